This is an optimization exercise on Yosys and OpenROAD, whose aim is small area, not a production implementation. At most, simulation tests tie the RTL to the original design; equivalence was not proved. Order is by start time. A run may have started before the one above it ended, and the first run may already hold edits. Some runs may be left out. An edit can pass the tests and still lose a function that they never use. The RTL of run 4 was laid out without a check of its function. The flow treats the clock pin as an ideal source, which a real chip does not have.

[constraint.sdc]
create_clock -name core_clock -period 10.0 [get_ports {clk}]
set_input_delay 2.0000 -clock core_clock [delete_from_list [all_inputs] [get_ports {clk}]]
set_output_delay 2.0000 -clock core_clock [all_outputs]
set_load 0.01 [all_outputs]
[lc3_microcode.mem]
01001001000000000000000000000000000
01001000000000011001000000000010000
01100100000100000100010001000000000
01011100000100000100010001000000000
01010001100000010000100000001000000
01001000000000011001000000000010100
01100100000100000100010010100010000
01011100000100000100010010100010000
00000000000000000000000000000000000
01001000000000011001000000000011000
01100000000100000100010001000000000
01110100000100000100010001000000000
01001000000000100000001010000010000
00000000000000000000000000000000000
01001000000000011100010001000000000
01110000000100000100000000000000000
01000000100000000000000000000000011
00000000000000000000000000000000000
10000110100100100000100000000000000
00000000000000000000000000000000000
01001000000000100000001010000010000
01001000000000100000001001100000000
01001000000000100000001001000000000
01000000000010000001000000000001100
01100000100010000000000000000000010
01100100100010000000000000000000010
01100100000100000010000000000000000
01001000000000011010000000000000000
01110000100010010000100000001000010
01110100100010000000000000000000010
01001000000000100010000100000000000
01011100000100000010000000000000000
00000000011000000000000000000000000
10000100100010000000000000000000010
00000000000000000000000000000000000
10000000000001000010000000000000000
00000000000000000000000000000000000
00000000000000000000000000000000000
00000000000000000000000000000000000
00000000000000000000000000000000000
00000000000000000000000000000000000
00000000000000000000000000000000000
00000000000000000000000000000000000
00000000000000000000000000000000000
00000000000000000000000000000000000
00000000000000000000000000000000000
00000000000000000000000000000000000
00000000000000000000000000000000000
00000000000000000000000000000000000
00000000000000000000000000000000000
00000000000000000000000000000000000
00000000000000000000000000000000000
00000000000000000000000000000000000
00000000000000000000000000000000000
00000000000000000000000000000000000
00000000000000000000000000000000000
00000000000000000000000000000000000
00000000000000000000000000000000000
00000000000000000000000000000000000
00000000000000000000000000000000000
00000000000000000000000000000000000
00000000000000000000000000000000000
00000000000000000000000000000000000
00000000000000000000000000000000000
[design.v]
module lc3_addr_sel
  (addr1mux,
   addr2mux,
   ir,
   pc,
   sr1out,
   addr_out
   );
  input         addr1mux;
  input  [1:0]  addr2mux;
  input  [15:0] ir;
  input  [15:0] pc;
  input  [15:0] sr1out;
  output [15:0] addr_out;
  reg    [15:0] addr1mux_out;
  reg    [15:0] addr2mux_out;
  always @(*)
    begin
      case (addr1mux)
        1'b0:    addr1mux_out = pc;
        1'b1:    addr1mux_out = sr1out;
        default: addr1mux_out = pc;
      endcase
    end
  always @(*)
    begin
      case (addr2mux)
        2'b00:   addr2mux_out = {16{1'b0}};
        2'b01:   addr2mux_out = {{10{ir[5]}}, ir[5:0]};
        2'b10:   addr2mux_out = {{7{ir[8]}}, ir[8:0]};
        2'b11:   addr2mux_out = {{5{ir[10]}}, ir[10:0]};
        default: addr2mux_out = 4'h0;
      endcase
    end
  assign addr_out = addr1mux_out + addr2mux_out;
endmodule
module lc3_alu
  (aluk,
   sr1out,
   ir,
   sr2out,
   alu_out
   );
  input  [1:0]   aluk;
  input  [15:0]  sr1out;
  input  [15:0]  ir;
  input  [15:0]  sr2out;
  output [15:0]  alu_out;
  reg    [15:0]  alu_comp;
  wire [15:0]    op_b;
  assign op_b = (ir[5] == 1'b1) ? {{11{ir[4]}}, ir[4:0]} : sr2out;
  always @(*)
    begin
      case (aluk)
        2'b00:   alu_comp = sr1out + op_b;
        2'b01:   alu_comp = sr1out & op_b;
        2'b10:   alu_comp = ~sr1out;
        2'b11:   alu_comp = sr1out;
        default: alu_comp = sr1out;
      endcase
    end
  assign alu_out = alu_comp;
endmodule
module lc3_control
  (clk,
   rst,
   ready,
   ir,
   ben,
   control_bits
   );
  input         clk;
  input         rst;
  input         ready;
  input [15:0]  ir;
  input         ben;
  output [25:0] control_bits;
  reg [34:0]    control_store [0:63];
  reg [5:0]     state;
  initial
    begin
      $readmemb("lc3_microcode.mem", control_store);
    end
  always @(posedge clk or negedge rst)
    begin
      if (rst == 1'b0)
        begin
          state <= 6'b010010;  
        end
      else
        begin
          if (control_store[state][25] == 1'b1)
            begin
              state <= {2'b00, ir[15:12]};
            end
          else
            begin
              case (control_store[state][28:26])
                3'b000: state <= control_store[state][34:29];
                3'b001: state <= control_store[state][34:29] | {4'h0, ready, 1'b0};
                3'b010: state <= control_store[state][34:29] | {3'b000, ben, 2'b00};
                3'b011: state <= control_store[state][34:29] | {5'h0, ir[11]};
                default: state <= control_store[state][34:29];
              endcase
            end  
        end
    end  
  assign control_bits = control_store[state][24:0];
endmodule
module lc3_ir
  (clk,
   rst,
   data_bus,
   ld_ir,
   ir
   );
  input              clk;
  input              rst;
  input [15:0]       data_bus;
  input              ld_ir;
  output [15:0]      ir;
  reg [15:0]         ir;
  always @(posedge clk or negedge rst)
    begin
      if (rst == 1'b0)
        begin
          ir <= {16{1'b0}};
        end
      else if (ld_ir)
        begin
          ir <= data_bus;
        end
    end
endmodule
module lc3_marmux
  (marmux,
   ir,
   addr_out,
   marmux_out
   );
  input         marmux;
  input [15:0]  ir;
  input [15:0]  addr_out;
  output [15:0] marmux_out;
  wire [15:0]   marmux_mux_out;
  assign marmux_mux_out = (marmux == 1'b1)
                           ? addr_out
                          : {{8{1'b0}}, ir[7:0]};
  assign marmux_out = marmux_mux_out;
endmodule
module lc3_mem
  (clk,
   rst,
   ld_mar,
   ld_mdr,
   mio_en,
   data_bus,
   mem_rdata,
   mar,
   mdr
   );
  input         clk;
  input         rst;
  input         ld_mar;
  input         ld_mdr;
  input         mio_en;
  input [15:0]  data_bus;
  input [15:0]  mem_rdata;
  output [15:0] mar;
  output [15:0] mdr;
  reg [15:0]    mar;
  reg [15:0]    mdr;
  always @(posedge clk or negedge rst)
    begin
      if (rst == 1'b0)
        begin
          mar <= {16{1'b0}};
          mdr <= {16{1'b0}};
        end
      else
        begin
          if (ld_mar)
            begin
              mar <= data_bus;
            end
          if (ld_mdr)
            begin
              mdr <= (mio_en == 1'b1) ? mem_rdata : data_bus;
            end
        end
    end
endmodule
module lc3_nzp
  (clk,
   rst,
   ld_cc,
   ld_ben,
   data_bus,
   ir,
   ben
   );
  input        clk;
  input        rst;
  input [15:0] ir;
  input [15:0] data_bus;
  input        ld_cc;
  input        ld_ben;
  output       ben;
  reg          n;
  reg          z;
  reg          p;
  reg          ben;
  always @(posedge clk or negedge rst)
    begin
      if (rst == 1'b0)
        begin
          n <= 1'b0;
          z <= 1'b0;
          p <= 1'b0;
          ben <= 1'b0;
        end
      else
        begin
          if (ld_cc)
            begin
              n <= data_bus[15];
              z <= data_bus == {16{1'b0}};
              p <= ~data_bus[15] && data_bus != 0;  
            end
          if (ld_ben)
            begin
              ben <= (ir[11] && n) || (ir[10] && z) || (ir[9] && p);
            end
        end
    end
endmodule
module lc3_pc
  (clk,
   rst,
   pcmux,
   ld_pc,
   addr_out,
   data_bus,
   pc
   );
  input         clk;
  input         rst;
  input  [1:0]  pcmux;
  input         ld_pc;
  input  [15:0] addr_out;
  input  [15:0] data_bus;
  output [15:0] pc;
  reg    [15:0] pc;
  always @(posedge clk or negedge rst)
    begin
      if (rst == 1'b0)
        begin
          pc <= 16'h0200;  
        end
      else if (ld_pc)
        begin
          case (pcmux)
            2'b00:   pc <= pc + 1'b1;
            2'b01:   pc <= data_bus;
            2'b10:   pc <= addr_out;
            default: pc <= pc + 1'b1;
          endcase
        end
    end  
endmodule
module lc3_regfile
  (clk,
   rst,
   ld_reg,
   drmux,
   sr1mux,
   ir,
   data_bus,
   sr1out,
   sr2out
   );
  input         clk;
  input         rst;
  input         ld_reg;
  input  [1:0]  drmux;
  input  [1:0]  sr1mux;
  input  [15:0] ir;
  input  [15:0] data_bus;
  output [15:0] sr1out;
  output [15:0] sr2out;
  reg    [15:0] registers [0:7];
  reg    [15:0] sr1out;
  integer       i;
  always @(posedge clk or negedge rst)
    begin
      if (rst == 1'b0)
        begin
          for (i = 0; i < 8; i = i + 1)
            begin
              registers[i] <= {16{1'b0}};
            end
        end
      else if (ld_reg)
        begin
          case (drmux)
            2'b00:   registers[ir[11:9]] <= data_bus;
            2'b01:   registers[3'b111] <= data_bus;
            2'b10:   registers[3'b110] <= data_bus;
            default: registers[ir[11:9]] <= data_bus;
          endcase  
        end
    end  
  always @(*)
    begin
      case (sr1mux)
        2'b00:   sr1out = registers[ir[11:9]];
        2'b01:   sr1out = registers[ir[8:6]];
        2'b10:   sr1out = registers[3'b110];
        default: sr1out = registers[ir[11:9]];
      endcase  
    end
  assign sr2out = registers[ir[2:0]];
endmodule
module lc3_datapath
  (clk,
   rst,
   mem_en,
   mem_we,
   mem_addr,
   mem_wdata,
   mem_ready,
   mem_rdata
   );
  input         clk;
  input         rst;
  output        mem_en;
  output        mem_we;
  output [15:0] mem_addr;
  output [15:0] mem_wdata;
  input         mem_ready;
  input  [15:0] mem_rdata;
  wire [15:0]   ir;
  wire          ben;
  wire          ready;
  wire          addr1mux;
  wire [1:0]    addr2mux;
  wire [1:0]    aluk;
  wire          clk;
  wire [1:0]    drmux;
  wire          gate_alu;
  wire          gate_marmux;
  wire          gate_mdr;
  wire          gate_pc;
  wire          ld_ben;
  wire          ld_cc;
  wire          ld_ir;
  wire          ld_mar;
  wire          ld_mdr;
  wire          ld_pc;
  wire          ld_reg;
  wire          marmux;
  wire          mio_en;
  wire [15:0]   pc;
  wire [1:0]    pcmux;
  wire          r_w;
  wire          rst;
  wire [1:0]    sr1mux;
  wire [15:0]   addr_out;
  wire [15:0]   data_bus;
  wire [15:0]   sr1out;
  wire [15:0]   sr2out;
  wire [25:0]   control_bits;
  wire [15:0]   alu_out;
  wire [15:0]   marmux_out;
  wire [15:0]   mar;
  wire [15:0]   mdr;
  assign data_bus = ({16{gate_alu}}    & alu_out)    |
                    ({16{gate_marmux}} & marmux_out) |
                    ({16{gate_mdr}}    & mdr)        |
                    ({16{gate_pc}}     & pc);
  assign ready     = mem_ready;
  assign mem_en    = mio_en;
  assign mem_we    = r_w;
  assign mem_addr  = mar;
  assign mem_wdata = mdr;
  assign {ld_ben, ld_mar, ld_mdr, ld_ir, ld_pc,
          ld_reg, ld_cc, gate_marmux, gate_mdr, gate_alu,
          gate_pc, marmux, pcmux, addr1mux, addr2mux, drmux,
          sr1mux, aluk, mio_en, r_w} = control_bits;
  lc3_addr_sel lc3_addr_sel_u1
    (.addr1mux(addr1mux),
     .addr2mux(addr2mux),
     .addr_out(addr_out),
     .ir(ir),
     .pc(pc),
     .sr1out(sr1out)
     );
  lc3_alu lc3_alu_u2
    (.aluk(aluk),
     .alu_out(alu_out),
     .ir(ir),
     .sr1out(sr1out),
     .sr2out(sr2out)
     );
  lc3_control lc3_control_u3
    (.ben(ben),
     .clk(clk),
     .control_bits(control_bits),
     .ir(ir),
     .ready(ready),
     .rst(rst)
     );
  lc3_ir lc3_ir_u4
    (.clk(clk),
     .data_bus(data_bus),
     .ir(ir),
     .ld_ir(ld_ir),
     .rst(rst)
     );
  lc3_marmux lc3_marmux_u5
    (.addr_out(addr_out),
     .marmux_out(marmux_out),
     .ir(ir),
     .marmux(marmux)
     );
  lc3_mem lc3_mem_u6
    (.clk(clk),
     .data_bus(data_bus),
     .ld_mar(ld_mar),
     .ld_mdr(ld_mdr),
     .mio_en(mio_en),
     .mem_rdata(mem_rdata),
     .mar(mar),
     .mdr(mdr),
     .rst(rst)
     );
  lc3_nzp lc3_nzp_u7
    (.ben(ben),
     .clk(clk),
     .data_bus(data_bus),
     .ir(ir),
     .ld_ben(ld_ben),
     .ld_cc(ld_cc),
     .rst(rst)
     );
  lc3_pc lc3_pc_u8
    (.addr_out(addr_out),
     .clk(clk),
     .data_bus(data_bus),
     .ld_pc(ld_pc),
     .pcmux(pcmux),
     .pc(pc),
     .rst(rst)
     );
  lc3_regfile lc3_regfile_u9
    (.clk(clk),
     .data_bus(data_bus),
     .drmux(drmux),
     .ir(ir),
     .ld_reg(ld_reg),
     .rst(rst),
     .sr1mux(sr1mux),
     .sr1out(sr1out),
     .sr2out(sr2out)
     );
endmodule
[config.mk]
export PLATFORM = sky130hd
export DESIGN_NAME = lc3_datapath
export DESIGN_NICKNAME = lc3_datapath
export VERILOG_FILES = /design/flow/design.v
export SDC_FILE = /design/flow/constraint.sdc
export NUM_CORES = 4
export LEC_CHECK = 0
export CAP_MARGIN = 20
export CORE_MARGIN = 2
export CORE_UTILIZATION = 40
export PLACE_DENSITY = 0.6
export SLEW_MARGIN = 20
[run.sh]
#!/bin/bash
# synth_recipe.tcl (not shown) runs the flow's synth.tcl, then flattens the netlist and writes it again
# the make line also repeats each setting of config.mk as NAME=value (left out here)
make -C /OpenROAD-flow-scripts/flow DESIGN_CONFIG=/design/flow/config.mk WORK_HOME=/design/flow/orfs CLKGATE_MAP_FILE= SYNTH_SCRIPT=/design/flow/synth_recipe.tcl finish
==> results of run 1 <==
==> worst paths after layout <==
path	start	endpoint	cells past startpoint	slack [ps]
min in group asynchronous	rst	lc3_mem_u6.mdr[0]$_DFFE_PN0P_	1	1410
max	lc3_control_u3.state[1]$_DFF_PN1_	lc3_nzp_u7.z$_DFFE_PN0P_	18	3470
max reg2reg	lc3_control_u3.state[1]$_DFF_PN1_	lc3_nzp_u7.z$_DFFE_PN0P_	18	3470
min	lc3_ir_u4.ir[12]$_DFFE_PN0P_	lc3_ir_u4.ir[12]$_DFFE_PN0P_	2	480
min reg2reg	lc3_ir_u4.ir[12]$_DFFE_PN0P_	lc3_ir_u4.ir[12]$_DFFE_PN0P_	2	480
max in group asynchronous	rst	lc3_ir_u4.ir[1]$_DFFE_PN0P_	2	7040
==> sequential cells by signal, summed over array words and instances (netlist names) <==
signal / count
lc3_regfile_u9.registers: 128
lc3_mem_u6.mdr: 16
lc3_control_u3.state: 6
lc3_nzp_u7.p: 1
lc3_nzp_u7.ben: 1
lc3_ir_u4.ir: 16
lc3_nzp_u7.n: 1
lc3_nzp_u7.z: 1
lc3_mem_u6.mar: 16
lc3_pc_u8.pc: 16
==> Yosys cell counts, drive strengths merged, types with 21 or more instances <==
library cell	number
a211oi	35
a21o	28
a21oi	148
a221oi	27
buf	37
clkbuf	101
dfrtp	199
ha	40
inv	52
mux2	66
mux2i	89
mux4	23
nand2	210
nand3	30
nor2	127
nor2b	28
o21ai	176
o22ai	21
o31ai	25
==> worst reg2reg max path: cells and delay by family, from the launching register on <==
| kind | cells | cell delay, ps |
|---|---|---|
| flip-flops | 1 | 440 |
| AND/OR/NAND/NOR | 6 | 2050 |
| adder cells (fa/ha/maj) | 2 | 820 |
| XOR/XNOR | 1 | 90 |
| AO/OA/AOI/OAI | 8 | 2810 |
| buffers and inverters | 1 | 240 |
==> stage by stage <==
step / instance area, µm² / hold slack, ps / setup slack, ps / util (%) / instances
floorplan: 15000 / 450 / 4800 / - / 1749
global placement: 15900 / 465 / 3550 / 43.2 / 2173
detailed placement: 15900 / 472 / 3620 / 43.3 / 2173
CTS: 16700 / 485 / 3540 / 45.5 / 2216
global route: 16700 / 519 / 3120 / 45.5 / 2217
finish: 16700 / 479 / 3470 / 45.5 / 2217
==> cell type report <==
| cell class | count | area, µm² |
|---|---|---|
| clock inverters | 9 | 150 |
| flip-flops and latches | 202 | 5060 |
| repair buffers | 95 | 855 |
| fillers | 3632 | 20000 |
| well taps | 468 | 586 |
| clock buffers | 34 | 658 |
| multi-input cells | 1354 | 9230 |
| inverters | 55 | 206 |
==> layer usage <==
layer	share of wire, %	vias to the layer above	track usage (%)
met2	44	701	45.5
met4	4.0	2	10.2
met5	0.057	-	0
met1	43	6929	40.4
li1	-	6427	-
met3	8.1	117	4.39
==> kinds of logic after synthesis <==
| logic type | share of synthesized area (%) |
|---|---|
| and+or+nand+nor | 16.1 |
| buffers and inverters | 5.30 |
| xor gates and xnor gates | 1.43 |
| AOI/OAI and AO/OA | 25.5 |
| DFF | 33.7 |
| adders and majority gates | 3.60 |
| muxes | 14.3 |
==> impl_metrics.json, run 1 <==
{
  "io-pin-count": 53,
  "tightest_slew_ps": 1080,
  "synth_nets": 1810,
  "wl_per_cell_um": 25.3,
  "grt_max_degree": 77,
  "report.final.slew_viol_count": 0,
  "cts_tree": "yes",
  "drc": 0,
  "path_cells": "inv_1 -> ha_1 -> nand2_1 -> nor3b_2 -> o211ai_1 -> a21o_1 -> nand2_1 -> o21ai_0 -> ha_1 -> a211oi_1 -> o21a_1 -> o31a_1 -> xnor2_1 -> a222oi_1 -> nand3_1 -> or4_4 -> nor4_4 -> a32o_1",
  "vias": 14200,
  "hold_violations": 0,
  "clockBufferDepth": 3,
  "crit_slowest_cell": "o211ai_1",
  "cts_made_buffers": 24,
  "layout_commonest_cell": "nand2_1",
  "cts.hold.buffers_added": 0,
  "min_path_type": "reg -> reg",
  "fmax_ghz": 0.153,
  "post_cts_buffers": 0,
  "dp_hpwl_um": 39400,
  "start_kind": "register",
  "setup_viol": 0,
  "cp_max_fo": 14,
  "syn-cell-area_um2": 15000,
  "synth-seq-cells": 202,
  "period_minus_slack_ps": 6530,
  "dieArea_um2": 39100,
  "synth.avg_cell_area_um2": 8.58,
  "cts_resized": 0,
  "synth_area_leader_cell": "dfrtp_1",
  "critical_path_buf_inv_count": 1,
  "grt_pass1_vias": 13500,
  "endpoint_kind": "register",
  "totalWireLength_um": 56100,
  "cp.arrival_ps": 7040,
  "grt_overflow": 0,
  "drtIter0Drc": 1722,
  "port_buffers": 52,
  "cts_sinks": 202,
  "final_nets": 1793,
  "insertedDiodeCount": 0,
  "yosysTopAreaCellShare_pct": 33.2,
  "rows": 70,
  "synth_edf_count": 0,
  "layout_common_cells": "nand2_1 (210), dfrtp_1 (195), o21ai_0 (172)",
  "netlist_instances": 1749,
  "synth_cell_types": 86,
  "slew_headroom_pct": 27.8,
  "clkTransAtPathRegs_ps": 60,
  "area_growth_pct": 11.6,
  "clk_latency_ps": 570,
  "start_util_pct": 40.8,
  "yosys_warnings": 9,
  "die_h_um": 198,
  "antenna_found_initial": 1,
  "root_buffer": "clkbuf_16",
  "core_area_um2": 36800,
  "htree_levels": 1,
  "final.setup.tns_ps": 0,
  "critical_path.max_stage_delay_ps": 870,
  "gp_congestion": 1.00,
  "period_share_pct": 65.3,
  "ant_nets": 0,
  "required_ps": 10510,
  "path_class": "reg -> reg",
  "grt_use_total_pct": 28.9,
  "synth_area_leaders": "dfrtp_1 (33%), mux2i_1 (5.9%), o21ai_0 (5.8%), nand2_1 (5.3%), mux2_2 (5.0%)",
  "cap_violations": 0,
  "grt_pass1_wl_um": 86200,
  "drive_above_1_share_pct": 11.9,
  "status": "complete, no violations",
  "drtPass1Iterations": 6,
  "clock_skew_ps": 15.3,
  "die_w_um": 198,
  "ys_seq_area_share_pct": 33.7,
  "cp_top_family": "compound AO/OA/AOI/OAI gates",
  "drt-vias-per-instance": 6.39,
  "async_reset_ff_share_pct": 100,
  "synth_ff_type": "dfrtp_1",
  "rsz0062_at_grt": "no"
}
Power of run 1 is not shown: the default activity estimate is doubtful for this run.
==> run 2, diff against run 1 <==
--- a/design.v
+++ b/design.v
@@ -341,126 +341,198 @@
   input  [15:0] mem_rdata;
-  wire [15:0]   ir;
-  wire          ben;
-  wire          ready;
-  wire          addr1mux;
-  wire [1:0]    addr2mux;
-  wire [1:0]    aluk;
-  wire          clk;
-  wire [1:0]    drmux;
-  wire          gate_alu;
-  wire          gate_marmux;
-  wire          gate_mdr;
-  wire          gate_pc;
-  wire          ld_ben;
-  wire          ld_cc;
-  wire          ld_ir;
-  wire          ld_mar;
-  wire          ld_mdr;
-  wire          ld_pc;
-  wire          ld_reg;
-  wire          marmux;
-  wire          mio_en;
-  wire [15:0]   pc;
-  wire [1:0]    pcmux;
-  wire          r_w;
-  wire          rst;
-  wire [1:0]    sr1mux;
-  wire [15:0]   addr_out;
-  wire [15:0]   data_bus;
-  wire [15:0]   sr1out;
-  wire [15:0]   sr2out;
-  wire [25:0]   control_bits;
-  wire [15:0]   alu_out;
-  wire [15:0]   marmux_out;
-  wire [15:0]   mar;
-  wire [15:0]   mdr;
-  assign data_bus = ({16{gate_alu}}    & alu_out)    |
-                    ({16{gate_marmux}} & marmux_out) |
-                    ({16{gate_mdr}}    & mdr)        |
-                    ({16{gate_pc}}     & pc);
-  assign ready     = mem_ready;
-  assign mem_en    = mio_en;
-  assign mem_we    = r_w;
+  localparam [4:0] S_INIT  = 5'd0,
+                   S_FETCH = 5'd1,
+                   S_INC   = 5'd2,
+                   S_CPY   = 5'd3,
+                   S_ALU   = 5'd4,
+                   S_BR    = 5'd5,
+                   S_JMP   = 5'd6,
+                   S_JSR   = 5'd7,
+                   S_JSRR  = 5'd8,
+                   S_LEA   = 5'd9,
+                   S_TRAP  = 5'd10,
+                   S_EA    = 5'd11,
+                   S_RDP   = 5'd12,
+                   S_RD    = 5'd13,
+                   S_WB    = 5'd14,
+                   S_SWAP  = 5'd15,
+                   S_WR    = 5'd16,
+                   S_RST   = 5'd17;
+  reg  [4:0]  state;
+  reg  [4:0]  state_nx;
+  reg  [3:0]  phase;
+  reg         run;
+  reg         carry;
+  reg  [1:0]  cc;           
+  reg  [15:0] ir;
+  reg  [15:0] mar;
+  reg  [15:0] t;
+  reg  [15:0] r [0:7];
+  wire is_req  = (state == S_FETCH) | (state == S_RDP) |
+                 (state == S_RD) | (state == S_WR);
+  wire is_pass = ~is_req;
+  wire act     = is_pass & run;
+  wire last    = (phase == 4'd15);
+  assign mem_en    = is_req;
+  assign mem_we    = (state == S_WR);
   assign mem_addr  = mar;
-  assign mem_wdata = mdr;
-  assign {ld_ben, ld_mar, ld_mdr, ld_ir, ld_pc,
-          ld_reg, ld_cc, gate_marmux, gate_mdr, gate_alu,
-          gate_pc, marmux, pcmux, addr1mux, addr2mux, drmux,
-          sr1mux, aluk, mio_en, r_w} = control_bits;
-  lc3_addr_sel lc3_addr_sel_u1
-    (.addr1mux(addr1mux),
-     .addr2mux(addr2mux),
-     .addr_out(addr_out),
-     .ir(ir),
-     .pc(pc),
-     .sr1out(sr1out)
-     );
-  lc3_alu lc3_alu_u2
-    (.aluk(aluk),
-     .alu_out(alu_out),
-     .ir(ir),
-     .sr1out(sr1out),
-     .sr2out(sr2out)
-     );
-  lc3_control lc3_control_u3
-    (.ben(ben),
-     .clk(clk),
-     .control_bits(control_bits),
-     .ir(ir),
-     .ready(ready),
-     .rst(rst)
-     );
-  lc3_ir lc3_ir_u4
-    (.clk(clk),
-     .data_bus(data_bus),
-     .ir(ir),
-     .ld_ir(ld_ir),
-     .rst(rst)
-     );
-  lc3_marmux lc3_marmux_u5
-    (.addr_out(addr_out),
-     .marmux_out(marmux_out),
-     .ir(ir),
-     .marmux(marmux)
-     );
-  lc3_mem lc3_mem_u6
-    (.clk(clk),
-     .data_bus(data_bus),
-     .ld_mar(ld_mar),
-     .ld_mdr(ld_mdr),
-     .mio_en(mio_en),
-     .mem_rdata(mem_rdata),
-     .mar(mar),
-     .mdr(mdr),
-     .rst(rst)
-     );
-  lc3_nzp lc3_nzp_u7
-    (.ben(ben),
-     .clk(clk),
-     .data_bus(data_bus),
-     .ir(ir),
-     .ld_ben(ld_ben),
-     .ld_cc(ld_cc),
-     .rst(rst)
-     );
-  lc3_pc lc3_pc_u8
-    (.addr_out(addr_out),
-     .clk(clk),
-     .data_bus(data_bus),
-     .ld_pc(ld_pc),
-     .pcmux(pcmux),
-     .pc(pc),
-     .rst(rst)
-     );
-  lc3_regfile lc3_regfile_u9
-    (.clk(clk),
-     .data_bus(data_bus),
-     .drmux(drmux),
-     .ir(ir),
-     .ld_reg(ld_reg),
-     .rst(rst),
-     .sr1mux(sr1mux),
-     .sr1out(sr1out),
-     .sr2out(sr2out)
-     );
+  assign mem_wdata = t;
+  reg  [2:0] rsel;
+  always @(*)
+    case (state)
+      S_CPY:         rsel = ir[2:0];
+      S_SWAP, S_RST: rsel = ir[11:9];
+      default:       rsel = ir[8:6];
+    endcase
+  wire rd = r[rsel][0];
+  wire mo = mar[0];
+  wire to = t[0];
+  reg  [3:0] olen;
+  reg        oext;
+  always @(*)
+    begin
+      olen = 4'd9;
+      oext = ir[8];
+      case (state)
+        S_ALU:  begin olen = 4'd5;  oext = ir[4];  end
+        S_EA:   if (ir[14]) begin olen = 4'd6; oext = ir[5]; end
+        S_JSR:  begin olen = 4'd11; oext = ir[10]; end
+        S_TRAP: begin olen = 4'd8;  oext = 1'b0;   end
+        default: ;
+      endcase
+    end
+  wire ob = (state == S_INIT) ? (phase == 4'd9) :
+            (phase < olen) ? ir[phase] : oext;
+  reg  a;
+  reg  b;
+  always @(*)
+    begin
+      case (state)
+        S_ALU, S_JMP: a = rd;
+        S_EA:         a = ir[14] ? rd : mo;
+        S_TRAP, S_INIT: a = 1'b0;
+        default:      a = mo;
+      endcase
+      case (state)
+        S_ALU:        b = ir[5] ? ob : to;
+        S_INC, S_JMP: b = 1'b0;
+        default:      b = ob;
+      endcase
+    end
+  wire ci   = (phase == 4'd0) ? (state == S_INC) : carry;
+  wire sum  = a ^ b ^ ci;
+  wire cout = (a & b) | (ci & (a ^ b));
+  reg alu;
+  always @(*)
+    if (state == S_ALU)
+      case (ir[15:14])
+        2'b01:   alu = a & b;
+        2'b10:   alu = ~a;
+        default: alu = sum;
+      endcase
+    else
+      alu = sum;
+  wire r7dst = (state == S_JSR) | (state == S_JSRR) | (state == S_TRAP);
+  wire wr    = act & ((state == S_ALU) | (state == S_LEA) | (state == S_WB) |
+                      (state == S_SWAP) | (state == S_RST) | r7dst |
+                      (state == S_INIT));
+  wire [2:0] dst = r7dst ? 3'd7 : ir[11:9];
+  reg wbit;
+  always @(*)
+    case (state)
+      S_INIT:                          wbit = 1'b0;
+      S_ALU, S_LEA:                    wbit = alu;
+      S_WB, S_JSR, S_JSRR, S_TRAP:     wbit = mo;
+      default:                         wbit = to;
+    endcase
+  integer i;
+  always @(posedge clk)
+    for (i = 0; i < 8; i = i + 1)
+      r[i] <= {(wr & ((state == S_INIT) | (dst == i))) ? wbit : r[i][0],
+               r[i][15:1]};
+  wire mar_sh = act & ((state == S_INIT) | (state == S_INC) | (state == S_BR) |
+                       (state == S_JMP) | (state == S_JSR) | (state == S_TRAP) |
+                       (state == S_EA) | (state == S_WB) | (state == S_RST) |
+                       (state == S_JSRR) | (state == S_LEA));
+  wire mar_in = (state == S_WB) ? to : (state == S_RST) ? rd :
+                ((state == S_JSRR) | (state == S_LEA)) ? mo : alu;
+  wire mar_ld = mem_ready & ((state == S_RDP) | (state == S_RD));
+  always @(posedge clk)
+    if (mar_ld)
+      mar <= mem_rdata;
+    else if (mar_sh)
+      mar <= {mar_in, mar[15:1]};
+  wire t_sh = act & ((state == S_EA) | (state == S_SWAP) | (state == S_CPY) |
+                     (state == S_ALU) | (state == S_WB) | (state == S_RST));
+  wire t_in = (state == S_EA) ? mo : rd;
+  always @(posedge clk)
+    if (t_sh)
+      t <= {t_in, t[15:1]};
+  always @(posedge clk)
+    if (mem_ready & (state == S_FETCH))
+      ir <= mem_rdata;
+  wire ben = (ir[11] & (cc == 2'b11)) | (ir[10] & (cc == 2'b10)) |
+             (ir[9] & (cc == 2'b01));
+  always @(*)
+    begin
+      state_nx = state;
+      case (state)
+        S_FETCH: if (mem_ready) state_nx = S_INC;
+        S_RDP:   if (mem_ready) state_nx = ir[14] ? S_FETCH :
+                                           ir[12] ? S_SWAP : S_RD;
+        S_RD:    if (mem_ready) state_nx = S_WB;
+        S_WR:    if (mem_ready) state_nx = S_RST;
+        default:
+          if (act & last)
+            case (state)
+              S_INC:
+                case (ir[15:12])
+                  4'b0000: state_nx = ben ? S_BR : S_FETCH;
+                  4'b0001,
+                  4'b0101: state_nx = ir[5] ? S_ALU : S_CPY;
+                  4'b1001: state_nx = S_ALU;
+                  4'b0010, 4'b0011, 4'b0110, 4'b0111,
+                  4'b1010, 4'b1011: state_nx = S_EA;
+                  4'b0100: state_nx = ir[11] ? S_JSR : S_JSRR;
+                  4'b1100: state_nx = S_JMP;
+                  4'b1110: state_nx = S_LEA;
+                  4'b1111: state_nx = S_TRAP;
+                  default: state_nx = S_FETCH;
+                endcase
+              S_CPY:  state_nx = S_ALU;
+              S_JSRR: state_nx = S_JMP;
+              S_TRAP: state_nx = S_RDP;
+              S_EA:   state_nx = ir[15] ? S_RDP : ir[12] ? S_SWAP : S_RD;
+              S_SWAP: state_nx = S_WR;
+              default: state_nx = S_FETCH;
+            endcase
+      endcase
+    end
+  wire nx_pass = ~((state_nx == S_FETCH) | (state_nx == S_RDP) |
+                   (state_nx == S_RD) | (state_nx == S_WR));
+  wire setcc = act & ((state == S_ALU) | (state == S_LEA) | (state == S_WB));
+  always @(posedge clk or negedge rst)
+    if (rst == 1'b0)
+      begin
+        state <= S_INIT;
+        phase <= 4'd0;
+        run   <= 1'b1;
+        carry <= 1'b0;
+        cc    <= 2'b00;
+      end
+    else
+      begin
+        state <= state_nx;
+        phase <= phase + 4'd1;
+        run   <= nx_pass & (last | (run & is_pass));
+        carry <= cout;
+        if (setcc)
+          begin
+            if (phase == 4'd0)
+              cc <= wbit ? 2'b01 : 2'b10;
+            else if (last)
+              cc <= wbit ? 2'b11 : cc;
+            else if (wbit)
+              cc <= 2'b01;
+          end
+      end
 endmodule
==> impl_metrics.json, run 2 <==
{
  "drc": 0,
  "synth_area_leaders": "dfxtp_1 (39%), edfxtp_1 (22%), dfrtp_1 (4.6%), mux2_2 (3.2%), ha_1 (2.1%)",
  "htree_levels": 4,
  "netlist_instances": 527,
  "cts_sinks": 189,
  "num-fill-cells": 1446,
  "vias": 4253,
  "cp.arrival_ps": 2850,
  "cts.hold.buffers_added": 0,
  "fin_area_um2": 7860,
  "async_reset_ff_share_pct": 6.88,
  "path_class": "reg -> out",
  "critical_path.max_stage_delay_ps": 960,
  "drtPass1Iterations": 5,
  "period_minus_slack_ps": 4850,
  "cts_made_buffers": 17,
  "report.final.slew_viol_count": 0,
  "top_usage_layer": "met2",
  "synth.most_common_cell": "dfxtp_1",
  "grt_max_degree": 32,
  "drive_above_1_share_pct": 12.3,
  "dieArea_um2": 17500,
  "ant_nets": 0,
  "multiInputGateArea_um2": 2050,
  "period_share_pct": 48.5,
  "largest_reg_flops": 128,
  "place_area_um2": 7280,
  "hold_violations": 0,
  "final_nets": 604,
  "status": "complete, no violations",
  "critPathLaunch": "state[4]$_DFF_PN0_",
  "netlist_top_cells_count": "dfxtp_1 (128), edfxtp_1 (48), nand2_1 (32), a21oi_1 (24)",
  "wl_per_cell_um": 18.0,
  "post_cts_buffers": 0,
  "r2r_slack_ps": 5150,
  "synth_edf_count": 48,
  "dp_hpwl_um": 10000,
  "gp_congestion": 0.916,
  "synth.avg_cell_area_um2": 12.5,
  "grt_use_met1_pct": 24.5,
  "root_buffer": "clkbuf_16",
  "rows": 46,
  "path_cells": "or3b_2 -> nor2_1 -> o21ai_1 -> inv_1 -> clkdlybuf4s50_1",
  "die_h_um": 132,
  "placed_cells": 770,
  "insertedDiodeCount": 0,
  "grt_use_total_pct": 17.3,
  "r2r-start": "state[4]$_DFF_PN0_",
  "rsz0062_at_grt": "no",
  "cts_resized": 0,
  "core_area_um2": 16000,
  "top_register": "r",
  "grt_overflow": 0,
  "cts_tree": "yes",
  "synth_cell_types": 76,
  "crit_slowest_cell": "dfrtp_1",
  "reg2reg_to": "r[4][15]$_DFF_P_",
  "regArea_um2": 4330,
  "die_w_um": 132,
  "clkTransAtPathRegs_ps": 70,
  "grt_use_met2_pct": 25.3,
  "io-pin-count": 53,
  "grt_pass1_vias": 4304,
  "min_path_type": "reg -> reg",
  "antenna_found_initial": 0,
  "clockBufferDepth": 2,
  "ff2ff_path_depth": 13,
  "clock_skew_ps": 12.0,
  "cp_top_family": "flip-flops",
  "endpoint_kind": "primary output",
  "instances_no_fill": 801,
  "syn-cell-area_um2": 6590,
  "start_util_pct": 41.2,
  "final.setup.tns_ps": 0,
  "layout_commonest_cell": "dfxtp_1",
  "layout_common_cells": "dfxtp_1 (128), clkdlybuf4s50_1 (52), edfxtp_1 (48)",
  "cp-endpoint": "mem_en",
  "slew_headroom_pct": 37.1,
  "synth-seq-cells": 189,
  "totalWireLength_um": 14400,
  "clk_latency_ps": 430,
  "drtIter0Drc": 450,
  "synth_area_leader_cell": "dfxtp_1",
  "worstSetupPathDepth": 5,
  "utilization_pct": 49.1,
  "yosys_warnings": 2,
  "fmax_ghz": 0.206,
  "start_kind": "register",
  "port_buffers": 52,
  "grt_pass1_wl_um": 23300,
  "tightest_slew_ps": 943,
  "cp_max_fo": 29,
  "yosysTopAreaCellShare_pct": 38.9,
  "synth_nets": 558,
  "setup_viol": 0,
  "area_growth_pct": 19.3,
  "critical_path_buf_inv_count": 2,
  "required_ps": 8000,
  "synth_ff_type": "dfxtp_1",
  "ys_seq_area_share_pct": 65.7,
  "drt-vias-per-instance": 5.31,
  "grtUsageMet3_pct": 4.23,
  "cap_violations": 0
}
==> run 2: changes by cell type after synthesis, sizes merged, moves of 47 or more <==
cell	before	now
dfrtp	199	12
nand2	210	32
o21ai	176	24
dfxtp	0	128
a21oi	148	25
nor2	127	23
mux2i	89	5
clkbuf	101	18
edfxtp	0	48
mux2	66	19
==> run 2: logic make-up after synthesis <==
| family | after synthesis | share of synthesized area, % |
|---|---|---|
| AOI/OAI and AO/OA | 119 | 12.8 |
| xor gates and xnor gates | 4 | 0.532 |
| adders and majority gates | 12 | 2.39 |
| buffers and inverters | 51 | 3.17 |
| DFF | 189 | 65.7 |
| muxes | 28 | 5.37 |
| and+or+nand+nor | 124 | 10.0 |
==> run 2: how the worst min path moves through the flow <==
stage                startpoint                to  depth (start not counted)
3_3_place_gp   r[6][14]$_DFF_P_  r[6][13]$_DFF_P_                          0
2_1_floorplan   r[0][1]$_DFF_P_   r[0][0]$_DFF_P_                          0
4_1_cts         r[3][1]$_DFF_P_   r[3][0]$_DFF_P_                          0
3_5_place_dp    r[5][1]$_DFF_P_   r[5][0]$_DFF_P_                          0
6_report        r[3][1]$_DFF_P_   r[3][0]$_DFF_P_                          0
5_1_grt        r[0][12]$_DFF_P_  r[0][11]$_DFF_P_                          0
==> run 2: layout make-up <==
type | instances | share of cell area, %
inverter | 24 | 1.15
clock buffer | 17 | 5.41
multi-input combinational | 287 | 26.1
timing repair buffer | 54 | 6.81
sequential | 189 | 55.1
clock inverter | 14 | 1.94
tap | 216 | 3.44
==> run 2: per-stage QoR <==
stage | worst slack [ps] | hold slack (ps)
after floorplan | 5970 | 310
after global placement | 5300 | 310
after detailed placement | 5220 | 312
after CTS | 5170 | 326
after global routing | 4800 | 331
final | 5150 | 323
==> run 2: routing by layer <==
layer  routed length, µm  vias up
li1                    -     2008
met4                 171        0
met1                6990     2095
met2                6430      137
met5                   0        -
met3                 843       13
Power of run 2 is not shown: the default activity estimate is doubtful for this run.
==> run 3, diff against run 2 <==
--- a/config.mk
+++ b/config.mk
@@ -7,2 +7,3 @@
 export LEC_CHECK = 0
+export ABC_AREA = 1
 export CAP_MARGIN = 20
@@ -10,2 +11,4 @@
 export CORE_UTILIZATION = 40
+export CTS_BUF_LIST = sky130_fd_sc_hd__clkbuf_8
+export CTS_CLUSTER_SIZE = 30
 export PLACE_DENSITY = 0.6
==> impl_metrics.json, run 3 <==
{
  "cp_max_fo": 6,
  "grt_use_total_pct": 16.1,
  "r2r-start": "state[1]$_DFF_PN0_",
  "period_share_pct": 42.7,
  "synth_area_leader_cell": "dfxtp_1",
  "syn-cell-area_um2": 6370,
  "die_w_um": 130,
  "top_layer": "met4",
  "wl_per_cell_um": 14.3,
  "synth-seq-cells": 189,
  "clkTransAtPathRegs_ps": 110,
  "period_minus_slack_ps": 4270,
  "path_cells": "inv_2 -> nand2_1 -> nor2_1 -> nand2_2 -> nand2_2 -> nor2_4 -> inv_1 -> clkdlybuf4s50_1",
  "cts_made_buffers": 17,
  "vias": 4191,
  "core_area_um2": 15700,
  "wl_met2_um": 5430,
  "grt_pass1_wl_um": 20800,
  "critical_path_buf_inv_count": 3,
  "root_buffer": "clkbuf_8",
  "drt-met1-wl_um": 6460,
  "antenna_found_initial": 0,
  "drtPass1Iterations": 5,
  "cts_sinks": 189,
  "synth.most_common_cell": "dfxtp_1",
  "largest_reg_flops": 128,
  "async_reset_ff_share_pct": 6.88,
  "synth_area_leaders": "dfxtp_1 (40%), edfxtp_1 (23%), nand2_1 (7.5%), dfrtp_1 (4.7%), inv_1 (3.6%)",
  "critical_path.max_stage_delay_ps": 540,
  "slew_headroom_pct": 38.3,
  "synth.avg_cell_area_um2": 10.7,
  "grt_overflow": 0,
  "layout_common_cells": "dfxtp_1 (128), nand2_1 (127), inv_1 (62)",
  "layout_commonest_cell": "dfxtp_1",
  "dp_hpwl_um": 9220,
  "grt_pass1_vias": 4149,
  "cts_tree": "yes",
  "htree_levels": 4,
  "yosysTopAreaCellShare_pct": 40.2,
  "netlist_top_cells_count": "dfxtp_1 (128), nand2_1 (127), inv_1 (61), edfxtp_1 (48), nor2_1 (46)",
  "drtIter0Drc": 282,
  "drc": 0,
  "ys_seq_area_share_pct": 68.0,
  "yosys_warnings": 2,
  "rows": 46,
  "drt-vias-per-instance": 4.72,
  "num-fill-cells": 1404,
  "r2r_slack_ps": 6280,
  "fmax_ghz": 0.234,
  "timing.final.ws_setup_ps": 5730,
  "top_register": "r",
  "dieArea_um2": 17000,
  "die_h_um": 130,
  "reg2reg_to": "mar[15]$_DFFE_PP_",
  "post_cts_buffers": 0,
  "clockBufferDepth": 2,
  "whs_endpoint": "r[4][6]$_DFF_P_",
  "synth_edf_count": 48,
  "insertedDiodeCount": 0,
  "final.setup.tns_ps": 0,
  "utilization_pct": 48.1,
  "area_growth_pct": 18.6,
  "clk_latency_ps": 450,
  "tightest_slew_ps": 925,
  "port_buffers": 52,
  "holdPathStages": 0,
  "cts_resized": 0,
  "report.final.slew_viol_count": 0,
  "setup_viol": 0,
  "clock_skew_ps": 25.2,
  "start_util_pct": 40.6,
  "final_nets": 691,
  "cp_top_family": "buffers and inverters",
  "synth_ff_type": "dfxtp_1",
  "start_kind": "register",
  "cp.arrival_ps": 2270,
  "totalWireLength_um": 12700,
  "wl_met3_um": 645,
  "drive_above_1_share_pct": 10.6,
  "cts.hold.buffers_added": 0,
  "crit_slowest_cell": "clkdlybuf4s50_1",
  "status": "complete, no violations",
  "ant_nets": 0,
  "rsz0062_at_grt": "no",
  "endpoint_kind": "primary output",
  "path_class": "reg -> out",
  "synth_nets": 628,
  "post-place-ws_ps": 5570,
  "crit_top_cell": "nand2_2",
  "cap_violations": 0,
  "grt_max_degree": 18,
  "ff2ff_path_depth": 23,
  "io-pin-count": 53,
  "synth_cell_types": 47,
  "critPathLaunch": "state[0]$_DFF_PN0_",
  "gp_congestion": 0.927,
  "netlist_instances": 597,
  "min_from": "r[4][7]$_DFF_P_",
  "min_path_type": "reg -> reg",
  "required_ps": 8000,
  "hold_violations": 0
}
-- run 3: cell count changes after synthesis, moves of 9 or more --
cell and change:
clkbuf_1 -12, nand2_1 +95, nand2_2 +9, mux2_2 -19, nor3_1 -13, nor2_1 +24
inv_1 +38, o21ai_1 +9
-- run 3: per-layer routing --
layer	GRT usage, %	up-vias
met1	22.7	1969
li1	-	2082
met2	24.0	127
met5	0	-
met3	4.55	13
met4	5.57	0
-- run 3: worst reg2reg max path: stages, from the launching register on --
cell      delay (ps)
dfrtp_1          480
inv_1            120
nor2_2           130
nand2_1          100
nor2_1           260
inv_1            130
nor2_1           210
nor2_1            80
ha_1             270
a21oi_1          140
nand3b_1         150
o211ai_1          90
nand2_1           70
nand3_1           70
nand2_1           60
nand2_1          100
fa_1             520
nand2_1           80
nand2_1           70
nand2_1           40
nand2_1           50
nand2_1          100
nand2_1           90
nand2_1           50
-- run 3: logic make-up after synthesis --
| family | synth area share, % |
|---|---|
| fa+ha+maj | 2.47 |
| compound gates | 7.38 |
| buf+inv | 4.81 |
| simple gates | 17.0 |
| flops | 68.0 |
| xor+xnor | 0.412 |
-- run 3: worst max-delay path by stage --
stage	endpoint	slack, ps	depth (start not counted)
after floorplan	mar[0]$_DFFE_PP_	6280	4
after global placement	mar[15]$_DFFE_PP_	5640	5
after detailed placement	mar[10]$_DFFE_PP_	5570	5
after CTS	mem_en	5710	8
after global routing	mem_en	5620	8
final	mem_en	5730	8
-- run 3: area by class of cell --
type | instances | area (µm²) | area share, %
Timing Repair Buffer | 53 | 528 | 6.98
Clock inverter | 12 | 159 | 2.10
Inverter | 69 | 262 | 3.46
Clock buffer | 19 | 262 | 3.46
Multi-Input combinational cell | 330 | 1750 | 23.1
Sequential cell | 189 | 4330 | 57.3
Tap cell | 216 | 270 | 3.57
-- run 3: metrics by stage --
stage,area [µm²],std cells,hold WS [ps]
final,7560,888,329
after global routing,7560,888,325
after CTS,7550,888,329
after detailed placement,7130,857,312
after global placement,7130,857,313
after floorplan,6370,597,310
Power of run 3 is not shown: the default activity estimate is doubtful for this run.
==> run 4, diff against run 3 <==
--- a/design.v
+++ b/design.v
@@ -342,19 +342,17 @@
   localparam [4:0] S_INIT  = 5'd0,
-                   S_FETCH = 5'd1,
-                   S_INC   = 5'd2,
-                   S_CPY   = 5'd3,
-                   S_ALU   = 5'd4,
-                   S_BR    = 5'd5,
-                   S_JMP   = 5'd6,
-                   S_JSR   = 5'd7,
-                   S_JSRR  = 5'd8,
-                   S_LEA   = 5'd9,
-                   S_TRAP  = 5'd10,
-                   S_EA    = 5'd11,
-                   S_RDP   = 5'd12,
-                   S_RD    = 5'd13,
-                   S_WB    = 5'd14,
-                   S_SWAP  = 5'd15,
-                   S_WR    = 5'd16,
-                   S_RST   = 5'd17;
+                   S_INC   = 5'd1,
+                   S_CPY   = 5'd2,
+                   S_ALU   = 5'd3,
+                   S_BR    = 5'd4,
+                   S_JMP   = 5'd5,
+                   S_JSR   = 5'd6,
+                   S_TRAP  = 5'd7,
+                   S_EA    = 5'd8,
+                   S_WB    = 5'd9,
+                   S_SWAP  = 5'd10,
+                   S_RST   = 5'd11,
+                   S_FETCH = 5'd16,
+                   S_RDP   = 5'd17,
+                   S_RD    = 5'd18,
+                   S_WR    = 5'd19;
   reg  [4:0]  state;
@@ -369,6 +367,4 @@
   reg  [15:0] r [0:7];
-  wire is_req  = (state == S_FETCH) | (state == S_RDP) |
-                 (state == S_RD) | (state == S_WR);
-  wire is_pass = ~is_req;
-  wire act     = is_pass & run;
+  wire is_req  = state[4];
+  wire act     = ~state[4] & run;
   wire last    = (phase == 4'd15);
@@ -378,9 +374,16 @@
   assign mem_wdata = t;
-  reg  [2:0] rsel;
-  always @(*)
-    case (state)
-      S_CPY:         rsel = ir[2:0];
-      S_SWAP, S_RST: rsel = ir[11:9];
-      default:       rsel = ir[8:6];
-    endcase
+  wire st_init = (state == S_INIT);
+  wire st_inc  = (state == S_INC);
+  wire st_cpy  = (state == S_CPY);
+  wire st_alu  = (state == S_ALU);
+  wire st_br   = (state == S_BR);
+  wire st_jmp  = (state == S_JMP);
+  wire st_jsr  = (state == S_JSR);
+  wire st_trap = (state == S_TRAP);
+  wire st_ea   = (state == S_EA);
+  wire st_wb   = (state == S_WB);
+  wire st_swap = (state == S_SWAP);
+  wire st_rst  = (state == S_RST);
+  wire [2:0] rsel = st_cpy ? ir[2:0] :
+                    (st_swap | st_rst) ? ir[11:9] : ir[8:6];
   wire rd = r[rsel][0];
@@ -391,32 +394,18 @@
   always @(*)
-    begin
-      olen = 4'd9;
-      oext = ir[8];
-      case (state)
-        S_ALU:  begin olen = 4'd5;  oext = ir[4];  end
-        S_EA:   if (ir[14]) begin olen = 4'd6; oext = ir[5]; end
-        S_JSR:  begin olen = 4'd11; oext = ir[10]; end
-        S_TRAP: begin olen = 4'd8;  oext = 1'b0;   end
-        default: ;
-      endcase
-    end
-  wire ob = (state == S_INIT) ? (phase == 4'd9) :
-            (phase < olen) ? ir[phase] : oext;
-  reg  a;
-  reg  b;
-  always @(*)
-    begin
-      case (state)
-        S_ALU, S_JMP: a = rd;
-        S_EA:         a = ir[14] ? rd : mo;
-        S_TRAP, S_INIT: a = 1'b0;
-        default:      a = mo;
-      endcase
-      case (state)
-        S_ALU:        b = ir[5] ? ob : to;
-        S_INC, S_JMP: b = 1'b0;
-        default:      b = ob;
-      endcase
-    end
-  wire ci   = (phase == 4'd0) ? (state == S_INC) : carry;
+    case (ir[15:12])
+      4'b0001, 4'b0101: begin olen = 4'd5;  oext = ir[4];  end  
+      4'b0110, 4'b0111: begin olen = 4'd6;  oext = ir[5];  end  
+      4'b0100:          begin olen = 4'd11; oext = ir[10]; end  
+      4'b1111:          begin olen = 4'd8;  oext = 1'b0;   end  
+      default:          begin olen = 4'd9;  oext = ir[8];  end
+    endcase
+  wire ob_en = (st_alu & ir[5]) | st_br | (st_jsr & ir[11]) | st_trap | st_ea;
+  wire ob    = (ob_en & ((phase < olen) ? ir[phase] : oext)) |
+               (st_init & (phase == 4'd9));
+  wire a_rd  = st_alu | st_jmp | st_rst | (st_ea & ~ir[15] & ir[14]);
+  wire a_0   = st_trap | st_wb | st_init;
+  wire a     = a_rd ? rd : a_0 ? 1'b0 : mo;
+  wire b_to  = st_wb | (st_alu & ~ir[5]);
+  wire b     = b_to ? to : ob;
+  wire ci   = (phase == 4'd0) ? st_inc : carry;
   wire sum  = a ^ b ^ ci;
@@ -425,3 +414,3 @@
   always @(*)
-    if (state == S_ALU)
+    if (st_alu)
       case (ir[15:14])
@@ -433,15 +422,8 @@
       alu = sum;
-  wire r7dst = (state == S_JSR) | (state == S_JSRR) | (state == S_TRAP);
-  wire wr    = act & ((state == S_ALU) | (state == S_LEA) | (state == S_WB) |
-                      (state == S_SWAP) | (state == S_RST) | r7dst |
-                      (state == S_INIT));
+  wire r7dst = st_jsr | st_trap;
+  wire wr    = act & (st_alu | st_wb | st_swap | st_rst | r7dst | st_init);
   wire [2:0] dst = r7dst ? 3'd7 : ir[11:9];
-  reg wbit;
-  always @(*)
-    case (state)
-      S_INIT:                          wbit = 1'b0;
-      S_ALU, S_LEA:                    wbit = alu;
-      S_WB, S_JSR, S_JSRR, S_TRAP:     wbit = mo;
-      default:                         wbit = to;
-    endcase
+  wire wbit  = st_init ? 1'b0 :
+               st_alu ? alu :
+               (st_swap | st_rst) ? to : mo;
   integer i;
@@ -449,11 +431,5 @@
     for (i = 0; i < 8; i = i + 1)
-      r[i] <= {(wr & ((state == S_INIT) | (dst == i))) ? wbit : r[i][0],
-               r[i][15:1]};
-  wire mar_sh = act & ((state == S_INIT) | (state == S_INC) | (state == S_BR) |
-                       (state == S_JMP) | (state == S_JSR) | (state == S_TRAP) |
-                       (state == S_EA) | (state == S_WB) | (state == S_RST) |
-                       (state == S_JSRR) | (state == S_LEA));
-  wire mar_in = (state == S_WB) ? to : (state == S_RST) ? rd :
-                ((state == S_JSRR) | (state == S_LEA)) ? mo : alu;
-  wire mar_ld = mem_ready & ((state == S_RDP) | (state == S_RD));
+      r[i] <= {(wr & (st_init | (dst == i))) ? wbit : r[i][0], r[i][15:1]};
+  wire mar_sh = act & ~st_alu;
+  wire mar_ld = mem_ready & (state == S_RDP | state == S_RD);
   always @(posedge clk)
@@ -462,9 +438,6 @@
     else if (mar_sh)
-      mar <= {mar_in, mar[15:1]};
-  wire t_sh = act & ((state == S_EA) | (state == S_SWAP) | (state == S_CPY) |
-                     (state == S_ALU) | (state == S_WB) | (state == S_RST));
-  wire t_in = (state == S_EA) ? mo : rd;
+      mar <= {alu, mar[15:1]};
   always @(posedge clk)
-    if (t_sh)
-      t <= {t_in, t[15:1]};
+    if (act)
+      t <= {st_ea ? mo : rd, t[15:1]};
   always @(posedge clk)
@@ -493,6 +466,5 @@
                   4'b0010, 4'b0011, 4'b0110, 4'b0111,
-                  4'b1010, 4'b1011: state_nx = S_EA;
-                  4'b0100: state_nx = ir[11] ? S_JSR : S_JSRR;
+                  4'b1010, 4'b1011, 4'b1110: state_nx = S_EA;
+                  4'b0100: state_nx = S_JSR;
                   4'b1100: state_nx = S_JMP;
-                  4'b1110: state_nx = S_LEA;
                   4'b1111: state_nx = S_TRAP;
@@ -501,5 +473,6 @@
               S_CPY:  state_nx = S_ALU;
-              S_JSRR: state_nx = S_JMP;
+              S_JSR:  state_nx = ir[11] ? S_FETCH : S_JMP;
               S_TRAP: state_nx = S_RDP;
-              S_EA:   state_nx = ir[15] ? S_RDP : ir[12] ? S_SWAP : S_RD;
+              S_EA:   state_nx = (ir[15] & ir[14]) ? S_WB :
+                                 ir[15] ? S_RDP : ir[12] ? S_SWAP : S_RD;
               S_SWAP: state_nx = S_WR;
@@ -509,5 +482,3 @@
     end
-  wire nx_pass = ~((state_nx == S_FETCH) | (state_nx == S_RDP) |
-                   (state_nx == S_RD) | (state_nx == S_WR));
-  wire setcc = act & ((state == S_ALU) | (state == S_LEA) | (state == S_WB));
+  wire setcc = act & (st_alu | st_wb);
   always @(posedge clk or negedge rst)
@@ -518,3 +489,2 @@
         run   <= 1'b1;
-        carry <= 1'b0;
         cc    <= 2'b00;
@@ -525,4 +495,3 @@
         phase <= phase + 4'd1;
-        run   <= nx_pass & (last | (run & is_pass));
-        carry <= cout;
+        run   <= ~state_nx[4] & (last | run);
         if (setcc)
@@ -537,2 +506,4 @@
       end
+  always @(posedge clk)
+    carry <= cout;
 endmodule
==> flow/run.sh (new file) <==
#!/bin/bash
# Standard ORFS layout (standard.sh), with two changes:
#  - the port buffers are the smallest buffer, sky130_fd_sc_hd__buf_1
#  - the clock tree uses larger sink clusters and no dummy loads
set -euo pipefail
export BUFFER_PORTS_ARGS="-buffer_cell sky130_fd_sc_hd__buf_1"
export CTS_ARGS="-sink_clustering_enable -repair_clock_nets -buf_list sky130_fd_sc_hd__clkbuf_16 -sink_clustering_size 40 -dont_use_dummy_load"
bash standard.sh finish > standard_make.log 2>&1
==> standard.sh (new file) <==
#!/bin/bash
# synth_recipe.tcl (not shown) runs the flow's synth.tcl, then flattens the netlist and writes it again
# the make line also repeats each setting of config.mk as NAME=value (left out here)
make -C /OpenROAD-flow-scripts/flow DESIGN_CONFIG=/design/flow/config.mk WORK_HOME=/design/flow/orfs CLKGATE_MAP_FILE= SYNTH_SCRIPT=/design/flow/synth_recipe.tcl "${@:-finish}"
--- a/config.mk
+++ b/config.mk
@@ -11,4 +11,2 @@
 export CORE_UTILIZATION = 40
-export CTS_BUF_LIST = sky130_fd_sc_hd__clkbuf_8
-export CTS_CLUSTER_SIZE = 30
 export PLACE_DENSITY = 0.6
removed: run.sh
==> impl_metrics.json, run 4 <==
{
  "status": "complete, no violations",
  "min_from": "r[1][10]$_DFF_P_",
  "path_class": "in -> reg",
  "synth_cell_types": 48,
  "gp_congestion": 0.919,
  "largest_reg_flops": 128,
  "synth_edf_count": 48,
  "layout_common_cells": "dfxtp_1 (129), nand2_1 (122), buf_1 (52)",
  "synth-seq-cells": 189,
  "start_kind": "primary input",
  "die_h_um": 129,
  "yosysTopAreaCellShare_pct": 41.6,
  "netlist_top_cells_count": "dfxtp_1 (129), nand2_1 (122), edfxtp_1 (48), inv_1 (47), nor2_1 (34)",
  "die_w_um": 129,
  "clkTransAtPathRegs_ps": 60,
  "cts_resized": 0,
  "setup_viol": 0,
  "timing.final.ws_setup_ps": 5790,
  "final_nets": 659,
  "dieArea_um2": 16500,
  "wl_per_cell_um": 14.4,
  "cap_violations": 0,
  "insertedDiodeCount": 0,
  "dp_hpwl_um": 8450,
  "root_buffer": "clkbuf_16",
  "drtPass1Iterations": 5,
  "antenna_found_initial": 0,
  "post_cts_buffers": 0,
  "synth_ff_type": "dfxtp_1",
  "async_reset_ff_share_pct": 6.35,
  "htree_levels": 4,
  "layout_commonest_cell": "dfxtp_1",
  "endpoint_kind": "register",
  "drtIter0Drc": 319,
  "start_util_pct": 40.9,
  "grt_pass1_vias": 3873,
  "r2r-start": "ir[15]$_DFFE_PP_",
  "totalWireLength_um": 11700,
  "fmax_ghz": 0.238,
  "grt_max_degree": 18,
  "netlist_instances": 561,
  "cp_max_fo": 17,
  "ant_nets": 0,
  "final.setup.tns_ps": 0,
  "post-place-ws_ps": 5370,
  "cts_tree": "yes",
  "area_growth_pct": 13.5,
  "clockBufferDepth": 2,
  "holdWs_ps": 308,
  "cts.hold.buffers_added": 0,
  "synth_nets": 593,
  "hold_violations": 0,
  "core_area_um2": 15200,
  "min_path_type": "reg -> reg",
  "drt-vias-per-instance": 4.93,
  "synth.most_common_cell": "dfxtp_1",
  "clk_latency_ps": 420,
  "report.final.slew_viol_count": 0,
  "slew_headroom_pct": 44.3,
  "tightest_slew_ps": 835,
  "top_register": "r",
  "vias": 4012,
  "grt_pass1_wl_um": 19200,
  "period_share_pct": 42.1,
  "synth_area_leader_cell": "dfxtp_1",
  "syn-cell-area_um2": 6210,
  "clock_skew_ps": 15.9,
  "drc": 0,
  "required_ps": 10030,
  "cts_made_buffers": 17,
  "cp.arrival_ps": 4240,
  "rsz0062_at_grt": "no",
  "cts_sinks": 189,
  "yosys_warnings": 2,
  "port_buffers": 52,
  "rows": 45,
  "grt_overflow": 0,
  "drive_above_1_share_pct": 8.16,
  "critPathLaunch": "mem_ready",
  "ys_seq_area_share_pct": 69.6,
  "period_minus_slack_ps": 4210,
  "io-pin-count": 53,
  "grt_use_total_pct": 15.2,
  "synth.avg_cell_area_um2": 11.1,
  "synth_area_leaders": "dfxtp_1 (42%), edfxtp_1 (23%), nand2_1 (7.4%), dfrtp_1 (4.4%), inv_1 (2.8%)"
}
==> run 4: cell types whose count changed after synthesis, moves of 3 or more <==
cell / before / now
clkbuf_1: 6 / 3
nand2_1: 127 / 122
o21ai_0: 30 / 24
nor2_1: 46 / 34
inv_1: 61 / 47
nand3_1: 17 / 26
nor3_1: 4 / 7
a21oi_1: 21 / 18
==> run 4: routing by layer <==
layer  global-route usage [%]  routed length, µm  up-vias
met5                        0                  0        -
met4                     7.16                260        0
met2                     22.4               5030      143
met1                     20.9               5810     1867
li1                         -                  -     1978
met3                     4.32                630       24
==> run 4: worst max-delay path, stage by stage <==
cell and delay (ps):
buf_1 110, inv_1 70, nor2_1 180, inv_1 140, a21oi_2 560, clkinv_1 630, o21ai_2 540
==> run 4: path summary, 6_finish.rpt <==
path | to | slack (ps) | cells past startpoint
min | r[1][9]$_DFF_P_ | 310 | 0
min in group asynchronous | state[1]$_DFFE_PN0P_ | 1640 | 1
max reg2reg | mar[15]$_DFFE_PP_ | 6090 | 19
max | mar[7]$_DFFE_PP_ | 5790 | 7
max in group asynchronous | cc[0]$_DFFE_PN0P_ | 7870 | 1
min reg2reg | r[1][9]$_DFF_P_ | 310 | 0
==> run 4: kinds of logic (layout without fill, tap and decap cells) <==
logic type	Yosys count	count (layout)	share of synthesized area [%]
simple gates	221	221	16.3
flops	189	189	69.6
compound gates	75	75	7.23
buf+inv	61	125	3.87
fa+ha+maj	13	13	2.74
xor+xnor	2	2	0.282
==> run 4: per-stage QoR <==
stage / utilization, % / cell area, µm² / instances
after CTS: 46.4 / 7050 / 813
after floorplan: - / 6210 / 561
after detailed placement: 43.6 / 6630 / 796
after global placement: 43.6 / 6620 / 796
after global routing: 46.4 / 7050 / 813
final: 46.4 / 7050 / 813
==> run 4: final cells by class <==
class,instances,area [µm²]
Clock buffer,17,425
Fill cell,1421,8150
Inverter,54,204
Multi-Input combinational cell,311,1650
Sequential cell,189,4330
Tap cell,188,235
Timing Repair Buffer,54,210
Power of run 4 is not shown: the default activity estimate is doubtful for this run.
==> run 5, diff against run 4 <==
--- a/design.v
+++ b/design.v
@@ -391,15 +391,9 @@
   wire to = t[0];
-  reg  [3:0] olen;
-  reg        oext;
-  always @(*)
-    case (ir[15:12])
-      4'b0001, 4'b0101: begin olen = 4'd5;  oext = ir[4];  end  
-      4'b0110, 4'b0111: begin olen = 4'd6;  oext = ir[5];  end  
-      4'b0100:          begin olen = 4'd11; oext = ir[10]; end  
-      4'b1111:          begin olen = 4'd8;  oext = 1'b0;   end  
-      default:          begin olen = 4'd9;  oext = ir[8];  end
-    endcase
+  wire op_rs  = ~ir[15] & ir[14] & ir[13];          
   wire ob_en = (st_alu & ir[5]) | st_br | (st_jsr & ir[11]) | st_trap | st_ea;
-  wire ob    = (ob_en & ((phase < olen) ? ir[phase] : oext)) |
-               (st_init & (phase == 4'd9));
+  wire osh   = act & ob_en;
+  wire sh4   = osh & ~(st_alu);                     
+  wire sh5   = sh4 & ~(st_ea & op_rs);              
+  wire sh8   = osh & st_jsr;                        
+  wire ob    = (ob_en & ir[0]) | (st_init & (phase == 4'd9));
   wire a_rd  = st_alu | st_jmp | st_rst | (st_ea & ~ir[15] & ir[14]);
@@ -442,5 +436,16 @@
       t <= {st_ea ? mo : rd, t[15:1]};
+  wire ld_ir = mem_ready & (state == S_FETCH);
+  always @(posedge clk)
+    if (ld_ir)
+      ir[15:10] <= mem_rdata[15:10];
   always @(posedge clk)
-    if (mem_ready & (state == S_FETCH))
-      ir <= mem_rdata;
+    if (ld_ir)
+      ir[9:0] <= mem_rdata[9:0];
+    else
+      begin
+        if (osh) ir[3:0] <= ir[4:1];
+        if (sh4) ir[4]   <= ir[5];
+        if (sh5) ir[7:5] <= {ir[8] & ~st_trap, ir[7:6]};
+        if (sh8) ir[9:8] <= ir[10:9];
+      end
   wire ben = (ir[11] & (cc == 2'b11)) | (ir[10] & (cc == 2'b10)) |
==> flow/run.sh (replaced) <==
#!/bin/bash
# The standard layout (standard.sh), with the port buffers made from the
# smallest buffer (sky130_fd_sc_hd__buf_1) and no dummy loads in the clock tree.
# make's full output goes to standard_make.log in this folder; each ORFS step
# also keeps its own log under orfs/logs/.
set -euo pipefail
export BUFFER_PORTS_ARGS="-buffer_cell sky130_fd_sc_hd__buf_1"
export CTS_ARGS="-sink_clustering_enable -repair_clock_nets -buf_list sky130_fd_sc_hd__clkbuf_8 -dont_use_dummy_load"
bash standard.sh finish > standard_make.log 2>&1
--- a/config.mk
+++ b/config.mk
@@ -11,2 +11,3 @@
 export CORE_UTILIZATION = 40
+export CTS_BUF_LIST = sky130_fd_sc_hd__clkbuf_8
 export PLACE_DENSITY = 0.6
==> impl_metrics.json, run 5 <==
{
  "status": "complete, no violations",
  "wl_per_cell_um": 14.3,
  "drtIter0Drc": 228,
  "critical_path.max_stage_delay_ps": 510,
  "synth_area_leaders": "dfxtp_1 (43%), edfxtp_1 (24%), nand2_1 (8.2%), dfrtp_1 (4.5%), inv_1 (3.2%)",
  "ant_nets": 0,
  "die_w_um": 127,
  "area_growth_pct": 10.5,
  "hold_violations": 0,
  "synth_area_leader_cell": "dfxtp_1",
  "clkTransAtPathRegs_ps": 80,
  "layout_commonest_cell": "nand2_1",
  "final_nets": 629,
  "period_minus_slack_ps": 3540,
  "setup_viol": 0,
  "min_path_type": "reg -> reg",
  "path_class": "reg -> out",
  "critical_path_buf_inv_count": 1,
  "synth-seq-cells": 189,
  "syn-cell-area_um2": 6060,
  "largest_reg_flops": 128,
  "path_cells": "nor2_2 -> nand2_1 -> nor2_1 -> buf_1",
  "rows": 44,
  "synth_cell_types": 46,
  "start_kind": "register",
  "antenna_found_initial": 0,
  "vias": 3842,
  "root_buffer": "clkbuf_8",
  "ys_seq_area_share_pct": 71.4,
  "cp.arrival_ps": 1540,
  "insertedDiodeCount": 0,
  "synth.avg_cell_area_um2": 11.3,
  "async_reset_ff_share_pct": 6.35,
  "drc": 0,
  "clockBufferDepth": 2,
  "tightest_slew_ps": 685,
  "endpoint_kind": "primary output",
  "yosys_warnings": 2,
  "port_buffers": 52,
  "cp_top_family": "flip-flops",
  "cts_sinks": 189,
  "synth_nets": 563,
  "synth_edf_count": 48,
  "clock_skew_ps": 25.4,
  "period_share_pct": 35.4,
  "grt_use_total_pct": 14.9,
  "fmax_ghz": 0.283,
  "r2r-start": "state[3]$_DFFE_PN0P_",
  "cts_resized": 0,
  "grt_overflow": 0,
  "critPathLaunch": "state[3]$_DFFE_PN0P_",
  "io-pin-count": 53,
  "layout_common_cells": "nand2_1 (133), dfxtp_1 (129), buf_1 (52)",
  "yosysTopAreaCellShare_pct": 42.6,
  "drtPass1Iterations": 5,
  "grt_pass1_vias": 3626,
  "cts_made_buffers": 17,
  "holdWs_ps": 314,
  "slew_headroom_pct": 54.2,
  "die_h_um": 127,
  "num-fill-cells": 1393,
  "crit_slowest_cell": "dfrtp_1",
  "top_register": "r",
  "dp_hpwl_um": 8240,
  "totalWireLength_um": 11200,
  "start_util_pct": 41.4,
  "cap_violations": 0,
  "htree_levels": 4,
  "netlist_instances": 535,
  "final.setup.tns_ps": 0,
  "drive_above_1_share_pct": 7.51,
  "required_ps": 8000,
  "drt-vias-per-instance": 4.91,
  "cp_max_fo": 9,
  "rsz0062_at_grt": "no",
  "clk_latency_ps": 440,
  "netlist_top_cells_count": "nand2_1 (133), dfxtp_1 (129), inv_1 (51), edfxtp_1 (48), nor2_1 (29)",
  "post_cts_buffers": 0,
  "synth_ff_type": "dfxtp_1",
  "gp_congestion": 0.900,
  "synth.most_common_cell": "nand2_1",
  "grt_max_degree": 25,
  "cts.hold.buffers_added": 0,
  "dieArea_um2": 16100,
  "grt_pass1_wl_um": 18400,
  "core_area_um2": 14600,
  "report.final.slew_viol_count": 0,
  "cts_tree": "yes",
  "min_from": "r[6][4]$_DFF_P_"
}
run 5: path summary, 6_finish.rpt:
check	cells after the start	endpoint	slack, ps
worst max-delay path	4	mem_we	6460
worst min-delay path	0	r[6][3]$_DFF_P_	310
worst max register to register	17	mar[15]$_DFFE_PP_	6520
worst min register to register	0	r[6][3]$_DFF_P_	310
max in group asynchronous	1	phase[1]$_DFF_PN0_	7980
min in group asynchronous	1	cc[0]$_DFFE_PN0P_	1580
run 5: through the flow:
stage,cell area [µm²],setup WS [ps],utilization [%],instances
after floorplan,6060,6350,-,535
after global placement,6460,6350,44.1,766
after detailed placement,6460,6210,44.1,766
after CTS,6690,6410,45.7,783
after global routing,6690,6270,45.7,783
final,6690,6460,45.7,783
run 5: logic make-up after synthesis:
group	Yosys count	synth area share [%]
and+or+nand+nor	215	15.6
DFF	189	71.4
buffers and inverters	60	4.05
adders and majority gates	9	1.98
xor gates and xnor gates	2	0.289
AOI/OAI and AO/OA	60	6.63
run 5: cell type report:
type | count | area [µm²] | share of cell area (%)
clock buffer | 17 | 234 | 3.50
timing repair buffer | 55 | 218 | 3.25
sequential | 189 | 4330 | 64.6
tap | 184 | 230 | 3.44
multi-input combinational | 286 | 1490 | 22.2
inverter | 52 | 198 | 2.95
run 5: worst register-to-register path: cells and delay by family, from the launching register on:
kind | cells | cell delay [ps]
buffers and inverters | 5 | 520
adders and majority gates | 1 | 520
AOI/OAI and AO/OA | 3 | 440
and+or+nand+nor | 8 | 1290
DFF | 1 | 510
run 5: layer usage:
| metal | part of all wire [%] | vias up | global-route usage, % |
|---|---|---|---|
| li1 | - | 1875 | - |
| met1 | 50 | 1812 | 21.4 |
| met2 | 41 | 129 | 20.8 |
| met3 | 6.1 | 26 | 4.15 |
| met4 | 2.2 | 0 | 7.11 |
| met5 | 0 | - | 0 |
Power of run 5 is not shown: the default activity estimate is doubtful for this run.
==> run 6, diff against run 5 <==
--- a/design.v
+++ b/design.v
@@ -341,20 +341,17 @@
   input  [15:0] mem_rdata;
-  localparam [4:0] S_INIT  = 5'd0,
-                   S_INC   = 5'd1,
-                   S_CPY   = 5'd2,
-                   S_ALU   = 5'd3,
-                   S_BR    = 5'd4,
-                   S_JMP   = 5'd5,
-                   S_JSR   = 5'd6,
-                   S_TRAP  = 5'd7,
-                   S_EA    = 5'd8,
-                   S_WB    = 5'd9,
-                   S_SWAP  = 5'd10,
-                   S_RST   = 5'd11,
-                   S_FETCH = 5'd16,
-                   S_RDP   = 5'd17,
-                   S_RD    = 5'd18,
-                   S_WR    = 5'd19;
-  reg  [4:0]  state;
-  reg  [4:0]  state_nx;
+  localparam [3:0] S_INIT  = 4'd4,    
+                   S_INC   = 4'd7,    
+                   S_ALU   = 4'd8,    
+                   S_BR    = 4'd0,    
+                   S_JMP   = 4'd5,    
+                   S_LINK  = 4'd10,    
+                   S_EA    = 4'd1,    
+                   S_WB    = 4'd3,    
+                   S_RST   = 4'd2,    
+                   S_FETCH = 4'd13,   
+                   S_RDP   = 4'd12,   
+                   S_RD    = 4'd15,   
+                   S_WR    = 4'd14;   
+  reg  [3:0]  state;
+  reg  [3:0]  state_nx;
   reg  [3:0]  phase;
@@ -367,12 +364,8 @@
   reg  [15:0] r [0:7];
-  wire is_req  = state[4];
-  wire act     = ~state[4] & run;
+  wire is_req  = state[3] & state[2];
+  wire act     = ~is_req & run;
+  wire ph0     = (phase == 4'd0);
   wire last    = (phase == 4'd15);
-  assign mem_en    = is_req;
-  assign mem_we    = (state == S_WR);
-  assign mem_addr  = mar;
-  assign mem_wdata = t;
   wire st_init = (state == S_INIT);
   wire st_inc  = (state == S_INC);
-  wire st_cpy  = (state == S_CPY);
   wire st_alu  = (state == S_ALU);
@@ -380,26 +373,27 @@
   wire st_jmp  = (state == S_JMP);
-  wire st_jsr  = (state == S_JSR);
-  wire st_trap = (state == S_TRAP);
+  wire st_link = (state == S_LINK);
   wire st_ea   = (state == S_EA);
   wire st_wb   = (state == S_WB);
-  wire st_swap = (state == S_SWAP);
   wire st_rst  = (state == S_RST);
-  wire [2:0] rsel = st_cpy ? ir[2:0] :
-                    (st_swap | st_rst) ? ir[11:9] : ir[8:6];
-  wire rd = r[rsel][0];
-  wire mo = mar[0];
-  wire to = t[0];
-  wire op_rs  = ~ir[15] & ir[14] & ir[13];          
-  wire ob_en = (st_alu & ir[5]) | st_br | (st_jsr & ir[11]) | st_trap | st_ea;
+  assign mem_en    = is_req;
+  assign mem_we    = (state == S_WR);
+  assign mem_addr  = mar;
+  assign mem_wdata = t;
+  wire rd  = r[ir[8:6]][0];
+  wire rd2 = r[st_alu ? ir[2:0] : ir[11:9]][0];
+  wire mo  = mar[0];
+  wire to  = t[0];
+  wire trap  = st_link & ir[15];                    
+  wire op_rs = ~ir[15] & ir[14];                    
+  wire ob_en = (st_alu & ir[5]) | st_br | (st_link & (ir[11] | ir[15])) | st_ea;
   wire osh   = act & ob_en;
-  wire sh4   = osh & ~(st_alu);                     
+  wire sh4   = osh & ~st_alu;                       
   wire sh5   = sh4 & ~(st_ea & op_rs);              
-  wire sh8   = osh & st_jsr;                        
+  wire sh8   = osh & st_link & ~ir[15];             
   wire ob    = (ob_en & ir[0]) | (st_init & (phase == 4'd9));
-  wire a_rd  = st_alu | st_jmp | st_rst | (st_ea & ~ir[15] & ir[14]);
-  wire a_0   = st_trap | st_wb | st_init;
+  wire a_rd  = st_alu | st_jmp | (st_ea & op_rs);
+  wire a_0   = trap | st_wb | st_rst | st_init;
   wire a     = a_rd ? rd : a_0 ? 1'b0 : mo;
-  wire b_to  = st_wb | (st_alu & ~ir[5]);
-  wire b     = b_to ? to : ob;
-  wire ci   = (phase == 4'd0) ? st_inc : carry;
+  wire b     = ((st_alu & ~ir[5]) | st_wb | st_rst) ? rd2 : ob;
+  wire ci   = ph0 ? st_inc : carry;
   wire sum  = a ^ b ^ ci;
@@ -416,8 +410,7 @@
       alu = sum;
-  wire r7dst = st_jsr | st_trap;
-  wire wr    = act & (st_alu | st_wb | st_swap | st_rst | r7dst | st_init);
-  wire [2:0] dst = r7dst ? 3'd7 : ir[11:9];
+  wire wr    = act & (st_alu | st_wb | st_ea | st_rst | st_link | st_init);
+  wire [2:0] dst = st_link ? 3'd7 : ir[11:9];
   wire wbit  = st_init ? 1'b0 :
                st_alu ? alu :
-               (st_swap | st_rst) ? to : mo;
+               st_rst ? to : mo;
   integer i;
@@ -427,3 +420,3 @@
   wire mar_sh = act & ~st_alu;
-  wire mar_ld = mem_ready & (state == S_RDP | state == S_RD);
+  wire mar_ld = mem_ready & ((state == S_RDP) | (state == S_RD));
   always @(posedge clk)
@@ -435,3 +428,3 @@
     if (act)
-      t <= {st_ea ? mo : rd, t[15:1]};
+      t <= {rd2, t[15:1]};
   wire ld_ir = mem_ready & (state == S_FETCH);
@@ -447,3 +440,3 @@
         if (sh4) ir[4]   <= ir[5];
-        if (sh5) ir[7:5] <= {ir[8] & ~st_trap, ir[7:6]};
+        if (sh5) ir[7:5] <= {ir[8] & ~trap, ir[7:6]};
         if (sh8) ir[9:8] <= ir[10:9];
@@ -458,3 +451,3 @@
         S_RDP:   if (mem_ready) state_nx = ir[14] ? S_FETCH :
-                                           ir[12] ? S_SWAP : S_RD;
+                                           ir[12] ? S_WR : S_RD;
         S_RD:    if (mem_ready) state_nx = S_WB;
@@ -465,20 +458,13 @@
               S_INC:
-                case (ir[15:12])
+                casez (ir[15:12])
                   4'b0000: state_nx = ben ? S_BR : S_FETCH;
-                  4'b0001,
-                  4'b0101: state_nx = ir[5] ? S_ALU : S_CPY;
-                  4'b1001: state_nx = S_ALU;
-                  4'b0010, 4'b0011, 4'b0110, 4'b0111,
-                  4'b1010, 4'b1011, 4'b1110: state_nx = S_EA;
-                  4'b0100: state_nx = S_JSR;
-                  4'b1100: state_nx = S_JMP;
-                  4'b1111: state_nx = S_TRAP;
-                  default: state_nx = S_FETCH;
+                  4'b??01: state_nx = S_ALU;             
+                  4'b0100,
+                  4'b1111: state_nx = S_LINK;            
+                  4'b1?00: state_nx = S_JMP;             
+                  default: state_nx = S_EA;              
                 endcase
-              S_CPY:  state_nx = S_ALU;
-              S_JSR:  state_nx = ir[11] ? S_FETCH : S_JMP;
-              S_TRAP: state_nx = S_RDP;
+              S_LINK: state_nx = ir[15] ? S_RDP : ir[11] ? S_FETCH : S_JMP;
               S_EA:   state_nx = (ir[15] & ir[14]) ? S_WB :
-                                 ir[15] ? S_RDP : ir[12] ? S_SWAP : S_RD;
-              S_SWAP: state_nx = S_WR;
+                                 ir[15] ? S_RDP : ir[12] ? S_WR : S_RD;
               default: state_nx = S_FETCH;
@@ -500,6 +486,6 @@
         phase <= phase + 4'd1;
-        run   <= ~state_nx[4] & (last | run);
+        run   <= ~(state_nx[3] & state_nx[2]) & (last | run);
         if (setcc)
           begin
-            if (phase == 4'd0)
+            if (ph0)
               cc <= wbit ? 2'b01 : 2'b10;
==> impl_metrics.json, run 6 <==
{
  "synth_edf_count": 48,
  "drtIter0Drc": 344,
  "utilization_pct": 44.9,
  "synth.avg_cell_area_um2": 11.5,
  "period_minus_slack_ps": 3550,
  "vias": 3565,
  "cts.hold.buffers_added": 0,
  "cts_resized": 0,
  "clockBufferDepth": 2,
  "netlist_top_cells_count": "dfxtp_1 (129), nand2_1 (124), edfxtp_1 (48), inv_1 (45), o21ai_0 (35)",
  "rows": 44,
  "period_share_pct": 35.5,
  "synth_nets": 535,
  "drc": 0,
  "synth_cell_types": 35,
  "path_class": "in -> reg",
  "layout_common_cells": "dfxtp_1 (129), nand2_1 (124), buf_1 (52)",
  "cp.arrival_ps": 3590,
  "drtPass1Iterations": 5,
  "setup_viol": 0,
  "post_cts_buffers": 0,
  "num-fill-cells": 1336,
  "yosys_warnings": 2,
  "cts_made_buffers": 17,
  "start_util_pct": 40.5,
  "area_growth_pct": 10.8,
  "insertedDiodeCount": 0,
  "grt_max_degree": 22,
  "rsz0062_at_grt": "no",
  "root_buffer": "clkbuf_8",
  "die_w_um": 125,
  "drive_above_1_share_pct": 7.03,
  "antenna_found_initial": 0,
  "fmax_ghz": 0.282,
  "start_kind": "primary input",
  "min_path_type": "reg -> reg",
  "die_h_um": 125,
  "status": "complete, no violations",
  "grt_overflow": 0,
  "cap_violations": 0,
  "htree_levels": 4,
  "top_register": "r",
  "cts_sinks": 188,
  "slew_headroom_pct": 35.7,
  "grt_use_total_pct": 14.0,
  "ant_nets": 0,
  "synth-seq-cells": 188,
  "clk_latency_ps": 440,
  "largest_reg_flops": 128,
  "io-pin-count": 53,
  "cts_tree": "yes",
  "grt_pass1_vias": 3465,
  "tightest_slew_ps": 964,
  "gp_congestion": 0.853,
  "cp_max_fo": 21,
  "report.final.slew_viol_count": 0,
  "async_reset_ff_share_pct": 5.85,
  "place_area_um2": 6210,
  "netlist_instances": 507,
  "final_nets": 599,
  "ys_seq_area_share_pct": 73.9,
  "synth.most_common_cell": "dfxtp_1",
  "core_area_um2": 14400,
  "endpoint_kind": "register",
  "totalWireLength_um": 10400,
  "dieArea_um2": 15500,
  "synth_area_leaders": "dfxtp_1 (44%), edfxtp_1 (25%), nand2_1 (8.0%), dfrtp_1 (3.9%), o21ai_0 (3.0%)",
  "dp_hpwl_um": 7430,
  "grt_pass1_wl_um": 17200,
  "wl_per_cell_um": 13.8,
  "synth_area_leader_cell": "dfxtp_1",
  "holdWs_ps": 307,
  "yosysTopAreaCellShare_pct": 44.4,
  "clock_skew_ps": 32.6,
  "port_buffers": 52,
  "drt-vias-per-instance": 4.73,
  "clkTransAtPathRegs_ps": 100,
  "final.setup.tns_ps": 0,
  "required_ps": 10040,
  "synth_ff_type": "dfxtp_1",
  "fin_area_um2": 6450,
  "layout_commonest_cell": "dfxtp_1",
  "hold_violations": 0,
  "syn-cell-area_um2": 5820
}
==> run 6: final timing paths <==
| check | start | to | slack (ps) | cells past startpoint |
|---|---|---|---|---|
| max in group asynchronous | rst | phase[1]$_DFF_PN0_ | 8070 | 1 |
| hold reg to reg | r[6][6]$_DFF_P_ | r[6][5]$_DFF_P_ | 310 | 0 |
| hold / removal | r[6][6]$_DFF_P_ | r[6][5]$_DFF_P_ | 310 | 0 |
| setup reg to reg | state[1]$_DFFE_PN0P_ | r[5][15]$_DFF_P_ | 6690 | 17 |
| setup / recovery | mem_ready | mar[12]$_DFFE_PP_ | 6450 | 5 |
| min in group asynchronous | rst | phase[3]$_DFF_PN0_ | 1540 | 1 |
==> run 6: critical path, cell delays in order <==
cell and delay [ps]:
buf_1 70, nand2_1 100, a21oi_2 490, inv_1 460, o21ai_2 460
==> run 6: final cells by class <==
| class | count | area [µm²] | area share, % |
|---|---|---|---|
| Sequential cell | 188 | 4300 | 66.7 |
| Clock buffer | 17 | 234 | 3.63 |
| Tap cell | 184 | 230 | 3.57 |
| Multi-Input combinational cell | 262 | 1300 | 20.1 |
| Inverter | 49 | 184 | 2.85 |
| Timing Repair Buffer | 53 | 203 | 3.14 |
==> run 6: stage by stage <==
step / instances / worst slack (ps)
3_3_place_gp: 736 / 5340
6_report: 753 / 6450
3_5_place_dp: 736 / 5520
2_1_floorplan: 507 / 6440
4_1_cts: 753 / 5960
5_1_grt: 753 / 6250
==> run 6: cell families (layout without fill, tap and decap cells) <==
logic type | after synthesis | count (layout) | share of synthesized area (%)
DFF | 188 | 188 | 73.9
and+or+nand+nor | 183 | 183 | 13.1
AOI/OAI and AO/OA | 68 | 68 | 6.73
buffers and inverters | 57 | 119 | 3.93
adders and majority gates | 9 | 9 | 2.06
xor gates and xnor gates | 2 | 2 | 0.301
==> run 6: per-layer routing <==
metal | global-route usage (%) | routed length [µm] | vias up
li1 | - | - | 1770
met1 | 20.4 | 5110 | 1656
met2 | 19.3 | 4470 | 126
met3 | 4.51 | 659 | 13
met4 | 5.49 | 174 | 0
met5 | 0 | 0 | -
Power of run 6 is not shown: the default activity estimate is doubtful for this run.
==> run 7, diff against run 6 <==
==> flow/run.sh (replaced) <==
#!/bin/bash
# The standard layout (standard.sh) with three changes:
#  1. after the standard synthesis, the combinational logic of its netlist is
#     mapped again by ABC for area (flow/reabc.abc); the flip-flops, their
#     cell types and names are kept as the standard synthesis made them;
#  2. the port buffers are the smallest buffer, sky130_fd_sc_hd__buf_1;
#  3. the clock tree uses sky130_fd_sc_hd__clkbuf_8 and no dummy loads.
# Each tool's output goes to a log of its own in this folder
# (standard_synth.log, reabc.log, standard_make.log); the ORFS steps also
# keep their logs under orfs/logs/.
set -euo pipefail
HERE=$(pwd)
R=$HERE/orfs/results/${FLOW_PLATFORM}/lc3_datapath/base
LIB=$FLOW_HOME/platforms/${FLOW_PLATFORM}/lib/sky130_fd_sc_hd__tt_025C_1v80.lib
YOSYS=$FLOW_HOME/../tools/install/yosys/bin/yosys
[ -x "$YOSYS" ] || YOSYS=yosys

bash standard.sh synth > standard_synth.log 2>&1

cp "$R/1_2_yosys.v" "$HERE/standard_synth_netlist.v"
cat > "$HERE/reabc.ys" <<EOS
read_liberty -ignore_miss_func $LIB
blackbox sky130_fd_sc_hd__df* sky130_fd_sc_hd__edf* sky130_fd_sc_hd__sdf* sky130_fd_sc_hd__dl* sky130_fd_sc_hd__conb_1
read_verilog $HERE/standard_synth_netlist.v
hierarchy -top ${FLOW_TOP}
flatten
hierarchy -top ${FLOW_TOP}
opt_clean
stat -liberty $LIB
abc -liberty $LIB -script $HERE/flow/reabc.abc -dont_use sky130_fd_sc_hd__probe_p_8 -dont_use sky130_fd_sc_hd__probec_p_8 -dont_use sky130_fd_sc_hd__lpflow_*
opt_clean -purge
hilomap -singleton -hicell sky130_fd_sc_hd__conb_1 HI -locell sky130_fd_sc_hd__conb_1 LO
splitnets
rename -hide w:*.*
opt_clean -purge
stat -liberty $LIB
read_liberty -lib -overwrite $LIB
check -assert
select ${FLOW_TOP}
write_verilog -noattr -selected $HERE/reabc_netlist.v
EOS
"$YOSYS" -s "$HERE/reabc.ys" > reabc.log 2>&1

cp "$HERE/reabc_netlist.v" "$R/1_2_yosys.v"
rm -f "$R/1_synth.odb" "$R/1_synth.sdc"
touch "$R/1_2_yosys.v" "$R/1_2_yosys.sdc"

export BUFFER_PORTS_ARGS="-buffer_cell sky130_fd_sc_hd__buf_1"
export CTS_ARGS="-sink_clustering_enable -repair_clock_nets -buf_list sky130_fd_sc_hd__clkbuf_8 -dont_use_dummy_load"
bash standard.sh finish > standard_make.log 2>&1
==> flow/reabc.abc (new file) <==
strash
dch -f
amap -F 20 -A 30 -C 5000
topo
==> impl_metrics.json, run 7 <==
{
  "report.final.slew_viol_count": 0,
  "netlist_instances": 405,
  "grt_use_total_pct": 14.5,
  "synth.avg_cell_area_um2": 13.5,
  "die_w_um": 121,
  "critical_path.max_stage_delay_ps": 480,
  "area_growth_pct": 12.6,
  "cts_resized": 0,
  "ff2ff_path_depth": 19,
  "start_kind": "register",
  "grt_pass1_wl_um": 16100,
  "cap_violations": 0,
  "port_buffers": 52,
  "required_ps": 10340,
  "grt_max_degree": 19,
  "utilization_pct": 46.3,
  "totalWireLength_um": 9750,
  "crit_slowest_cell": "dfrtp_1",
  "io-pin-count": 53,
  "rsz0062_at_grt": "no",
  "path_cells": "nor2_1 -> clkinv_1 -> nor3_1 -> buf_4 -> clkinv_1 -> o22ai_1 -> nor2_1 -> a222oi_1 -> a32oi_1 -> a222oi_1 -> nor2b_1 -> or2_0 -> xor2_1 -> nor3_1 -> o21ai_0 -> o21ai_0 -> nor2_1 -> nor3_1 -> a21oi_1",
  "status": "complete, no violations",
  "layout_commonest_cell": "dfxtp_1",
  "period_share_pct": 44.0,
  "synth_nets": 424,
  "cp.arrival_ps": 4740,
  "dieArea_um2": 14600,
  "min_path_type": "reg -> reg",
  "yosys_warnings": 2,
  "r2r_slack_ps": 5600,
  "path_class": "reg -> reg",
  "final_nets": 500,
  "endpoint_kind": "register",
  "grt_pass1_vias": 3228,
  "top_register": "r",
  "layout_common_cells": "dfxtp_1 (129), buf_1 (52), edfxtp_1 (48)",
  "critPathLaunch": "state[1]$_DFFE_PN0P_",
  "worstSetupPathDepth": 19,
  "wl_per_cell_um": 14.9,
  "antenna_found_initial": 0,
  "drt-vias-per-instance": 4.92,
  "fmax_ghz": 0.227,
  "cp-endpoint": "cc[1]$_DFFE_PN0P_",
  "cts_sinks": 188,
  "drtIter0Drc": 381,
  "cp_top_family": "compound AO/OA/AOI/OAI gates",
  "cts.hold.buffers_added": 0,
  "syn-cell-area_um2": 5470,
  "slew_headroom_pct": 31.8,
  "cts_tree": "yes",
  "core_area_um2": 13300,
  "htree_levels": 4,
  "final.setup.tns_ps": 0,
  "clock_skew_ps": 33.0,
  "reg2reg_to": "cc[1]$_DFFE_PN0P_",
  "drive_above_1_share_pct": 5.22,
  "root_buffer": "clkbuf_8",
  "start_util_pct": 41.1,
  "insertedDiodeCount": 0,
  "cts_made_buffers": 17,
  "critical_path_buf_inv_count": 3,
  "r2r-start": "state[1]$_DFFE_PN0P_",
  "hold_violations": 0,
  "period_minus_slack_ps": 4400,
  "drc": 0,
  "clkTransAtPathRegs_ps": 100,
  "vias": 3224,
  "drtPass1Iterations": 5,
  "dp_hpwl_um": 6990,
  "die_h_um": 121,
  "setup_viol": 0,
  "ant_nets": 0,
  "tightest_slew_ps": 1010,
  "post_cts_buffers": 0,
  "cp_max_fo": 11,
  "gp_congestion": 0.820,
  "num-fill-cells": 1220,
  "rows": 42,
  "largest_reg_flops": 128,
  "grt_overflow": 0,
  "clk_latency_ps": 440,
  "clockBufferDepth": 2
}
## run 7: cell count changes in the layout (fill, tap and decap cells not counted), moves of 9 or more
cell	delta
inv_1	-45
nand3_1	-24
nand2_1	-100
nor2_1	+17
o22ai_1	+9
nor3_1	+11
o22a_1	+21
clkinv_1	+31
## run 7: final cells by class
class	count	area [µm²]	share of cell area, %
Inverter	31	116	1.89
Multi-Input combinational cell	186	1060	17.2
Sequential cell	188	4300	69.8
Timing Repair Buffer	57	233	3.78
Clock buffer	17	234	3.80
Tap cell	176	220	3.57
## run 7: metal layers
metal	GRT usage, %	vias up	part of all wire, %
li1	-	1591	-
met3	5.08	10	6.3
met2	21.1	96	45
met4	5.67	0	0.90
met1	19.8	1527	48
met5	0	-	0
## run 7: worst register-to-register path, delay by kind of cell, from the launching register on
| kind | cells | cell delay (ps) |
|---|---|---|
| XOR/XNOR | 1 | 190 |
| flip-flops | 1 | 480 |
| buffers and inverters | 3 | 460 |
| AO/OA/AOI/OAI | 7 | 2020 |
| AND/OR/NAND/NOR | 8 | 1170 |
## run 7: worst min-delay path by stage
stage / startpoint / endpoint / slack (ps) / cells after the start
after floorplan: r[0][1]$_DFF_P_ / r[0][0]$_DFF_P_ / 310 / 0
after global placement: r[4][15]$_DFF_P_ / r[4][14]$_DFF_P_ / 310 / 0
after detailed placement: r[1][15]$_DFF_P_ / r[1][14]$_DFF_P_ / 310 / 0
after CTS: r[3][1]$_DFF_P_ / r[3][0]$_DFF_P_ / 300 / 0
after global routing: r[5][15]$_DFF_P_ / r[5][14]$_DFF_P_ / 300 / 0
final: r[0][14]$_DFF_P_ / r[0][13]$_DFF_P_ / 300 / 0
## run 7: per-stage QoR
step / cells / instance area (µm²) / hold slack, ps / setup slack (ps)
after global placement: 638 / 5920 / 310 / 5980
final: 655 / 6160 / 297 / 5600
after detailed placement: 638 / 5920 / 313 / 5700
after floorplan: 405 / 5470 / 310 / 5640
after CTS: 655 / 6160 / 301 / 5660
after global routing: 655 / 6160 / 300 / 5070
Power of run 7 is not shown: the default activity estimate is doubtful for this run.
==> run 8, diff against run 7 <==
--- a/flow/run.sh
+++ b/flow/run.sh
@@ -6,3 +6,5 @@
 #  2. the port buffers are the smallest buffer, sky130_fd_sc_hd__buf_1;
-#  3. the clock tree uses sky130_fd_sc_hd__clkbuf_8 and no dummy loads.
+#  3. the clock tree uses sky130_fd_sc_hd__clkbuf_8 and no dummy loads, and
+#     after it is built each leaf buffer is swapped for a smaller one where
+#     the slew at its flip-flops stays low (flow/clk_downsize.tcl).
 # Each tool's output goes to a log of its own in this folder
@@ -49,2 +51,5 @@
 export CTS_ARGS="-sink_clustering_enable -repair_clock_nets -buf_list sky130_fd_sc_hd__clkbuf_8 -dont_use_dummy_load"
+export POST_CTS_TCL=$HERE/flow/clk_downsize.tcl
+export CLK_SLEW_LIMIT=0.105
+export CLK_SMALL_BUFS="sky130_fd_sc_hd__clkbuf_2 sky130_fd_sc_hd__clkbuf_4"
 bash standard.sh finish > standard_make.log 2>&1
==> flow/clk_downsize.tcl (new file) <==
# Run after clock tree synthesis (POST_CTS_TCL): each clock buffer that
# drives only flip-flop clock pins is swapped for the smallest buffer of
# CLK_SMALL_BUFS that keeps the slew at all of its flip-flops at or below
# CLK_SLEW_LIMIT (ns, placement-based estimate); otherwise it is left as is.
proc clk_sink_slew {net} {
  set worst 0
  foreach it [$net getITerms] {
    if {[[$it getMTerm] getName] != "CLK"} { continue }
    set pin [get_pins -quiet [$it getName]]
    if {$pin == ""} { continue }
    foreach rf {rise fall} {
      set s [get_property $pin slew_max_$rf]
      if {$s > $worst} { set worst $s }
    }
  }
  return $worst
}
set clk_limit $::env(CLK_SLEW_LIMIT)
set clk_small $::env(CLK_SMALL_BUFS)
set clk_changed 0
foreach inst [[ord::get_db_block] getInsts] {
  set m [[$inst getMaster] getName]
  if {![string match "sky130_fd_sc_hd__clkbuf_*" $m]} { continue }
  set out [[$inst findITerm X] getNet]
  if {$out == "NULL"} { continue }
  set leaf 1
  foreach it [$out getITerms] {
    set t [[$it getMTerm] getName]
    if {$t != "X" && $t != "CLK"} { set leaf 0 }
  }
  if {!$leaf} { continue }
  set sta_inst [get_cells [$inst getName]]
  foreach cand $clk_small {
    replace_cell $sta_inst $cand
    estimate_parasitics -placement
    set w [clk_sink_slew $out]
    if {$w <= $clk_limit} {
      puts "clk_downsize: [$inst getName] $m -> $cand (slew $w)"
      incr clk_changed
      set m $cand
      break
    }
    replace_cell $sta_inst $m
  }
}
estimate_parasitics -placement
puts "clk_downsize: $clk_changed clock buffers downsized"
--- a/config.mk
+++ b/config.mk
@@ -8,3 +8,3 @@
 export ABC_AREA = 1
-export CAP_MARGIN = 20
+export CAP_MARGIN = 0
 export CORE_MARGIN = 2
@@ -13,2 +13,2 @@
 export PLACE_DENSITY = 0.6
-export SLEW_MARGIN = 20
+export SLEW_MARGIN = 0
==> impl_metrics.json, run 8 <==
{
  "status": "complete, no violations",
  "cp_max_fo": 11,
  "clock_skew_ps": 26.7,
  "area_growth_pct": 11.8,
  "grtUsageMet3_pct": 5.08,
  "drive_above_1_share_pct": 5.01,
  "hold_violations": 0,
  "wl_per_cell_um": 14.9,
  "start_util_pct": 41.1,
  "drtPass1Iterations": 5,
  "ant_nets": 0,
  "synth.avg_cell_area_um2": 13.5,
  "fmax_ghz": 0.228,
  "yosys_warnings": 2,
  "crit_slowest_cell": "dfrtp_1",
  "regArea_um2": 4300,
  "dp_hpwl_um": 6990,
  "netlist_instances": 405,
  "die_w_um": 121,
  "insertedDiodeCount": 0,
  "grt_pass1_wl_um": 16100,
  "path_cells": "nor2_1 -> clkinv_1 -> nor3_1 -> buf_4 -> clkinv_1 -> o22ai_1 -> nor2_1 -> a222oi_1 -> a32oi_1 -> a222oi_1 -> nor2b_1 -> or2_0 -> xor2_1 -> nor3_1 -> o21ai_0 -> o21ai_0 -> nor2_1 -> nor3_1 -> a21oi_1",
  "min_path_type": "reg -> reg",
  "slew_headroom_pct": 35.3,
  "grt_overflow": 0,
  "cp.arrival_ps": 4730,
  "grt_use_met2_pct": 21.1,
  "core_area_um2": 13300,
  "multiInputGateArea_um2": 1050,
  "synth_nets": 424,
  "endpoint_kind": "register",
  "start_kind": "register",
  "antenna_found_initial": 0,
  "io-pin-count": 53,
  "place_area_um2": 5920,
  "report.final.slew_viol_count": 0,
  "grt_use_met1_pct": 19.8,
  "ff2ff_path_depth": 19,
  "grt_max_degree": 19,
  "period_minus_slack_ps": 4380,
  "num-fill-cells": 1228,
  "layout_common_cells": "dfxtp_1 (129), buf_1 (52), edfxtp_1 (48)",
  "required_ps": 10350,
  "cap_violations": 0,
  "cts_tree": "yes",
  "drtIter0Drc": 340,
  "final_nets": 500,
  "layout_commonest_cell": "dfxtp_1",
  "grt_pass1_vias": 3224,
  "vias": 3279,
  "setup_viol": 0,
  "port_buffers": 52,
  "die_h_um": 121,
  "clkTransAtPathRegs_ps": 100,
  "gp_congestion": 0.820,
  "period_share_pct": 43.8,
  "grt_use_total_pct": 14.5,
  "fin_area_um2": 6110,
  "totalWireLength_um": 9740,
  "dieArea_um2": 14600,
  "rows": 42,
  "top_usage_layer": "met2",
  "rsz0062_at_grt": "no",
  "cts_sinks": 188,
  "holdPathStages": 0,
  "largest_reg_flops": 128,
  "tightest_slew_ps": 961,
  "critical_path.max_stage_delay_ps": 480,
  "syn-cell-area_um2": 5470,
  "final.setup.tns_ps": 0,
  "holdWs_ps": 303,
  "clk_latency_ps": 420,
  "drt-vias-per-instance": 5.01,
  "drc": 0,
  "path_class": "reg -> reg",
  "top_register": "r"
}
run 8: path summary, 6_finish.rpt:
kind | start | endpoint | slack, ps
setup / recovery | state[1]$_DFFE_PN0P_ | cc[1]$_DFFE_PN0P_ | 5620
hold / removal | r[7][7]$_DFF_P_ | r[7][6]$_DFF_P_ | 300
setup reg to reg | state[1]$_DFFE_PN0P_ | cc[1]$_DFFE_PN0P_ | 5620
hold reg to reg | r[7][7]$_DFF_P_ | r[7][6]$_DFF_P_ | 300
max in group asynchronous | rst | cc[0]$_DFFE_PN0P_ | 8070
min in group asynchronous | rst | phase[1]$_DFF_PN0_ | 1550
run 8: final cells by class:
class | count | share of cell area [%]
clock buffer | 17 | 3.11
sequential | 188 | 70.4
inverter | 31 | 1.90
multi-input combinational | 186 | 17.2
timing repair buffer | 57 | 3.81
tap | 176 | 3.60
run 8: worst max-delay path: cells and delay by family (launching register included):
| kind | cells | cell delay [ps] |
|---|---|---|
| xor+xnor | 1 | 190 |
| simple gates | 8 | 1160 |
| buf+inv | 3 | 450 |
| flops | 1 | 480 |
| compound gates | 7 | 2010 |
run 8: metrics by stage:
step | cells | util (%) | setup WS (ps)
2_1_floorplan | 405 | - | 5640
5_1_grt | 655 | 46.0 | 5080
6_report | 655 | 46.0 | 5620
3_3_place_gp | 638 | 44.6 | 5980
3_5_place_dp | 638 | 44.6 | 5700
run 8: metal layers:
layer	wire, µm	share of wire [%]
met5	0	0
met4	120	1.2
met3	670	6.9
met2	4290	44
met1	4660	48
Power of run 8 is not shown: the default activity estimate is doubtful for this run.
==> run 9, diff against run 8 <==
--- a/design.v
+++ b/design.v
@@ -421,7 +421,6 @@
   wire mar_ld = mem_ready & ((state == S_RDP) | (state == S_RD));
+  wire mar_hd = ~(mar_ld | mar_sh);
   always @(posedge clk)
-    if (mar_ld)
-      mar <= mem_rdata;
-    else if (mar_sh)
-      mar <= {alu, mar[15:1]};
+    mar <= ({16{mar_ld}} & mem_rdata) | ({16{mar_sh}} & {alu, mar[15:1]}) |
+           ({16{mar_hd}} & mar);
   always @(posedge clk)
@@ -433,12 +432,8 @@
       ir[15:10] <= mem_rdata[15:10];
+  wire [9:0] ir_sh = {sh8, sh8, sh5, sh5, sh5, sh4, osh, osh, osh, osh};
+  wire [9:0] ir_hd = ~(ir_sh | {10{ld_ir}});
   always @(posedge clk)
-    if (ld_ir)
-      ir[9:0] <= mem_rdata[9:0];
-    else
-      begin
-        if (osh) ir[3:0] <= ir[4:1];
-        if (sh4) ir[4]   <= ir[5];
-        if (sh5) ir[7:5] <= {ir[8] & ~trap, ir[7:6]};
-        if (sh8) ir[9:8] <= ir[10:9];
-      end
+    ir[9:0] <= ({10{ld_ir}} & mem_rdata[9:0]) |
+               (ir_sh & {ir[10:9], ir[8] & ~trap, ir[7:1]}) |
+               (ir_hd & ir[9:0]);
   wire ben = (ir[11] & (cc == 2'b11)) | (ir[10] & (cc == 2'b10)) |
==> impl_metrics.json, run 9 <==
{
  "synth_nets": 451,
  "min_from": "r[2][14]$_DFF_P_",
  "clk_latency_ps": 430,
  "setup_viol": 0,
  "io-pin-count": 53,
  "multiInputGateArea_um2": 1090,
  "required_ps": 10290,
  "dp_hpwl_um": 6830,
  "num-fill-cells": 1231,
  "grt_use_total_pct": 14.3,
  "min_path_type": "reg -> reg",
  "critical_path.max_stage_delay_ps": 670,
  "layout_common_cells": "dfxtp_1 (155), clkinv_1 (58), buf_1 (52)",
  "clock_skew_ps": 34.9,
  "fmax_ghz": 0.192,
  "drive_above_1_share_pct": 4.55,
  "totalWireLength_um": 9620,
  "area_growth_pct": 12.1,
  "path_cells": "clkinv_1 -> nand2_1 -> nor3_1 -> clkinv_1 -> o22ai_1 -> clkinv_1 -> o22ai_1 -> nor2_1 -> o31a_1 -> a222oi_1 -> clkinv_1 -> nand2_1 -> o21ai_0 -> xor2_1 -> o22ai_1 -> a31oi_1 -> o22ai_1 -> nor2_1 -> nor3_1 -> a21oi_1",
  "grt_overflow": 0,
  "cap_violations": 0,
  "regArea_um2": 4040,
  "port_buffers": 52,
  "wl_per_cell_um": 14.1,
  "layout_commonest_cell": "dfxtp_1",
  "rows": 42,
  "r2r_slack_ps": 4780,
  "start_util_pct": 40.7,
  "final.setup.tns_ps": 0,
  "whs_endpoint": "r[2][13]$_DFF_P_",
  "place_area_um2": 5790,
  "period_share_pct": 52.2,
  "report.final.slew_viol_count": 0,
  "die_w_um": 120,
  "top_register": "r",
  "hold_violations": 0,
  "insertedDiodeCount": 0,
  "final_nets": 526,
  "tightest_slew_ps": 1020,
  "ant_nets": 0,
  "largest_reg_flops": 128,
  "reg2reg_to": "cc[1]$_DFFE_PN0P_",
  "start_kind": "register",
  "fin_area_um2": 5990,
  "cts_tree": "yes",
  "crit_slowest_cell": "nor3_1",
  "yosys_warnings": 2,
  "dieArea_um2": 14300,
  "drc": 0,
  "cp.arrival_ps": 5510,
  "cts_sinks": 188,
  "clkTransAtPathRegs_ps": 100,
  "drtIter0Drc": 354,
  "drtPass1Iterations": 6,
  "grt_pass1_wl_um": 15800,
  "grt_pass1_vias": 3201,
  "syn-cell-area_um2": 5350,
  "vias": 3449,
  "path_class": "reg -> reg",
  "synth.avg_cell_area_um2": 12.4,
  "core_area_um2": 13100,
  "status": "complete, no violations",
  "rsz0062_at_grt": "no",
  "grt_max_degree": 19,
  "antenna_found_initial": 0,
  "ff2ff_path_depth": 20,
  "period_minus_slack_ps": 5220,
  "die_h_um": 120,
  "cp_max_fo": 10,
  "netlist_instances": 432,
  "r2r-start": "state[1]$_DFFE_PN0P_",
  "slew_headroom_pct": 31.6,
  "endpoint_kind": "register",
  "gp_congestion": 0.957,
  "drt-vias-per-instance": 5.06,
  "holdPathStages": 0
}
-- run 9: cell type report --
class / instances / share of cell area [%]
inverters: 58 / 3.63
multi-input cells: 186 / 18.1
clock buffers: 17 / 3.38
flip-flops and latches: 188 / 67.4
well taps: 176 / 3.67
repair buffers: 56 / 3.76
-- run 9: how the worst max path moves through the flow --
stage	startpoint	end	slack, ps	cells past startpoint
2_1_floorplan	state[1]$_DFFE_PN0P_	cc[1]$_DFFE_PN0P_	5860	19
3_3_place_gp	state[1]$_DFFE_PN0P_	cc[1]$_DFFE_PN0P_	5270	19
3_5_place_dp	state[1]$_DFFE_PN0P_	cc[1]$_DFFE_PN0P_	4970	20
5_1_grt	state[1]$_DFFE_PN0P_	cc[1]$_DFFE_PN0P_	4370	20
6_report	state[1]$_DFFE_PN0P_	cc[1]$_DFFE_PN0P_	4780	20
-- run 9: through the flow --
stage	hold slack (ps)	util, %	setup WS [ps]	std cells
finish	296	45.6	4780	681
global route	302	45.6	4370	681
detailed placement	312	44.1	4970	664
global placement	311	44.1	5270	664
floorplan	310	-	5860	432
-- run 9: worst max-delay path: cells and delay by family (launching register included) --
| family | cells | cell delay [ps] |
|---|---|---|
| flip-flops | 1 | 420 |
| XOR/XNOR | 1 | 180 |
| AO/OA/AOI/OAI | 9 | 2180 |
| buffers and inverters | 4 | 970 |
| AND/OR/NAND/NOR | 6 | 1300 |
-- run 9: metal layers --
metal | wire (µm) | global-route usage, % | vias to the layer above | part of all wire [%]
met5 | 0 | 0 | - | 0
met1 | 4720 | 19.8 | 1616 | 49
met4 | 78 | 5.22 | 0 | 0.81
li1 | - | - | 1679 | -
met3 | 601 | 4.52 | 11 | 6.2
met2 | 4220 | 21.0 | 143 | 44
Power of run 9 is not shown: the default activity estimate is doubtful for this run.
==> run 10, diff against run 9 <==
--- a/config.mk
+++ b/config.mk
@@ -12,2 +12,3 @@
 export CTS_BUF_LIST = sky130_fd_sc_hd__clkbuf_8
+export GPL_TIMING_DRIVEN = 0
 export PLACE_DENSITY = 0.6
==> impl_metrics.json, run 10 <==
{
  "drtPass1Iterations": 6,
  "port_buffers": 52,
  "dieArea_um2": 14300,
  "final.setup.tns_ps": 0,
  "drtIter0Drc": 399,
  "area_growth_pct": 11.8,
  "netlist_instances": 432,
  "path_class": "reg -> reg",
  "gp_congestion": 0.867,
  "antenna_found_initial": 0,
  "yosys_warnings": 2,
  "ant_nets": 0,
  "holdPathStages": 0,
  "drc": 0,
  "synth.avg_cell_area_um2": 12.4,
  "ff2ff_path_depth": 18,
  "largest_reg_flops": 128,
  "period_share_pct": 54.1,
  "die_w_um": 120,
  "min_from": "r[1][3]$_DFF_P_",
  "grt_use_total_pct": 14.4,
  "required_ps": 10250,
  "regArea_um2": 4040,
  "num-fill-cells": 1283,
  "synth_nets": 451,
  "vias": 3420,
  "io-pin-count": 53,
  "grt_overflow": 0,
  "rows": 42,
  "layout_commonest_cell": "dfxtp_1",
  "drt-vias-per-instance": 5.05,
  "die_h_um": 120,
  "syn-cell-area_um2": 5350,
  "min_path_type": "reg -> reg",
  "tightest_slew_ps": 1180,
  "drive_above_1_share_pct": 3.99,
  "start_util_pct": 40.7,
  "start_kind": "register",
  "place_area_um2": 5760,
  "period_minus_slack_ps": 5410,
  "hold_violations": 0,
  "fin_area_um2": 5980,
  "r2r_slack_ps": 4590,
  "clkTransAtPathRegs_ps": 90,
  "core_area_um2": 13100,
  "cp_max_fo": 10,
  "final_nets": 522,
  "status": "complete, no violations",
  "slew_headroom_pct": 21.4,
  "dp_hpwl_um": 6840,
  "cap_violations": 0,
  "endpoint_kind": "register",
  "fmax_ghz": 0.185,
  "report.final.slew_viol_count": 0,
  "multiInputGateArea_um2": 1090,
  "cp.arrival_ps": 5660,
  "totalWireLength_um": 9600,
  "setup_viol": 0,
  "top_register": "r",
  "clock_skew_ps": 36.8,
  "grt_max_degree": 19,
  "grt_pass1_wl_um": 15800,
  "utilization_pct": 45.5,
  "wl_per_cell_um": 14.2,
  "grt_pass1_vias": 3145,
  "reg2reg_to": "r[1][15]$_DFF_P_",
  "cts_sinks": 188,
  "rsz0062_at_grt": "no",
  "insertedDiodeCount": 0,
  "clk_latency_ps": 450,
  "layout_common_cells": "dfxtp_1 (155), clkinv_1 (58), buf_1 (52)",
  "cts_tree": "yes",
  "whs_endpoint": "r[1][2]$_DFF_P_",
  "r2r-start": "state[1]$_DFFE_PN0P_"
}
-- run 10: changes by cell type in the layout (fill, tap and decap cells not counted) --
| cell | previous run | this run |
|---|---|---|
| buf_4 | 4 | 0 |
| clkbuf_4 | 5 | 4 |
| clkbuf_8 | 12 | 13 |
| nor4_1 | 6 | 5 |
| nor4_2 | 0 | 1 |
-- run 10: layout make-up --
type / count / share of cell area, %
Tap cell: 176 / 3.69
Sequential cell: 188 / 67.6
Inverter: 58 / 3.64
Clock buffer: 17 / 3.50
Timing Repair Buffer: 52 / 3.27
Multi-Input combinational cell: 186 / 18.3
-- run 10: worst max path at each step --
stage                              endpoint            startpoint  cells past startpoint  slack (ps)
after floorplan           cc[1]$_DFFE_PN0P_  state[1]$_DFFE_PN0P_                     19        5860
after global routing       r[1][15]$_DFF_P_  state[1]$_DFFE_PN0P_                     18        4130
final                      r[1][15]$_DFF_P_  state[1]$_DFFE_PN0P_                     18        4590
after detailed placement  cc[1]$_DFFE_PN0P_  state[1]$_DFFE_PN0P_                     20        4770
after global placement     r[1][15]$_DFF_P_  state[1]$_DFFE_PN0P_                     17        4770
-- run 10: per-layer routing --
| layer | routed length (µm) | part of all wire, % | global-route usage, % |
|---|---|---|---|
| met3 | 593 | 6.2 | 5.56 |
| met2 | 4120 | 43 | 20.1 |
| met5 | 0 | 0 | 0 |
| met1 | 4760 | 50 | 20.2 |
| met4 | 131 | 1.4 | 5.15 |
-- run 10: worst max-delay path, stage by stage (launching register included) --
cell and delay (ps):
dfrtp_1 440, clkinv_1 180, nand2_1 140, nor3_1 720, clkinv_1 440, o22ai_1 460
clkinv_1 220, o22ai_1 200, nor2_1 60, o31a_1 350, a222oi_1 310, clkinv_1 180
nand2_1 120, o21ai_0 100, xor2_1 170, o22ai_1 200, a31oi_1 80, o22ai_1 570
o21ai_0 290
-- run 10: stage by stage --
step | worst slack [ps] | hold slack [ps] | std cells
floorplan | 5860 | 310 | 432
global placement | 4770 | 312 | 660
detailed placement | 4770 | 312 | 660
global route | 4130 | 303 | 677
finish | 4590 | 308 | 677
Power of run 10 is not shown: the default activity estimate is doubtful for this run.
==> run 11, diff against run 10 <==
--- a/flow/run.sh
+++ b/flow/run.sh
@@ -52,3 +52,3 @@
 export POST_CTS_TCL=$HERE/flow/clk_downsize.tcl
-export CLK_SLEW_LIMIT=0.105
+export CLK_SLEW_LIMIT=0.112
 export CLK_SMALL_BUFS="sky130_fd_sc_hd__clkbuf_2 sky130_fd_sc_hd__clkbuf_4"
--- a/config.mk
+++ b/config.mk
@@ -10,6 +10,6 @@
 export CORE_MARGIN = 2
-export CORE_UTILIZATION = 40
+export CORE_UTILIZATION = 60
 export CTS_BUF_LIST = sky130_fd_sc_hd__clkbuf_8
 export GPL_TIMING_DRIVEN = 0
-export PLACE_DENSITY = 0.6
+export PLACE_DENSITY = 0.75
 export SLEW_MARGIN = 0
==> impl_metrics.json, run 11 <==
{
  "status": "complete, no violations",
  "ant_nets": 0,
  "dieArea_um2": 9680,
  "cap_violations": 0,
  "critical_path_buf_inv_count": 4,
  "synth.avg_cell_area_um2": 12.4,
  "io-pin-count": 53,
  "top_register": "r",
  "layout_commonest_cell": "dfxtp_1",
  "rows": 34,
  "cp_top_family": "compound AO/OA/AOI/OAI gates",
  "vias": 3439,
  "fmax_ghz": 0.188,
  "totalWireLength_um": 9210,
  "die_h_um": 98.4,
  "final_nets": 523,
  "insertedDiodeCount": 0,
  "final.setup.tns_ps": 0,
  "grt_pass1_vias": 3242,
  "hold_violations": 0,
  "synth_nets": 451,
  "tightest_slew_ps": 1180,
  "grt_pass1_wl_um": 15400,
  "core_area_um2": 8680,
  "layout_common_cells": "dfxtp_1 (155), clkinv_1 (58), buf_1 (52)",
  "drc": 0,
  "netlist_instances": 432,
  "crit_top_cell": "clkinv_1",
  "dp_hpwl_um": 6510,
  "num-fill-cells": 685,
  "drtPass1Iterations": 5,
  "clock_skew_ps": 31.2,
  "report.final.slew_viol_count": 0,
  "cp_max_fo": 10,
  "required_ps": 10250,
  "grt_use_total_pct": 20.4,
  "crit_slowest_cell": "nor3_1",
  "antenna_found_initial": 0,
  "min_path_type": "reg -> reg",
  "rsz0062_at_grt": "no",
  "grt_overflow": 0,
  "yosys_warnings": 2,
  "cts_tree": "yes",
  "wl_per_cell_um": 15.1,
  "path_class": "reg -> reg",
  "cp.arrival_ps": 5560,
  "start_kind": "register",
  "cts_sinks": 188,
  "slew_headroom_pct": 20.8,
  "largest_reg_flops": 128,
  "port_buffers": 52,
  "start_util_pct": 61.6,
  "die_w_um": 98.4,
  "drive_above_1_share_pct": 3.98,
  "path_cells": "clkinv_1 -> nand2_1 -> nor3_1 -> clkinv_1 -> o22ai_1 -> clkinv_1 -> o221a_1 -> o31a_1 -> a222oi_1 -> clkinv_1 -> nand2_1 -> o21ai_0 -> xor2_1 -> o22ai_1 -> a31oi_1 -> o22ai_1 -> o21ai_0",
  "critical_path.max_stage_delay_ps": 700,
  "gp_congestion": 0.859,
  "grt_max_degree": 19,
  "clk_latency_ps": 420,
  "syn-cell-area_um2": 5350,
  "period_share_pct": 53.1,
  "clkTransAtPathRegs_ps": 100,
  "drtIter0Drc": 284,
  "endpoint_kind": "register",
  "drt-vias-per-instance": 5.64,
  "setup_viol": 0,
  "period_minus_slack_ps": 5310,
  "area_growth_pct": 9.71
}
run 11: worst register-to-register path, cell delays in order, from the launching register on:
cell	delay (ps)
dfrtp_1	430
clkinv_1	170
nand2_1	130
nor3_1	700
clkinv_1	420
o22ai_1	490
clkinv_1	230
o221a_1	250
o31a_1	350
a222oi_1	260
clkinv_1	170
nand2_1	120
o21ai_0	120
xor2_1	220
o22ai_1	200
a31oi_1	70
o22ai_1	550
o21ai_0	290
run 11: final timing paths:
path,from,endpoint,slack (ps),depth (start not counted)
worst max-delay path,state[1]$_DFFE_PN0P_,r[1][15]$_DFF_P_,4690,17
worst min-delay path,r[3][9]$_DFF_P_,r[3][8]$_DFF_P_,300,0
worst max register to register,state[1]$_DFFE_PN0P_,r[1][15]$_DFF_P_,4690,17
worst min register to register,r[3][9]$_DFF_P_,r[3][8]$_DFF_P_,300,0
max in group asynchronous,rst,state[1]$_DFFE_PN0P_,8060,1
min in group asynchronous,rst,phase[2]$_DFF_PN0_,1530,1
run 11: cell type report:
class / count / area (µm²) / area share, %
timing repair buffer: 53 / 200 / 3.41
multi-input combinational: 186 / 1090 / 18.5
sequential: 188 / 4040 / 68.9
inverter: 58 / 218 / 3.71
tap: 108 / 135 / 2.30
clock buffer: 17 / 184 / 3.14
run 11: per-layer routing:
metal | vias to the layer above | global-route usage [%] | wire length [µm]
met5 | - | 0 | 0
met4 | 0 | 8.54 | 163
met1 | 1608 | 28.8 | 4320
li1 | 1675 | - | -
met2 | 141 | 30.0 | 4120
met3 | 15 | 5.80 | 608
run 11: per-stage QoR:
| step | worst slack [ps] | instance area, µm² | util [%] | instances | hold slack, ps |
|---|---|---|---|---|---|
| 6_report | 4690 | 5860 | 67.6 | 610 | 301 |
| 2_1_floorplan | 5860 | 5350 | - | 432 | 310 |
| 5_1_grt | 4280 | 5860 | 67.6 | 610 | 295 |
| 3_5_place_dp | 4740 | 5680 | 65.4 | 592 | 312 |
| 3_3_place_gp | 4850 | 5680 | 65.4 | 592 | 312 |
Power of run 11 is not shown: the default activity estimate is doubtful for this run.
==> run 12, diff against run 11 <==
--- a/config.mk
+++ b/config.mk
@@ -8,8 +8,8 @@
 export ABC_AREA = 1
-export CAP_MARGIN = 0
+export CAP_MARGIN = 5
 export CORE_MARGIN = 2
-export CORE_UTILIZATION = 60
+export CORE_UTILIZATION = 65
 export CTS_BUF_LIST = sky130_fd_sc_hd__clkbuf_8
 export GPL_TIMING_DRIVEN = 0
-export PLACE_DENSITY = 0.75
-export SLEW_MARGIN = 0
+export PLACE_DENSITY = 0.78
+export SLEW_MARGIN = 5
==> impl_metrics.json, run 12 <==
{
  "grt_max_degree": 19,
  "cp_max_fo": 10,
  "status": "complete, no violations",
  "cp.arrival_ps": 5680,
  "largest_reg_flops": 128,
  "final.setup.tns_ps": 0,
  "report.final.slew_viol_count": 0,
  "grt_pass1_vias": 3193,
  "min_path_type": "reg -> reg",
  "endpoint_kind": "register",
  "slew_headroom_pct": 14.3,
  "netlist_instances": 432,
  "rsz0062_at_grt": "no",
  "critical_path.max_stage_delay_ps": 740,
  "port_buffers": 52,
  "die_w_um": 94.7,
  "cap_violations": 0,
  "layout_common_cells": "dfxtp_1 (155), clkinv_1 (58), buf_1 (52)",
  "drtPass1Iterations": 6,
  "vias": 3421,
  "drive_above_1_share_pct": 3.79,
  "clock_skew_ps": 31.2,
  "path_class": "reg -> reg",
  "core_area_um2": 8090,
  "synth_nets": 451,
  "synth.avg_cell_area_um2": 12.4,
  "setup_viol": 0,
  "required_ps": 10270,
  "start_kind": "register",
  "layout_commonest_cell": "dfxtp_1",
  "yosys_warnings": 2,
  "r2r_slack_ps": 4600,
  "period_share_pct": 54.0,
  "cts_sinks": 188,
  "dp_hpwl_um": 6680,
  "hold_violations": 0,
  "cts_tree": "yes",
  "crit_slowest_cell": "nor3_1",
  "path_cells": "clkinv_1 -> nand2_1 -> nor3_1 -> clkinv_1 -> o22ai_1 -> clkinv_1 -> o22ai_1 -> nor2_1 -> o31a_1 -> a222oi_1 -> clkinv_1 -> nand2_1 -> o21ai_0 -> xor2_1 -> o22ai_1 -> a31oi_1 -> o22ai_1 -> nor2_1 -> nor3_1 -> a21oi_1",
  "grt_overflow": 0,
  "fmax_ghz": 0.185,
  "insertedDiodeCount": 0,
  "syn-cell-area_um2": 5350,
  "drtIter0Drc": 340,
  "die_h_um": 94.7,
  "area_growth_pct": 9.55,
  "antenna_found_initial": 0,
  "gp_congestion": 0.934,
  "clk_latency_ps": 420,
  "rows": 33,
  "drt-vias-per-instance": 5.65,
  "wl_per_cell_um": 15.6,
  "totalWireLength_um": 9470,
  "clkTransAtPathRegs_ps": 100,
  "start_util_pct": 66.0,
  "top_register": "r",
  "ant_nets": 0,
  "grt_use_total_pct": 22.6,
  "grt_pass1_wl_um": 15400,
  "drc": 0,
  "final_nets": 522,
  "dieArea_um2": 8960,
  "io-pin-count": 53,
  "tightest_slew_ps": 1270,
  "period_minus_slack_ps": 5400
}
-- run 12: cell count changes in the layout (fill, tap and decap cells not counted), sizes merged --
cell    change
clkbuf      -1
-- run 12: per-stage QoR --
stage / instances / hold slack (ps) / area [µm²] / util (%) / worst slack [ps]
detailed placement: 589 / 312 / 5670 / 70.1 / 4790
global placement: 589 / 312 / 5670 / 70.1 / 4900
global route: 606 / 315 / 5860 / 72.4 / 4160
finish: 606 / 306 / 5860 / 72.4 / 4600
floorplan: 432 / 310 / 5350 / - / 5860
-- run 12: path summary, 6_finish.rpt --
kind,start,end,cells past startpoint
min in group asynchronous,rst,phase[0]$_DFF_PN0_,1
worst min register to register,r[1][4]$_DFF_P_,r[1][3]$_DFF_P_,0
worst max-delay path,state[1]$_DFFE_PN0P_,cc[1]$_DFFE_PN0P_,20
worst max register to register,state[1]$_DFFE_PN0P_,cc[1]$_DFFE_PN0P_,20
max in group asynchronous,rst,state[2]$_DFF_PN1_,1
worst min-delay path,r[1][4]$_DFF_P_,r[1][3]$_DFF_P_,0
-- run 12: layout make-up --
cell class,count,area [µm²]
clock buffer,17,184
fill,566,2240
inverter,58,218
multi-input combinational,186,1090
sequential,188,4040
tap,105,131
timing repair buffer,52,195
-- run 12: metal layers --
metal  track usage [%]  wire length, µm
met1              32.7             4460
met2              33.6             4250
met3              6.46              690
met4              6.52               73
met5                 0                0
-- run 12: critical path: cells and delay by family (launching register included) --
family	cells	cell delay [ps]
AOI/OAI and AO/OA	9	2310
xor gates and xnor gates	1	200
and+or+nand+nor	6	1370
buffers and inverters	4	980
DFF	1	430
Power of run 12 is not shown: the default activity estimate is doubtful for this run.
==> run 13, diff against run 12 <==
--- a/design.v
+++ b/design.v
@@ -341,15 +341,18 @@
   input  [15:0] mem_rdata;
-  localparam [3:0] S_INIT  = 4'd4,    
-                   S_INC   = 4'd7,    
-                   S_ALU   = 4'd8,    
-                   S_BR    = 4'd0,    
-                   S_JMP   = 4'd5,    
-                   S_LINK  = 4'd10,    
-                   S_EA    = 4'd1,    
-                   S_WB    = 4'd3,    
-                   S_RST   = 4'd2,    
-                   S_FETCH = 4'd13,   
-                   S_RDP   = 4'd12,   
-                   S_RD    = 4'd15,   
-                   S_WR    = 4'd14;   
+  localparam [3:0] S_INIT  = 4'd0,    
+                   S_INC   = 4'd1,    
+                   S_ALU   = 4'd2,    
+                   S_BR    = 4'd3,    
+                   S_JMP   = 4'd4,    
+                   S_LINK  = 4'd5,    
+                   S_EA    = 4'd6,    
+                   S_WB    = 4'd7,    
+                   S_SEA   = 4'd8,    
+                   S_SEAI  = 4'd9,    
+                   S_RST   = 4'd10,   
+                   S_RDPS  = 4'd11,   
+                   S_FETCH = 4'd12,   
+                   S_RDP   = 4'd13,   
+                   S_RD    = 4'd14,   
+                   S_WR    = 4'd15;   
   reg  [3:0]  state;
@@ -359,8 +362,11 @@
   reg         carry;
+  reg         ext;
   reg  [1:0]  cc;           
   reg  [15:0] ir;
+  reg  [2:0]  f;            
+  reg  [2:0]  bs;           
+  reg         k14;          
   reg  [15:0] mar;
-  reg  [15:0] t;
   reg  [15:0] r [0:7];
-  wire is_req  = state[3] & state[2];
+  wire is_req  = state[3] & (state[2] | (state[1] & state[0]));
   wire act     = ~is_req & run;
@@ -376,2 +382,3 @@
   wire st_wb   = (state == S_WB);
+  wire st_sea  = (state == S_SEA) | (state == S_SEAI);
   wire st_rst  = (state == S_RST);
@@ -380,10 +387,10 @@
   assign mem_addr  = mar;
-  assign mem_wdata = t;
-  wire rd  = r[ir[8:6]][0];
-  wire rd2 = r[st_alu ? ir[2:0] : ir[11:9]][0];
+  assign mem_wdata = ir;
+  wire rd  = r[bs][0];
+  wire rd2 = r[st_alu ? ir[2:0] : f][0];
   wire mo  = mar[0];
-  wire to  = t[0];
   wire trap  = st_link & ir[15];                    
   wire op_rs = ~ir[15] & ir[14];                    
-  wire ob_en = (st_alu & ir[5]) | st_br | (st_link & (ir[11] | ir[15])) | st_ea;
+  wire ob_en = (st_alu & ir[5]) | st_br | (st_link & (f[2] | ir[15])) |
+               st_ea | st_sea;
   wire osh   = act & ob_en;
@@ -392,4 +399,7 @@
   wire sh8   = osh & st_link & ~ir[15];             
-  wire ob    = (ob_en & ir[0]) | (st_init & (phase == 4'd9));
-  wire a_rd  = st_alu | st_jmp | (st_ea & op_rs);
+  wire full  = act & (st_sea | st_rst);             
+  wire in_off = k14 ? (phase < 4'd6) : (phase < 4'd9);
+  wire ob    = (ob_en & (st_sea & ~in_off ? ext : ir[0])) |
+               (st_init & (phase == 4'd9));
+  wire a_rd  = st_alu | st_jmp | (st_ea & op_rs) | (st_sea & k14);
   wire a_0   = trap | st_wb | st_rst | st_init;
@@ -410,7 +420,8 @@
       alu = sum;
-  wire wr    = act & (st_alu | st_wb | st_ea | st_rst | st_link | st_init);
-  wire [2:0] dst = st_link ? 3'd7 : ir[11:9];
+  wire wr    = act & (st_alu | st_wb | st_ea | st_sea | st_rst | st_link |
+                      st_init);
+  wire [2:0] dst = st_link ? 3'd7 : f;
   wire wbit  = st_init ? 1'b0 :
                st_alu ? alu :
-               st_rst ? to : mo;
+               st_rst ? ir[0] : mo;
   integer i;
@@ -420,3 +431,4 @@
   wire mar_sh = act & ~st_alu;
-  wire mar_ld = mem_ready & ((state == S_RDP) | (state == S_RD));
+  wire mar_ld = mem_ready & ((state == S_RDP) | (state == S_RD) |
+                             (state == S_RDPS));
   wire mar_hd = ~(mar_ld | mar_sh);
@@ -425,17 +437,22 @@
            ({16{mar_hd}} & mar);
-  always @(posedge clk)
-    if (act)
-      t <= {rd2, t[15:1]};
   wire ld_ir = mem_ready & (state == S_FETCH);
+  wire [15:0] ir_sh = {{6{full}},
+                       {2{full | sh8}}, {3{full | sh5}}, full | sh4,
+                       {4{osh | full}}};
+  wire [15:0] ir_hd = ~(ir_sh | {16{ld_ir}});
+  always @(posedge clk)
+    ir <= ({16{ld_ir}} & mem_rdata) |
+          (ir_sh & {rd2, ir[15:9], ir[8] & ~trap, ir[7:1]}) |
+          (ir_hd & ir);
   always @(posedge clk)
     if (ld_ir)
-      ir[15:10] <= mem_rdata[15:10];
-  wire [9:0] ir_sh = {sh8, sh8, sh5, sh5, sh5, sh4, osh, osh, osh, osh};
-  wire [9:0] ir_hd = ~(ir_sh | {10{ld_ir}});
+      begin
+        f   <= mem_rdata[11:9];
+        bs  <= mem_rdata[8:6];
+        k14 <= mem_rdata[14];
+      end
   always @(posedge clk)
-    ir[9:0] <= ({10{ld_ir}} & mem_rdata[9:0]) |
-               (ir_sh & {ir[10:9], ir[8] & ~trap, ir[7:1]}) |
-               (ir_hd & ir[9:0]);
-  wire ben = (ir[11] & (cc == 2'b11)) | (ir[10] & (cc == 2'b10)) |
-             (ir[9] & (cc == 2'b01));
+    ext <= ob;
+  wire ben = (f[2] & (cc == 2'b11)) | (f[1] & (cc == 2'b10)) |
+             (f[0] & (cc == 2'b01));
   always @(*)
@@ -445,4 +462,4 @@
         S_FETCH: if (mem_ready) state_nx = S_INC;
-        S_RDP:   if (mem_ready) state_nx = ir[14] ? S_FETCH :
-                                           ir[12] ? S_WR : S_RD;
+        S_RDP:   if (mem_ready) state_nx = ir[14] ? S_FETCH : S_RD;
+        S_RDPS:  if (mem_ready) state_nx = S_WR;
         S_RD:    if (mem_ready) state_nx = S_WB;
@@ -459,7 +476,11 @@
                   4'b1?00: state_nx = S_JMP;             
+                  4'b0?11: state_nx = S_SEA;             
+                  4'b1011: state_nx = S_SEAI;            
                   default: state_nx = S_EA;              
                 endcase
-              S_LINK: state_nx = ir[15] ? S_RDP : ir[11] ? S_FETCH : S_JMP;
+              S_LINK: state_nx = ir[15] ? S_RDP : f[2] ? S_FETCH : S_JMP;
               S_EA:   state_nx = (ir[15] & ir[14]) ? S_WB :
-                                 ir[15] ? S_RDP : ir[12] ? S_WR : S_RD;
+                                 ir[15] ? S_RDP : S_RD;
+              S_SEA:  state_nx = S_WR;
+              S_SEAI: state_nx = S_RDPS;
               default: state_nx = S_FETCH;
@@ -468,3 +489,4 @@
     end
-  wire setcc = act & (st_alu | st_wb);
+  wire nx_req = state_nx[3] & (state_nx[2] | (state_nx[1] & state_nx[0]));
+  wire setcc  = act & (st_alu | st_wb);
   always @(posedge clk or negedge rst)
@@ -481,3 +503,3 @@
         phase <= phase + 4'd1;
-        run   <= ~(state_nx[3] & state_nx[2]) & (last | run);
+        run   <= ~nx_req & (last | run);
         if (setcc)
--- a/config.mk
+++ b/config.mk
@@ -8,8 +8,8 @@
 export ABC_AREA = 1
-export CAP_MARGIN = 5
+export CAP_MARGIN = 0
 export CORE_MARGIN = 2
-export CORE_UTILIZATION = 65
+export CORE_UTILIZATION = 60
 export CTS_BUF_LIST = sky130_fd_sc_hd__clkbuf_8
 export GPL_TIMING_DRIVEN = 0
-export PLACE_DENSITY = 0.78
-export SLEW_MARGIN = 5
+export PLACE_DENSITY = 0.75
+export SLEW_MARGIN = 0
==> impl_metrics.json, run 13 <==
{
  "endpoint_kind": "register",
  "clk_latency_ps": 410,
  "path_cells": "buf_1 -> clkinv_1 -> o32a_1 -> nor2_1 -> nor2_1 -> a222oi_1 -> clkinv_1",
  "ant_nets": 0,
  "rsz0062_at_grt": "no",
  "final_nets": 560,
  "syn-cell-area_um2": 5260,
  "period_minus_slack_ps": 4460,
  "die_w_um": 97.7,
  "antenna_found_initial": 0,
  "cp_max_fo": 17,
  "regArea_um2": 3730,
  "insertedDiodeCount": 0,
  "drtPass1Iterations": 5,
  "crit_slowest_cell": "nor2_1",
  "layout_common_cells": "dfxtp_1 (162), clkinv_1 (70), buf_1 (52)",
  "cp.arrival_ps": 4760,
  "path_class": "in -> reg",
  "port_buffers": 52,
  "yosys_warnings": 2,
  "synth.avg_cell_area_um2": 11.2,
  "report.final.slew_viol_count": 0,
  "clock_skew_ps": 39.9,
  "vias": 3661,
  "hold_violations": 0,
  "fmax_ghz": 0.224,
  "area_growth_pct": 9.60,
  "period_share_pct": 44.6,
  "gp_congestion": 0.917,
  "slew_headroom_pct": 16.1,
  "netlist_instances": 470,
  "reg_top3": "r x128, ir x16, mar x16",
  "layout_commonest_cell": "dfxtp_1",
  "die_h_um": 97.7,
  "num-fill-cells": 719,
  "io-pin-count": 53,
  "core_area_um2": 8590,
  "dieArea_um2": 9540,
  "cap_violations": 0,
  "dp_hpwl_um": 7580,
  "grt_overflow": 0,
  "start_kind": "primary input",
  "wl_per_cell_um": 16.1,
  "required_ps": 10300,
  "start_util_pct": 61.3,
  "critical_path.max_stage_delay_ps": 940,
  "grt_max_degree": 27,
  "final.setup.tns_ps": 0,
  "status": "complete, no violations",
  "setup_viol": 0,
  "grt_pass1_vias": 3549,
  "drc": 0,
  "multiInputGateArea_um2": 1270,
  "grt_pass1_wl_um": 17500,
  "tightest_slew_ps": 1250,
  "drtIter0Drc": 382,
  "grt_use_total_pct": 23.4,
  "cts_tree": "yes",
  "clkTransAtPathRegs_ps": 110,
  "drt-vias-per-instance": 5.66,
  "largest_reg_flops": 128,
  "cts_sinks": 180,
  "drive_above_1_share_pct": 3.34,
  "min_path_type": "reg -> reg",
  "top_register": "r",
  "totalWireLength_um": 10400,
  "synth_nets": 489,
  "rows": 34
}
run 13: cell count changes in the layout (fill, tap and decap cells not counted), moves of 5 or more:
cell / delta
a22oi_1: +6
dfxtp_1: +7
clkinv_1: +12
edfxtp_1: -15
nor2_1: +20
nand3_1: -7
nand2_1: +5
run 13: layout make-up:
cell class              count  share of cell area (%)
flip-flops and latches    180                    64.6
repair buffers             52                    3.38
inverters                  70                    4.55
clock buffers              17                    3.04
well taps                 108                    2.34
multi-input cells         220                    22.0
run 13: path summary, 6_finish.rpt:
| kind | startpoint | endpoint | slack (ps) | cells after the start |
|---|---|---|---|---|
| setup reg to reg | state[0]$_DFF_PN0_ | cc[1]$_DFFE_PN0P_ | 5550 | 17 |
| hold reg to reg | r[6][14]$_DFF_P_ | r[6][13]$_DFF_P_ | 300 | 0 |
| hold / removal | r[6][14]$_DFF_P_ | r[6][13]$_DFF_P_ | 300 | 0 |
| max in group asynchronous | rst | run$_DFF_PN1_ | 8060 | 1 |
| setup / recovery | mem_ready | mar[14]$_DFF_P_ | 5540 | 7 |
| min in group asynchronous | rst | phase[0]$_DFF_PN0_ | 1540 | 1 |
run 13: worst max-delay path, delay by kind of cell:
family                 cells  cell delay (ps)
AO/OA/AOI/OAI              2              880
AND/OR/NAND/NOR            2             1480
buffers and inverters      3              380
run 13: layer usage:
metal  track usage (%)  up-vias  share of wire [%]
li1                  -     1802                  -
met1              33.1     1712                 48
met2              35.2      129                 45
met3              6.19       18                5.5
met4              8.33        0                1.6
met5                 0        -                  0
run 13: metrics by stage:
step	cells	setup slack, ps	utilization (%)	instance area, µm²	hold WS (ps)
after floorplan	470	6050	-	5260	310
after global placement	630	5260	65.1	5590	312
after detailed placement	630	5190	65.1	5590	312
after global routing	647	5060	67.1	5770	306
final	647	5540	67.1	5770	301
Power of run 13 is not shown: the default activity estimate is doubtful for this run.
==> run 14, diff against run 13 <==
--- a/design.v
+++ b/design.v
@@ -344,3 +344,3 @@
                    S_ALU   = 4'd2,    
-                   S_BR    = 4'd3,    
+                   S_SEAR  = 4'd3,    
                    S_JMP   = 4'd4,    
@@ -367,3 +367,2 @@
   reg  [2:0]  bs;           
-  reg         k14;          
   reg  [15:0] mar;
@@ -377,3 +376,3 @@
   wire st_alu  = (state == S_ALU);
-  wire st_br   = (state == S_BR);
+  wire op_br   = (ir[15:12] == 4'b0000);
   wire st_jmp  = (state == S_JMP);
@@ -382,3 +381,4 @@
   wire st_wb   = (state == S_WB);
-  wire st_sea  = (state == S_SEA) | (state == S_SEAI);
+  wire st_sear = (state == S_SEAR);
+  wire st_sea  = (state == S_SEA) | (state == S_SEAI) | st_sear;
   wire st_rst  = (state == S_RST);
@@ -391,6 +391,8 @@
   wire mo  = mar[0];
+  wire ben = (f[2] & (cc == 2'b11)) | (f[1] & (cc == 2'b10)) |
+             (f[0] & (cc == 2'b01));
   wire trap  = st_link & ir[15];                    
   wire op_rs = ~ir[15] & ir[14];                    
-  wire ob_en = (st_alu & ir[5]) | st_br | (st_link & (f[2] | ir[15])) |
-               st_ea | st_sea;
+  wire ob_en = (st_alu & ir[5]) | (st_inc & op_br & ben) |
+               (st_link & (f[2] | ir[15])) | st_ea | st_sea;
   wire osh   = act & ob_en;
@@ -400,6 +402,6 @@
   wire full  = act & (st_sea | st_rst);             
-  wire in_off = k14 ? (phase < 4'd6) : (phase < 4'd9);
+  wire in_off = st_sear ? (phase < 4'd6) : (phase < 4'd9);
   wire ob    = (ob_en & (st_sea & ~in_off ? ext : ir[0])) |
                (st_init & (phase == 4'd9));
-  wire a_rd  = st_alu | st_jmp | (st_ea & op_rs) | (st_sea & k14);
+  wire a_rd  = st_alu | st_jmp | (st_ea & op_rs) | st_sear;
   wire a_0   = trap | st_wb | st_rst | st_init;
@@ -451,3 +453,2 @@
         bs  <= mem_rdata[8:6];
-        k14 <= mem_rdata[14];
       end
@@ -455,4 +456,2 @@
     ext <= ob;
-  wire ben = (f[2] & (cc == 2'b11)) | (f[1] & (cc == 2'b10)) |
-             (f[0] & (cc == 2'b01));
   always @(*)
@@ -471,3 +470,3 @@
                 casez (ir[15:12])
-                  4'b0000: state_nx = ben ? S_BR : S_FETCH;
+                  4'b0000: state_nx = S_FETCH;           
                   4'b??01: state_nx = S_ALU;             
@@ -476,3 +475,4 @@
                   4'b1?00: state_nx = S_JMP;             
-                  4'b0?11: state_nx = S_SEA;             
+                  4'b0011: state_nx = S_SEA;             
+                  4'b0111: state_nx = S_SEAR;            
                   4'b1011: state_nx = S_SEAI;            
@@ -483,3 +483,4 @@
                                  ir[15] ? S_RDP : S_RD;
-              S_SEA:  state_nx = S_WR;
+              S_SEA,
+              S_SEAR: state_nx = S_WR;
               S_SEAI: state_nx = S_RDPS;
==> impl_metrics.json, run 14 <==
{
  "period_share_pct": 47.3,
  "synth.avg_cell_area_um2": 11.2,
  "io-pin-count": 53,
  "synth_nets": 485,
  "grtUsageMet3_pct": 5.40,
  "clk_latency_ps": 420,
  "grt_pass1_wl_um": 16600,
  "top_usage_layer": "met2",
  "rsz0062_at_grt": "no",
  "wl_per_cell_um": 15.4,
  "clkTransAtPathRegs_ps": 110,
  "cap_violations": 0,
  "path_cells": "clkinv_1 -> nor3_1 -> clkinv_1 -> o22ai_1 -> nor2_1 -> a222oi_1 -> a32oi_1 -> a21oi_1 -> a21oi_1 -> nor3_1 -> o32a_1 -> nor2_1 -> nor3_1 -> a21oi_1",
  "final.setup.tns_ps": 0,
  "drtIter0Drc": 277,
  "layout_commonest_cell": "dfxtp_1",
  "gp_congestion": 0.871,
  "endpoint_kind": "register",
  "start_kind": "register",
  "whs_endpoint": "r[6][13]$_DFF_P_",
  "num-fill-cells": 701,
  "holdPathStages": 0,
  "port_buffers": 52,
  "cts_sinks": 179,
  "report.final.slew_viol_count": 0,
  "period_minus_slack_ps": 4730,
  "grt_max_degree": 25,
  "slew_headroom_pct": 24.0,
  "grt_pass1_vias": 3509,
  "clock_skew_ps": 42.9,
  "antenna_found_initial": 0,
  "status": "complete, no violations",
  "die_w_um": 97.4,
  "min_from": "r[6][14]$_DFF_P_",
  "regArea_um2": 3700,
  "core_area_um2": 8590,
  "area_growth_pct": 9.97,
  "dp_hpwl_um": 7150,
  "setup_viol": 0,
  "netlist_instances": 466,
  "hold_violations": 0,
  "start_util_pct": 60.9,
  "ant_nets": 0,
  "yosys_warnings": 2,
  "drive_above_1_share_pct": 3.73,
  "grt_use_total_pct": 22.0,
  "r2r-start": "state[1]$_DFF_PN0_",
  "multiInputGateArea_um2": 1280,
  "grt_overflow": 0,
  "critical_path_buf_inv_count": 2,
  "cp_max_fo": 11,
  "die_h_um": 97.4,
  "final_nets": 557,
  "largest_reg_flops": 128,
  "drt-vias-per-instance": 5.63,
  "min_path_type": "reg -> reg",
  "r2r_slack_ps": 5270,
  "cts_tree": "yes",
  "grt_use_met1_pct": 28.7,
  "cp_top_family": "compound AO/OA/AOI/OAI gates",
  "drc": 0,
  "crit_slowest_cell": "nor3_1",
  "fmax_ghz": 0.212,
  "cp.arrival_ps": 5010,
  "top_register": "r",
  "ff2ff_path_depth": 14,
  "totalWireLength_um": 9920,
  "tightest_slew_ps": 1140,
  "path_class": "reg -> reg",
  "rows": 34,
  "critical_path.max_stage_delay_ps": 890,
  "dieArea_um2": 9480,
  "vias": 3624,
  "syn-cell-area_um2": 5230,
  "insertedDiodeCount": 0,
  "grt_use_met2_pct": 36.2,
  "required_ps": 10280,
  "reg_top3": "r x128, ir x16, mar x16",
  "drtPass1Iterations": 6,
  "reg2reg_to": "cc[1]$_DFFE_PN0P_",
  "layout_common_cells": "dfxtp_1 (162), clkinv_1 (67), buf_1 (52)"
}
[run 14: worst register-to-register path, stage by stage, from the launching register on]
cell and delay [ps]:
dfrtp_1 570, clkinv_1 250, nor3_1 890, clkinv_1 410, o22ai_1 410, nor2_1 110, a222oi_1 340, a32oi_1 220
a21oi_1 340, a21oi_1 190, nor3_1 180, o32a_1 390, nor2_1 100, nor3_1 140, a21oi_1 60
[run 14: worst max-delay path by stage]
stage,from,endpoint,slack [ps],cells past startpoint
floorplan,mem_ready,mar[0]$_DFF_P_,5540,7
global placement,mem_ready,mar[7]$_DFF_P_,4630,8
detailed placement,mem_ready,ir[11]$_DFF_P_,5390,10
global route,state[1]$_DFF_PN0_,cc[1]$_DFFE_PN0P_,4800,14
finish,state[1]$_DFF_PN0_,cc[1]$_DFFE_PN0P_,5270,14
[run 14: through the flow]
step           worst slack (ps)  instance area [µm²]  hold WS [ps]  std cells  utilization, %
3_5_place_dp               5390                 5570           312        627            64.9
2_1_floorplan              5540                 5230           310        466               -
6_report                   5270                 5750           306        644            67.0
3_3_place_gp               4630                 5560           311        626            64.7
5_1_grt                    4800                 5750           309        644            67.0
[run 14: final cells by class]
type | instances | share of cell area (%)
clock buffer | 17 | 3.15
inverter | 67 | 4.37
multi-input combinational | 220 | 22.3
sequential | 179 | 64.3
tap | 108 | 2.35
timing repair buffer | 53 | 3.52
[run 14: routing by layer]
| layer | wire [µm] | vias to the layer above |
|---|---|---|
| met5 | 0 | - |
| met4 | 141 | 0 |
| met3 | 471 | 17 |
| met2 | 4780 | 93 |
| met1 | 4520 | 1721 |
| li1 | - | 1793 |
Power of run 14 is not shown: the default activity estimate is doubtful for this run.

## what the ideal ports hide
How much do the figures lean on ideal ports? The routed layouts below were timed once more, with nothing changed but the port constraints.
Step 1 (the two cells are an assumption about what drives the block):
set clk [get_ports {clk}]
set_driving_cell -lib_cell sky130_fd_sc_hd__clkbuf_16 $clk
set_driving_cell -lib_cell sky130_fd_sc_hd__buf_2 [delete_from_list [all_inputs] $clk]
Step 2 also shifts input and output timing later by t, the mid clock arrival at the registers, as if the neighbouring blocks saw the same clock.
Slacks: ideal ports / drivers / drivers and shift; pairs: ideal ports / drivers.
| run | t, ns | setup WS [ns] | worst setup path after step 2 | slew at the worst register clock pin (ns) |
|---|---|---|---|---|
| run 1 | 0.619 | 3.473 / 3.473 / 3.473 | register to register | 0.07 / 0.07 |
| run 2 | 0.468 | 5.145 / 5.102 / 5.149 | register to register | 0.08 / 0.08 |
| run 3 | 0.477 | 5.729 / 5.695 / 5.998 | input to register | 0.11 / 0.11 |
| run 4 | 0.450 | 5.790 / 5.802 / 5.352 | input to register | 0.07 / 0.07 |
| run 5 | 0.466 | 6.461 / 6.424 / 6.186 | input to register | 0.09 / 0.09 |
| run 6 | 0.462 | 6.448 / 6.456 / 5.994 | input to register | 0.10 / 0.10 |
| run 7 | 0.460 | 5.604 / 5.604 / 5.604 | register to register | 0.10 / 0.10 |
| run 8 | 0.447 | 5.616 / 5.616 / 5.616 | register to register | 0.10 / 0.10 |
| run 9 | 0.448 | 4.781 / 4.781 / 4.781 | register to register | 0.10 / 0.10 |
| run 10 | 0.465 | 4.586 / 4.586 / 4.586 | register to register | 0.10 / 0.10 |
| run 11 | 0.441 | 4.690 / 4.690 / 4.690 | register to register | 0.11 / 0.11 |
| run 12 | 0.434 | 4.597 / 4.597 / 4.597 | register to register | 0.10 / 0.10 |
| run 13 | 0.428 | 5.540 / 5.548 / 5.124 | input to register | 0.11 / 0.11 |
| run 14 | 0.439 | 5.272 / 5.272 / 5.272 | register to register | 0.11 / 0.11 |
After both steps setup and hold are still met in every run listed. The setup slack of run 6, which loses most, moves by +0.008 ns with the drivers and by -0.454 ns with both steps.
